This design comes from an exercise in tuning for small area and a short achievable clock period on the open sky130 flow, not from production work. RTL that was checked went through simulation tests only; none was proved equivalent to the original. Order is by start time. A run may have started before the one above it ended, and the first run may already hold edits. The series may have gaps, and a smaller design here may also do less where the tests do not look. Function not checked in runs 7 and 8: the RTL went through the layout flow alone. No activity file was given, so power comes from the tool's default toggle rates. The clock port is modelled as an ideal driver; clocking choices that lean on that would not hold on a real chip.

File: flow/run.sh
#!/bin/bash
# synth_recipe.tcl (not shown) runs the flow's synth.tcl, then flattens the netlist and writes it again
# the make line also repeats each setting of config.mk as NAME=value (left out here)
make -C /OpenROAD-flow-scripts/flow DESIGN_CONFIG=/design/flow/config.mk WORK_HOME=/design/flow/orfs CLKGATE_MAP_FILE= SYNTH_SCRIPT=/design/flow/synth_recipe.tcl finish
File: flow/config.mk
export PLATFORM = sky130hd
export DESIGN_NAME = pic_buffer_v2
export DESIGN_NICKNAME = pic_buffer_v2
export VERILOG_FILES = /design/flow/design.v
export SDC_FILE = /design/flow/constraint.sdc
export NUM_CORES = 4
export LEC_CHECK = 0
export CAP_MARGIN = 20
export CORE_MARGIN = 2
export CORE_UTILIZATION = 50
export PLACE_DENSITY = 0.6
export SLEW_MARGIN = 20
export SYNTH_MEMORY_MAX_BITS = 16384
File: flow/constraint.sdc
create_clock -name core_clock -period 4.6 [get_ports {clk}]
set_input_delay 0.9200 -clock core_clock [delete_from_list [all_inputs] [get_ports {clk}]]
set_output_delay 0.9200 -clock core_clock [all_outputs]
set_load 0.01 [all_outputs]
File: flow/design.v
`timescale 1ns/1ps
module pic_buffer_v2 #(
    parameter DSIZE = 8,
    parameter IMAGE_WIDTH = 256,
    parameter IMAGE_LENGTH= 256,
    parameter BUFFER_SIZE = IMAGE_WIDTH*2+3
) (
	input               clk, 
    input               rst_n,
    input               frame_start,
    input               shift,
	input  [DSIZE-1:0]  sr_in,
    output rng_flag,
    output              sr_pixel_valid,
    output [DSIZE-1:0]  sr_pixel_0, sr_pixel_1, sr_pixel_2,
    output [DSIZE-1:0]  sr_pixel_3, sr_pixel_4, sr_pixel_5,
    output [DSIZE-1:0]  sr_pixel_6, sr_pixel_7, sr_pixel_8 
);
localparam IMAGE_SIZE           = IMAGE_WIDTH*IMAGE_LENGTH;
localparam ISIZE                = $clog2(IMAGE_SIZE+1);
localparam STARTING_OFFSET      = IMAGE_WIDTH+1;
localparam BUFFER_TOP_OFFSET    = IMAGE_WIDTH+2-1;
localparam BUFFER_BOT_OFFSET    = IMAGE_SIZE-IMAGE_WIDTH-1;
localparam WSIZE                = $clog2(IMAGE_WIDTH+1);
localparam CSIZE                = $clog2(STARTING_OFFSET);
localparam TOP_LIMIT = 2*IMAGE_WIDTH-1;
localparam BOT_LIMIT = IMAGE_SIZE-IMAGE_WIDTH-1;
reg [DSIZE-1:0] sr [BUFFER_SIZE-1:0];
reg 			sr_valid;
reg [ISIZE-1:0] image_counter;
reg [WSIZE-1:0] column_counter;
reg [CSIZE-1:0] offset_counter;
wire bottom_shift;
wire init_tag,t_tag,rm_tag,b_tag,r_tag,cm_tag,l_tag;
reg activate_rng;
assign rng_flag = activate_rng;
always @(posedge clk, negedge rst_n) begin
    if (!rst_n) begin
        activate_rng    <= 1'b0;
    end else begin
        if (offset_counter == IMAGE_WIDTH || offset_counter == IMAGE_WIDTH + 1) begin
            activate_rng <= 1'b1;
        end else if (!shift) begin
            activate_rng <= 1'b0;
        end
    end
end
always @(posedge clk, negedge rst_n) begin
    if (!rst_n) begin
        image_counter   <=  'd0;
        column_counter  <=  'd0;
        offset_counter <='d0;
        sr_valid        <= 1'b0;
    end else if (frame_start) begin
        image_counter       <=  'd0;
        offset_counter      <=  'd0;
        column_counter      <=  'd0;
        sr_valid            <= 1'b0;
    end else if ((shift) && (offset_counter <  STARTING_OFFSET)) begin
        sr_valid            <= 1'b0;
        image_counter       <=  'd0;
        column_counter      <=  'd0;
        if (offset_counter == STARTING_OFFSET-1) begin
            offset_counter  <= STARTING_OFFSET;
        end else begin
            offset_counter  <= offset_counter + 'd1;
        end
    end else if (((shift || bottom_shift) && init_tag) && (image_counter != IMAGE_SIZE)) begin
        sr_valid <= 1'b1;
        image_counter <= image_counter + 1;
        if ( column_counter == IMAGE_WIDTH) begin
            column_counter <= 'd1;
        end else begin
            column_counter <= column_counter+ 1;
        end
    end else if ((image_counter == IMAGE_SIZE)) begin
        sr_valid <= 1'b0;
        image_counter <=  'd0;
    end
end
integer n;
always @ (posedge clk)begin
    for (n = BUFFER_SIZE-1; n>0; n = n-1) begin
        sr[n] <= sr[n-1];
    end
    if (shift == 1'b1) begin
        sr[0] <= sr_in;
    end else begin
        sr[0] <= 'd0;
    end
end
assign sr_pixel_valid = sr_valid;
assign bottom_shift = sr_valid && image_counter >= IMAGE_SIZE - IMAGE_WIDTH - 1 && image_counter  <= IMAGE_SIZE;
assign init_tag = offset_counter == STARTING_OFFSET;
assign l_tag    = sr_valid && column_counter == 'd1;
assign r_tag    = sr_valid && column_counter == IMAGE_WIDTH;
assign t_tag    = sr_valid && image_counter  <= 0+IMAGE_WIDTH;
assign b_tag    = sr_valid && image_counter  >= IMAGE_SIZE - IMAGE_WIDTH + 1 && image_counter  <= IMAGE_SIZE;
assign cm_tag   = sr_valid && !(r_tag || l_tag);
assign rm_tag   = sr_valid && !(t_tag || b_tag);
assign sr_pixel_0 = 
(t_tag)?(   
        (r_tag)?    (sr[IMAGE_WIDTH * 1 + 2]):
        (cm_tag)?   (sr[IMAGE_WIDTH * 1 + 2]):
                    (sr[IMAGE_WIDTH * 1 + 1]) 
):(
(rm_tag)?(
        (r_tag)?    (sr[IMAGE_WIDTH * 2 + 2]):
        (cm_tag)?   (sr[IMAGE_WIDTH * 2 + 2]):
                    (sr[IMAGE_WIDTH * 2 + 1]) 
):(
(b_tag)?(
        (r_tag)?    (sr[IMAGE_WIDTH * 2 + 2]):
        (cm_tag)?   (sr[IMAGE_WIDTH * 2 + 2]):
                    (sr[IMAGE_WIDTH * 2 + 1]) 
):('d0)
));
assign sr_pixel_1 = 
(t_tag)?(   
        (r_tag)?    (sr[IMAGE_WIDTH * 1 + 1]):
        (cm_tag)?   (sr[IMAGE_WIDTH * 1 + 1]):
                    (sr[IMAGE_WIDTH * 1 + 1]) 
):(
(rm_tag)?(
        (r_tag)?    (sr[IMAGE_WIDTH * 2 + 1]):
        (cm_tag)?   (sr[IMAGE_WIDTH * 2 + 1]):
                    (sr[IMAGE_WIDTH * 2 + 1]) 
):(
(b_tag)?(
        (r_tag)?    (sr[IMAGE_WIDTH * 2 + 1]):
        (cm_tag)?   (sr[IMAGE_WIDTH * 2 + 1]):
                    (sr[IMAGE_WIDTH * 2 + 1]) 
):('d0)
));
assign sr_pixel_2 = 
(t_tag)?(   
        (r_tag)?    (sr[IMAGE_WIDTH * 1 + 1]):
        (cm_tag)?   (sr[IMAGE_WIDTH * 1 + 0]):
                    (sr[IMAGE_WIDTH * 1 + 0]) 
):(
(rm_tag)?(
        (r_tag)?    (sr[IMAGE_WIDTH * 2 + 1]):
        (cm_tag)?   (sr[IMAGE_WIDTH * 2 + 0]):
                    (sr[IMAGE_WIDTH * 2 + 0]) 
):(
(b_tag)?(
        (r_tag)?    (sr[IMAGE_WIDTH * 2 + 1]):
        (cm_tag)?   (sr[IMAGE_WIDTH * 2 + 0]):
                    (sr[IMAGE_WIDTH * 2 + 0]) 
):('d0)
));
assign sr_pixel_3 = 
(t_tag)?(   
        (r_tag)?    (sr[IMAGE_WIDTH * 1 + 2]):
        (cm_tag)?   (sr[IMAGE_WIDTH * 1 + 2]):
                    (sr[IMAGE_WIDTH * 1 + 1]) 
):(
(rm_tag)?(
        (r_tag)?    (sr[IMAGE_WIDTH * 1 + 2]):
        (cm_tag)?   (sr[IMAGE_WIDTH * 1 + 2]):
                    (sr[IMAGE_WIDTH * 1 + 1]) 
):(
(b_tag)?(
        (r_tag)?    (sr[IMAGE_WIDTH * 1 + 2]):
        (cm_tag)?   (sr[IMAGE_WIDTH * 1 + 2]):
                    (sr[IMAGE_WIDTH * 1 + 1]) 
):('d0)
));
assign sr_pixel_4 = sr[IMAGE_WIDTH * 1 + 1]; 
assign sr_pixel_5 = 
(t_tag)?(   
        (r_tag)?    (sr[IMAGE_WIDTH * 1 + 1]):
        (cm_tag)?   (sr[IMAGE_WIDTH * 1 + 0]):
                    (sr[IMAGE_WIDTH * 1 + 0]) 
):(
(rm_tag)?(
        (r_tag)?    (sr[IMAGE_WIDTH * 1 + 1]):
        (cm_tag)?   (sr[IMAGE_WIDTH * 1 + 0]):
                    (sr[IMAGE_WIDTH * 1 + 0]) 
):(
(b_tag)?(
        (r_tag)?    (sr[IMAGE_WIDTH * 1 + 1]):
        (cm_tag)?   (sr[IMAGE_WIDTH * 1 + 0]):
                    (sr[IMAGE_WIDTH * 1 + 0]) 
):('d0)
));
assign sr_pixel_6 = 
(t_tag)?(   
        (r_tag)?    (sr[IMAGE_WIDTH * 0 + 2]):
        (cm_tag)?   (sr[IMAGE_WIDTH * 0 + 2]):
                    (sr[IMAGE_WIDTH * 0 + 1]) 
):(
(rm_tag)?(
        (r_tag)?    (sr[IMAGE_WIDTH * 0 + 2]):
        (cm_tag)?   (sr[IMAGE_WIDTH * 0 + 2]):
                    (sr[IMAGE_WIDTH * 0 + 1]) 
):(
(b_tag)?(
        (r_tag)?    (sr[IMAGE_WIDTH * 1 + 2]):
        (cm_tag)?   (sr[IMAGE_WIDTH * 1 + 2]):
                    (sr[IMAGE_WIDTH * 1 + 1]) 
):('d0)
));
assign sr_pixel_7 = 
(t_tag)?(   
        (r_tag)?    (sr[IMAGE_WIDTH * 0 + 1]):
        (cm_tag)?   (sr[IMAGE_WIDTH * 0 + 1]):
                    (sr[IMAGE_WIDTH * 0 + 1]) 
):(
(rm_tag)?(
        (r_tag)?    (sr[IMAGE_WIDTH * 0 + 1]):
        (cm_tag)?   (sr[IMAGE_WIDTH * 0 + 1]):
                    (sr[IMAGE_WIDTH * 0 + 1]) 
):(
(b_tag)?(
        (r_tag)?    (sr[IMAGE_WIDTH * 1 + 1]):
        (cm_tag)?   (sr[IMAGE_WIDTH * 1 + 1]):
                    (sr[IMAGE_WIDTH * 1 + 1]) 
):('d0)
));
assign sr_pixel_8 = 
(t_tag)?(   
        (r_tag)?    (sr[IMAGE_WIDTH * 0 + 1]):
        (cm_tag)?   (sr[IMAGE_WIDTH * 0 + 0]):
                    (sr[IMAGE_WIDTH * 0 + 0]) 
):(
(rm_tag)?(
        (r_tag)?    (sr[IMAGE_WIDTH * 0 + 1]):
        (cm_tag)?   (sr[IMAGE_WIDTH * 0 + 0]):
                    (sr[IMAGE_WIDTH * 0 + 0]) 
):(
(b_tag)?(
        (r_tag)?    (sr[IMAGE_WIDTH * 1 + 1]):
        (cm_tag)?   (sr[IMAGE_WIDTH * 1 + 0]):
                    (sr[IMAGE_WIDTH * 1 + 0]) 
):('d0)
 ));
endmodule
==> results.txt, run 1 <==
* Post-CTS Hold Fix Bufs at 0
* Port Buffers at between 80 and 90
* Worst Slack Setup Final at 0.138 ns
* Top layer in use: met4
* Area growth syn-to-layout at 19.1%
* Met2 WL at 37.7 mm
* Worst Setup Path Type: reg2out
* Clock H-tree levels at 5
* Hold Crit Class: reg2reg
* Share of layout cells above drive strength 1 at 0.126
* DR vias/cell at between 3 and 4
* CTS root buffer: clkbuf_16
* Final ANT Viol Nets at 0
* DRC violations left at 0
* Xor and xnor fraction of the mapped netlist area at 0.00163
* Antenna violations before repair at 1
* Place WS at 0.468 ns
* Area share of the largest cell type after synthesis at 0.957
* Fin nets at 5077
* Clk_skew at 0.0488 ns
* Die Y at 419 µm
* Dpl cells at ~7000
* First-pass GRT wire length at 160 mm
* Hold Fails Final Rpt at 0
* Total length of routed wires at approximately 96 mm
* Mux share of post-synthesis cell area at 0.00697
* Worst-path maximum fanout at 8
* Iteration-0 DRC count of the detailed router at 1313
* Core footprint at 172000 µm²
* Clk slew on worst S/H paths at 0.06 ns
* Top-Level Pins at 86
* Worst skew pair latency at 0.91 ns
* WL/cell at 12.5 µm
* CTS tree: built
* Post-synth top flop: dfxtp_1
* Complex-gate fraction of the synthesized area at 0.00623
* Post-synth EDFFs at 0
* Simple-gate share of the synthesized area at 0.0139
* Hold Path Sink: sr[192][6]$_DFF_P_
* Post-synthesis adder-cell area fraction at 0.00131
* Flops & latches, synth at 4157
* Die span in x at between 400 and 500 µm
* Hold Crit Start: sr[191][6]$_DFF_P_
* Synth Area per Inst at 18.7 µm²
* Slew HR at 0.517
* Longest Clk Path Bufs at 4
* DPL Wire Length at 45.2 mm
* Most frequent cells in the layout: 4120 x dfxtp_1, 384 x clkbuf_16, 88 x clkbuf_8
* Crit end category: primary output
* Gp weighted congestion at between 0.7 and 0.8
* FMAX at 224 MHz
* CP Data Required Time at approximately 3.7 ns
* Row count at roughly 150
* Gate Count Post-Synth at about 4600
* RSZ-0062 raised after global routing: false
* Commonest non-fill, non-tap cell in the layout: dfxtp_1
* Worst Tran Pin Value at 0.725 ns
* Yosys cell types at 50
* Vias in the first global route at 30821
* Wl on met1 at roughly 50 mm
* Clock buffer count from CTS at roughly 380
* Final cell count without fillers at 7647
* Routed wl met3 at 4.27 mm
* Clk sink count at about 4200
* Synth area leaders: dfxtp_1 96%, dfrtp_1 1.1%, mux2i_1 0.38%, mux2_2 0.31%, nand2_1 0.26%
* Setup slack, reg-to-reg at 1.81 ns
* Mapped Nets at 4620
* Max-cap violations at 0
* Crit path DAT at 3.54 ns
* Hold path depth at 0
* Period utilization at 0.970
* Total GRT Usage at 0.112
* Asr flop ratio synth at 0.00890
* Max-slew violations at 0
* Die area at between 150000 and 200000 µm²
* Register area share after synthesis at 0.967
* Area leader, netlist: dfxtp_1
* Largest family of logic cells by synthesized area: simple AND/OR/NAND/NOR gates
* Synthesized cell area at 86200 µm²
* Final worst path period need at 4.46 ns
* Via count at 30344
* Synth warn at 2
* Worst R2R Start: image_counter[0]$_DFFE_PN0P_
* Outcome: no timing/DRC/antenna violations
* R2R depth at 7
* Final setup fails at 0
* Worst setup SP type: flop
* Congestion Overflow GR at 0
* Drt pass-1 iters at 4
* Initial Utilization at 0.503
* Pin count of the biggest net entering global routing at 38
* R2R Path End: column_counter[5]$_DFFE_PN0P_
[flip-flops by register name, indices dropped and copies added, names as in the netlist]
signal / flops
sr: 4120
image_counter: 17
offset_counter: 9
activate_rng: 1
sr_valid: 1
column_counter: 9
[Yosys cell counts, drive strengths merged (2+ instances only)]
master	instances
or4	2
a31oi	3
nand4b	3
o211ai	3
o31ai	11
nand2b	14
a41oi	2
nor4	18
or3	5
o22ai	2
buf	13
dfxtp	4120
and3	10
nor3	7
nor2	56
dfrtp	37
and2	9
clkbuf	16
nand4	10
o41ai	2
xnor2	16
o21ai	47
nand2	60
ha	9
o21a	3
mux2	24
inv	20
mux2i	33
or2	2
a21oi	11
nand3	25
[cell families (layout without fill, tap and decap cells)]
| family | Yosys count | in the layout |
|---|---|---|
| flops | 4157 | 4157 |
| simple gates | 223 | 223 |
| compound gates | 87 | 88 |
| mux | 57 | 57 |
| buf+inv | 50 | 786 |
| xor+xnor | 16 | 16 |
| fa+ha+maj | 9 | 9 |
| other cells | 0 | 1 |
[routing by layer]
layer	up-vias	GRT usage
li1	15335	-
met1	14245	0.162
met2	449	0.153
met3	315	0.0317
met4	0	0.0619
met5	-	0
[worst max path at each step]
stage | startpoint | endpoint | slack, ns | depth (start not counted)
4_1_cts | column_counter[4]$_DFFE_PN0P_ | sr_pixel_8[7] | -0.09 | 7
3_3_place_gp | column_counter[4]$_DFFE_PN0P_ | sr_pixel_5[0] | 0.51 | 8
2_1_floorplan | column_counter[4]$_DFFE_PN0P_ | sr_pixel_2[0] | 1.57 | 8
3_5_place_dp | column_counter[4]$_DFFE_PN0P_ | sr_pixel_5[0] | 0.47 | 8
5_1_grt | column_counter[3]$_DFFE_PN0P_ | sr_pixel_5[0] | 0.003 | 9
6_report | column_counter[4]$_DFFE_PN0P_ | sr_pixel_8[7] | 0.14 | 8
[metrics by stage]
step	utilization	hold slack, ns	setup TNS [ns]	instance area [µm²]
after global placement	0.524	0.310	0	90000
after global routing	0.599	0.282	0	103000
after CTS	0.598	0.276	-0.210	103000
after floorplan	-	0.310	0	86200
final	0.599	0.283	0	103000
after detailed placement	0.524	0.312	0	90000
[critical path, cell delays in order, from the launching register on]
cell             delay, ns
dfrtp_1               0.42
or4_1                 0.59
nor3_4                0.20
and3_4                0.26
buf_12                0.12
nand2_8               0.11
mux2i_2               0.23
mux2i_1               0.15
clkdlybuf4s50_1       0.58
[cell type report]
type / instances / area [µm²]
Sequential cell: 4157 / 83400
Fill cell: 12543 / 68800
Clock buffer: 541 / 11100
Tap cell: 2310 / 2890
Multi-Input combinational cell: 393 / 2710
Clock inverter: 116 / 1440
Timing Repair Buffer: 108 / 1100
Inverter: 21 / 78.8
Antenna cell: 1 / 2.50
[repair_timing]
action,in CTS,in global routing
setup endpoints to repair,51,20
hold endpoints to repair,0,0
resized for setup,32,13
gates cloned,2,0
buffers inserted,6,1
pin swaps,5,2
Power of run 1 is not shown: the default activity estimate is doubtful for this run.
==> run 2, diff against run 1 <==
==> flow/design.v (replaced) <==
`timescale 1ns/1ps
module pic_buffer_v2 #(
    parameter DSIZE = 8,
    parameter IMAGE_WIDTH = 256,
    parameter IMAGE_LENGTH= 256,
    parameter BUFFER_SIZE = IMAGE_WIDTH*2+3
) (
    input               clk,
    input               rst_n,
    input               frame_start,
    input               shift,
    input  [DSIZE-1:0]  sr_in,
    output              rng_flag,
    output              sr_pixel_valid,
    output [DSIZE-1:0]  sr_pixel_0, sr_pixel_1, sr_pixel_2,
    output [DSIZE-1:0]  sr_pixel_3, sr_pixel_4, sr_pixel_5,
    output [DSIZE-1:0]  sr_pixel_6, sr_pixel_7, sr_pixel_8
);
localparam W     = IMAGE_WIDTH;
localparam NPOS  = IMAGE_WIDTH*IMAGE_LENGTH;       
localparam PSIZE = $clog2(NPOS);                   
localparam CW    = $clog2(IMAGE_WIDTH);            
localparam RW    = PSIZE - CW;                     
localparam OSIZE = $clog2(IMAGE_WIDTH+2);          
localparam PRE   = IMAGE_WIDTH+1;                  
localparam NS    = 2*W+2;
reg              valid;
reg              rng;
reg [OSIZE-1:0]  oc;           
reg [CW-1:0]     col;          
reg [RW-1:0]     row;
reg              tt, bb, ll, rr;   
reg              bsf;          
wire init  = (oc == PRE);
wire endf  = valid & bb & rr;                       
wire adv   = !frame_start & init & (shift | bsf) & !endf;
wire hold  = valid & !frame_start & !endf & !(shift | bsf);
wire pre   = !frame_start & shift & !init;
wire col_last1 = (col == W-2);
wire row_last1 = (row == {RW{1'b1}} - 1'b1);
wire a_t = valid ? (tt & !rr) : 1'b1;
wire a_b = valid ? (bb | (row_last1 & rr)) : 1'b0;
wire a_l = valid ? rr : 1'b1;
wire a_r = valid ? col_last1 : 1'b0;
always @(posedge clk, negedge rst_n) begin
    if (!rst_n) begin
        valid <= 1'b0;
        oc    <= 'd0;
        rng   <= 1'b0;
        bsf   <= 1'b0;
    end else begin
        rng <= (oc >= W) | (shift & rng);
        if (frame_start)
            oc <= 'd0;
        else if (pre)
            oc <= oc + 1'b1;
        if (adv) begin
            valid <= 1'b1;
            bsf   <= valid & (bsf | (row_last1 & (col == W-3)));
        end else if (!hold) begin
            valid <= 1'b0;
            bsf   <= 1'b0;
        end
    end
end
always @(posedge clk) begin
    if (adv) begin
        if (valid) begin
            {row, col} <= {row, col} + 1'b1;
        end else begin
            {row, col} <= 'd0;
        end
        tt <= a_t;
        bb <= a_b;
        ll <= a_l;
        rr <= a_r;
    end
end
wire [DSIZE-1:0] din = shift ? sr_in : {DSIZE{1'b0}};
reg  [DSIZE*NS-1:0] sr;
always @(posedge clk)
    sr <= {sr[DSIZE*(NS-1)-1:0], din};
wire [DSIZE-1:0] n00 = sr[DSIZE*(2*W+1)+DSIZE-1:DSIZE*(2*W+1)], n01 = sr[DSIZE*(2*W)+DSIZE-1:DSIZE*(2*W)], n02 = sr[DSIZE*(2*W-1)+DSIZE-1:DSIZE*(2*W-1)];
wire [DSIZE-1:0] n10 = sr[DSIZE*(W+1)+DSIZE-1:DSIZE*(W+1)],   n11 = sr[DSIZE*(W)+DSIZE-1:DSIZE*(W)],   n12 = sr[DSIZE*(W-1)+DSIZE-1:DSIZE*(W-1)];
wire [DSIZE-1:0] n20 = sr[DSIZE*(1)+DSIZE-1:DSIZE*(1)],     n21 = sr[DSIZE*(0)+DSIZE-1:DSIZE*(0)],   n22 = din;
function [8*DSIZE-1:0] win;
    input t, b, l, r;
    input [DSIZE-1:0] a0, a1, a2, b0, b1, b2, c0, c1, c2;
    reg [DSIZE-1:0] r00, r01, r02, r20, r21, r22;
    begin
        r00 = t ? b0 : a0;  r01 = t ? b1 : a1;  r02 = t ? b2 : a2;
        r20 = b ? b0 : c0;  r21 = b ? b1 : c1;  r22 = b ? b2 : c2;
        win = { l ? r01 : r00, r01, r ? r01 : r02,
                l ? b1  : b0,       r ? b1  : b2,
                l ? r21 : r20, r21, r ? r21 : r22 };
    end
endfunction
wire [8*DSIZE-1:0] wa = win(a_t, a_b, a_l, a_r, n00, n01, n02, n10, n11, n12, n20, n21, n22);
wire [8*DSIZE-1:0] wh = win(tt,  bb,  ll,  rr,  n00, n01, n02, n10, n11, n12, n20, n21, n22);
reg [8*DSIZE-1:0] ow;
always @(posedge clk, negedge rst_n) begin
    if (!rst_n)
        ow <= 'd0;
    else
        ow <= ({8*DSIZE{adv}} & wa) | ({8*DSIZE{hold}} & wh);
end
assign rng_flag       = rng;
assign sr_pixel_valid = valid;
assign {sr_pixel_0, sr_pixel_1, sr_pixel_2, sr_pixel_3,
        sr_pixel_5, sr_pixel_6, sr_pixel_7, sr_pixel_8} = ow;
assign sr_pixel_4 = sr[DSIZE*(W+1)+DSIZE-1:DSIZE*(W+1)];
endmodule
==> run 2 against run 1 <==
Net effect:
- count of clock-buffer cells in the layout grew 8
- global-route usage grew 0.94 points
- synthesized cell count up 0.30%
- sequential share of layout area shrank 0.079 points
- critical path depth fell by 7
- clock skew grew 0.010 ns
- non-clock buffer count decreased by 13
- utilization decreased by 0.38 points
- worst hold slack lost 0.20 ns
- final cell count rose by 0.34%
- setup slack gained 1.1 ns
- design area grew 1.8%
- critical endpoint is now sr_pixel_4[2]
- largest cell class unchanged
- highest routed layer unchanged
==> results.txt, run 2 <==
* Final setup fails at 0
* Synth Area per Inst at 19.1 µm²
* Delay-heaviest family, CP: flip-flops
* Clk sink count at roughly 4200
* Fin nets at 5055
* Mapped Nets at 4631
* Clock H-tree levels at 5
* Worst-path maximum fanout at 7
* Area leader, netlist: dfxtp_1
* Clk slew on worst S/H paths at 0.06 ns
* Via count at 31194
* Gate Count Post-Synth at 4613
* Max-cap violations at 0
* Crit path DAT at 2.45 ns
* Most frequent cells in the layout: 4112 x dfxtp_1, 390 x clkbuf_16, 91 x clkbuf_8
* DR vias/cell at roughly 4
* CTS root buffer: clkbuf_16
* Worst Tran Pin Value at 0.887 ns
* Post-layout util at 0.595
* Crit path cell chain: clkdlybuf4s50_1
* Fill cells at 13001
* Worst Setup Path Type: reg2out
* Congestion Overflow GR at 0
* Longest Clk Path Bufs at 4
* Vias in the first global route at about 32000
* Clock buffer count from CTS at 384
* Place WS at 0.946 ns
* FMAX at 297 MHz
* Iteration-0 DRC count of the detailed router at between 1000 and 1500
* Clk_skew at a little under 0.06 ns
* Setup bufs post-CTS at 0
* First-pass GRT wire length at 175 mm
* Largest Register: sr
* Top flop regs: sr: 4112 flops, ow: 64 flops, oc: 9 flops
* Commonest non-fill, non-tap cell in the layout: dfxtp_1
* Final worst path period need at ~3.4 ns
* PostCTS Resize Cnt at 0
* RSZ-0062 raised after global routing: false
* Share of layout cells above drive strength 1 at 0.130
* Die Y at roughly 420 µm
* DRC violations left at 0
* Synth warn at 1
* Worst skew pair latency at 0.91 ns
* WL/cell at 13.9 µm
* CTS tree: built
* Antenna violations before repair at 3
* Asr flop ratio synth at 0.0181
* Flops & latches, synth at around 4200
* Period utilization at 0.732
* Most frequent cell after synthesis: dfxtp_1
* Total GRT Usage at 0.122
* Drt pass-1 iters at 5
* DPL Wire Length at 53.2 mm
* Yosys cell types at 57
* Die area at 180000 µm²
* Core footprint at 176000 µm²
* Initial Utilization at 0.502
* Row count at 154
* Hold Slack at 0.0858 ns
* Worst setup SP type: flop
* Max reg flops at 4112
* Area growth syn-to-layout at 18.5%
* Area share of the largest cell type after synthesis at 0.933
* Register area share after synthesis at 0.961
* Final ANT Viol Nets at 0
* Most frequent cells after synthesis: 4112 x dfxtp_1, 76 x dfrtp_1, 43 x a22o_1
* Outcome: no timing/DRC/antenna violations
* Gp weighted congestion at 0.736
* Top-Level Pins at 86
* Pin count of the biggest net entering global routing at 77
* Max-slew violations at 0
* Slew HR at 0.408
* CP Data Required Time at 3.68 ns
* Post-synth EDFFs at 20
* Post-CTS Hold Fix Bufs at 0
* Synthesized cell area at 88200 µm²
* Slowest cell on crit path: dfxtp_1
* Crit end category: primary output
* Synth area leaders: dfxtp_1 93%, dfrtp_1 2.2%, mux4_2 1.0%, edfxtp_1 0.68%, a22o_1 0.43%
* Setup TNS at 0 ns
* Worst Slack Setup Final at 1.23 ns
* Port Buffers at 85
* Total length of routed wires at 107 mm
* Max stage delay on crit path at 0.90 ns
* Hold Fails Final Rpt at 0
* Post-synth top flop: dfxtp_1
* Die span in x at roughly 420 µm
* Hold Crit Class: in2async
* WP buf/inv at 1
==> run 2: cell count changes after synthesis, moves of 20 or more <==
cell,previous run,this run
a22o_1,0,43
dfrtp_1,37,76
edfxtp_1,0,20
mux2i_1,33,5
mux4_2,0,41
nand2_1,59,25
nor2_1,56,27
==> run 2: stage by stage <==
stage | instance area [µm²] | std cells
final | 105000 | 7673
after floorplan | 88200 | 4613
after detailed placement | 91800 | 6991
after global placement | 91800 | 6991
after CTS | 105000 | 7671
after global routing | 105000 | 7671
==> run 2: worst paths after layout <==
kind / from / to / slack [ns] / cells past startpoint
setup / recovery: sr[2058]$_DFF_P_ / sr_pixel_4[2] / 1.23 / 1
hold / removal: rst_n / ow[55]$_DFF_PN0_ / 0.09 / 1
min in group core_clock: sr[2013]$_DFF_P_ / sr[2021]$_DFF_P_ / 0.27 / 0
hold reg to reg: sr[2013]$_DFF_P_ / sr[2021]$_DFF_P_ / 0.27 / 0
max in group asynchronous: rst_n / ow[1]$_DFF_PN0_ / 3.96 / 1
setup reg to reg: bb$_DFFE_PP_ / ow[9]$_DFF_PN0_ / 1.62 / 5
==> run 2: cells by family after synthesis <==
logic type | count (synthesis) | synth area share
flops | 4208 | 0.961
simple gates | 108 | 0.00658
compound gates | 136 | 0.0122
xor+xnor | 19 | 0.00189
buf+inv | 76 | 0.00427
mux | 60 | 0.0128
fa+ha+maj | 6 | 0.000851
==> run 2: per-layer routing <==
metal	track usage	vias up	routed length, µm
li1	-	15489	-
met1	0.173	14831	53500
met2	0.171	554	43700
met3	0.0343	320	5420
met4	0.0580	0	3860
met5	0	-	0
==> run 2: cell type report <==
cell class,instances,area (µm²),area share
multi-input cells,329,3030,0.0290
clock inverters,131,1490,0.0143
well taps,2340,2930,0.0280
repair buffers,95,927,0.00887
flip-flops and latches,4208,84800,0.811
clock buffers,549,11300,0.108
diodes,2,5.00,0.0000479
inverters,19,76.3,0.000730
Power of run 2 is not shown: the default activity estimate is doubtful for this run.
==> run 3, diff against run 2 <==
--- a/flow/config.mk
+++ b/flow/config.mk
@@ -9,5 +9,8 @@
 export CORE_MARGIN = 2
 export CORE_UTILIZATION = 50
+export CTS_CLUSTER_DIAMETER = 60
+export CTS_CLUSTER_SIZE = 24
 export PLACE_DENSITY = 0.6
+export SETUP_SLACK_MARGIN = 2.4
 export SLEW_MARGIN = 20
 export SYNTH_MEMORY_MAX_BITS = 16384
==> run 3 against run 2 <==
Net effect:
- still clean on timing, DRC and antenna
- utilization fell by 3.5 points
- register-to-register slack improved by 0.68 ns
- synthesized cell count did not move
==> results.txt, run 3 <==
* Core footprint at 176000 µm²
* Port Buffers at 85
* Iteration-0 DRC count of the detailed router at 1511
* Crit path DAT at 1.51 ns
* Die Y at approximately 420 µm
* Post-synth top flop: dfxtp_1
* Die span in x at between 400 and 500 µm
* Row count at 154
* Worst Setup Path Type: reg2out
* Max stage delay on crit path at 0.51 ns
* Max-cap violations at 0
* WL/cell at 14.2 µm
* Clock buffer count from CTS at 208
* Max-slew violations at 0
* Clk sink count at 4208
* Max reg flops at 4112
* FMAX at 411 MHz
* First-pass GRT wire length at 168 mm
* Post-CTS Hold Fix Bufs at 0
* Via count at 30009
* Synth warn at 1
* Crit path cell chain: buf_6
* Final instance area at 98400 µm²
* Total GRT Usage at 0.118
* Longest Clk Path Bufs at 3
* Final worst path period need at 2.43 ns
* DPL Wire Length at between 50 and 60 mm
* Mapped Nets at between 4000 and 5000
* Delay-heaviest family, CP: flip-flops
* RSZ-0062 raised after global routing: true
* Final setup fails at 0
* Final ANT Viol Nets at 0
* Share of layout cells above drive strength 1 at 0.103
* Total length of routed wires at 104 mm
* Slowest cell on crit path: dfrtp_2
* Crit end category: primary output
* Gate Count Post-Synth at roughly 4600
* Gp weighted congestion at 0.740
* Most frequent cells in the layout: 4104 x dfxtp_1, 211 x clkbuf_16, 57 x dfrtp_1
* Largest Register: sr
* Antenna violations before repair at 3
* Vias in the first global route at approximately 30000
* Slew HR at 0.301
* CTS root buffer: clkbuf_16
* Period utilization at 0.528
* CTS tree: built
* Clock H-tree levels at 4
* Area growth syn-to-layout at 11.6%
* Synthesized cell area at about 88000 µm²
* DRC violations left at 0
* CP Data Required Time at 3.68 ns
* Asr flop ratio synth at 0.0181
* Worst skew pair latency at 0.83 ns
* Area leader, netlist: dfxtp_1
* Yosys cell types at 57
* Die area at 180000 µm²
* Outcome: no timing/DRC/antenna violations
* Fin nets at between 4000 and 5000
* Fill cells at roughly 13000
* Flops & latches, synth at 4208
* Initial Utilization at 0.502
* Commonest non-fill, non-tap cell in the layout: dfxtp_1
* Worst-path maximum fanout at 1
* Setup TNS at 0 ns
* WP buf/inv at 1
* Worst Tran Pin Value at 1.05 ns
* Hold Crit Class: in2async
* DR vias/cell at 4.10
* Area share of the largest cell type after synthesis at 0.933
* Top-Level Pins at 86
* Hold Fails Final Rpt at 0
* Register area share after synthesis at 0.961
* Top flop regs: sr: 4112 flops, ow: 64 flops, oc: 9 flops
* Most frequent cell after synthesis: dfxtp_1
* Dpl cell area at 91800 µm²
* Clk slew on worst S/H paths at around 0.090 ns
* Synth area leaders: dfxtp_1 93%, dfrtp_1 2.2%, mux4_2 1.0%, edfxtp_1 0.68%, a22o_1 0.43%
* Synth Area per Inst at 19.1 µm²
* Setup slack, reg-to-reg at 2.30 ns
* Drt pass-1 iters at 4
* Congestion Overflow GR at 0
* Most frequent cells after synthesis: 4112 x dfxtp_1, 76 x dfrtp_1, 43 x a22o_1
* Post-synth EDFFs at 20
* Clk_skew at approximately 0.043 ns
* Worst setup SP type: flop
* Pin count of the biggest net entering global routing at 47
## run 3: cell counts after synthesis
No cell type changed its count.
## run 3: worst paths after layout
path                       cells past startpoint         startpoint          endpoint
hold reg to reg                                0    sr[107]$_DFF_P_   sr[115]$_DFF_P_
min in group core_clock                        0    sr[107]$_DFF_P_   sr[115]$_DFF_P_
setup / recovery                               1    ow[6]$_DFF_PN0_     sr_pixel_8[6]
setup reg to reg                               6  oc[3]$_DFFE_PN0P_  ow[51]$_DFF_PN0_
hold / removal                                 1              rst_n  ow[59]$_DFF_PN0_
max in group asynchronous                      2              rst_n  ow[58]$_DFF_PN0_
## run 3: timing repair
action,CTS,global route
gates cloned,2,2
pin swaps,12,11
buffers inserted,34,9
resized for setup,406,32
setup endpoints to repair,163,132
## run 3: area by class of cell
| class | count | area (µm²) | area share |
|---|---|---|---|
| sequential | 4208 | 84900 | 0.862 |
| timing repair inverter | 4 | 43.8 | 0.000445 |
| clock inverter | 46 | 677 | 0.00688 |
| timing repair buffer | 143 | 1280 | 0.0130 |
| antenna | 2 | 5.00 | 0.0000508 |
| multi-input combinational | 329 | 3130 | 0.0318 |
| inverter | 19 | 104 | 0.00105 |
| clock buffer | 226 | 5400 | 0.0548 |
| tap | 2340 | 2930 | 0.0297 |
## run 3: stage by stage
step	utilization	hold slack, ns	std cells	setup slack (ns)
after floorplan	-	0.310	4613	2.35
after global placement	0.523	0.310	6996	0.924
after detailed placement	0.523	0.312	6996	0.900
after CTS	0.559	0.0677	7304	2.07
after global routing	0.560	0.109	7315	2.11
final	0.560	0.126	7317	2.17
## run 3: metal layers
| metal | vias to the layer above | GRT usage | share of wire |
|---|---|---|---|
| met5 | - | 0 | 0 |
| met4 | 0 | 0.0470 | 0.031 |
| met3 | 218 | 0.0292 | 0.043 |
| met2 | 372 | 0.164 | 0.40 |
| met1 | 14408 | 0.177 | 0.52 |
| li1 | 15011 | - | - |
## run 3: cell families (layout without fill, tap and decap cells)
| family | count (synthesis) | in the layout | synth area share |
|---|---|---|---|
| compound gates | 136 | 136 | 0.0122 |
| other cells | 0 | 2 | 0 |
| xor+xnor | 19 | 19 | 0.00189 |
| buf+inv | 76 | 438 | 0.00427 |
| simple gates | 108 | 108 | 0.00658 |
| flops | 4208 | 4208 | 0.961 |
| fa+ha+maj | 6 | 6 | 0.000851 |
| mux | 60 | 60 | 0.0128 |
Power of run 3 is not shown: the default activity estimate is doubtful for this run.
==> run 4, diff against run 3 <==
--- a/flow/config.mk
+++ b/flow/config.mk
@@ -9,6 +9,4 @@
 export CORE_MARGIN = 2
 export CORE_UTILIZATION = 50
-export CTS_CLUSTER_DIAMETER = 60
-export CTS_CLUSTER_SIZE = 24
 export PLACE_DENSITY = 0.6
 export SETUP_SLACK_MARGIN = 2.4
==> run 4 against run 3 <==
Net effect:
- non-clock buffer count shrank 5
- clock skew grew 0.018 ns
- register-to-register slack lost 0.08 ns
- maximum frequency shrank 0.97%
- area after synthesis is the same
- sequential share of layout area shrank 5.5 points
- critical endpoint is now sr_pixel_6[0]
==> results.txt, run 4 <==
* Outcome: no timing/DRC/antenna violations
* Largest Register: sr
* WP buf/inv at 1
* Die Y at between 400 and 500 µm
* Most frequent cell after synthesis: dfxtp_1
* Fin nets at 5104
* Max-slew violations at 0
* Register area share after synthesis at 0.961
* Initial Utilization at 0.502
* Worst-path maximum fanout at 1
* Clk sink count at 4208
* Final worst path period need at about 2.5 ns
* Fill cells at ~13000
* Mapped Nets at between 4000 and 5000
* Total length of routed wires at 109 mm
* Post-layout util at 0.598
* Worst skew pair latency at 0.93 ns
* Vias in the first global route at 32498
* Top flop regs: sr: 4112 flops, ow: 64 flops, oc: 9 flops
* Iteration-0 DRC count of the detailed router at around 1300
* DPL Wire Length at 53.3 mm
* Die span in x at approximately 420 µm
* GR Util met2 at 0.173
* Yosys cell types at 57
* Port Buffers at 85
* Final setup fails at 0
* Longest Clk Path Bufs at 4
* CTS tree: built
* WL/cell at roughly 14 µm
* GR Layer Usage met3 at 0.0364
* Period utilization at 0.534
* Area share of the largest cell type after synthesis at 0.933
* Gate Count Post-Synth at 4613
* Slew HR at 0.268
* Via count at 31412
* DRC violations left at 0
* Antenna violations before repair at 4
* RSZ-0062 raised after global routing: true
* Die area at 180000 µm²
* Core footprint at 176000 µm²
* Max reg flops at 4112
* Dpl cells at 6996
* Crit path DAT at between 1.5 and 2 ns
* Drt pass-1 iters at 4
* Hold Fails Final Rpt at 0
* FMAX at 407 MHz
* Clk_skew at 0.0609 ns
* Gp weighted congestion at 0.740
* CTS root buffer: clkbuf_16
* Clk slew on worst S/H paths at around 0.060 ns
* Commonest non-fill, non-tap cell in the layout: dfxtp_1
* Area growth syn-to-layout at 19.1%
* Synth warn at 1
* Hold Crit Class: in2async
* Synthesized cell area at 88200 µm²
* Setup TNS at 0 ns
* Final ANT Viol Nets at 0
* Top-Level Pins at 86
* Max-cap violations at 0
* Delay-heaviest family, CP: flip-flops
* Worst Setup Path Type: reg2out
* Crit path cell chain: buf_6
* Area leader, netlist: dfxtp_1
* Global Route met1 Usage at 0.179
* Synth area leaders: dfxtp_1 93%, dfrtp_1 2.2%, mux4_2 1.0%, edfxtp_1 0.68%, a22o_1 0.43%
* GR peak layer: met1
* Worst Tran Pin Value at 1.10 ns
* Most frequent cells after synthesis: 4112 x dfxtp_1, 76 x dfrtp_1, 43 x a22o_1
* Total GRT Usage at 0.124
* Asr flop ratio synth at 0.0181
* Flops & latches, synth at roughly 4200
* Worst setup SP type: flop
* DR vias/cell at 4.07
* Synth Area per Inst at approximately 19 µm²
* Most frequent cells in the layout: 4104 x dfxtp_1, 398 x clkbuf_16, 78 x clkbuf_1
* Share of layout cells above drive strength 1 at 0.157
* Post-synth top flop: dfxtp_1
* First-pass GRT wire length at 177 mm
* Row count at 154
* Congestion Overflow GR at 0
* Slowest cell on crit path: dfrtp_2
* Clock H-tree levels at 5
* Final cell count without fillers at a little under 8000
* Post-synth EDFFs at 20
* Max stage delay on crit path at 0.49 ns
* CP Data Required Time at between 3 and 4 ns
* Crit end category: primary output
* Clock buffer count from CTS at 386
* Pin count of the biggest net entering global routing at 47
## run 4: cell counts after synthesis
Identical to the previous run, type by type.
## run 4: logic make-up after synthesis
| family | after synthesis | synth area share |
|---|---|---|
| AOI/OAI and AO/OA | 136 | 0.0122 |
| adders and majority gates | 6 | 0.000851 |
| DFF | 4208 | 0.961 |
| xor gates and xnor gates | 19 | 0.00189 |
| muxes | 60 | 0.0128 |
| and+or+nand+nor | 108 | 0.00658 |
| buffers and inverters | 76 | 0.00427 |
## run 4: path summary, 6_finish.rpt
kind                                         from          endpoint  slack, ns  cells after the start
worst max-delay path             ow[16]$_DFF_PN0_     sr_pixel_6[0]       2.15                      1
worst min-delay path                        rst_n  ow[59]$_DFF_PN0_       0.07                      1
worst max register to register  oc[3]$_DFFE_PN0P_  ow[14]$_DFF_PN0_       2.22                      6
worst min register to register   sr[1614]$_DFF_P_  sr[1622]$_DFF_P_       0.28                      0
max in group asynchronous                   rst_n  ow[24]$_DFF_PN0_       3.56                      2
min in group core_clock          sr[1614]$_DFF_P_  sr[1622]$_DFF_P_       0.28                      0
## run 4: worst register-to-register path, cell delays in order (launching register included)
cell and delay, ns:
dfrtp_1 0.39, or4_4 0.56, or4_4 0.68, buf_12 0.21
clkinv_16 0.06, a22o_2 0.25, a22o_1 0.16
## run 4: stage by stage
step | setup WS (ns) | hold slack (ns) | cell area (µm²)
floorplan | 2.35 | 0.310 | 88200
global placement | 0.924 | 0.310 | 91800
detailed placement | 0.900 | 0.312 | 91800
CTS | 2.02 | 0.0249 | 105000
global route | 2.06 | 0.0732 | 105000
finish | 2.15 | 0.0732 | 105000
## run 4: area by class of cell
| type | instances | area (µm²) | share of cell area |
|---|---|---|---|
| diodes | 2 | 5.00 | 0.0000476 |
| clock inverters | 126 | 1470 | 0.0140 |
| repair buffers | 138 | 1220 | 0.0117 |
| inverters | 19 | 100 | 0.000952 |
| well taps | 2340 | 2930 | 0.0279 |
| flip-flops and latches | 4208 | 84900 | 0.808 |
| repair inverters | 4 | 60.1 | 0.000571 |
| multi-input cells | 329 | 3140 | 0.0299 |
| clock buffers | 551 | 11300 | 0.107 |
## run 4: metal layers
metal  vias up  part of all wire
met5         -                 0
met4         0             0.032
met3       266             0.052
met2       573              0.41
met1     14990              0.51
li1      15583                 -
## run 4: timing repair
item,4_1_cts,5_1_grt
setup buffers,22,16
resized for setup,403,41
pin swaps,8,16
cloned,1,3
endpoints found under the setup margin,163,126
hold buffers,0,0
Power of run 4 is not shown: the default activity estimate is doubtful for this run.
==> run 5, diff against run 4 <==
--- a/flow/config.mk
+++ b/flow/config.mk
@@ -8,6 +8,8 @@
 export CAP_MARGIN = 20
 export CORE_MARGIN = 2
-export CORE_UTILIZATION = 50
-export PLACE_DENSITY = 0.6
+export CORE_UTILIZATION = 70
+export CTS_CLUSTER_DIAMETER = 60
+export CTS_CLUSTER_SIZE = 24
+export PLACE_DENSITY = 0.8
 export SETUP_SLACK_MARGIN = 2.4
 export SLEW_MARGIN = 20
==> run 5 against run 4 <==
Net effect:
- global-route usage rose by 8.3 points
- largest cell class unchanged
- wire length up 19%
- final cell count is 15% lower
- worst hold slack improved by 0.076 ns
- count of clock-buffer cells in the layout fell by 335
- critical path depth did not move
- register-to-register slack gained 0.13 ns
- maximum frequency grew 3.9%
- synthesized cell count did not move
- setup slack better by 0.091 ns
- die area is 28% lower
- still clean
- first-iteration DRC count up 58%
==> results.txt, run 5 <==
* Outcome: no timing/DRC/antenna violations
* Most frequent cell after synthesis: dfxtp_1
* Via count at 30851
* Complex-gate fraction of the synthesized area at 0.0122
* Slowest cell on crit path: dfrtp_1
* Flops & latches, synth at 4208
* Post-CTS Hold Fix Bufs at 0
* Post-synth top flop: dfxtp_1
* Crit end category: primary output
* Synth Area per Inst at roughly 19 µm²
* Max-slew violations at 0
* Register area share after synthesis at 0.961
* Routed wl met3 at 5.87 mm
* Fin nets at between 4000 and 5000
* Congestion Overflow GR at 0
* Final cell count without fillers at between 6000 and 7000
* Largest Register: sr
* DRC violations left at 0
* Crit path cell chain: buf_6
* Wl on met1 at 58.2 mm
* CP Data Required Time at 3.68 ns
* Area growth syn-to-layout at 9.83%
* Total GRT Usage at 0.207
* Dpl cells at 6310
* Delay-heaviest family, CP: flip-flops
* Synth warn at 1
* Max stage delay on crit path at 0.46 ns
* Port Buffers at 85
* Synth area leaders: dfxtp_1 93%, dfrtp_1 2.2%, mux4_2 1.0%, edfxtp_1 0.68%, a22o_1 0.43%
* Final setup fails at 0
* Mapped Nets at 4631
* Share of layout cells above drive strength 1 at 0.0958
* Area share of the largest cell type after synthesis at 0.933
* Clock H-tree levels at 4
* Largest family of logic cells by synthesized area: multiplexers
* Antenna violations before repair at 9
* Top-Level Pins at 86
* Post-synthesis adder-cell area fraction at 0.000851
* Met2 WL at between 60 and 70 mm
* Fill cells at 6248
* Worst setup SP type: flop
* Initial Utilization at 0.704
* Iteration-0 DRC count of the detailed router at approximately 2100
* Mux share of post-synthesis cell area at 0.0128
* Top flop regs: sr: 4112 flops, ow: 64 flops, oc: 9 flops
* Clk slew on worst S/H paths at 0.09 ns
* CTS root buffer: clkbuf_16
* Total length of routed wires at 130 mm
* Xor and xnor fraction of the mapped netlist area at 0.00189
* Synthesized cell area at around 88000 µm²
* Worst Tran Pin Value at between 1 and 1.5 ns
* Max reg flops at 4112
* Crit path DAT at 1.44 ns
* Clk sink count at ~4200
* Vias in the first global route at 33866
* Pin count of the biggest net entering global routing at 77
* CTS tree: built
* Most frequent cells in the layout: 4104 x dfxtp_1, 200 x clkbuf_16, 56 x dfrtp_1
* Drt pass-1 iters at 5
* Core footprint at about 130000 µm²
* Hold Fails Final Rpt at 0
* Simple-gate share of the synthesized area at 0.00658
* WP buf/inv at 1
* Final worst path period need at 2.36 ns
* Top layer in use: met5
* Die area at ~130000 µm²
* Hold Crit Class: in2async
* Gp weighted congestion at 0.790
* Slew HR at 0.318
* Die Y at 359 µm
* FMAX at between 400 and 500 MHz
* Final ANT Viol Nets at 0
* Gate Count Post-Synth at 4613
* Period utilization at 0.514
* Area leader, netlist: dfxtp_1
* Most frequent cells after synthesis: 4112 x dfxtp_1, 76 x dfrtp_1, 43 x a22o_1
* Worst-path maximum fanout at 1
* Longest Clk Path Bufs at 3
* Post-synth EDFFs at 20
* Clock buffer count from CTS at 197
* WL/cell at between 15 and 20 µm
* Asr flop ratio synth at 0.0181
* First-pass GRT wire length at about 200 mm
* Yosys cell types at 57
* Setup TNS at 0 ns
* Commonest non-fill, non-tap cell in the layout: dfxtp_1
* DR vias/cell at 4.68
* Clk_skew at approximately 0.027 ns
* Max-cap violations at 0
* RSZ-0062 raised after global routing: true
* DPL Wire Length at approximately 57 mm
* Worst Setup Path Type: reg2out
* Die span in x at 359 µm
* Row count at 130
* Worst skew pair latency at a little over 0.8 ns
-- run 5: what timing repair did --
action / 4_1_cts / 5_1_grt
setup endpoints to repair: 162 / 122
pin swaps: 10 / 14
resized for setup: 403 / 33
buffers inserted: 31 / 4
gates cloned: 2 / 2
-- run 5: path summary, 6_finish.rpt --
check / endpoint / slack, ns / start / depth (start not counted)
worst min register to register: sr[2921]$_DFF_P_ / 0.31 / sr[2913]$_DFF_P_ / 0
worst min-delay path: ow[59]$_DFF_PN0_ / 0.15 / rst_n / 1
worst max-delay path: sr_pixel_5[5] / 2.24 / ow[29]$_DFF_PN0_ / 1
worst max register to register: ow[27]$_DFF_PN0_ / 2.35 / oc[3]$_DFFE_PN0P_ / 5
min in group core_clock: sr[2921]$_DFF_P_ / 0.31 / sr[2913]$_DFF_P_ / 0
max in group asynchronous: valid$_DFFE_PN0P_ / 3.93 / rst_n / 1
-- run 5: area by class of cell --
| class | instances | area [µm²] | area share |
|---|---|---|---|
| Clock inverter | 20 | 292 | 0.00301 |
| Antenna cell | 1 | 2.50 | 0.0000258 |
| Sequential cell | 4208 | 84900 | 0.876 |
| Timing Repair inverter | 3 | 43.8 | 0.000452 |
| Inverter | 19 | 106 | 0.00110 |
| Multi-Input combinational cell | 330 | 3210 | 0.0331 |
| Timing Repair Buffer | 139 | 1240 | 0.0128 |
| Clock buffer | 216 | 5080 | 0.0525 |
| Tap cell | 1650 | 2060 | 0.0213 |
-- run 5: metrics by stage --
step | util | area, µm² | setup slack (ns) | hold slack (ns)
finish | 0.773 | 96900 | 2.24 | 0.150
global route | 0.773 | 96900 | 2.19 | 0.168
CTS | 0.771 | 96700 | 2.17 | 0.252
detailed placement | 0.726 | 91000 | 1.11 | 0.312
global placement | 0.726 | 91000 | 1.17 | 0.310
floorplan | - | 88200 | 2.35 | 0.310
-- run 5: worst register-to-register path: cells and delay by family, from the launching register on --
kind                   cells  cell delay [ns]
flip-flops                 1             0.39
AND/OR/NAND/NOR            2             1.17
AO/OA/AOI/OAI              2             0.46
buffers and inverters      1             0.17
-- run 5: cell families after synthesis --
| group | Yosys count |
|---|---|
| flip-flops | 4208 |
| buffers and inverters | 76 |
| XOR/XNOR | 19 |
| AND/OR/NAND/NOR | 108 |
| AO/OA/AOI/OAI | 136 |
| multiplexers | 60 |
| adder cells (fa/ha/maj) | 6 |
-- run 5: metal layers --
| layer | vias up | global-route usage |
|---|---|---|
| met2 | 652 | 0.340 |
| li1 | 14956 | - |
| met1 | 15028 | 0.288 |
| met4 | 2 | 0.0564 |
| met3 | 213 | 0.0377 |
| met5 | - | 0 |
Power of run 5 is not shown: the default activity estimate is doubtful for this run.
==> run 6, diff against run 5 <==
--- a/flow/config.mk
+++ b/flow/config.mk
@@ -8,8 +8,8 @@
 export CAP_MARGIN = 20
 export CORE_MARGIN = 2
-export CORE_UTILIZATION = 70
-export CTS_CLUSTER_DIAMETER = 60
-export CTS_CLUSTER_SIZE = 24
-export PLACE_DENSITY = 0.8
+export CORE_UTILIZATION = 50
+export CTS_CLUSTER_DIAMETER = 50
+export CTS_CLUSTER_SIZE = 32
+export PLACE_DENSITY = 0.6
 export SETUP_SLACK_MARGIN = 2.4
 export SLEW_MARGIN = 20
==> run 6 against run 5 <==
Net effect:
- final cell count rose by 13%
- first-iteration DRC count fell by 27%
- clock skew rose by 0.024 ns
- synthesized cell count did not move
- sequential cell count did not move
- register-to-register slack got worse by 0.03 ns
- utilization fell by 20 points
- worst hold slack got worse by 0.029 ns
==> results.txt, run 6 <==
* Outcome: no timing/DRC/antenna violations
* R2R depth at 5
* Largest family of logic cells by synthesized area: multiplexers
* Die area at 180000 µm²
* Period utilization at 0.523
* Worst skew pair latency at around 0.85 ns
* Crit path launch: ow[16]$_DFF_PN0_
* RSZ-0062 raised after global routing: true
* Post-CTS Hold Fix Bufs at 0
* Max-cap violations at 0
* Iteration-0 DRC count of the detailed router at around 1500
* Die Y at 424 µm
* First-pass GRT wire length at 168 mm
* Longest Clk Path Bufs at 3
* Post-layout util at 0.571
* Max reg flops at 4112
* Clk sink count at 4208
* Final worst path period need at 2.40 ns
* Crit path DAT at 1.48 ns
* Flops & latches, synth at 4208
* Port Buffers at 85
* Delay-heaviest family, CP: flip-flops
* WL/cell at 13.9 µm
* Synthesized cell area at approximately 88000 µm²
* Worst setup SP type: flop
* Final setup fails at 0
* Post-synth EDFFs at 20
* DPL Wire Length at 53.3 mm
* Top flop regs: sr: 4112 flops, ow: 64 flops, oc: 9 flops
* Drt pass-1 iters at 4
* Clock H-tree levels at 4
* Worst R2R Start: oc[3]$_DFFE_PN0P_
* DR vias/cell at 4.07
* Worst Tran Pin Value at 1.04 ns
* Yosys cell types at between 50 and 60
* Largest Register: sr
* Total length of routed wires at 104 mm
* CTS tree: built
* Most frequent cells after synthesis: 4112 x dfxtp_1, 76 x dfrtp_1, 43 x a22o_1
* Max-slew violations at 0
* Row count at between 150 and 200
* Synth area leaders: dfxtp_1 93%, dfrtp_1 2.2%, mux4_2 1.0%, edfxtp_1 0.68%, a22o_1 0.43%
* WP buf/inv at 1
* Total GRT Usage at 0.118
* R2R Path End: ow[14]$_DFF_PN0_
* Complex-gate fraction of the synthesized area at 0.0122
* Gp weighted congestion at approximately 0.74
* Via count at 30298
* FMAX at 416 MHz
* Synth Area per Inst at between 15 and 20 µm²
* Area share of the largest cell type after synthesis at 0.933
* Pin count of the biggest net entering global routing at 47
* Antenna violations before repair at 3
* Die span in x at between 400 and 500 µm
* Slew HR at 0.308
* Final ANT Viol Nets at 0
* Initial Utilization at 0.502
* Fin nets at just under 5000
* Crit path cell chain: buf_6
* CTS root buffer: clkbuf_16
* Setup slack, reg-to-reg at ~2.3 ns
* Congestion Overflow GR at 0
* Clk slew on worst S/H paths at 0.09 ns
* Setup TNS at 0 ns
* Area leader, netlist: dfxtp_1
* Hold Fails Final Rpt at 0
* Most frequent cell after synthesis: dfxtp_1
* Vias in the first global route at 30023
* Clock buffer count from CTS at 214
* Commonest non-fill, non-tap cell in the layout: dfxtp_1
* Fill cells at 13330
* Post-synthesis adder-cell area fraction at 0.000851
* DRC violations left at 0
* Area growth syn-to-layout at 13.7%
* Post-synth top flop: dfxtp_1
* Asr flop ratio synth at 0.0181
* CP Data Required Time at 3.68 ns
* Crit end category: primary output
* Share of layout cells above drive strength 1 at 0.127
* Core footprint at 176000 µm²
* Most frequent cells in the layout: 4104 x dfxtp_1, 216 x clkbuf_16, 57 x dfrtp_1
* Register area share after synthesis at 0.961
* Max stage delay on crit path at 0.50 ns
* Slowest cell on crit path: dfrtp_2
* Worst-path maximum fanout at 1
* Mux share of post-synthesis cell area at 0.0128
* Simple-gate share of the synthesized area at 0.00658
* Synth warn at 1
* Final instance area at 100000 µm²
* Mapped Nets at 4631
* Hold Crit Class: in2async
* Clk_skew at 0.0508 ns
* Dpl cell area at 91800 µm²
* Xor and xnor fraction of the mapped netlist area at 0.00189
* Gate Count Post-Synth at 4613
* Worst Setup Path Type: reg2out
* Top-Level Pins at 86
[run 6: cell types whose count changed in the layout (fill, tap and decap cells not counted), moves of 15 or more]
cell	change
clkinv_8	+26
inv_16	+15
inv_8	+32
inv_6	+40
clkbuf_16	+16
[run 6: worst reg2reg max path, cell delays in order, from the launching register on]
cell and delay [ns]:
dfrtp_1 0.38, or4_4 0.55, or4_4 0.64, buf_12 0.19
o22ai_4 0.27, a22o_1 0.20
[run 6: metal layers]
metal	vias to the layer above	part of all wire	GRT usage
met5	-	0	0
met4	0	0.037	0.0502
met3	238	0.044	0.0296
met2	404	0.40	0.162
met1	14468	0.52	0.176
li1	15188	-	-
[run 6: layout make-up]
class / count / area (µm²) / area share
clock buffers: 226 / 5500 / 0.0549
well taps: 2340 / 2930 / 0.0292
multi-input cells: 329 / 3120 / 0.0311
repair buffers: 142 / 1230 / 0.0123
inverters: 19 / 103 / 0.00102
diodes: 1 / 2.50 / 0.0000250
flip-flops and latches: 4208 / 84900 / 0.846
repair inverters: 3 / 30.0 / 0.000299
clock inverters: 179 / 2510 / 0.0250
[run 6: what timing repair did]
action / 4_1_cts / 5_1_grt
pin swaps: 10 / 8
gates cloned: 2 / 1
endpoints found under the hold margin: 0 / 0
setup endpoints to repair: 163 / 120
buffers inserted: 36 / 6
resized for setup: 405 / 21
[run 6: metrics by stage]
step | setup WS (ns) | hold WS [ns] | instances
after floorplan | 2.35 | 0.310 | 4613
after global placement | 0.924 | 0.310 | 6996
after detailed placement | 0.900 | 0.312 | 6996
after CTS | 2.07 | 0.0643 | 7439
after global routing | 2.11 | 0.103 | 7446
final | 2.20 | 0.121 | 7447
[run 6: how the worst max path moves through the flow]
| stage | endpoint | slack [ns] | cells after the start |
|---|---|---|---|
| 2_1_floorplan | bb$_DFFE_PP_ | 2.35 | 6 |
| 3_3_place_gp | ow[10]$_DFF_PN0_ | 0.92 | 6 |
| 3_5_place_dp | ow[14]$_DFF_PN0_ | 0.90 | 6 |
| 4_1_cts | sr_pixel_7[6] | 2.07 | 1 |
| 5_1_grt | sr_pixel_7[6] | 2.11 | 1 |
| 6_report | sr_pixel_6[0] | 2.20 | 1 |
[run 6: kinds of logic after synthesis]
family	count (synthesis)
fa+ha+maj	6
flops	4208
compound gates	136
mux	60
xor+xnor	19
simple gates	108
buf+inv	76
Power of run 6 is not shown: the default activity estimate is doubtful for this run.
==> run 7, diff against run 6 <==
--- a/flow/design.v
+++ b/flow/design.v
@@ -28,37 +28,44 @@
 reg              rng;
 reg [OSIZE-1:0]  oc;           
-reg [CW-1:0]     col;          
+reg              init;         
+reg              lastf;        
+reg              bsf;          
+reg [CW-1:0]     col;
 reg [RW-1:0]     row;
 reg              tt, bb, ll, rr;   
-reg              bsf;          
-wire init  = (oc == PRE);
-wire endf  = valid & bb & rr;                       
-wire adv   = !frame_start & init & (shift | bsf) & !endf;
-wire hold  = valid & !frame_start & !endf & !(shift | bsf);
-wire pre   = !frame_start & shift & !init;
-wire col_last1 = (col == W-2);
-wire row_last1 = (row == {RW{1'b1}} - 1'b1);
-wire a_t = valid ? (tt & !rr) : 1'b1;
-wire a_b = valid ? (bb | (row_last1 & rr)) : 1'b0;
-wire a_l = valid ? rr : 1'b1;
-wire a_r = valid ? col_last1 : 1'b0;
+reg              at, ab, al, ar;   
+wire adv  = !frame_start & init & (shift | bsf) & !lastf;
+wire hold = valid & !frame_start & !lastf & !(shift | bsf);
+wire pre  = !frame_start & shift & !init;
+wire row_top  = (row == {RW{1'b0}});
+wire row_m1   = (row == {RW{1'b1}} - 1'b1);
+wire row_last = (row == {RW{1'b1}});
+wire col_m1   = (col[CW-1:1] == {(CW-1){1'b1}});      
+wire col_m3   = (col == W-3);
 always @(posedge clk, negedge rst_n) begin
     if (!rst_n) begin
         valid <= 1'b0;
         oc    <= 'd0;
+        init  <= 1'b0;
         rng   <= 1'b0;
         bsf   <= 1'b0;
+        lastf <= 1'b0;
     end else begin
-        rng <= (oc >= W) | (shift & rng);
-        if (frame_start)
-            oc <= 'd0;
-        else if (pre)
-            oc <= oc + 1'b1;
+        rng <= oc[OSIZE-1] | (shift & rng);
+        if (frame_start) begin
+            oc   <= 'd0;
+            init <= 1'b0;
+        end else if (pre) begin
+            oc   <= oc + 1'b1;
+            init <= (oc == PRE-1);
+        end
         if (adv) begin
             valid <= 1'b1;
-            bsf   <= valid & (bsf | (row_last1 & (col == W-3)));
+            bsf   <= valid & (bsf | (row_m1 & col_m3));
+            lastf <= ab & ar;
         end else if (!hold) begin
             valid <= 1'b0;
             bsf   <= 1'b0;
+            lastf <= 1'b0;
         end
     end
@@ -66,13 +73,22 @@
 always @(posedge clk) begin
     if (adv) begin
+        if (valid)
+            {row, col} <= {row, col} + 1'b1;
+        else
+            {row, col} <= 'd0;
+        {tt, bb, ll, rr} <= {at, ab, al, ar};
         if (valid) begin
-            {row, col} <= {row, col} + 1'b1;
+            at <= row_top & !col_m1;
+            ab <= row_last | (row_m1 & col_m1);
+            al <= ar;
+            ar <= col_m3;
         end else begin
-            {row, col} <= 'd0;
+            at <= 1'b1;
+            ab <= 1'b0;
+            al <= 1'b0;
+            ar <= 1'b0;
         end
-        tt <= a_t;
-        bb <= a_b;
-        ll <= a_l;
-        rr <= a_r;
+    end else if (!hold) begin
+        {at, ab, al, ar} <= 4'b1010;
     end
 end
@@ -96,5 +112,5 @@
     end
 endfunction
-wire [8*DSIZE-1:0] wa = win(a_t, a_b, a_l, a_r, n00, n01, n02, n10, n11, n12, n20, n21, n22);
+wire [8*DSIZE-1:0] wa = win(at,  ab,  al,  ar,  n00, n01, n02, n10, n11, n12, n20, n21, n22);
 wire [8*DSIZE-1:0] wh = win(tt,  bb,  ll,  rr,  n00, n01, n02, n10, n11, n12, n20, n21, n22);
 reg [8*DSIZE-1:0] ow;
--- a/flow/config.mk
+++ b/flow/config.mk
@@ -8,8 +8,8 @@
 export CAP_MARGIN = 20
 export CORE_MARGIN = 2
-export CORE_UTILIZATION = 50
-export CTS_CLUSTER_DIAMETER = 50
-export CTS_CLUSTER_SIZE = 32
-export PLACE_DENSITY = 0.6
+export CORE_UTILIZATION = 80
+export CTS_CLUSTER_DIAMETER = 60
+export CTS_CLUSTER_SIZE = 24
+export PLACE_DENSITY = 0.9
 export SETUP_SLACK_MARGIN = 2.4
 export SLEW_MARGIN = 20
==> run 7 against run 6 <==
Net effect:
- the flow now stops in 3_5_place_dp
- synthesized cell count up 0.37%
- area after synthesis down 0.39%
==> results.txt, run 7 <==
* Synth Area per Inst at between 15 and 20 µm²
* Asr flop ratio synth at 0.0185
* Yosys cell types at 58
* Register area share after synthesis at 0.967
* Gp weighted congestion at approximately 0.83
* Mapped Nets at 4646
* Post-synth top flop: dfxtp_1
* Top-Level Pins at 86
* Die Y at 335 µm
* Post-synth EDFFs at 24
* Gate Count Post-Synth at 4630
* Flops & latches, synth at 4214
* Row count at 121
* Die span in x at 335 µm
* Initial Utilization at 0.807
* Outcome: aborted with a tool error
* Synth warn at 1
* Most frequent cell after synthesis: dfxtp_1
* Error msg: [ERROR DPL-0033] detailed placement checks failed during check placement.
* DPL Wire Length at between 90 and 100 mm
* Port Buffers at 85
* Synth area leaders: dfxtp_1 94%, dfrtp_1 2.2%, edfxtp_1 0.82%, mux2i_1 0.62%, o221ai_1 0.20%
* Stage reached: 3_5_place_dp
* Synthesized cell area at 87900 µm²
* Most frequent cells after synthesis: 4112 x dfxtp_1, 78 x dfrtp_1, 54 x mux2i_1
* Area share of the largest cell type after synthesis at 0.937
* Area leader, netlist: dfxtp_1
==> run 7: changes by cell type after synthesis, sizes merged, moves of 10 or more <==
cell | before | now
o221ai | 1 | 20
a22o | 46 | 19
mux2i | 5 | 54
a211oi | 15 | 3
o21ai | 28 | 8
o22a | 0 | 15
clkbuf | 31 | 14
o22ai | 8 | 27
mux4 | 41 | 0
mux2 | 14 | 2
a221o | 0 | 10
==> run 7: through the flow <==
stage          instance area (µm²)  hold slack, ns  power [mW]  worst slack (ns)
2_1_floorplan                87900           0.310        37.6              2.40
3_3_place_gp                 90400           0.311        37.6              1.14
==> run 7: cell families after synthesis <==
kind of cell,Yosys count,share of synthesized area
xor+xnor,20,0.00199
buf+inv,64,0.00340
fa+ha+maj,4,0.000569
mux,56,0.00641
flops,4214,0.967
simple gates,135,0.00817
compound gates,137,0.0124
==> run 7: worst max-delay path by stage <==
stage                  endpoint  cells past startpoint  slack [ns]         from
2_1_floorplan  ar$_SDFFCE_PN0P_                      5        2.40        shift
3_3_place_gp   ow[12]$_DFF_PN0_                      6        1.14  frame_start
==> run 7: power groups by stage <==
stage | Clock [mW] | Combinational (mW) | Sequential [mW]
3_3_place_gp | 0 | 0.0571 | 37.6
2_1_floorplan | 0 | 0.0255 | 37.6
==> run 8, diff against run 7 <==
--- a/flow/config.mk
+++ b/flow/config.mk
@@ -8,8 +8,8 @@
 export CAP_MARGIN = 20
 export CORE_MARGIN = 2
-export CORE_UTILIZATION = 80
+export CORE_UTILIZATION = 70
 export CTS_CLUSTER_DIAMETER = 60
 export CTS_CLUSTER_SIZE = 24
-export PLACE_DENSITY = 0.9
+export PLACE_DENSITY = 0.8
 export SETUP_SLACK_MARGIN = 2.4
 export SLEW_MARGIN = 20
==> run 8 against run 7 <==
Net effect:
- the run fails in 4_1_cts
- area after synthesis is the same
- synthesized cell count is the same
==> results.txt, run 8 <==
* Synth warn at 1
* Outcome: aborted with a tool error
* Gp weighted congestion at about 0.82
* Stage reached: 4_1_cts
* Clock H-tree levels at 4
* Most frequent cell after synthesis: dfxtp_1
* Register area share after synthesis at 0.967
* PostCTS Resize Cnt at 362
* Clk sink count at 4214
* Flops & latches, synth at 4214
* Post-synth EDFFs at 24
* Mapped Nets at 4646
* Yosys cell types at 58
* Synth area leaders: dfxtp_1 94%, dfrtp_1 2.2%, edfxtp_1 0.82%, mux2i_1 0.62%, o221ai_1 0.20%
* Top-Level Pins at between 80 and 90
* Longest Clk Path Bufs at 3
* Post-CTS Hold Fix Bufs at 0
* Initial Utilization at 0.703
* Most frequent cells after synthesis: 4112 x dfxtp_1, 78 x dfrtp_1, 54 x mux2i_1
* Post-synth top flop: dfxtp_1
* Asr flop ratio synth at 0.0185
* Setup bufs post-CTS at 9
* Gate Count Post-Synth at 4630
* Die Y at 358 µm
* Port Buffers at 85
* Clock buffer count from CTS at 201
* Area leader, netlist: dfxtp_1
* Synthesized cell area at 87900 µm²
* CTS root buffer: clkbuf_16
* Area share of the largest cell type after synthesis at 0.937
* Die span in x at between 300 and 400 µm
* Synth Area per Inst at approximately 19 µm²
* Error msg: [ERROR DPL-0033] detailed placement checks failed during check placement.
* Dpl cells at between 6000 and 7000
* Place WS at 0.960 ns
* Row count at 130
* DPL Wire Length at ~59 mm
run 8: cell counts after synthesis:
No cell type changed its count.
run 8: power groups by stage:
stage               clock network [mW]  registers [mW]  logic [mW]
detailed placement                   0            37.6      0.0606
floorplan                            0            37.6      0.0255
global placement                     0            37.6      0.0611
run 8: cell families after synthesis:
kind of cell | synth area share
flip-flops | 0.967
AO/OA/AOI/OAI | 0.0124
AND/OR/NAND/NOR | 0.00817
buffers and inverters | 0.00340
multiplexers | 0.00641
XOR/XNOR | 0.00199
adder cells (fa/ha/maj) | 0.000569
run 8: worst max path at each step:
| stage | slack, ns | start | endpoint | cells after the start |
|---|---|---|---|---|
| floorplan | 2.40 | shift | ar$_SDFFCE_PN0P_ | 5 |
| global placement | 0.97 | frame_start | ow[27]$_DFF_PN0_ | 5 |
| detailed placement | 0.96 | frame_start | ow[32]$_DFF_PN0_ | 5 |
run 8: stage by stage:
stage	cell area [µm²]	hold slack, ns	util
after floorplan	87900	0.310	-
after global placement	90700	0.311	0.725
after detailed placement	90700	0.312	0.725
==> run 9, diff against run 8 <==
--- a/flow/design.v
+++ b/flow/design.v
@@ -112,6 +112,10 @@
     end
 endfunction
-wire [8*DSIZE-1:0] wa = win(at,  ab,  al,  ar,  n00, n01, n02, n10, n11, n12, n20, n21, n22);
-wire [8*DSIZE-1:0] wh = win(tt,  bb,  ll,  rr,  n00, n01, n02, n10, n11, n12, n20, n21, n22);
+wire nv = adv | hold;
+wire nt = adv ? at : tt;
+wire nb = adv ? ab : bb;
+wire nl = adv ? al : ll;
+wire nr = adv ? ar : rr;
+wire [8*DSIZE-1:0] wn = win(nt, nb, nl, nr, n00, n01, n02, n10, n11, n12, n20, n21, n22);
 reg [8*DSIZE-1:0] ow;
 always @(posedge clk, negedge rst_n) begin
@@ -119,5 +123,5 @@
         ow <= 'd0;
     else
-        ow <= ({8*DSIZE{adv}} & wa) | ({8*DSIZE{hold}} & wh);
+        ow <= {8*DSIZE{nv}} & wn;
 end
 assign rng_flag       = rng;
--- a/flow/config.mk
+++ b/flow/config.mk
@@ -8,8 +8,8 @@
 export CAP_MARGIN = 20
 export CORE_MARGIN = 2
-export CORE_UTILIZATION = 70
+export CORE_UTILIZATION = 60
 export CTS_CLUSTER_DIAMETER = 60
 export CTS_CLUSTER_SIZE = 24
-export PLACE_DENSITY = 0.8
+export PLACE_DENSITY = 0.7
 export SETUP_SLACK_MARGIN = 2.4
 export SLEW_MARGIN = 20
==> run 9 against run 8 <==
Net effect:
- the run now finishes clean
- area after synthesis is 0.99% lower
- synthesized cell count is 2.3% lower
==> results.txt, run 9 <==
* Worst-path maximum fanout at 2
* Hold Crit Class: in2async
* Synth warn at 1
* Largest Register: sr
* FF+latch area at 85000 µm²
* Commonest non-fill, non-tap cell in the layout: dfxtp_1
* Clk slew on worst S/H paths at 0.09 ns
* Row count at 139
* Period utilization at 0.511
* Flops & latches, synth at roughly 4200
* Synth area leaders: dfxtp_1 95%, dfrtp_1 2.2%, edfxtp_1 0.69%, mux2i_1 0.52%, o22ai_1 0.23%
* Top flop regs: sr: 4112 flops, ow: 64 flops, oc: 9 flops
* Register area share after synthesis at 0.976
* Post-synth EDFFs at 20
* Area growth syn-to-layout at 10.2%
* First-pass GRT wire length at between 150 and 200 mm
* Pin count of the biggest net entering global routing at 79
* Die span in x at just under 400 µm
* Synth Area per Inst at 19.2 µm²
* Clk_skew at 0.0214 ns
* Fill cells at 9576
* DR vias/cell at 4.17
* Port Buffers at 85
* DPL Wire Length at 42.9 mm
* Post-CTS Hold Fix Bufs at 0
* Max reg flops at 4112
* Die area at 148000 µm²
* Global Route met1 Usage at 0.209
* Share of layout cells above drive strength 1 at 0.0784
* Max-slew violations at 0
* Hold Fails Final Rpt at 0
* Longest Clk Path Bufs at 3
* RSZ-0062 raised after global routing: true
* Clk sink count at 4214
* Most frequent cells after synthesis: 4116 x dfxtp_1, 78 x dfrtp_1, 50 x nand2_1
* Fin nets at between 4000 and 5000
* Final setup fails at 0
* GR Util met2 at 0.157
* Crit end category: primary output
* Setup TNS at 0 ns
* Final ANT Viol Nets at 0
* CTS tree: built
* Clock H-tree levels at 4
* Worst Setup Path Type: reg2out
* Synthesized cell area at 87000 µm²
* Final worst path period need at roughly 2.4 ns
* Worst skew pair latency at 0.81 ns
* Worst setup SP type: flop
* Worst Tran Pin Value at 0.727 ns
* DRC violations left at 0
* Gp weighted congestion at around 0.73
* Clock buffer count from CTS at between 200 and 250
* Antenna violations before repair at 7
* Die Y at 385 µm
* CP Data Required Time at 3.68 ns
* Drt pass-1 iters at 4
* Yosys cell types at 39
* Area share of the largest cell type after synthesis at 0.947
* WL/cell at 13.4 µm
* GR Layer Usage met3 at 0.0322
* Core footprint at roughly 140000 µm²
* Top-Level Pins at 86
* Initial Utilization at 0.605
* Congestion Overflow GR at 0
* Vias in the first global route at 28564
* Iteration-0 DRC count of the detailed router at 1280
* Most frequent cell after synthesis: dfxtp_1
* Via count at between 20000 and 30000
* Slew HR at 0.515
* Total GRT Usage at 0.126
* Total length of routed wires at 90.7 mm
* Asr flop ratio synth at 0.0185
* Max-cap violations at 0
* Gate Count Post-Synth at about 4500
* Multi-input gate area at 1930 µm²
* CTS root buffer: clkbuf_16
* Crit path DAT at 1.43 ns
* FMAX at roughly 430 MHz
* Mapped Nets at 4538
* Area leader, netlist: dfxtp_1
* GR peak layer: met1
* Outcome: no timing/DRC/antenna violations
* Post-synth top flop: dfxtp_1
* Most frequent cells in the layout: 4108 x dfxtp_1, 204 x clkbuf_16, 77 x dfrtp_1
## run 9: cell types whose count changed after synthesis, moves of 9 or more
cell	change
a21oi_1	+9
a221o_1	-10
a22o_1	-19
buf_2	-10
inv_1	-16
mux2i_1	-9
nand2_1	+22
o221ai_1	-20
o22a_1	-15
## run 9: worst paths after layout
check                           depth (start not counted)  slack (ns)                 to               from
worst max-delay path                                    2        2.25      sr_pixel_4[3]   sr[2059]$_DFF_P_
worst min-delay path                                    1        0.16  oc[4]$_DFFE_PN0P_              rst_n
worst max register to register                          6        2.68   ow[58]$_DFF_PN0_  lastf$_DFFE_PN0P_
worst min register to register                          0        0.32   sr[2787]$_DFF_P_   sr[2779]$_DFF_P_
max in group asynchronous                               1        3.89  valid$_DFFE_PN0P_              rst_n
min in group core_clock                                 0        0.32   sr[2787]$_DFF_P_   sr[2779]$_DFF_P_
## run 9: cell type report
class / instances / area share
tap: 1903 / 0.0248
sequential: 4214 / 0.886
clock inverter: 35 / 0.00432
timing repair buffer: 112 / 0.00998
clock buffer: 216 / 0.0541
inverter: 9 / 0.000352
antenna: 1 / 0.0000261
multi-input combinational: 272 / 0.0201
## run 9: per-stage QoR
step                setup WS, ns  cells  instance area (µm²)  hold slack [ns]  utilization
CTS                         2.17   6758                95700            0.242        0.665
floorplan                   2.16   4522                87100            0.310            -
global route                2.15   6761                95900            0.148        0.667
detailed placement          1.08   6496                90200            0.312        0.627
global placement            1.09   6496                90200            0.311        0.627
finish                      2.25   6762                95900            0.157        0.667
## run 9: critical path, cell delays in order (launching register included)
cell	delay, ns
dfxtp_2	0.35
buf_8	0.15
buf_6	0.11
## run 9: layer usage
metal	part of all wire	up-vias
met3	0.048	193
li1	-	14473
met5	0	-
met4	0.027	0
met2	0.35	402
met1	0.57	13147
## run 9: repair_timing
action / CTS / global route
gates resized for setup: 338 / 34
hold endpoints to repair: 0 / 0
pin swaps: 0 / 0
setup endpoints to repair: 137 / 109
buffers inserted: 11 / 3
## run 9: logic make-up after synthesis
family,Yosys count,synth area share
compound gates,55,0.00374
simple gates,139,0.00771
mux,52,0.00690
fa+ha+maj,4,0.000575
flops,4214,0.976
xor+xnor,22,0.00221
buf+inv,36,0.00262
Power of run 9 is not shown: the default activity estimate is doubtful for this run.
==> run 10, diff against run 9 <==
--- a/flow/config.mk
+++ b/flow/config.mk
@@ -8,8 +8,8 @@
 export CAP_MARGIN = 20
 export CORE_MARGIN = 2
-export CORE_UTILIZATION = 60
+export CORE_UTILIZATION = 70
 export CTS_CLUSTER_DIAMETER = 60
 export CTS_CLUSTER_SIZE = 24
-export PLACE_DENSITY = 0.7
+export PLACE_DENSITY = 0.75
 export SETUP_SLACK_MARGIN = 2.4
 export SLEW_MARGIN = 20
==> run 10 against run 9 <==
Net effect:
- still clean on timing, DRC and antenna
- die area fell by 14%
- synthesized cell count stayed put
- wire length increased by 8.6%
- sequential cell count is the same
- non-clock buffer count is 4 lower
- first-iteration DRC count rose by 30%
- clock skew rose by 0.00087 ns
- maximum frequency decreased by 0.90%
- area after synthesis unchanged
- setup slack worse by 0.021 ns
- design area shrank 0.72%
==> results.txt, run 10 <==
* Crit path cell chain: buf_12 -> buf_6
* DR vias/cell at 4.41
* WP buf/inv at 2
* Gate Count Post-Synth at 4522
* Slowest cell on crit path: dfxtp_4
* Slew HR at 0.508
* Synthesized cell area at slightly below 90000 µm²
* Initial Utilization at 0.705
* Worst Tran Pin Value at 0.737 ns
* Die area at 127000 µm²
* Worst setup SP type: flop
* Clock H-tree levels at 4
* Final worst path period need at around 2.4 ns
* Outcome: no timing/DRC/antenna violations
* Crit path DAT at 1.45 ns
* Gp weighted congestion at 0.792
* Die span in x at around 360 µm
* CTS tree: built
* Commonest non-fill, non-tap cell in the layout: dfxtp_1
* Max reg flops at 4112
* Fin nets at 4817
* Synth warn at 1
* Clk slew on worst S/H paths at 0.09 ns
* Row count at 129
* Worst-path maximum fanout at 4
* Final setup fails at 0
* Delay-heaviest family, CP: flip-flops
* Worst skew pair latency at 0.81 ns
* Synth area leaders: dfxtp_1 95%, dfrtp_1 2.2%, edfxtp_1 0.69%, mux2i_1 0.52%, o22ai_1 0.23%
* Crit end category: primary output
* Asr flop ratio synth at 0.0185
* Most frequent cells in the layout: 4108 x dfxtp_1, 204 x clkbuf_16, 77 x dfrtp_1
* Clock buffer count from CTS at about 200
* Largest Register: sr
* Port Buffers at 85
* Post-CTS Hold Fix Bufs at 0
* Final ANT Viol Nets at 0
* Mapped Nets at 4538
* Antenna violations before repair at 9
* CTS root buffer: clkbuf_16
* Area share of the largest cell type after synthesis at 0.947
* FMAX at 422 MHz
* Max-cap violations at 0
* Flops & latches, synth at 4214
* Period utilization at 0.516
* Max stage delay on crit path at ~0.37 ns
* RSZ-0062 raised after global routing: true
* Worst Setup Path Type: reg2out
* Top-Level Pins at 86
* Pin count of the biggest net entering global routing at 50
* Clk sink count at 4214
* Via count at 28527
* Post-synth top flop: dfxtp_1
* Total length of routed wires at 98.5 mm
* Most frequent cell after synthesis: dfxtp_1
* Register area share after synthesis at 0.976
* CP Data Required Time at 3.68 ns
* Clk_skew at between 0.02 and 0.025 ns
* Most frequent cells after synthesis: 4116 x dfxtp_1, 78 x dfrtp_1, 50 x nand2_1
* Total GRT Usage at 0.161
* Core footprint at between 100000 and 150000 µm²
* Setup TNS at 0 ns
* Synth Area per Inst at ~19 µm²
* Share of layout cells above drive strength 1 at 0.0745
* Die Y at 357 µm
* DPL Wire Length at 43.5 mm
* Drt pass-1 iters at 5
* Top flop regs: sr: 4112 flops, ow: 64 flops, oc: 9 flops
* DRC violations left at 0
* Longest Clk Path Bufs at 3
* WL/cell at 15.2 µm
* Hold Fails Final Rpt at 0
* Congestion Overflow GR at 0
* Max-slew violations at 0
* Area growth syn-to-layout at 9.41%
* Area leader, netlist: dfxtp_1
* Vias in the first global route at 30041
* Post-synth EDFFs at 20
* First-pass GRT wire length at 162 mm
* Iteration-0 DRC count of the detailed router at 1664
* Hold Crit Class: in2async
* Yosys cell types at 39
==> run 10: cell types whose count changed in the layout (fill, tap and decap cells not counted), moves of 3 or more <==
cell | previous run | this run
buf_6 | 42 | 26
buf_2 | 34 | 49
inv_6 | 11 | 4
clkinvlp_4 | 4 | 0
buf_4 | 24 | 21
clkinv_2 | 3 | 0
inv_8 | 4 | 1
==> run 10: final timing paths <==
path / from / endpoint / slack, ns / depth (start not counted)
worst max-delay path: sr[2063]$_DFF_P_ / sr_pixel_4[7] / 2.23 / 2
worst min-delay path: rst_n / bsf$_DFFE_PN0P_ / 0.13 / 1
worst max register to register: bsf$_DFFE_PN0P_ / ow[63]$_DFF_PN0_ / 2.51 / 8
worst min register to register: sr[1045]$_DFF_P_ / sr[1053]$_DFF_P_ / 0.31 / 0
max in group asynchronous: rst_n / ow[44]$_DFF_PN0_ / 3.65 / 2
min in group core_clock: sr[1045]$_DFF_P_ / sr[1053]$_DFF_P_ / 0.31 / 0
==> run 10: per-stage QoR <==
step	utilization	instances	area [µm²]	setup slack, ns	hold slack [ns]
after floorplan	-	4522	87100	2.16	0.310
after global placement	0.727	6225	89800	0.759	0.311
after detailed placement	0.727	6225	89800	0.694	0.312
after CTS	0.770	6465	95100	2.16	0.275
after global routing	0.771	6470	95200	2.17	0.119
final	0.771	6473	95200	2.23	0.130
==> run 10: cell type report <==
type	instances	area, µm²
tap	1637	2050
sequential	4214	85000
timing repair buffer	108	831
antenna	3	7.51
clock inverter	16	229
inverter	9	33.8
multi-input combinational	272	1910
fill	6632	28300
clock buffer	214	5160
==> run 10: routing by layer <==
layer  part of all wire  global-route usage
met4              0.026              0.0589
met5            0.00035                   0
met1               0.52               0.245
met3              0.051              0.0406
met2               0.41               0.227
==> run 10: logic make-up after synthesis <==
kind of cell	count (synthesis)	synth area share
XOR/XNOR	22	0.00221
AND/OR/NAND/NOR	139	0.00771
flip-flops	4214	0.976
multiplexers	52	0.00690
adder cells (fa/ha/maj)	4	0.000575
AO/OA/AOI/OAI	55	0.00374
buffers and inverters	36	0.00262
==> run 10: repair_timing <==
item	4_1_cts	5_1_grt
pin swaps	0	0
gates resized for setup	339	23
setup buffers	10	5
endpoints found under the setup margin	163	102
Power of run 10 is not shown: the default activity estimate is doubtful for this run.
==> run 11, diff against run 10 <==
--- a/flow/config.mk
+++ b/flow/config.mk
@@ -8,9 +8,10 @@
 export CAP_MARGIN = 20
 export CORE_MARGIN = 2
-export CORE_UTILIZATION = 70
+export CORE_UTILIZATION = 60
 export CTS_CLUSTER_DIAMETER = 60
 export CTS_CLUSTER_SIZE = 24
-export PLACE_DENSITY = 0.75
+export PLACE_DENSITY = 0.7
 export SETUP_SLACK_MARGIN = 2.4
 export SLEW_MARGIN = 20
 export SYNTH_MEMORY_MAX_BITS = 16384
+export TNS_END_PERCENT = 5
==> run 11 against run 10 <==
Net effect:
- setup slack improved by 0.015 ns
- count of clock-buffer cells in the layout increased by 3
- design area increased by 0.59%
- final cell count increased by 4.3%
- clock skew increased by 0.0069 ns
- largest cell class unchanged
==> results.txt, run 11 <==
* Area growth syn-to-layout at 10.0%
* Clk sink count at 4214
* Worst Setup Path Type: reg2out
* Yosys cell types at 39
* Commonest non-fill, non-tap cell in the layout: dfxtp_1
* Synthesized cell area at 87000 µm²
* Register area share after synthesis at 0.976
* FMAX at 424 MHz
* Port Buffers at 85
* Post-synth top flop: dfxtp_1
* RSZ-0062 raised after global routing: true
* DR vias/cell at approximately 4.2
* Clk slew on worst S/H paths at 0.09 ns
* Area leader, netlist: dfxtp_1
* Worst R2R Start: lastf$_DFFE_PN0P_
* Fill cells at 9518
* Drt pass-1 iters at 4
* Clock buffer count from CTS at roughly 200
* Top-Level Pins at 86
* Pin count of the biggest net entering global routing at 79
* Max reg flops at 4112
* Crit path DAT at 1.44 ns
* Vias in the first global route at 28123
* Gate Count Post-Synth at 4522
* Initial Utilization at 0.605
* Final ANT Viol Nets at 0
* Congestion Overflow GR at 0
* Total length of routed wires at 89.7 mm
* WL/cell at 13.3 µm
* Worst skew pair latency at a little over 0.8 ns
* Most frequent cells after synthesis: 4116 x dfxtp_1, 78 x dfrtp_1, 50 x nand2_1
* DRC violations left at 0
* Outcome: no timing/DRC/antenna violations
* DPL Wire Length at 42.5 mm
* Slew HR at 0.516
* Share of layout cells above drive strength 1 at 0.0697
* Die area at 148000 µm²
* Post-CTS Hold Fix Bufs at 0
* Clk_skew at 0.0292 ns
* Antenna violations before repair at 5
* Most frequent cell after synthesis: dfxtp_1
* Worst Tran Pin Value at 0.726 ns
* Post-synth EDFFs at 20
* Worst setup SP type: flop
* Total GRT Usage at 0.124
* Longest Clk Path Bufs at 3
* R2R Path End: ow[44]$_DFF_PN0_
* CP Data Required Time at approximately 3.7 ns
* Synth warn at 1
* Final setup fails at 0
* Max-cap violations at 0
* Most frequent cells in the layout: 4108 x dfxtp_1, 203 x clkbuf_16, 77 x dfrtp_1
* Die Y at 385 µm
* Top flop regs: sr: 4112 flops, ow: 64 flops, oc: 9 flops
* Gp weighted congestion at approximately 0.73
* Hold Fails Final Rpt at 0
* Setup slack, reg-to-reg at 2.50 ns
* Clock H-tree levels at 4
* CTS tree: built
* Core footprint at 144000 µm²
* R2R depth at 6
* First-pass GRT wire length at around 150 mm
* Row count at 139
* Mapped Nets at approximately 4500
* Period utilization at 0.512
* Worst-path maximum fanout at 2
* CTS root buffer: clkbuf_16
* Fin nets at 4818
* Iteration-0 DRC count of the detailed router at around 1100
* Largest Register: sr
* Via count at 28067
* Synth Area per Inst at a little under 20 µm²
* Synth area leaders: dfxtp_1 95%, dfrtp_1 2.2%, edfxtp_1 0.69%, mux2i_1 0.52%, o22ai_1 0.23%
* Die span in x at about 380 µm
* Hold Crit Class: in2async
* Area share of the largest cell type after synthesis at 0.947
* Final worst path period need at 2.36 ns
* Flops & latches, synth at 4214
* Asr flop ratio synth at 0.0185
* Setup TNS at 0 ns
* Crit end category: primary output
* Max-slew violations at 0
==> run 11: cell counts after synthesis <==
Identical to the previous run, type by type.
==> run 11: cells by family after synthesis <==
family          after synthesis  synth area share
flops                      4214             0.976
simple gates                139           0.00771
compound gates               55           0.00374
mux                          52           0.00690
buf+inv                      36           0.00262
xor+xnor                     22           0.00221
fa+ha+maj                     4          0.000575
==> run 11: final cells by class <==
type	count	area (µm²)	area share
flip-flops and latches	4214	85000	0.887
diodes	1	2.50	0.0000261
well taps	1903	2380	0.0249
multi-input cells	272	1870	0.0195
inverters	9	33.8	0.000353
clock inverters	32	472	0.00493
repair buffers	106	865	0.00903
clock buffers	217	5160	0.0539
==> run 11: stage by stage <==
stage | setup slack [ns] | util | cell area [µm²] | hold WS [ns] | instances
global placement | 0.834 | 0.627 | 90100 | 0.310 | 6492
detailed placement | 0.836 | 0.627 | 90100 | 0.312 | 6492
global route | 2.17 | 0.666 | 95800 | 0.168 | 6753
finish | 2.24 | 0.666 | 95800 | 0.159 | 6754
CTS | 2.18 | 0.666 | 95800 | 0.262 | 6753
floorplan | 2.16 | - | 87000 | 0.310 | 4522
==> run 11: worst max path at each step <==
stage                                 from                to  slack, ns  cells after the start
after floorplan                frame_start  ow[45]$_DFF_PN0_       2.16                      7
after global placement         frame_start  ow[62]$_DFF_PN0_       0.83                      6
after detailed placement       frame_start  ow[62]$_DFF_PN0_       0.84                      6
after CTS                 sr[2058]$_DFF_P_     sr_pixel_4[2]       2.18                      2
after global routing      sr[2058]$_DFF_P_     sr_pixel_4[2]       2.17                      2
final                     sr[2058]$_DFF_P_     sr_pixel_4[2]       2.24                      2
==> run 11: critical path: stages (launching register included) <==
cell	delay, ns
dfxtp_2	0.35
buf_8	0.15
buf_6	0.12
==> run 11: metal layers <==
layer  GRT usage  up-vias  part of all wire
met5           0        -                 0
met4      0.0469        0             0.028
met3      0.0290      199             0.047
met2       0.153      375              0.35
met1       0.207    13040              0.57
li1            -    14453                 -
==> run 11: timing repair <==
item                       CTS  global route
gates resized for setup    264             9
cloned                       0             0
setup buffers               12             0
setup endpoints to repair  142           120
Power of run 11 is not shown: the default activity estimate is doubtful for this run.
==> run 12, diff against run 11 <==
--- a/flow/design.v
+++ b/flow/design.v
@@ -25,5 +25,6 @@
 localparam PRE   = IMAGE_WIDTH+1;                  
 localparam NS    = 2*W+2;
-reg              valid;
+reg              valid;        
+reg              vn;           
 reg              rng;
 reg [OSIZE-1:0]  oc;           
@@ -36,5 +37,5 @@
 reg              at, ab, al, ar;   
 wire adv  = !frame_start & init & (shift | bsf) & !lastf;
-wire hold = valid & !frame_start & !lastf & !(shift | bsf);
+wire hold = !vn & !frame_start & !lastf & !(shift | bsf);
 wire pre  = !frame_start & shift & !init;
 wire row_top  = (row == {RW{1'b0}});
@@ -46,4 +47,5 @@
     if (!rst_n) begin
         valid <= 1'b0;
+        vn    <= 1'b1;
         oc    <= 'd0;
         init  <= 1'b0;
@@ -60,10 +62,10 @@
             init <= (oc == PRE-1);
         end
+        valid <= adv | hold;
+        vn    <= !(adv | hold);
         if (adv) begin
-            valid <= 1'b1;
-            bsf   <= valid & (bsf | (row_m1 & col_m3));
+            bsf   <= !vn & (bsf | (row_m1 & col_m3));
             lastf <= ab & ar;
         end else if (!hold) begin
-            valid <= 1'b0;
             bsf   <= 1'b0;
             lastf <= 1'b0;
@@ -73,10 +75,10 @@
 always @(posedge clk) begin
     if (adv) begin
-        if (valid)
+        if (!vn)
             {row, col} <= {row, col} + 1'b1;
         else
             {row, col} <= 'd0;
         {tt, bb, ll, rr} <= {at, ab, al, ar};
-        if (valid) begin
+        if (!vn) begin
             at <= row_top & !col_m1;
             ab <= row_last | (row_m1 & col_m1);
@@ -94,10 +96,17 @@
 end
 wire [DSIZE-1:0] din = shift ? sr_in : {DSIZE{1'b0}};
-reg  [DSIZE*NS-1:0] sr;
-always @(posedge clk)
-    sr <= {sr[DSIZE*(NS-1)-1:0], din};
-wire [DSIZE-1:0] n00 = sr[DSIZE*(2*W+1)+DSIZE-1:DSIZE*(2*W+1)], n01 = sr[DSIZE*(2*W)+DSIZE-1:DSIZE*(2*W)], n02 = sr[DSIZE*(2*W-1)+DSIZE-1:DSIZE*(2*W-1)];
-wire [DSIZE-1:0] n10 = sr[DSIZE*(W+1)+DSIZE-1:DSIZE*(W+1)],   n11 = sr[DSIZE*(W)+DSIZE-1:DSIZE*(W)],   n12 = sr[DSIZE*(W-1)+DSIZE-1:DSIZE*(W-1)];
-wire [DSIZE-1:0] n20 = sr[DSIZE*(1)+DSIZE-1:DSIZE*(1)],     n21 = sr[DSIZE*(0)+DSIZE-1:DSIZE*(0)],   n22 = din;
+reg  [DSIZE*(W+1)-1:0]  sra;
+reg  [DSIZE*(NS-W-2)-1:0] srb;
+reg  [DSIZE-1:0]    p4, srn;
+wire [DSIZE-1:0]    t_w1 = ~srn;    
+always @(posedge clk) begin
+    sra <= {sra[DSIZE*W-1:0], din};
+    srn <= ~sra[DSIZE*(W+1)-1:DSIZE*W];
+    p4  <= sra[DSIZE*(W+1)-1:DSIZE*W];
+    srb <= {srb[DSIZE*(NS-W-3)-1:0], t_w1};
+end
+wire [DSIZE-1:0] n00 = srb[DSIZE*((2*W+1)-W-2)+DSIZE-1:DSIZE*((2*W+1)-W-2)], n01 = srb[DSIZE*((2*W)-W-2)+DSIZE-1:DSIZE*((2*W)-W-2)], n02 = srb[DSIZE*((2*W-1)-W-2)+DSIZE-1:DSIZE*((2*W-1)-W-2)];
+wire [DSIZE-1:0] n10 = t_w1,        n11 = sra[DSIZE*(W)+DSIZE-1:DSIZE*(W)],   n12 = sra[DSIZE*(W-1)+DSIZE-1:DSIZE*(W-1)];
+wire [DSIZE-1:0] n20 = sra[DSIZE*(1)+DSIZE-1:DSIZE*(1)],     n21 = sra[DSIZE*(0)+DSIZE-1:DSIZE*(0)],   n22 = din;
 function [8*DSIZE-1:0] win;
     input t, b, l, r;
@@ -129,4 +138,4 @@
 assign {sr_pixel_0, sr_pixel_1, sr_pixel_2, sr_pixel_3,
         sr_pixel_5, sr_pixel_6, sr_pixel_7, sr_pixel_8} = ow;
-assign sr_pixel_4 = sr[DSIZE*(W+1)+DSIZE-1:DSIZE*(W+1)];
+assign sr_pixel_4 = p4;
 endmodule
==> flow/flow/run.sh (new file) <==
#!/bin/bash
set -euo pipefail
export CTS_ARGS="-sink_clustering_enable -repair_clock_nets -sink_clustering_size 24 -sink_clustering_max_diameter 60 -dont_use_dummy_load"
bash standard.sh > standard_flow.log 2>&1
==> flow/standard.sh (new file) <==
#!/bin/bash
# synth_recipe.tcl (not shown) runs the flow's synth.tcl, then flattens the netlist and writes it again
# the make line also repeats each setting of config.mk as NAME=value (left out here)
make -C /OpenROAD-flow-scripts/flow DESIGN_CONFIG=/design/flow/config.mk WORK_HOME=/design/flow/orfs CLKGATE_MAP_FILE= SYNTH_SCRIPT=/design/flow/synth_recipe.tcl "${@:-finish}"
--- a/flow/config.mk
+++ b/flow/config.mk
@@ -15,3 +15,2 @@
 export SLEW_MARGIN = 20
 export SYNTH_MEMORY_MAX_BITS = 16384
-export TNS_END_PERCENT = 5
removed: flow/run.sh
==> run 12 against run 11 <==
Net effect:
- first-iteration DRC count grew 20%
- final cell count hardly changed
- wire length increased by 6.2%
- utilization shrank 0.26 points
- count of clock-buffer cells in the layout down 17
- critical path type unchanged
==> results.txt, run 12 <==
* Outcome: no timing/DRC/antenna violations
* Share of layout cells above drive strength 1 at 0.0704
* FMAX at 411 MHz
* Max-slew violations at 0
* Initial Utilization at 0.605
* Worst setup SP type: flop
* Longest Clk Path Bufs at 3
* Worst-path maximum fanout at 1
* Most frequent cells in the layout: 4123 x dfxtp_1, 200 x clkbuf_16, 68 x dfrtp_1
* Slew HR at 0.484
* Worst Setup Path Type: reg2out
* Register area share after synthesis at 0.977
* Xor and xnor fraction of the mapped netlist area at 0.00191
* Clk slew on worst S/H paths at 0.09 ns
* Port Buffers at 85
* Most frequent cell after synthesis: dfxtp_1
* Post-CTS Hold Fix Bufs at 0
* PD cells at 571 nW/µm²
* Die span in x at 385 µm
* Dpl cells at about 6500
* Gp weighted congestion at 0.745
* Area leader, netlist: dfxtp_1
* Via count at 28456
* Delay-heaviest family, CP: flip-flops
* Pin count of the biggest net entering global routing at 80
* Die Y at between 300 and 400 µm
* Total length of routed wires at between 90 and 100 mm
* WP buf/inv at 1
* Top-Level Pins at 86
* Hold Crit Class: in2async
* Drt pass-1 iters at 5
* Synth area leaders: dfxtp_1 95%, dfrtp_1 2.2%, edfxtp_1 0.69%, mux2i_1 0.38%, a21oi_1 0.29%
* Worst Slack Setup Final at 2.17 ns
* Synth warn at 1
* Worst skew pair latency at 0.80 ns
* DR vias/cell at 4.22
* Area growth syn-to-layout at 9.55%
* Synthesized cell area at 87200 µm²
* Max stage delay on crit path at 0.55 ns
* Vias in the first global route at ~29000
* Post-synth EDFFs at 20
* Period utilization at 0.529
* Slowest cell on crit path: dfrtp_2
* Crit path cell chain: buf_6
* Top flop regs: sra: 2056 flops, srb: 2048 flops, ow: 64 flops
* Mapped Nets at 4576
* Final cell count without fillers at 6750
* Total GRT Usage at 0.131
* Gate Count Post-Synth at 4560
* Die area at 148000 µm²
* Max reg flops at 2056
* Clk_skew at approximately 0.07 ns
* VDD IR max at 0.438 mV
* WL/cell at 14.1 µm
* Most frequent cells after synthesis: 4124 x dfxtp_1, 78 x dfrtp_1, 51 x a21oi_1
* Static Leak at 38.4 nW
* Asr flop ratio synth at 0.0187
* Yosys cell types at 47
* Setup TNS at 0 ns
* Post-synth top flop: dfxtp_1
* CP Data Required Time at 3.68 ns
* CTS root buffer: clkbuf_16
* DPL Wire Length at 47.4 mm
* Final setup fails at 0
* Core footprint at 144000 µm²
* Crit path DAT at 1.51 ns
* Flops & latches, synth at 4223
* Area share of the largest cell type after synthesis at 0.947
* Complex-gate fraction of the synthesized area at 0.00644
* Hold Fails Final Rpt at 0
* Antenna violations before repair at 4
* First-pass GRT wire length at ~150 mm
* Max-cap violations at 0
* Final ANT Viol Nets at 0
* Simple-gate share of the synthesized area at 0.00779
* Fin nets at 4864
* CTS tree: built
* Final worst path period need at 2.43 ns
* Largest family of logic cells by synthesized area: simple AND/OR/NAND/NOR gates
* RSZ-0062 raised after global routing: true
* Largest Register: sra
* Commonest non-fill, non-tap cell in the layout: dfxtp_1
* Post-synthesis adder-cell area fraction at 0.000574
* Synth Area per Inst at 19.1 µm²
* Congestion Overflow GR at 0
* Place WS at 0.890 ns
* DRC violations left at 0
* Crit end category: primary output
* Row count at ~140
* Iteration-0 DRC count of the detailed router at 1319
* Clk sink count at 4223
* Worst Tran Pin Value at between 0.7 and 0.8 ns
* Clock H-tree levels at 4
* Clock buffer count from CTS at 200
* Mux share of post-synthesis cell area at 0.00405
==> run 12: changes by cell type after synthesis, sizes merged, moves of 6 or more <==
cell and change:
a21oi +32, and2 -11, dfxtp +8, inv +17, mux2i -17, nand2 -6, nor2 +13, xnor2 -9
xor2 +6
==> run 12: timing repair <==
action | in CTS | in global routing
setup buffers | 12 | 3
gates cloned | 2 | 0
pin swaps | 4 | 1
resized for setup | 357 | 27
endpoints found under the setup margin | 142 | 109
==> run 12: area by class of cell <==
cell class | instances | area, µm²
multi-input cells | 294 | 1960
fillers | 9554 | 48500
repair buffers | 103 | 892
well taps | 1903 | 2380
inverters | 26 | 119
diodes | 1 | 2.50
flip-flops and latches | 4223 | 85200
clock buffers | 200 | 5000
==> run 12: cells by family after synthesis <==
logic type      count (synthesis)
fa+ha+maj                       4
flops                        4223
compound gates                 95
xor+xnor                       19
simple gates                  140
mux                            34
buf+inv                        45
==> run 12: where the power goes <==
part / leakage [nW] / total (mW) / switching [mW] / internal, mW
sequential: 34.6 / 36.8 / 0.0677 / 36.7
clock: 2.46 / 17.7 / 9.93 / 7.73
combinational: 1.29 / 0.0917 / 0.0599 / 0.0318
total: 38.4 / 54.6 / 10.1 / 44.5
==> run 12: through the flow <==
| stage | area (µm²) | hold slack (ns) | util | power (mW) |
|---|---|---|---|---|
| 6_report | 95500 | 0.190 | 0.663 | 54.6 |
| 5_1_grt | 95500 | 0.196 | 0.663 | 56.5 |
| 4_1_cts | 95300 | 0.266 | 0.662 | 55.1 |
| 3_5_place_dp | 90400 | 0.312 | 0.628 | 37.8 |
| 3_3_place_gp | 90400 | 0.310 | 0.628 | 37.8 |
| 2_1_floorplan | 87300 | 0.310 | - | 37.7 |
==> run 12: worst paths after layout <==
kind / cells past startpoint / end / start / slack (ns)
setup reg to reg: 6 / ow[58]$_DFF_PN0_ / init$_DFFE_PN0P_ / 2.59
hold reg to reg: 0 / srb[2015]$_DFF_P_ / srb[2007]$_DFF_P_ / 0.27
hold / removal: 1 / ow[44]$_DFF_PN0_ / rst_n / 0.19
max in group asynchronous: 1 / ow[35]$_DFF_PN0_ / rst_n / 3.79
min in group core_clock: 0 / srb[2015]$_DFF_P_ / srb[2007]$_DFF_P_ / 0.27
setup / recovery: 1 / sr_pixel_6[3] / ow[19]$_DFF_PN0_ / 2.17
==> run 12: metal layers <==
metal | wire length [µm] | share of wire | global-route usage | up-vias
met5 | 0 | 0 | 0 | -
met4 | 2540 | 0.027 | 0.0468 | 0
met3 | 4390 | 0.046 | 0.0320 | 187
met2 | 33600 | 0.35 | 0.163 | 422
met1 | 54800 | 0.57 | 0.218 | 13295
li1 | - | - | - | 14552
==> run 13, diff against run 12 <==
==> flow/design.v: back to that of run 9 <==
==> run 13 against run 12 <==
Net effect:
- via count fell by 1.3%
- setup slack improved by 0.12 ns
- sequential share of layout area fell by 0.080 points
- non-clock buffer count rose by 17
- utilization barely moved
- wire length fell by 4.5%
==> results.txt, run 13 <==
* Vias in the first global route at 28437
* Via count at 28099
* Core footprint at ~140000 µm²
* CP Data Required Time at 3.68 ns
* WL/cell at 13.6 µm
* Area growth syn-to-layout at 9.64%
* Slew HR at 0.522
* Clk slew on worst S/H paths at about 0.09 ns
* Die Y at 385 µm
* Clock buffer count from CTS at 201
* Crit path DAT at between 1 and 1.5 ns
* Iteration-0 DRC count of the detailed router at 1366
* Asr flop ratio synth at 0.0185
* Clock H-tree levels at 4
* Hold Crit Class: in2async
* Most frequent cells after synthesis: 4116 x dfxtp_1, 78 x dfrtp_1, 50 x nand2_1
* Congestion Overflow GR at 0
* Crit path launch: sr[2061]$_DFF_P_
* CTS root buffer: clkbuf_16
* Yosys cell types at 39
* RSZ-0062 raised after global routing: true
* Period utilization at 0.503
* Crit path cell chain: buf_6
* Largest Register: sr
* Gp weighted congestion at approximately 0.73
* Gate Count Post-Synth at 4522
* DR vias/cell at 4.18
* Post-CTS Hold Fix Bufs at 0
* Row count at around 140
* Fin nets at 4835
* Crit end category: primary output
* Share of layout cells above drive strength 1 at 0.0725
* Antenna violations before repair at 8
* Worst skew pair latency at 0.80 ns
* Synth warn at 1
* FMAX at 432 MHz
* Post-synth EDFFs at 20
* Register area share after synthesis at 0.976
* Worst-path maximum fanout at 2
* Max-slew violations at 0
* Clk_skew at 0.0610 ns
* Commonest non-fill, non-tap cell in the layout: dfxtp_1
* Area share of the largest cell type after synthesis at 0.947
* Mapped Nets at 4538
* Synth Area per Inst at 19.2 µm²
* Drt pass-1 iters at 4
* Area leader, netlist: dfxtp_1
* Top-Level Pins at 86
* Outcome: no timing/DRC/antenna violations
* Pin count of the biggest net entering global routing at 79
* Slowest cell on crit path: dfxtp_4
* Worst R2R Start: lastf$_DFFE_PN0P_
* Top flop regs: sr: 4112 flops, ow: 64 flops, oc: 9 flops
* Most frequent cells in the layout: 4108 x dfxtp_1, 201 x clkbuf_16, 77 x dfrtp_1
* CTS tree: built
* First-pass GRT wire length at between 150 and 200 mm
* Synth area leaders: dfxtp_1 95%, dfrtp_1 2.2%, edfxtp_1 0.69%, mux2i_1 0.52%, o22ai_1 0.23%
* Port Buffers at 85
* Worst setup SP type: flop
* Total GRT Usage at 0.126
* Total length of routed wires at 91.1 mm
* Max-cap violations at 0
* DPL Wire Length at approximately 43 mm
* Initial Utilization at 0.605
* Final setup fails at 0
* Post-synth top flop: dfxtp_1
* Max reg flops at 4112
* Longest Clk Path Bufs at 3
* Hold Fails Final Rpt at 0
* Synthesized cell area at 87000 µm²
* Most frequent cell after synthesis: dfxtp_1
* Die area at 148000 µm²
* DRC violations left at 0
* Setup TNS at 0 ns
* Worst Tran Pin Value at between 0.7 and 0.8 ns
* Final worst path period need at 2.31 ns
* Final ANT Viol Nets at 0
* Worst Setup Path Type: reg2out
* Die span in x at 385 µm
* Clk sink count at about 4200
* Delay-heaviest family, CP: flip-flops
* Flops & latches, synth at 4214
* Max stage delay on crit path at between 0.4 and 0.5 ns
* WP buf/inv at 1
## run 13: worst paths after layout
kind / slack (ns) / to / cells past startpoint
setup / recovery: 2.29 / sr_pixel_4[5] / 1
hold / removal: 0.17 / oc[1]$_DFFE_PN0P_ / 1
setup reg to reg: 2.71 / ow[58]$_DFF_PN0_ / 7
hold reg to reg: 0.27 / sr[2787]$_DFF_P_ / 0
max in group asynchronous: 3.84 / valid$_DFFE_PN0P_ / 1
min in group core_clock: 0.27 / sr[2787]$_DFF_P_ / 0
## run 13: per-layer routing
metal / wire length, µm / vias to the layer above / share of wire / track usage
met5: 12 / - / 0.00013 / 0
met4: 2360 / 2 / 0.026 / 0.0450
met2: 32000 / 387 / 0.35 / 0.157
met1: 52100 / 13097 / 0.57 / 0.209
met3: 4600 / 186 / 0.050 / 0.0325
li1: - / 14427 / - / -
## run 13: cell families after synthesis
family          Yosys count  synth area share
compound gates           55           0.00374
xor+xnor                 22           0.00221
fa+ha+maj                 4          0.000575
buf+inv                  36           0.00262
flops                  4214             0.976
mux                      52           0.00690
simple gates            139           0.00771
## run 13: through the flow
| stage | utilization | hold slack, ns | instance area [µm²] | instances | setup WS [ns] |
|---|---|---|---|---|---|
| after global routing | 0.663 | 0.160 | 95400 | 6720 | 2.17 |
| after global placement | 0.627 | 0.311 | 90200 | 6496 | 1.09 |
| final | 0.663 | 0.165 | 95400 | 6721 | 2.29 |
| after detailed placement | 0.627 | 0.312 | 90200 | 6496 | 1.08 |
| after CTS | 0.661 | 0.261 | 95100 | 6710 | 2.20 |
| after floorplan | - | 0.310 | 87100 | 4522 | 2.16 |
## run 13: final cells by class
class | instances | area [µm²]
well taps | 1903 | 2380
diodes | 1 | 2.50
repair buffers | 120 | 1030
clock buffers | 201 | 5030
fillers | 9624 | 48400
multi-input cells | 273 | 1950
inverters | 9 | 33.8
flip-flops and latches | 4214 | 85000
## run 13: repair_timing
action / CTS / global route
gates resized for setup: 339 / 34
hold endpoints to repair: 0 / 0
setup endpoints to repair: 144 / 112
gates cloned: 0 / 1
setup buffers: 13 / 9
Power of run 13 is not shown: the default activity estimate is doubtful for this run.
==> run 14, diff against run 13 <==
==> flow/design.v: back to that of run 12 <==
==> flow/flow/run.sh (replaced) <==
#!/bin/bash
# The standard layout, with two changes:
#  - after placement, each register that drives an output port is moved next
#    to that port's buffer and the placement is legalised again;
#  - clock tree synthesis without dummy loads on the leaf buffers.
set -euo pipefail
export CTS_ARGS="-sink_clustering_enable -repair_clock_nets -sink_clustering_size 30 -sink_clustering_max_diameter 60 -dont_use_dummy_load"
R=orfs/results/${FLOW_PLATFORM}/pic_buffer_v2/base
bash standard.sh place > place_flow.log 2>&1
MOVE_IN=$R/3_place.odb MOVE_OUT=$R/3_place_moved.odb \
  openroad -no_init -exit flow/move_out_regs.tcl > move_out_regs.log 2>&1
mv -f $R/3_place_moved.odb $R/3_place.odb
touch $R/3_place.odb $R/3_place.sdc
bash standard.sh > finish_flow.log 2>&1
==> flow/flow/move_out_regs.tcl (new file) <==
# Pull each register that drives an output port (through its port buffer and
# any repair buffers) next to that port buffer, then legalise. The registers'
# inputs have ample slack; their outputs are the critical paths.
set odb_in  $::env(MOVE_IN)
set odb_out $::env(MOVE_OUT)
read_db $odb_in
set block [ord::get_db_block]

proc driver_inst {net} {
  if {$net == "NULL"} { return "NULL" }
  foreach it [$net getITerms] {
    if {[$it isOutputSignal]} { return [$it getInst] }
  }
  return "NULL"
}
proc is_reg {inst} {
  return [string match "*__df*" [[$inst getMaster] getName]]
}
proc data_in_net {inst} {
  foreach it [$inst getITerms] {
    if {[$it isInputSignal]} { return [$it getNet] }
  }
  return "NULL"
}

set moved 0
foreach bt [$block getBTerms] {
  if {[$bt getIoType] != "OUTPUT"} { continue }
  set obuf [driver_inst [$bt getNet]]
  if {$obuf == "NULL"} { continue }
  set inst [driver_inst [data_in_net $obuf]]
  set hops 0
  while {$inst != "NULL" && ![is_reg $inst] && $hops < 3} {
    set inst [driver_inst [data_in_net $inst]]
    incr hops
  }
  if {$inst == "NULL" || ![is_reg $inst]} { continue }
  # only registers whose output goes nowhere else but towards this port
  set qn "NULL"
  foreach it [$inst getITerms] { if {[$it isOutputSignal] && [$it getNet] != "NULL"} { set qn [$it getNet] } }
  if {[llength [$qn getITerms]] > 2 && $hops == 0} { continue }
  set loc [$obuf getLocation]
  $inst setLocation [lindex $loc 0] [lindex $loc 1]
  incr moved
}
puts "moved $moved output registers"
if {[info exists ::env(CELL_PAD_IN_SITES_DETAIL_PLACEMENT)]} {
  set_placement_padding -global -left $::env(CELL_PAD_IN_SITES_DETAIL_PLACEMENT) -right $::env(CELL_PAD_IN_SITES_DETAIL_PLACEMENT)
}
detailed_placement
check_placement -verbose
write_db $odb_out
==> run 14 against run 13 <==
Net effect:
- still clean on timing, DRC and antenna
- first-iteration DRC count is 13% lower
- setup slack better by 0.064 ns
- sequential cell count up 9
- non-clock buffer count shrank 10
- utilization is 0.24 points lower
- sequential share of layout area is 0.38 points higher
- register-to-register slack got worse by 0.31 ns
- synthesized cell count grew 0.84%
- worst hold slack gained 0.054 ns
- critical path depth is the same
- maximum frequency is 2.8% higher
- largest cell class unchanged
==> results.txt, run 14 <==
* Outcome: no timing/DRC/antenna violations
* Fill cells at 9532
* Synthesized cell area at 87200 µm²
* Worst Tran Pin Value at 0.838 ns
* DR vias/cell at 4.20
* Row count at between 100 and 150
* PD cells at 560 nW/µm²
* Worst-path maximum fanout at 2
* Diode count at 0
* R2R depth at 9
* Period utilization at 0.489
* Initial Utilization at 0.605
* Die Y at between 300 and 400 µm
* Yosys cell types at 47
* Fin nets at 4847
* Core footprint at between 100000 and 150000 µm²
* CP Data Required Time at 3.68 ns
* Post-synth EDFFs at 20
* Mapped Nets at approximately 4600
* Commonest non-fill, non-tap cell in the layout: dfxtp_1
* DRC violations left at 0
* Post-CTS Hold Fix Bufs at 0
* Register area share after synthesis at 0.977
* DPL Wire Length at 47.4 mm
* WP buf/inv at 1
* Most frequent cells in the layout: 4117 x dfxtp_1, 174 x clkbuf_16, 77 x dfrtp_1
* FMAX at 445 MHz
* Gp weighted congestion at between 0.7 and 0.8
* Post-synth top flop: dfxtp_1
* Worst skew pair latency at roughly 0.79 ns
* Post-layout util at 0.661
* Hold Fails Final Rpt at 0
* Final worst path period need at 2.25 ns
* First-pass GRT wire length at 152 mm
* Setup TNS at 0 ns
* VDD IR max at roughly 0.34 mV
* Synth area leaders: dfxtp_1 95%, dfrtp_1 2.2%, edfxtp_1 0.69%, mux2i_1 0.38%, a21oi_1 0.29%
* WL/cell at 14.1 µm
* Largest Register: sra
* Worst R2R Start: bsf$_DFFE_PN0P_
* Longest Clk Path Bufs at 3
* Delay-heaviest family, CP: flip-flops
* Dpl cells at 6532
* Share of layout cells above drive strength 1 at 0.0702
* Hold Crit Class: in2async
* Synth Area per Inst at 19.1 µm²
* Antenna violations before repair at 11
* Clk_skew at roughly 0.079 ns
* Port Buffers at 85
* Crit path cell chain: buf_2
* Clk sink count at 4223
* Iteration-0 DRC count of the detailed router at around 1200
* Drt pass-1 iters at 4
* Place WS at just under 0.9 ns
* R2R Path End: ow[46]$_DFF_PN0_
* Slew HR at 0.441
* Area growth syn-to-layout at 9.18%
* Final ANT Viol Nets at 0
* Asr flop ratio synth at 0.0187
* Max-slew violations at 0
* Flops & latches, synth at 4223
* Worst setup SP type: flop
* Most frequent cell after synthesis: dfxtp_1
* Die area at 148000 µm²
* RSZ-0062 raised after global routing: true
* Clock H-tree levels at 4
* Top-Level Pins at 86
* Vias in the first global route at 28059
* Congestion Overflow GR at 0
* Die span in x at 385 µm
* Max stage delay on crit path at 0.42 ns
* CTS root buffer: clkbuf_16
* Setup slack, reg-to-reg at between 2 and 2.5 ns
* Final instance area at 95200 µm²
* Clk slew on worst S/H paths at 0.10 ns
* Slowest cell on crit path: dfrtp_1
* Worst Setup Path Type: reg2out
* Total GRT Usage at 0.130
* Area leader, netlist: dfxtp_1
* Max reg flops at 2056
* Most frequent cells after synthesis: 4124 x dfxtp_1, 78 x dfrtp_1, 51 x a21oi_1
* Dpl cell area at between 90000 and 100000 µm²
* Top flop regs: sra: 2056 flops, srb: 2048 flops, ow: 64 flops
* Worst Slack Setup Final at 2.35 ns
* Max-cap violations at 0
* Crit path DAT at 1.33 ns
* CTS tree: built
* Crit end category: primary output
* Static Leak at between 30 and 40 nW
* Clock buffer count from CTS at between 150 and 200
* Via count at 28292
* Synth warn at 1
* Total length of routed wires at between 90 and 100 mm
* Area share of the largest cell type after synthesis at 0.947
* Final cell count without fillers at between 6000 and 7000
* Pin count of the biggest net entering global routing at 80
* Gate Count Post-Synth at about 4600
* Final setup fails at 0
run 14: how the worst max path moves through the flow:
stage / from / endpoint / slack [ns] / depth (start not counted)
finish: rng$_DFF_PN0_ / rng_flag / 2.35 / 1
global route: ow[3]$_DFF_PN0_ / sr_pixel_8[3] / 2.26 / 1
CTS: rng$_DFF_PN0_ / rng_flag / 2.27 / 1
detailed placement: frame_start / ow[47]$_DFF_PN0_ / 0.89 / 7
global placement: frame_start / ow[47]$_DFF_PN0_ / 0.93 / 7
floorplan: frame_start / ow[5]$_DFF_PN0_ / 2.16 / 7
run 14: cell type report:
| class | count | area [µm²] | area share |
|---|---|---|---|
| repair buffers | 110 | 1040 | 0.0109 |
| flip-flops and latches | 4223 | 85100 | 0.895 |
| well taps | 1903 | 2380 | 0.0250 |
| inverters | 26 | 119 | 0.00125 |
| repair inverters | 1 | 8.76 | 0.0000920 |
| multi-input cells | 295 | 2130 | 0.0224 |
| clock buffers | 174 | 4350 | 0.0457 |
run 14: layer usage:
metal  wire length, µm  up-vias  part of all wire  global-route usage
li1                  -    14528                 -                   -
met1             54100    13241              0.57               0.217
met2             33400      351              0.35               0.163
met3              5030      172             0.053              0.0319
met4              2180        0             0.023              0.0404
met5                 0        -                 0                   0
run 14: power by group:
group          switching [mW]  total [mW]  internal [mW]
sequential             0.0621        36.8           36.8
clock                    9.56        16.3           6.78
combinational          0.0736       0.110         0.0364
total                    9.69        53.3           43.6
run 14: cells by family (layout without fill, tap and decap cells):
group | Yosys count | count (layout) | share of synthesized area
xor gates and xnor gates | 19 | 19 | 0.00191
adders and majority gates | 4 | 4 | 0.000574
AOI/OAI and AO/OA | 95 | 95 | 0.00644
DFF | 4223 | 4223 | 0.977
muxes | 34 | 34 | 0.00405
buffers and inverters | 45 | 311 | 0.00267
and+or+nand+nor | 140 | 143 | 0.00779
run 14: stage by stage:
step / hold WS [ns] / total power [mW]
2_1_floorplan: 0.310 / 37.7
3_3_place_gp: 0.310 / 37.8
3_5_place_dp: 0.312 / 37.8
4_1_cts: 0.273 / 53.8
5_1_grt: 0.199 / 55.1
6_report: 0.219 / 53.3
run 14: what timing repair did:
action	4_1_cts	5_1_grt
buffers inserted	18	4
pin swaps	9	4
endpoints found under the setup margin	142	90
cloned	2	2
resized for setup	383	41
==> run 15, diff against run 14 <==
--- a/flow/flow/run.sh
+++ b/flow/flow/run.sh
@@ -5,5 +5,5 @@
 #  - clock tree synthesis without dummy loads on the leaf buffers.
 set -euo pipefail
-export CTS_ARGS="-sink_clustering_enable -repair_clock_nets -sink_clustering_size 30 -sink_clustering_max_diameter 60 -dont_use_dummy_load"
+export CTS_ARGS="-sink_clustering_enable -repair_clock_nets -sink_clustering_size 24 -sink_clustering_max_diameter 60 -dont_use_dummy_load"
 R=orfs/results/${FLOW_PLATFORM}/pic_buffer_v2/base
 bash standard.sh place > place_flow.log 2>&1
==> run 15 against run 14 <==
Net effect:
- critical path depth unchanged
- count of clock-buffer cells in the layout up 28
- first-iteration DRC count down 3.2%
- critical path type unchanged
- sequential share of layout area down 0.59 points
- clock power up 8%
- maximum frequency down 0.56%
- still clean on timing, DRC and antenna
==> results.txt, run 15 <==
* PD cells at 569 nW/µm²
* CTS tree: built
* Drt pass-1 iters at 4
* Dpl cell area at 90400 µm²
* Crit path DAT at 1.34 ns
* Worst Slack Setup Final at about 2.3 ns
* WP buf/inv at 1
* Total power at between 50 and 60 mW
* Fin nets at 4870
* Asr flop ratio synth at 0.0187
* Fill cells at 9494
* Area share of the largest cell type after synthesis at 0.947
* Die Y at 385 µm
* Final worst path period need at 2.26 ns
* Gate Count Post-Synth at 4560
* Final setup fails at 0
* Slew HR at 0.421
* Clock H-tree levels at 4
* Synth warn at 1
* DRC violations left at 0
* Slowest cell on crit path: dfrtp_1
* Congestion Overflow GR at 0
* Core footprint at 144000 µm²
* First-pass GRT wire length at 155 mm
* Most frequent cell after synthesis: dfxtp_1
* Clk sink count at 4223
* Post-synth top flop: dfxtp_1
* CP endpoint: sr_pixel_5[5]
* Post-synth EDFFs at 20
* Die span in x at 385 µm
* Port Buffers at 85
* Initial Utilization at 0.605
* Worst setup SP type: flop
* Crit path cell chain: buf_6
* FMAX at 442 MHz
* Dpl cells at ~6500
* Synth area leaders: dfxtp_1 95%, dfrtp_1 2.2%, edfxtp_1 0.69%, mux2i_1 0.38%, a21oi_1 0.29%
* Max-cap violations at 0
* Yosys cell types at 47
* WL/cell at 14.2 µm
* Delay-heaviest family, CP: flip-flops
* Synth Area per Inst at roughly 19 µm²
* Setup slack, reg-to-reg at 2.45 ns
* Worst-path maximum fanout at 1
* Flop pwr share at 0.676
* Largest Register: sra
* Crit path launch: ow[29]$_DFF_PN0_
* Final instance area at 95800 µm²
* Clock share of power at 0.322
* Place WS at slightly below 0.9 ns
* Max stage delay on crit path at 0.41 ns
* Setup TNS at 0 ns
* RSZ-0062 raised after global routing: true
* Mapped Nets at 4576
* Most frequent cells in the layout: 4119 x dfxtp_1, 202 x clkbuf_16, 77 x dfrtp_1
* Final cell count without fillers at 6755
* Vias in the first global route at 28613
* Outcome: no timing/DRC/antenna violations
* P_int at 44.6 mW
* CTS root buffer: clkbuf_16
* Static Leak at slightly below 40 nW
* Area growth syn-to-layout at 9.90%
* VDD IR max at 0.379 mV
* Worst Setup Path Type: reg2out
* Combinational Power Share at 0.002
* Worst Tran Pin Value at 0.868 ns
* Row count at roughly 140
* Crit end category: primary output
* Register area share after synthesis at 0.977
* Net Sw Power at between 9 and 10 mW
* Via count at 28502
* Flops & latches, synth at ~4200
* Worst R2R Start: init$_DFFE_PN0P_
* Antenna violations before repair at 11
* Hold Fails Final Rpt at 0
* DPL Wire Length at ~47 mm
* Final ANT Viol Nets at 0
* Most frequent cells after synthesis: 4124 x dfxtp_1, 78 x dfrtp_1, 51 x a21oi_1
* Worst skew pair latency at 0.80 ns
* Switching Fraction at 0.182
* Pin count of the biggest net entering global routing at 80
* Clk slew on worst S/H paths at 0.09 ns
* CP Data Required Time at 3.68 ns
* Die area at around 150000 µm²
* Post-CTS Hold Fix Bufs at 0
* Clock buffer count from CTS at 202
* Gp weighted congestion at roughly 0.74
* Top flop regs: sra: 2056 flops, srb: 2048 flops, ow: 64 flops
* R2R depth at 7
* Area leader, netlist: dfxtp_1
* Max-slew violations at 0
* Synthesized cell area at between 80000 and 90000 µm²
* Clk_skew at between 0.06 and 0.07 ns
* Worst path depth at 1
* Total GRT Usage at 0.132
* Period utilization at 0.492
* DR vias/cell at 4.22
* Hold Crit Class: in2async
* Longest Clk Path Bufs at 3
* Commonest non-fill, non-tap cell in the layout: dfxtp_1
* Share of layout cells above drive strength 1 at 0.0744
* R2R Path End: ow[19]$_DFF_PN0_
* Diode count at 0
* Max reg flops at 2056
* Total length of routed wires at 95.8 mm
* Iteration-0 DRC count of the detailed router at 1156
* Top-Level Pins at between 80 and 90
## run 15: worst min-delay path by stage
stage	to	slack, ns	cells after the start
global route	ow[31]$_DFF_PN0_	0.19	1
detailed placement	sra[104]$_DFF_P_	0.31	0
finish	ow[31]$_DFF_PN0_	0.22	1
global placement	srb[1890]$_DFF_P_	0.31	0
CTS	sra[2023]$_DFF_P_	0.28	0
floorplan	sra[1000]$_DFF_P_	0.31	0
## run 15: repair_timing
action                     CTS  global route
gates resized for setup    387            33
buffers inserted            18             1
setup endpoints to repair  142            91
pin swaps                    7             0
cloned                       2             0
## run 15: kinds of logic after synthesis
group	count (synthesis)	synth area share
AO/OA/AOI/OAI	95	0.00644
adder cells (fa/ha/maj)	4	0.000574
flip-flops	4223	0.977
multiplexers	34	0.00405
XOR/XNOR	19	0.00191
buffers and inverters	45	0.00267
AND/OR/NAND/NOR	140	0.00779
## run 15: worst reg2reg max path, cell delays in order (launching register included)
cell	delay, ns
dfrtp_2	0.42
nor3b_4	0.28
nand2_4	0.14
inv_12	0.15
mux2i_2	0.23
buf_6	0.20
nand2_8	0.14
o22ai_4	0.48
## run 15: area by class of cell
class	count	area (µm²)	area share
timing repair buffer	107	996	0.0104
sequential	4223	85100	0.889
inverter	26	119	0.00124
clock buffer	202	5050	0.0528
multi-input combinational	294	2120	0.0221
tap	1903	2380	0.0249
## run 15: layer usage
metal | track usage | wire length (µm)
met1 | 0.216 | 54200
met3 | 0.0314 | 4770
met4 | 0.0469 | 2400
met2 | 0.169 | 34400
met5 | 0 | 13
## run 15: power by group through the flow
stage | Clock [mW] | Sequential [mW] | Combinational, mW
floorplan | 0 | 37.6 | 0.0358
global placement | 0 | 37.7 | 0.0879
CTS | 18.1 | 36.8 | 0.109
global route | 19.4 | 36.8 | 0.118
finish | 17.6 | 36.8 | 0.110
detailed placement | 0 | 37.7 | 0.0901
## run 15: through the flow
stage | util | hold WS (ns)
2_1_floorplan | - | 0.310
3_3_place_gp | 0.628 | 0.310
3_5_place_dp | 0.628 | 0.312
4_1_cts | 0.664 | 0.284
5_1_grt | 0.665 | 0.187
6_report | 0.665 | 0.216
==> run 16, diff against run 15 <==
--- a/flow/config.mk
+++ b/flow/config.mk
@@ -8,8 +8,8 @@
 export CAP_MARGIN = 20
 export CORE_MARGIN = 2
-export CORE_UTILIZATION = 60
+export CORE_UTILIZATION = 65
 export CTS_CLUSTER_DIAMETER = 60
 export CTS_CLUSTER_SIZE = 24
-export PLACE_DENSITY = 0.7
+export PLACE_DENSITY = 0.75
 export SETUP_SLACK_MARGIN = 2.4
 export SLEW_MARGIN = 20
==> run 16 against run 15 <==
Net effect:
- wire length up 5.2%
- via count up 1.4%
- largest cell class unchanged
- clock power about the same
- first-iteration DRC count up 32%
- sequential power about the same
- area after synthesis unchanged
- design area down 0.27%
- critical path depth unchanged
- still clean
- total power down 0.11%
==> results.txt, run 16 <==
* Crit path cell chain: buf_6
* Worst skew pair latency at ~0.8 ns
* Register area share after synthesis at 0.977
* VDD IR max at about 0.4 mV
* Complex-gate fraction of the synthesized area at 0.00644
* Top-Level Pins at 86
* Period utilization at 0.493
* Dpl cells at 6396
* DPL Wire Length at around 48 mm
* Most frequent cells in the layout: 4117 x dfxtp_1, 198 x clkbuf_16, 77 x dfrtp_1
* Max-slew violations at 0
* Post-layout util at 0.717
* Worst setup SP type: flop
* Total power at about 54 mW
* WP buf/inv at 1
* Flops & latches, synth at ~4200
* Most frequent cell after synthesis: dfxtp_1
* Clock buffer count from CTS at 198
* Commonest non-fill, non-tap cell in the layout: dfxtp_1
* CTS tree: built
* Most frequent cells after synthesis: 4124 x dfxtp_1, 78 x dfrtp_1, 51 x a21oi_1
* Total GRT Usage at 0.152
* Area leader, netlist: dfxtp_1
* Final worst path period need at ~2.3 ns
* Total length of routed wires at 101 mm
* Initial Utilization at 0.654
* DR vias/cell at 4.36
* Congestion Overflow GR at 0
* Clk slew on worst S/H paths at 0.09 ns
* Worst-path maximum fanout at 1
* Multi-input gate area at ~2100 µm²
* Gate Count Post-Synth at between 4000 and 5000
* Clk_skew at 0.0693 ns
* Post-synthesis adder-cell area fraction at 0.000574
* Die span in x at roughly 370 µm
* Max-cap violations at 0
* Area share of the largest cell type after synthesis at 0.947
* Antenna violations before repair at 11
* Final ANT Viol Nets at 0
* Core footprint at 133000 µm²
* First-pass GRT wire length at around 160 mm
* Synth warn at 1
* Hold Fails Final Rpt at 0
* Largest Register: sra
* Die Y at 370 µm
* Hold Crit Class: in2async
* Mapped Nets at between 4000 and 5000
* Synth Area per Inst at 19.1 µm²
* RSZ-0062 raised after global routing: true
* Iteration-0 DRC count of the detailed router at approximately 1500
* CP Data Required Time at between 3 and 4 ns
* Asr flop ratio synth at 0.0187
* Clock H-tree levels at 4
* Worst Setup Path Type: reg2out
* Static Leak at 38.4 nW
* Synthesized cell area at 87200 µm²
* Row count at roughly 130
* Pin count of the biggest net entering global routing at 80
* Drt pass-1 iters at 5
* Delay-heaviest family, CP: flip-flops
* Max reg flops at ~2000
* Max stage delay on crit path at between 0.4 and 0.5 ns
* Vias in the first global route at 29459
* Xor and xnor fraction of the mapped netlist area at 0.00191
* FMAX at between 400 and 500 MHz
* Post-synth EDFFs at 20
* Final cell count without fillers at approximately 6600
* Top flop regs: sra: 2056 flops, srb: 2048 flops, ow: 64 flops
* Slew HR at 0.429
* Post-synth top flop: dfxtp_1
* Setup TNS at 0 ns
* Yosys cell types at 47
* Synth area leaders: dfxtp_1 95%, dfrtp_1 2.2%, edfxtp_1 0.69%, mux2i_1 0.38%, a21oi_1 0.29%
* Crit end category: primary output
* Fill cells at 7941
* Largest family of logic cells by synthesized area: simple AND/OR/NAND/NOR gates
* Via count at 28904
* Mux share of post-synthesis cell area at 0.00405
* FF+latch area at between 80000 and 90000 µm²
* CTS root buffer: clkbuf_16
* Port Buffers at 85
* DRC violations left at 0
* Gp weighted congestion at 0.768
* Outcome: no timing/DRC/antenna violations
* Crit path DAT at around 1.4 ns
* WL/cell at roughly 15 µm
* Area growth syn-to-layout at 9.61%
* PD cells at 570 nW/µm²
* Worst Tran Pin Value at roughly 0.86 ns
* Simple-gate share of the synthesized area at 0.00779
* Final setup fails at 0
* Die area at 137000 µm²
* Share of layout cells above drive strength 1 at 0.0734
* Clk sink count at about 4200
* Hold Slack at 0.219 ns
* Slowest cell on crit path: dfrtp_1
* Fin nets at approximately 5000
* Longest Clk Path Bufs at 3
* Post-CTS Hold Fix Bufs at 0
==> run 16: timing repair <==
action                                 in CTS  in global routing
setup buffers                              15                  8
setup endpoints to repair                 143                107
gates cloned                                2                  0
resized for setup                         397                 30
endpoints found under the hold margin       0                  0
pin swaps                                   7                  6
==> run 16: metrics by stage <==
stage               worst slack, ns  area, µm²
finish                         2.33      95600
global route                   2.25      95500
CTS                            2.23      95300
detailed placement            0.739      90200
global placement              0.809      90200
floorplan                      2.16      87300
==> run 16: logic make-up after synthesis <==
family,Yosys count
simple gates,140
xor+xnor,19
buf+inv,45
fa+ha+maj,4
flops,4223
mux,34
compound gates,95
==> run 16: layout make-up <==
type                            count  area share
Antenna cell                        4    0.000105
Inverter                           26     0.00124
Multi-Input combinational cell    294      0.0219
Sequential cell                  4223       0.891
Clock buffer                      198      0.0519
Tap cell                         1768      0.0231
Timing Repair Buffer              110      0.0107
==> run 16: final timing paths <==
kind                                   start           endpoint  slack [ns]  cells after the start
min in group core_clock    sra[1660]$_DFF_P_  sra[1668]$_DFF_P_        0.29                      0
max reg2reg                  bsf$_DFFE_PN0P_    ow[3]$_DFF_PN0_        2.46                      8
min                                    rst_n   ow[26]$_DFF_PN0_        0.22                      1
max in group asynchronous              rst_n   init$_DFFE_PN0P_        3.74                      1
max                          ow[4]$_DFF_PN0_      sr_pixel_8[4]        2.33                      1
min reg2reg                sra[1660]$_DFF_P_  sra[1668]$_DFF_P_        0.29                      0
==> run 16: power by group <==
group          internal [mW]  switching, mW  leakage, nW
Clock                   7.66           9.84         2.44
Sequential              36.7         0.0668         34.6
Combinational         0.0361         0.0700         1.32
Total                   44.4           9.98         38.4
==> run 16: layer usage <==
layer	vias to the layer above	part of all wire	track usage
met4	4	0.022	0.0492
met1	13705	0.53	0.238
met3	170	0.048	0.0339
met2	435	0.40	0.210
met5	-	0.00021	0
li1	14590	-	-
==> run 16: worst register-to-register path: cells and delay by family (launching register included) <==
kind	cells	cell delay [ns]
flops	1	0.41
buf+inv	3	0.38
compound gates	1	0.43
simple gates	3	0.57
mux	1	0.19
==> run 17, diff against run 16 <==
--- a/flow/flow/run.sh
+++ b/flow/flow/run.sh
@@ -5,5 +5,5 @@
 #  - clock tree synthesis without dummy loads on the leaf buffers.
 set -euo pipefail
-export CTS_ARGS="-sink_clustering_enable -repair_clock_nets -sink_clustering_size 24 -sink_clustering_max_diameter 60 -dont_use_dummy_load"
+export CTS_ARGS="-sink_clustering_enable -repair_clock_nets -sink_clustering_size 36 -sink_clustering_max_diameter 60 -dont_use_dummy_load"
 R=orfs/results/${FLOW_PLATFORM}/pic_buffer_v2/base
 bash standard.sh place > place_flow.log 2>&1
==> run 17 against run 16 <==
Net effect:
- non-clock buffer count is 2 lower
- area after synthesis stayed put
- maximum frequency is 2.0% lower
- count of clock-buffer cells in the layout is 46 lower
- largest power group unchanged
- highest routed layer unchanged
==> results.txt, run 17 <==
* Antenna violations before repair at 8
* Met2 WL at 37.8 mm
* DPL Wire Length at 47.8 mm
* Share of layout cells above drive strength 1 at 0.0637
* Outcome: no timing/DRC/antenna violations
* VDD IR max at 0.427 mV
* Top layer in use: met5
* Post-synth EDFFs at 20
* Dpl cell area at 90200 µm²
* Worst path depth at 7
* Dpl cells at roughly 6400
* Most frequent cells in the layout: 4120 x dfxtp_1, 152 x clkbuf_16, 78 x dfrtp_1
* Row count at 134
* RSZ-0062 raised after global routing: true
* Wl on met1 at between 50 and 60 mm
* WP buf/inv at 2
* Die area at 137000 µm²
* Delay-heaviest family, CP: simple AND/OR/NAND/NOR gates
* Gp weighted congestion at 0.768
* Final instance area at between 90000 and 100000 µm²
* Synth Area per Inst at 19.1 µm²
* Area growth syn-to-layout at 8.23%
* Core footprint at 133000 µm²
* Via count at 28347
* R2R depth at 6
* CTS root buffer: clkbuf_16
* Worst Tran Pin Value at 0.818 ns
* Static Leak at 37.8 nW
* Hold Fails Final Rpt at 0
* WL/cell at between 10 and 15 µm
* Longest Clk Path Bufs at 3
* Worst setup SP type: input pin
* Hold Slack at 0.200 ns
* Final cell count without fillers at 6572
* Routed wl met3 at between 3 and 4 mm
* Setup slack, reg-to-reg at 2.34 ns
* First-pass GRT wire length at 157 mm
* FMAX at 432 MHz
* Max stage delay on crit path at between 0.5 and 0.6 ns
* R2R Path End: ow[9]$_DFF_PN0_
* Iteration-0 DRC count of the detailed router at 1585
* Drt pass-1 iters at 4
* CP Data Required Time at 5.20 ns
* Clk slew on worst S/H paths at roughly 0.11 ns
* Top flop regs: sra: 2056 flops, srb: 2048 flops, ow: 64 flops
* Synth warn at 1
* Clk_skew at slightly above 0.06 ns
* PD cells at approximately 560 nW/µm²
* Hold Crit Class: in2async
* Worst R2R Start: init$_DFFE_PN0P_
* Max reg flops at 2056
* Worst-path maximum fanout at 13
* Worst skew pair latency at 0.79 ns
* Pin count of the biggest net entering global routing at 80
* Total power at 52.4 mW
* Most frequent cell after synthesis: dfxtp_1
* Yosys cell types at 47
* Crit path cell chain: clkdlybuf4s15_2 -> nor3b_4 -> buf_4 -> nand3_4 -> and2_4 -> mux2i_4 -> nor2_2
* Gate Count Post-Synth at between 4000 and 5000
* Final setup fails at 0
* Largest Register: sra
* Post-synth top flop: dfxtp_1
* Max-slew violations at 0
* Final worst path period need at 2.31 ns
* Slew HR at 0.455
* Fin nets at 4821
* Die span in x at 370 µm
* Commonest non-fill, non-tap cell in the layout: dfxtp_1
* Area share of the largest cell type after synthesis at 0.947
* Flops & latches, synth at approximately 4200
* CP endpoint: ow[9]$_DFF_PN0_
* Final ANT Viol Nets at 0
* Congestion Overflow GR at 0
* Clock buffer count from CTS at 152
* Register area share after synthesis at 0.977
* Die Y at 370 µm
* Post-layout util at 0.708
* Most frequent cells after synthesis: 4124 x dfxtp_1, 78 x dfrtp_1, 51 x a21oi_1
* Clk sink count at 4223
* DRC violations left at 0
* Place WS at roughly 0.74 ns
* Synth area leaders: dfxtp_1 95%, dfrtp_1 2.2%, edfxtp_1 0.69%, mux2i_1 0.38%, a21oi_1 0.29%
* Total length of routed wires at 98.2 mm
* DR vias/cell at 4.31
* Worst Slack Setup Final at 2.29 ns
* Slowest cell on crit path: nor2_2
* Vias in the first global route at around 28000
* Port Buffers at 85
* Area leader, netlist: dfxtp_1
* Crit path launch: frame_start
* Crit end category: flop
* CTS tree: built
* Asr flop ratio synth at 0.0187
* Top-Level Pins at 86
* Clock H-tree levels at 4
* Initial Utilization at 0.654
* Worst Setup Path Type: in2reg
* Total GRT Usage at 0.146
* Synthesized cell area at 87200 µm²
* Mapped Nets at roughly 4600
* Setup TNS at 0 ns
* Crit path DAT at 2.91 ns
* Max-cap violations at 0
* Period utilization at 0.503
## run 17: per-layer routing
metal  vias up  global-route usage
met1     13376               0.236
li1      14481                   -
met4         2              0.0449
met2       330               0.197
met5         -                   0
met3       158              0.0297
## run 17: how the worst min path moves through the flow
stage	endpoint	cells after the start
floorplan	sra[1000]$_DFF_P_	0
global placement	srb[1960]$_DFF_P_	0
detailed placement	sra[1045]$_DFF_P_	0
CTS	srb[862]$_DFF_P_	0
global route	ow[41]$_DFF_PN0_	1
finish	ow[30]$_DFF_PN0_	1
## run 17: area by class of cell
type                       count  area, µm²
inverter                      26        116
multi-input combinational    294       2090
clock buffer                 152       3800
timing repair buffer         108        988
antenna                        1       2.50
tap                         1768       2210
fill                        8091      38900
sequential                  4223      85100
## run 17: report_power, final
part | switching, mW | internal, mW
Sequential | 0.0666 | 36.8
Clock | 9.49 | 5.99
Combinational | 0.0692 | 0.0350
## run 17: cells by family after synthesis
logic type                 share of synthesized area
muxes                                        0.00405
xor gates and xnor gates                     0.00191
AOI/OAI and AO/OA                            0.00644
buffers and inverters                        0.00267
adders and majority gates                   0.000574
and+or+nand+nor                              0.00779
DFF                                            0.977
## run 17: what timing repair did
| item | in CTS | in global routing |
|---|---|---|
| hold buffers | 0 | 0 |
| gates cloned | 2 | 0 |
| buffers inserted | 16 | 5 |
| pin swaps | 6 | 3 |
| endpoints found under the setup margin | 143 | 95 |
| gates resized for setup | 391 | 28 |
==> run 18, diff against run 17 <==
--- a/flow/flow/run.sh
+++ b/flow/flow/run.sh
@@ -5,5 +5,5 @@
 #  - clock tree synthesis without dummy loads on the leaf buffers.
 set -euo pipefail
-export CTS_ARGS="-sink_clustering_enable -repair_clock_nets -sink_clustering_size 36 -sink_clustering_max_diameter 60 -dont_use_dummy_load"
+export CTS_ARGS="-sink_clustering_enable -repair_clock_nets -sink_clustering_size 24 -sink_clustering_max_diameter 60 -dont_use_dummy_load"
 R=orfs/results/${FLOW_PLATFORM}/pic_buffer_v2/base
 bash standard.sh place > place_flow.log 2>&1
--- a/flow/config.mk
+++ b/flow/config.mk
@@ -12,5 +12,5 @@
 export CTS_CLUSTER_SIZE = 24
 export PLACE_DENSITY = 0.75
-export SETUP_SLACK_MARGIN = 2.4
+export SETUP_SLACK_MARGIN = 2.7
 export SLEW_MARGIN = 20
 export SYNTH_MEMORY_MAX_BITS = 16384
==> run 18 against run 17 <==
Net effect:
- critical path depth is 6 lower
- sequential power hardly changed
- design area is 2.3% higher
- first-iteration DRC count is 9.8% lower
- still clean
- non-clock buffer count is 33 higher
- critical path type is now reg2out
- critical endpoint is now sr_pixel_6[1]
- sequential share of layout area is 2.0 points lower
- clock skew is 0.034 ns higher
- utilization is 1.6 points higher
==> results.txt, run 18 <==
* GR peak layer: met1
* DR vias/cell at 4.36
* Flops & latches, synth at 4223
* Hold Crit Class: in2async
* Clk_skew at roughly 0.094 ns
* GR Util met2 at 0.232
* Synth warn at 1
* Clock buffer count from CTS at 199
* Static Leak at 38.7 nW
* Area leader, netlist: dfxtp_1
* Most frequent cells after synthesis: 4124 x dfxtp_1, 78 x dfrtp_1, 51 x a21oi_1
* Core footprint at 133000 µm²
* Setup TNS at 0 ns
* Clk sink count at ~4200
* Post-CTS Hold Fix Bufs at 0
* Drt pass-1 iters at 5
* Worst Slack Setup Final at 2.31 ns
* Top-Level Pins at 86
* Max-cap violations at 0
* Port Buffers at 85
* CTS tree: built
* Die area at ~140000 µm²
* CTS root buffer: clkbuf_16
* Share of layout cells above drive strength 1 at 0.0939
* Delay-heaviest family, CP: flip-flops
* Period utilization at 0.499
* DPL Wire Length at 48.4 mm
* Clk slew on worst S/H paths at 0.09 ns
* Congestion Overflow GR at 0
* VDD IR max at 0.430 mV
* Synth area leaders: dfxtp_1 95%, dfrtp_1 2.2%, edfxtp_1 0.69%, mux2i_1 0.38%, a21oi_1 0.29%
* Fin nets at 4906
* Worst Tran Pin Value at 0.820 ns
* Slew HR at 0.454
* Die span in x at around 370 µm
* Multi-input gate area at 2680 µm²
* Most frequent cells in the layout: 4118 x dfxtp_1, 200 x clkbuf_16, 77 x dfrtp_1
* Commonest non-fill, non-tap cell in the layout: dfxtp_1
* CP Data Required Time at roughly 3.7 ns
* Worst-path maximum fanout at 1
* Post-synth EDFFs at 20
* Max reg flops at 2056
* Total GRT Usage at 0.159
* Via count at 29038
* WP buf/inv at 1
* Max stage delay on crit path at around 0.4 ns
* Top flop regs: sra: 2056 flops, srb: 2048 flops, ow: 64 flops
* FMAX at 436 MHz
* Largest Register: sra
* Total length of routed wires at around 110 mm
* Area share of the largest cell type after synthesis at 0.947
* GR Layer Usage met3 at 0.0322
* Antenna violations before repair at 6
* Row count at ~130
* Worst skew pair latency at 0.81 ns
* Mapped Nets at 4576
* Asr flop ratio synth at 0.0187
* DRC violations left at 0
* Outcome: no timing/DRC/antenna violations
* Vias in the first global route at 30656
* Area growth syn-to-layout at 10.7%
* Slowest cell on crit path: dfrtp_1
* Crit end category: primary output
* PD cells at 565 nW/µm²
* Die Y at 370 µm
* WL/cell at 15.9 µm
* Synthesized cell area at 87200 µm²
* Place WS at approximately 0.59 ns
* Final ANT Viol Nets at 0
* FF+latch area at 85200 µm²
* Most frequent cell after synthesis: dfxtp_1
* Worst setup SP type: flop
* Post-synth top flop: dfxtp_1
* Final setup fails at 0
* Synth Area per Inst at 19.1 µm²
* Final worst path period need at 2.29 ns
* Global Route met1 Usage at 0.242
* Gp weighted congestion at 0.738
* Crit path DAT at 1.37 ns
* Fill cells at 7752
* Crit path cell chain: buf_6
* Pin count of the biggest net entering global routing at 80
* Hold Fails Final Rpt at 0
* Max-slew violations at 0
* Iteration-0 DRC count of the detailed router at 1430
* Gate Count Post-Synth at 4560
* Clock H-tree levels at 4
* First-pass GRT wire length at about 170 mm
* RSZ-0062 raised after global routing: true
* Longest Clk Path Bufs at 3
* Yosys cell types at 47
* Register area share after synthesis at 0.977
* Initial Utilization at 0.654
* Worst Setup Path Type: reg2out
[run 18: worst paths after layout]
check	start	to	slack, ns	cells after the start
min reg2reg	srb[2007]$_DFF_P_	srb[2015]$_DFF_P_	0.28	0
max	ow[17]$_DFF_PN0_	sr_pixel_6[1]	2.31	1
max reg2reg	init$_DFFE_PN0P_	ow[19]$_DFF_PN0_	2.51	8
min	rst_n	ow[31]$_DFF_PN0_	0.21	1
max in group asynchronous	rst_n	init$_DFFE_PN0P_	3.80	1
min in group core_clock	srb[2007]$_DFF_P_	srb[2015]$_DFF_P_	0.28	0
[run 18: through the flow]
step	util	power [mW]	hold slack, ns	cells	cell area, µm²
after global placement	0.677	37.8	0.310	6396	90200
after global routing	0.724	56.3	0.206	6656	96500
after detailed placement	0.677	37.8	0.312	6396	90200
final	0.724	54.6	0.208	6657	96500
after floorplan	-	37.7	0.310	4560	87300
after CTS	0.721	55.0	0.285	6640	96000
[run 18: repair_timing]
action,4_1_cts,5_1_grt
gates cloned,4,4
pin swaps,21,19
endpoints found under the setup margin,155,135
gates resized for setup,478,71
setup buffers,41,12
[run 18: final cells by class]
cell class                 instances  area share
timing repair inverter             2    0.000181
antenna                            1   0.0000259
multi-input combinational        297      0.0277
sequential                      4223       0.882
timing repair buffer             141      0.0141
inverter                          26     0.00139
clock buffer                     199      0.0516
tap                             1768      0.0229
[run 18: cell families (layout without fill, tap and decap cells)]
group,after synthesis,in the layout,share of synthesized area
flops,4223,4223,0.977
simple gates,140,145,0.00779
compound gates,95,95,0.00644
buf+inv,45,368,0.00267
mux,34,34,0.00405
xor+xnor,19,19,0.00191
fa+ha+maj,4,4,0.000574
other cells,0,1,0
[run 18: where the power goes]
| group | leakage (nW) | switching, mW | internal, mW | total, mW |
|---|---|---|---|---|
| logic | 1.59 | 0.0794 | 0.0423 | 0.122 |
| clock network | 2.45 | 9.94 | 7.70 | 17.6 |
| registers | 34.6 | 0.0694 | 36.7 | 36.8 |
| total | 38.7 | 10.1 | 44.5 | 54.6 |
[run 18: per-layer routing]
| metal | vias to the layer above | part of all wire | wire (µm) |
|---|---|---|---|
| met3 | 185 | 0.037 | 3930 |
| li1 | 14661 | - | - |
| met5 | - | 0 | 0 |
| met2 | 392 | 0.42 | 44500 |
| met1 | 13800 | 0.52 | 55100 |
| met4 | 0 | 0.024 | 2560 |
==> run 19, diff against run 18 <==
--- a/flow/flow/run.sh
+++ b/flow/flow/run.sh
@@ -5,5 +5,5 @@
 #  - clock tree synthesis without dummy loads on the leaf buffers.
 set -euo pipefail
-export CTS_ARGS="-sink_clustering_enable -repair_clock_nets -sink_clustering_size 24 -sink_clustering_max_diameter 60 -dont_use_dummy_load"
+export CTS_ARGS="-sink_clustering_enable -repair_clock_nets -sink_clustering_size 28 -sink_clustering_max_diameter 60 -dont_use_dummy_load"
 R=orfs/results/${FLOW_PLATFORM}/pic_buffer_v2/base
 bash standard.sh place > place_flow.log 2>&1
--- a/flow/config.mk
+++ b/flow/config.mk
@@ -11,6 +11,6 @@
 export CTS_CLUSTER_DIAMETER = 60
 export CTS_CLUSTER_SIZE = 24
-export PLACE_DENSITY = 0.75
-export SETUP_SLACK_MARGIN = 2.7
+export PLACE_DENSITY = 0.8
+export SETUP_SLACK_MARGIN = 2.1
 export SLEW_MARGIN = 20
 export SYNTH_MEMORY_MAX_BITS = 16384
==> run 19 against run 18 <==
Net effect:
- still clean
- area after synthesis stayed put
- global-route usage is 2.3 points higher
- non-clock buffer count is 38 lower
- total power is 1.2% lower
- synthesized cell count stayed put
- critical path type is now in2reg
==> results.txt, run 19 <==
* Slowest cell on crit path: clkdlybuf4s50_1
* Flops & latches, synth at about 4200
* Switching Fraction at 0.189
* Met2 WL at 53.8 mm
* Total GRT Usage at 0.182
* Setup TNS at 0 ns
* First-pass GRT wire length at around 190 mm
* Share of layout cells above drive strength 1 at 0.0498
* Period utilization at 0.562
* Total power at approximately 54 mW
* Setup slack, reg-to-reg at 2.29 ns
* Clock buffer count from CTS at 177
* Area leader, netlist: dfxtp_1
* Die span in x at 370 µm
* Worst-path maximum fanout at 20
* Gate Count Post-Synth at ~4600
* Congestion Overflow GR at 0
* Yosys cell types at 47
* Clk sink count at approximately 4200
* Slew HR at 0.469
* Die area at roughly 140000 µm²
* Synth Area per Inst at 19.1 µm²
* Top flop regs: sra: 2056 flops, srb: 2048 flops, ow: 64 flops
* Delay-heaviest family, CP: buffers and inverters
* Max-cap violations at 0
* Wl on met1 at 58.9 mm
* Flop pwr share at 0.684
* Most frequent cells in the layout: 4124 x dfxtp_1, 177 x clkbuf_16, 78 x dfrtp_1
* Max stage delay on crit path at 0.42 ns
* Most frequent cell after synthesis: dfxtp_1
* Clock share of power at 0.314
* Post-synth EDFFs at 20
* Die Y at 370 µm
* DRC violations left at 0
* VDD IR max at 0.489 mV
* Fin nets at 4839
* Net Sw Power at a little over 10 mW
* Critical Path Most Common Cell: buf_6
* PD cells at 568 nW/µm²
* Antenna violations before repair at 14
* FMAX at 387 MHz
* DR vias/cell at approximately 4.4
* Outcome: no timing/DRC/antenna violations
* R2R depth at 8
* Multi-input gate area at 2030 µm²
* Vias in the first global route at about 32000
* Asr flop ratio synth at 0.0187
* RSZ-0062 raised after global routing: true
* Final ANT Viol Nets at 0
* Clock H-tree levels at 4
* Initial Utilization at 0.654
* Iteration-0 DRC count of the detailed router at around 1600
* Top layer in use: met5
* Longest Clk Path Bufs at 3
* Top-Level Pins at 86
* Routed wl met3 at 5.92 mm
* Final instance area at 94900 µm²
* Crit path cell chain: clkdlybuf4s50_1 -> buf_6 -> or2_4 -> nand2_4 -> clkinv_8 -> mux2i_1 -> buf_4 -> inv_2 -> nand2_1 -> buf_6 -> o22ai_4
* Core footprint at 133000 µm²
* Most frequent cells after synthesis: 4124 x dfxtp_1, 78 x dfrtp_1, 51 x a21oi_1
* Hold Slack at ~0.20 ns
* WP buf/inv at 6
* Worst R2R Start: init$_DFFE_PN0P_
* FF+latch area at 85100 µm²
* Max reg flops at 2056
* Crit end category: flop
* Dpl cells at 6402
* Max-slew violations at 0
* Synth area leaders: dfxtp_1 95%, dfrtp_1 2.2%, edfxtp_1 0.69%, mux2i_1 0.38%, a21oi_1 0.29%
* Dpl cell area at roughly 90000 µm²
* R2R Path End: ow[18]$_DFF_PN0_
* Commonest non-fill, non-tap cell in the layout: dfxtp_1
* CTS tree: built
* Hold Fails Final Rpt at 0
* DPL Wire Length at 55.3 mm
* Synth warn at 1
* Worst Slack Setup Final at 2.01 ns
* Register area share after synthesis at 0.977
* Area share of the largest cell type after synthesis at 0.947
* Final worst path period need at 2.59 ns
* Hold Crit Class: in2async
* Combinational Power Share at 0.002
* Worst Tran Pin Value at 0.796 ns
* Mapped Nets at 4576
* Post-synth top flop: dfxtp_1
* CTS root buffer: clkbuf_16
* Worst Setup Path Type: in2reg
* Worst skew pair latency at 0.82 ns
* Pin count of the biggest net entering global routing at 80
* Worst setup SP type: input pin
* Port Buffers at 85
* Clk_skew at 0.0960 ns
* Post-layout util at 0.712
* Static Leak at between 30 and 40 nW
* Total length of routed wires at 121 mm
* Via count at 29042
* Largest Register: sra
* P_int at 43.7 mW
* Area growth syn-to-layout at 8.83%
* Synthesized cell area at 87200 µm²
* CP Data Required Time at 5.21 ns
* WL/cell at 18.4 µm
* Drt pass-1 iters at 5
* Final setup fails at 0
* Final cell count without fillers at between 6000 and 7000
* Fill cells at about 7500
* Gp weighted congestion at 0.749
* Row count at 134
* Place WS at 0.673 ns
* Clk slew on worst S/H paths at 0.10 ns
* Crit path DAT at 3.20 ns
-- run 19: cell types whose count changed in the layout (fill, tap and decap cells not counted), moves of 9 or more --
cell / before / now
a21oi_1: 36 / 45
a21oi_2: 11 / 2
buf_2: 33 / 2
buf_4: 23 / 11
buf_6: 66 / 5
clkbuf_16: 200 / 177
dlygate4sd2_1: 1 / 66
mux2i_1: 12 / 30
mux2i_4: 20 / 3
nand2_1: 26 / 42
nand2_2: 9 / 0
nor2_1: 32 / 42
o22ai_1: 4 / 26
o22ai_2: 19 / 3
-- run 19: kinds of logic after synthesis --
| logic type | Yosys count | synth area share |
|---|---|---|
| XOR/XNOR | 19 | 0.00191 |
| flip-flops | 4223 | 0.977 |
| multiplexers | 34 | 0.00405 |
| adder cells (fa/ha/maj) | 4 | 0.000574 |
| buffers and inverters | 45 | 0.00267 |
| AO/OA/AOI/OAI | 95 | 0.00644 |
| AND/OR/NAND/NOR | 140 | 0.00779 |
-- run 19: how the worst max path moves through the flow --
stage                                  end  cells after the start  slack [ns]   startpoint
after floorplan            ow[6]$_DFF_PN0_                      8        2.10  frame_start
after global placement    ow[47]$_DFF_PN0_                      8        0.69  frame_start
after detailed placement  ow[41]$_DFF_PN0_                      8        0.67  frame_start
after CTS                 ow[18]$_DFF_PN0_                      8        2.09        shift
after global routing      ow[18]$_DFF_PN0_                     11        1.98        shift
final                     ow[18]$_DFF_PN0_                     11        2.01        shift
-- run 19: final cells by class --
type                            instances  share of cell area
Multi-Input combinational cell        292              0.0214
Antenna cell                            1           0.0000264
Clock buffer                          177              0.0467
Tap cell                             1768              0.0233
Sequential cell                      4223               0.897
Timing Repair Buffer                  103              0.0100
Inverter                               26             0.00128
-- run 19: power groups by stage --
stage / Sequential [mW] / Clock, mW / Combinational (mW)
4_1_cts: 36.8 / 17.3 / 0.104
5_1_grt: 36.9 / 18.5 / 0.115
6_report: 36.8 / 16.9 / 0.107
2_1_floorplan: 37.6 / 0 / 0.0338
3_5_place_dp: 37.7 / 0 / 0.0910
3_3_place_gp: 37.7 / 0 / 0.0899
-- run 19: timing repair --
action / in CTS / in global routing
pin swaps: 4 / 4
gates resized for setup: 135 / 15
buffers inserted: 5 / 5
hold buffers: 0 / 0
endpoints found under the setup margin: 138 / 34
-- run 19: metal layers --
metal	track usage	up-vias
li1	-	14517
met1	0.264	13954
met2	0.276	380
met3	0.0468	181
met4	0.0502	10
met5	0	-
==> run 20, diff against run 19 <==
--- a/flow/config.mk
+++ b/flow/config.mk
@@ -6,4 +6,5 @@
 export NUM_CORES = 4
 export LEC_CHECK = 0
+export ABC_AREA = 1
 export CAP_MARGIN = 20
 export CORE_MARGIN = 2
@@ -12,5 +13,5 @@
 export CTS_CLUSTER_SIZE = 24
 export PLACE_DENSITY = 0.8
-export SETUP_SLACK_MARGIN = 2.1
+export SETUP_SLACK_MARGIN = 2.4
 export SLEW_MARGIN = 20
 export SYNTH_MEMORY_MAX_BITS = 16384
==> run 20 against run 19 <==
Net effect:
- total power up 0.14%
- clock skew up 0.014 ns
- critical path depth down 10
- area after synthesis up 0.63%
- wire length up 7.2%
- via count up 4.3%
- sequential cell count unchanged
- global-route usage up 1.2 points
- worst hold slack better by 0.063 ns
- design area up 0.81%
- utilization up 0.31 points
- setup slack better by 0.28 ns
- critical endpoint is now sr_pixel_6[1]
- largest cell class unchanged
==> results.txt, run 20 <==
* Diode count at 0
* Period utilization at 0.502
* P_int at between 40 and 50 mW
* Worst-path maximum fanout at 1
* Worst R2R Start: vn$_DFF_PN1_
* Via count at 30302
* Total power at 54.0 mW
* Max-cap violations at 0
* Total GRT Usage at 0.195
* Port Buffers at 85
* VDD IR max at approximately 0.5 mV
* R2R depth at 9
* Net Sw Power at 10.3 mW
* Clk slew on worst S/H paths at 0.10 ns
* Die Y at ~370 µm
* Top flop regs: sra: 2056 flops, srb: 2048 flops, ow: 64 flops
* Area leader, netlist: dfxtp_1
* Top-Level Pins at 86
* Dpl cells at 6606
* Synthesized cell area at 87700 µm²
* Final cell count without fillers at 6817
* Antenna violations before repair at 14
* Yosys cell types at 28
* WP buf/inv at 1
* CTS tree: built
* Final worst path period need at 2.31 ns
* Vias in the first global route at ~33000
* Max-slew violations at 0
* Most frequent cell after synthesis: dfxtp_1
* Crit path launch: ow[17]$_DFF_PN0_
* Worst Setup Path Type: reg2out
* Longest Clk Path Bufs at 3
* Most frequent cells after synthesis: 4124 x dfxtp_1, 163 x nand2_1, 114 x nand3_1
* First-pass GRT wire length at 202 mm
* Setup slack, reg-to-reg at 2.63 ns
* Routed wl met3 at 4.13 mm
* Slowest cell on crit path: dfrtp_1
* Fin nets at between 5000 and 6000
* Static Leak at 38.5 nW
* Hold path depth at 0
* Die span in x at 371 µm
* Register area share after synthesis at 0.970
* Final setup fails at 0
* Delay-heaviest family, CP: flip-flops
* Worst setup SP type: flop
* Slew HR at 0.482
* Wl on met1 at 61.9 mm
* Iteration-0 DRC count of the detailed router at 1878
* Initial Utilization at 0.656
* Area share of the largest cell type after synthesis at 0.941
* Area growth syn-to-layout at 9.03%
* DRC violations left at 0
* Synth area leaders: dfxtp_1 94%, dfrtp_1 2.2%, nand2_1 0.70%, edfxtp_1 0.68%, nand3_1 0.65%
* Multi-input gate area at 2290 µm²
* Die area at 138000 µm²
* Worst Tran Pin Value at a little under 0.8 ns
* Congestion Overflow GR at 0
* Crit path cell chain: buf_6
* CP Data Required Time at 3.68 ns
* CTS root buffer: clkbuf_16
* Combinational Power Share at 0.002
* Setup TNS at 0 ns
* Clk sink count at between 4000 and 5000
* Final ANT Viol Nets at 0
* Worst Slack Setup Final at 2.29 ns
* Place WS at between 1 and 1.5 ns
* Clk_skew at roughly 0.11 ns
* Hold Crit Start: sra[1946]$_DFF_P_
* Gp weighted congestion at 0.766
* Fill cells at ~7500
* Crit end category: primary output
* Core footprint at 134000 µm²
* Hold Fails Final Rpt at 0
* Flop pwr share at 0.683
* Clock share of power at 0.316
* Hold Crit Class: reg2reg
* Max stage delay on crit path at about 0.43 ns
* Pin count of the biggest net entering global routing at 50
* Worst skew pair latency at 0.84 ns
* Drt pass-1 iters at 5
* Hold Path Sink: sra[1954]$_DFF_P_
* Mapped Nets at roughly 4800
* Max reg flops at approximately 2000
* Crit path DAT at 1.39 ns
* Flops & latches, synth at 4223
* Switching Fraction at 0.190
* Share of layout cells above drive strength 1 at 0.0654
* Gate Count Post-Synth at 4771
* Top layer in use: met5
* DR vias/cell at 4.45
* Clock buffer count from CTS at 177
* Met2 WL at 60.8 mm
* Largest Register: sra
* Total length of routed wires at 130 mm
* FF+latch area at 85100 µm²
* Most frequent cells in the layout: 4118 x dfxtp_1, 178 x clkbuf_16, 159 x nand2_1
* FMAX at between 400 and 500 MHz
* R2R Path End: ow[20]$_DFF_PN0_
* Post-synth EDFFs at 20
* Asr flop ratio synth at 0.0187
* Outcome: no timing/DRC/antenna violations
* WL/cell at 19.1 µm
* Commonest non-fill, non-tap cell in the layout: dfxtp_1
* PD cells at about 560 nW/µm²
* RSZ-0062 raised after global routing: true
* Row count at 134
* Post-synth top flop: dfxtp_1
* Clock H-tree levels at 4
* DPL Wire Length at ~59 mm
* Synth warn at 1
* Synth Area per Inst at 18.4 µm²
## run 20: cell count changes after synthesis, moves of 5 or more
| cell | change |
|---|---|
| a21oi_1 | -5 |
| and2_1 | -12 |
| buf_2 | +5 |
| inv_1 | +66 |
| mux2i_1 | -33 |
| nand2_1 | +120 |
| nand2_4 | +10 |
| nand3_1 | +109 |
| nor2_1 | -19 |
| nor3_1 | +9 |
| o21ai_0 | +27 |
| o22ai_1 | -32 |
| xor2_1 | -16 |
## run 20: area by class of cell
| type | count | area share |
|---|---|---|
| sequential | 4223 | 0.890 |
| tap | 1768 | 0.0231 |
| timing repair buffer | 120 | 0.0126 |
| inverter | 93 | 0.00379 |
| clock buffer | 177 | 0.0463 |
| multi-input combinational | 436 | 0.0239 |
## run 20: worst max path at each step
stage / cells past startpoint / slack (ns) / to
2_1_floorplan: 6 / 2.53 / al$_SDFFCE_PN1P_
3_3_place_gp: 11 / 1.01 / ow[59]$_DFF_PN0_
3_5_place_dp: 11 / 1.01 / ow[23]$_DFF_PN0_
4_1_cts: 1 / 2.21 / sr_pixel_2[6]
5_1_grt: 1 / 2.22 / sr_pixel_2[6]
6_report: 1 / 2.29 / sr_pixel_6[1]
## run 20: cells by family after synthesis
kind of cell / synth area share
flops: 0.970
simple gates: 0.0189
buf+inv: 0.00548
compound gates: 0.00454
fa+ha+maj: 0.000570
xor+xnor: 0.0000998
## run 20: power by group through the flow
stage	Clock, mW	Combinational [mW]	Sequential (mW)
final	17.0	0.102	36.8
after global routing	18.5	0.111	36.9
after CTS	17.3	0.0945	36.8
after detailed placement	0	0.0861	37.7
after global placement	0	0.0833	37.7
after floorplan	0	0.0361	37.6
## run 20: per-layer routing
layer,GRT usage,vias to the layer above
met3,0.0311,190
met1,0.278,14555
li1,-,15143
met2,0.312,412
met4,0.0565,2
met5,0,-
## run 20: through the flow
stage / utilization / area, µm² / hold slack (ns)
final: 0.715 / 95700 / 0.266
after floorplan: - / 87700 / 0.310
after detailed placement: 0.678 / 90700 / 0.312
after global placement: 0.678 / 90700 / 0.310
after global routing: 0.715 / 95700 / 0.256
after CTS: 0.713 / 95400 / 0.257
## run 20: timing repair
| action | 4_1_cts | 5_1_grt |
|---|---|---|
| pin swaps | 8 | 6 |
| gates resized for setup | 403 | 29 |
| buffers inserted | 18 | 11 |
| cloned | 3 | 1 |
| hold buffers | 1 | 0 |
| hold endpoints to repair | 8 | 0 |
| setup endpoints to repair | 157 | 131 |
==> run 21, diff against run 20 <==
--- a/flow/config.mk
+++ b/flow/config.mk
@@ -6,5 +6,4 @@
 export NUM_CORES = 4
 export LEC_CHECK = 0
-export ABC_AREA = 1
 export CAP_MARGIN = 20
 export CORE_MARGIN = 2
==> run 21 against run 20 <==
Net effect:
- largest cell class unchanged
- clock skew down 0.044 ns
- utilization down 0.15 points
- sequential power about the same
- largest power group unchanged
- maximum frequency up 1.3%
- still clean
- count of clock-buffer cells in the layout unchanged
- area after synthesis down 0.63%
- setup slack better by 0.029 ns
- sequential cell count unchanged
- critical endpoint is now sr_pixel_8[5]
- highest routed layer unchanged
- die area down 0.62%
- critical path depth unchanged
==> results.txt, run 21 <==
* PD cells at 566 nW/µm²
* Max reg flops at 2056
* Yosys cell types at 47
* Clk slew on worst S/H paths at 0.10 ns
* Max-cap violations at 0
* Longest Clk Path Bufs at 3
* Total length of routed wires at approximately 120 mm
* DR vias/cell at about 4.4
* Final setup fails at 0
* Drt pass-1 iters at 5
* Iteration-0 DRC count of the detailed router at 1865
* Most frequent cells in the layout: 4118 x dfxtp_1, 177 x clkbuf_16, 77 x dfrtp_1
* Hold Fails Final Rpt at 0
* Largest Register: sra
* Initial Utilization at 0.654
* Place WS at 0.865 ns
* Worst path depth at 1
* Row count at 134
* Setup TNS at 0 ns
* CTS tree: built
* Dpl cells at 6396
* Most frequent cells after synthesis: 4124 x dfxtp_1, 78 x dfrtp_1, 51 x a21oi_1
* Congestion Overflow GR at 0
* Total GRT Usage at 0.180
* Synth area leaders: dfxtp_1 95%, dfrtp_1 2.2%, edfxtp_1 0.69%, mux2i_1 0.38%, a21oi_1 0.29%
* Area leader, netlist: dfxtp_1
* DRC violations left at 0
* Final worst path period need at ~2.3 ns
* Worst setup SP type: flop
* Via count at 29300
* Die span in x at 370 µm
* Fin nets at 4853
* Commonest non-fill, non-tap cell in the layout: dfxtp_1
* Gp weighted congestion at 0.757
* WL/cell at 18.1 µm
* RSZ-0062 raised after global routing: true
* CTS root buffer: clkbuf_16
* Flops & latches, synth at 4223
* Clock H-tree levels at 4
* Mapped Nets at 4576
* Gate Count Post-Synth at 4560
* Clk_skew at 0.0666 ns
* VDD IR max at 0.393 mV
* Crit path cell chain: buf_6
* Crit path DAT at approximately 1.4 ns
* Most frequent cell after synthesis: dfxtp_1
* DPL Wire Length at 53.5 mm
* Worst-path maximum fanout at 1
* Post-synth top flop: dfxtp_1
* Share of layout cells above drive strength 1 at 0.0703
* Area growth syn-to-layout at 9.07%
* Delay-heaviest family, CP: flip-flops
* Max-slew violations at 0
* Clk sink count at between 4000 and 5000
* Slew HR at 0.449
* FMAX at about 440 MHz
* R2R depth at 6
* Hold Crit Class: in2async
* Static Leak at 38.2 nW
* Synth warn at 1
* Slowest cell on crit path: dfrtp_1
* Pin count of the biggest net entering global routing at 80
* Outcome: no timing/DRC/antenna violations
* Die area at 137000 µm²
* Final ANT Viol Nets at 0
* CP Data Required Time at approximately 3.7 ns
* Period utilization at 0.495
* Worst Slack Setup Final at 2.32 ns
* Vias in the first global route at 31370
* WP buf/inv at 1
* Worst skew pair latency at 0.80 ns
* Worst Tran Pin Value at 0.827 ns
* Max stage delay on crit path at between 0.4 and 0.5 ns
* Top flop regs: sra: 2056 flops, srb: 2048 flops, ow: 64 flops
* Clock buffer count from CTS at about 180
* Asr flop ratio synth at 0.0187
* Crit end category: primary output
* Top-Level Pins at 86
* Register area share after synthesis at 0.977
* Synthesized cell area at just under 90000 µm²
* Area share of the largest cell type after synthesis at 0.947
* Post-synth EDFFs at 20
* Die Y at 370 µm
* Antenna violations before repair at 8
* Post-CTS Hold Fix Bufs at 0
* Final cell count without fillers at 6603
* First-pass GRT wire length at 189 mm
* Diode count at 0
* Worst Setup Path Type: reg2out
* Core footprint at 133000 µm²
* Total power at about 54 mW
* Synth Area per Inst at approximately 19 µm²
* Port Buffers at 85
[run 21: cell types whose count changed after synthesis, sizes merged, moves of 25 or more]
cell	delta
inv	-67
nand2	-131
nand3	-112
o21ai	-25
o22ai	+32
mux2i	+34
[run 21: path summary, 6_finish.rpt]
kind                                        start                to  slack, ns
worst max-delay path              ow[5]$_DFF_PN0_     sr_pixel_8[5]       2.32
worst min-delay path                        rst_n  ow[60]$_DFF_PN0_       0.20
worst max register to register  lastf$_DFFE_PN0P_  ow[19]$_DFF_PN0_       2.49
worst min register to register   srb[951]$_DFF_P_  srb[959]$_DFF_P_       0.28
max in group asynchronous                   rst_n  init$_DFFE_PN0P_       3.76
min in group core_clock          srb[951]$_DFF_P_  srb[959]$_DFF_P_       0.28
[run 21: area by class of cell]
type	instances	area, µm²
sequential	4223	85100
fill	7450	38200
clock buffer	177	4430
tap	1768	2210
multi-input combinational	296	2140
timing repair buffer	112	1020
inverter	26	134
timing repair inverter	1	8.76
[run 21: timing repair]
action / in CTS / in global routing
gates cloned: 5 / 1
pin swaps: 6 / 6
resized for setup: 408 / 24
buffers inserted: 14 / 10
endpoints found under the setup margin: 143 / 116
[run 21: through the flow]
stage                     utilization  area (µm²)  hold WS [ns]
after CTS                       0.712       94900         0.288
after floorplan                     -       87300         0.310
after detailed placement        0.677       90200         0.312
after global routing            0.713       95100         0.210
final                           0.713       95100         0.201
after global placement          0.677       90200         0.309
[run 21: kinds of logic after synthesis]
| logic type | count (synthesis) | share of synthesized area |
|---|---|---|
| fa+ha+maj | 4 | 0.000574 |
| mux | 34 | 0.00405 |
| buf+inv | 45 | 0.00267 |
| compound gates | 95 | 0.00644 |
| simple gates | 140 | 0.00779 |
| xor+xnor | 19 | 0.00191 |
| flops | 4223 | 0.977 |
[run 21: where the power goes]
| group | internal, mW | switching [mW] | total [mW] |
|---|---|---|---|
| Combinational | 0.0348 | 0.0772 | 0.112 |
| Sequential | 36.8 | 0.0763 | 36.8 |
| Clock | 6.91 | 9.99 | 16.9 |
[run 21: metal layers]
metal	wire, µm	part of all wire	vias to the layer above	global-route usage
met5	8	0.000067	-	0
met1	58300	0.49	14074	0.267
met2	52800	0.44	479	0.270
met3	5060	0.042	183	0.0352
li1	-	-	14562	-
met4	2980	0.025	2	0.0564

## what the ideal ports hide
No port has a modelled driver above. Below, the same layouts with a new extraction and two added sets of constraints. Step 1 sets driving cells, clkbuf_16 on the clock port and buf_2 on the other inputs (assumed; they add their load-dependent delay and slew). Step 2, shift: input delay + t, output delay - t, t = (earliest + latest rising clock arrival at the registers) / 2. This alone moves slack from input paths to output paths. Slacks: ideal / step 1 / step 2; pairs: ideal / step 1.
| run | t (ns) | slack for setup (ns) | worst data-port slew with drivers (ns) |
|---|---|---|---|
| run 1 | 0.961 | 0.138 / 0.065 / 1.025 | 0.22 |
| run 2 | 0.955 | 1.232 / 1.158 / 0.989 | 0.04 |
| run 3 | 0.884 | 2.169 / 2.098 / 1.561 | 0.03 |
| run 4 | 0.976 | 2.145 / 2.074 / 1.323 | 0.03 |
| run 5 | 0.891 | 2.237 / 2.159 / 1.546 | 0.07 |
| run 6 | 0.901 | 2.196 / 2.125 / 1.559 | 0.03 |
| run 9 | 0.860 | 2.249 / 2.179 / 1.532 | 0.12 |
| run 10 | 0.877 | 2.228 / 2.156 / 1.576 | 0.14 |
| run 11 | 0.867 | 2.243 / 2.172 / 1.395 | 0.12 |
| run 12 | 0.851 | 2.167 / 2.092 / 1.618 | 0.12 |
| run 13 | 0.840 | 2.288 / 2.218 / 1.523 | 0.12 |
| run 14 | 0.829 | 2.351 / 2.279 / 1.573 | 0.12 |
| run 15 | 0.846 | 2.339 / 2.265 / 1.579 | 0.12 |
| run 16 | 0.836 | 2.333 / 2.261 / 1.587 | 0.14 |
| run 17 | 0.831 | 2.287 / 2.277 / 1.470 | 0.12 |
| run 18 | 0.847 | 2.305 / 2.231 / 1.681 | 0.12 |
| run 19 | 0.851 | 2.014 / 2.058 / 1.207 | 0.07 |
| run 20 | 0.852 | 2.293 / 2.221 / 1.615 | 0.04 |
| run 21 | 0.858 | 2.322 / 2.246 / 1.708 | 0.08 |
After both steps setup and hold are still met in every run listed. For run 11, which loses most, drivers alone change the setup slack by -0.071 ns; drivers and shift together by -0.848 ns.
